Context: an optimization exercise on an open-source flow, tuned for small area, a short achievable clock period and few clock cycles. The choices shown serve that exercise and are no tape-out recipe. The RTL was checked by simulation tests, not by an equivalence proof against the original design. Runs are listed by start time; runs that overlapped did not see each other's results, and the first one shown may already differ from the original design. Some runs may be left out. An edit can pass the tests and still lose a function that they never use. No activity file was given, so power comes from the tool's default toggle rates.

==> design/flow/design.v <==
module HAMMING_IP #(parameter IP_BIT = 8) (
    IN_code,
    OUT_code
);
input [IP_BIT+4-1:0]  IN_code;
output reg [IP_BIT-1:0] OUT_code;
wire [11-IP_BIT:0] padding;
wire [15:0]        full;
wire [3:0]         correct;
reg  [10:0]  decode;
assign padding = 0;
assign full = {IN_code, padding};
assign correct[0] = full[15] ^ full[13] ^ full[11] ^ full[9] ^ full[7] ^ full[5] ^ full[3] ^ full[1];
assign correct[1] = full[14] ^ full[13] ^ full[10] ^ full[9] ^ full[6] ^ full[5] ^ full[2] ^ full[1];
assign correct[2] = full[12] ^ full[11] ^ full[10] ^ full[9] ^ full[4] ^ full[3] ^ full[2] ^ full[1];
assign correct[3] = full[8]  ^ full[7]  ^ full[6]  ^ full[5] ^ full[4] ^ full[3] ^ full[2] ^ full[1];
always @(*) begin
    decode[0]  = full[1];
    decode[1]  = full[2];
    decode[2]  = full[3];
    decode[3]  = full[4];
    decode[4]  = full[5];
    decode[5]  = full[6];
    decode[6]  = full[7];
    decode[7]  = full[9];
    decode[8]  = full[10];
    decode[9]  = full[11];
    decode[10] = full[13];
    case (correct)
        4'd3: begin
            decode[10] = ~full[13];
        end
        4'd5: begin
            decode[9]  = ~full[11];
        end
        4'd6: begin
            decode[8]  = ~full[10];
        end
        4'd7: begin
            decode[7]  = ~full[9];
        end
        4'd9: begin
            decode[6]  = ~full[7];
        end
        4'd10: begin
            decode[5]  = ~full[6];
        end
        4'd11: begin
            decode[4]  = ~full[5];
        end
        4'd12: begin
            decode[3]  = ~full[4];
        end
        4'd13: begin
            decode[2]  = ~full[3];
        end
        4'd14: begin
            decode[1]  = ~full[2];
        end
        4'd15: begin
            decode[0]  = ~full[1];
        end
    endcase
end
assign OUT_code = (decode >> (11-IP_BIT));
endmodule
module MDC(
    clk,
	rst_n,
	in_valid,
    in_data, 
	in_mode,
    out_valid, 
	out_data
);
input clk, rst_n, in_valid;
input [8:0] in_mode;
input [14:0] in_data;
output reg out_valid;
output reg [206:0] out_data;
parameter IDLE = 2'b00;
parameter IPUT = 2'b01;
parameter CALC = 2'b11;
parameter OPUT = 2'b10;
parameter IN_OVER = 4'd15;
parameter IP_BIT_1 = 5;
parameter IP_BIT_2 = 11;
integer i, j, k;
reg [1:0] mode_cs, mode_ns;
reg [3:0] count_cs, count_ns;
reg [1:0] in_mode_cs, in_mode_ns;
reg signed [10:0] single_cs [0:1][0:3];
reg signed [10:0] single_ns [0:1][0:3];
reg signed [21:0] double_cs [0:2][0:3];
reg signed [21:0] double_ns [0:2][0:3];
reg signed [22:0] triple_cs [0:13];
reg signed [22:0] triple_ns [0:13];
reg signed [35:0] quadru_cs [0:5];
reg signed [35:0] quadru_ns [0:5];
reg signed [48:0] quintu_cs [0:1];
reg signed [48:0] quintu_ns [0:1];
reg signed [33:0] pre_qua_cs [0:5];
reg signed [33:0] pre_qua_ns [0:5];
wire signed [4:0]  ham_5b;
wire signed [10:0] ham_11b;
reg  signed [10:0] muls_a;
reg  signed [10:0] muls_b;
wire signed [21:0] muls_out;
reg  signed [11:0] mulm_a [0:2];
reg  signed [22:0] mulm_b [0:2];
wire signed [33:0] mulm_out [0:2];
reg  signed [11:0] mull_a;
reg  signed [35:0] mull_b;
wire signed [46:0] mull_out;
reg  signed [47:0] add_a [0:2];
reg  signed [47:0] add_b [0:2];
wire signed [48:0] add_out [0:2];
always @(posedge clk or negedge rst_n)begin
    if(!rst_n)begin
        mode_cs <= IDLE;
        for(i=0 ; i<2 ; i=i+1) for(j=0 ; j<4 ; j=j+1) single_cs[i][j] <= 11'd0;
        for(i=0 ; i<3 ; i=i+1) for(j=0 ; j<4 ; j=j+1) double_cs[i][j] <= 22'd0;
        for(i=0 ; i<14 ; i=i+1) triple_cs[i] <= 23'd0;
        for(i=0 ; i<6 ; i=i+1)  quadru_cs[i] <= 36'd0;
        for(i=0 ; i<2 ; i=i+1)  quintu_cs[i] <= 49'd0;
    end
    else begin
        mode_cs <= mode_ns;
        for(i=0 ; i<2 ; i=i+1) for(j=0 ; j<4 ; j=j+1) single_cs[i][j] <= single_ns[i][j];
        for(i=0 ; i<3 ; i=i+1) for(j=0 ; j<4 ; j=j+1) double_cs[i][j] <= double_ns[i][j];
        for(i=0 ; i<14 ; i=i+1) triple_cs[i] <= triple_ns[i];
        for(i=0 ; i<6 ; i=i+1)  quadru_cs[i] <= quadru_ns[i];
        for(i=0 ; i<2 ; i=i+1)  quintu_cs[i] <= quintu_ns[i];
    end
end
always @(posedge clk) begin
    count_cs <= count_ns;
    in_mode_cs <= in_mode_ns;
    for(i=0 ; i<6 ; i=i+1) pre_qua_cs[i] <= pre_qua_ns[i];
end
always @(*) begin
    case (mode_cs)
        IDLE: begin
            if(in_valid) mode_ns = IPUT;
            else         mode_ns = mode_cs;
        end
        IPUT: begin
            if(count_cs == IN_OVER)begin
                if(in_mode_cs == 3) mode_ns = CALC;
                else                mode_ns = OPUT;
            end
            else                    mode_ns = mode_cs;
        end
        CALC: begin
            mode_ns = OPUT;
        end
        OPUT: mode_ns = IDLE;
        default: mode_ns = mode_cs;
    endcase
end
HAMMING_IP #(IP_BIT_1) HI_5B ( .IN_code(in_mode), .OUT_code(ham_5b) );
HAMMING_IP #(IP_BIT_2) HI_11B ( .IN_code(in_data), .OUT_code(ham_11b) );
MULT_11B11B MU0( .a(muls_a),    .b(muls_b),    .out(muls_out) );
MULT_11B23B MU1( .a(mulm_a[0]), .b(mulm_b[0]), .out(mulm_out[0]) );
MULT_11B23B MU2( .a(mulm_a[1]), .b(mulm_b[1]), .out(mulm_out[1]) );
MULT_11B23B MU3( .a(mulm_a[2]), .b(mulm_b[2]), .out(mulm_out[2]) );
MULT_11B36B MU4( .a(mull_a),    .b(mull_b),    .out(mull_out) );
always @(*) begin
    case (mode_cs)
        IDLE: count_ns = 0;
        IPUT: begin
            if(count_cs == IN_OVER) count_ns = 0;
            else                    count_ns = count_cs + 1;
        end
        CALC: begin
            count_ns = count_cs + 1;
        end
        OPUT: count_ns = 0;
    endcase
end
always @(*) begin
    case (mode_cs)
        IDLE: begin
            if(in_valid) in_mode_ns = {ham_5b[4], ham_5b[1]};
            else         in_mode_ns = 0;
        end
        IPUT: in_mode_ns = in_mode_cs;
        CALC: in_mode_ns = in_mode_cs;
        OPUT: in_mode_ns = 0;
    endcase
end
always @(*) begin
    for(i=0 ; i<2 ; i=i+1) for(j=0 ; j<4 ; j=j+1) single_ns[i][j] = single_cs[i][j];
    case (mode_cs)
        IDLE: if(in_valid) single_ns[0][0] = ham_11b;
        IPUT: begin
            case (count_cs)
                0: single_ns[0][1] = ham_11b;
                1: single_ns[0][2] = ham_11b;
                2: single_ns[0][3] = ham_11b;
                3: single_ns[1][0] = ham_11b;
                4: single_ns[1][1] = ham_11b;
                5: single_ns[1][2] = ham_11b;
                6: single_ns[1][3] = ham_11b;
                7: begin
                    single_ns[0][0] = single_cs[1][0];
                    single_ns[0][1] = single_cs[1][1];
                    single_ns[0][2] = single_cs[1][2];
                    single_ns[0][3] = single_cs[1][3];
                    single_ns[1][0] = ham_11b;
                end
                8: single_ns[1][1] = ham_11b;
                9: single_ns[1][2] = ham_11b;
                10: single_ns[1][3] = ham_11b;
                11: begin
                    single_ns[0][0] = single_cs[1][0];
                    single_ns[0][1] = single_cs[1][1];
                    single_ns[0][2] = single_cs[1][2];
                    single_ns[0][3] = single_cs[1][3];
                    single_ns[1][0] = ham_11b;
                end
                12: single_ns[1][1] = ham_11b;
                13: single_ns[1][2] = ham_11b;
                14: single_ns[1][3] = ham_11b;
            endcase
        end
    endcase
end
always @(*) begin
    case (mode_cs)
        IDLE: for(i=0 ; i<6 ; i=i+1)  quadru_ns[i] = 0;
        IPUT: for(i=0 ; i<6 ; i=i+1)  quadru_ns[i] = quadru_cs[i] + pre_qua_cs[i];
        CALC: for(i=0 ; i<6 ; i=i+1)  quadru_ns[i] = quadru_cs[i] + pre_qua_cs[i];
        OPUT: for(i=0 ; i<6 ; i=i+1)  quadru_ns[i] = quadru_cs[i] + pre_qua_cs[i];
    endcase
end
always @(*) begin
    for(i=0 ; i<3 ; i=i+1) for(j=0 ; j<4 ; j=j+1) double_ns[i][j] = double_cs[i][j];
    for(i=0 ; i<14 ; i=i+1) triple_ns[i] = triple_cs[i];
    for(i=0 ; i<6 ; i=i+1)  pre_qua_ns[i] = 0;
    quintu_ns[0] = quintu_cs[0] + quintu_cs[1];
    quintu_ns[1] = 0;
    muls_a = 0; muls_b = 0;
    mulm_a[0] = 0; mulm_b[0] = 0; mulm_a[1] = 0; mulm_b[1] = 0; mulm_a[2] = 0; mulm_b[2] = 0;
    mull_a = 0; mull_b = 0;
    case (mode_cs)
        IDLE: begin
            for(i=0 ; i<3 ; i=i+1) for(j=0 ; j<4 ; j=j+1) double_ns[i][j] = 0;
            for(i=0 ; i<14 ; i=i+1) triple_ns[i] = 0;
            quintu_ns[0] = 0;
        end
        IPUT: begin
            case (count_cs)
                4: begin         
                    muls_a    = single_cs[1][0]; muls_b    = single_cs[0][1];                              double_ns[0][0] = muls_out;  
                    mulm_a[2] = $signed({single_cs[1][0][10], single_cs[1][0]}); mulm_b[2] = {{12{single_cs[0][2][10]}}, single_cs[0][2]}; double_ns[1][0] = mulm_out[2][21:0];  
                    mull_a    = $signed({single_cs[1][0][10], single_cs[1][0]}); mull_b    = {{25{single_cs[0][3][10]}}, single_cs[0][3]}; double_ns[2][0] = mull_out;  
                end
                5: begin         
                    muls_a    = single_cs[1][1]; muls_b    = single_cs[0][0];                              double_ns[0][1] = muls_out;  
                    mulm_a[2] = $signed({single_cs[1][1][10], single_cs[1][1]}); mulm_b[2] = {{12{single_cs[0][2][10]}}, single_cs[0][2]}; double_ns[1][1] = mulm_out[2][21:0];  
                    mull_a    = $signed({single_cs[1][1][10], single_cs[1][1]}); mull_b    = {{25{single_cs[0][3][10]}}, single_cs[0][3]}; double_ns[2][1] = mull_out;  
                end
                6: begin         
                    muls_a    = single_cs[1][2]; muls_b    = single_cs[0][0];                              double_ns[0][2] = muls_out;  
                    mulm_a[2] = $signed({single_cs[1][2][10], single_cs[1][2]}); mulm_b[2] = {{12{single_cs[0][1][10]}}, single_cs[0][1]}; double_ns[1][2] = mulm_out[2][21:0];  
                    mull_a    = $signed({single_cs[1][2][10], single_cs[1][2]}); mull_b    = {{25{single_cs[0][3][10]}}, single_cs[0][3]}; double_ns[2][2] = mull_out;  
                    triple_ns[0] = double_cs[0][1] - double_cs[0][0];  
                end
                7: begin         
                    muls_a    = single_cs[1][3]; muls_b    = single_cs[0][0];                              double_ns[0][3] = muls_out;  
                    mulm_a[2] = $signed({single_cs[1][3][10], single_cs[1][3]}); mulm_b[2] = {{12{single_cs[0][1][10]}}, single_cs[0][1]}; double_ns[1][3] = mulm_out[2][21:0];  
                    mull_a    =$signed( {single_cs[1][3][10], single_cs[1][3]}); mull_b    = {{25{single_cs[0][2][10]}}, single_cs[0][2]}; double_ns[2][3] = mull_out;  
                    triple_ns[1] = double_cs[0][2] - double_cs[1][0];  
                    triple_ns[2] = double_cs[1][2] - double_cs[1][1];  
                end
                8: begin         
                    muls_a    = $signed({single_cs[1][0][10], single_cs[1][0]}); muls_b    = single_cs[0][1];                              double_ns[0][0] = muls_out;  
                    mulm_a[2] = $signed({single_cs[1][0][10], single_cs[1][0]}); mulm_b[2] = {{12{single_cs[0][2][10]}}, single_cs[0][2]}; double_ns[1][0] = mulm_out[2][21:0];  
                    triple_ns[3] = double_cs[0][3] - double_cs[2][0];  
                    triple_ns[4] = double_cs[1][3] - double_cs[2][1];  
                    triple_ns[5] = double_cs[2][3] - double_cs[2][2];  
                    mulm_a[0] = $signed({single_cs[1][0][10], single_cs[1][0]}); mulm_b[0] = triple_cs[2]; pre_qua_ns[0] = mulm_out[0];  
                end
                9: begin         
                    muls_a    = single_cs[1][1]; muls_b    = single_cs[0][0];                              double_ns[0][1] = muls_out;  
                    mulm_a[2] = $signed({single_cs[1][1][10], single_cs[1][1]}); mulm_b[2] = {{12{single_cs[0][2][10]}}, single_cs[0][2]}; double_ns[1][1] = mulm_out[2][21:0];  
                    mull_a    = $signed({single_cs[1][1][10], single_cs[1][1]}); mull_b    = {{25{single_cs[0][3][10]}}, single_cs[0][3]}; double_ns[2][1] = mull_out;  
                    mulm_a[0] = $signed({single_cs[1][0][10], single_cs[1][0]}); mulm_b[0] = triple_cs[5]; pre_qua_ns[4] = mulm_out[0];  
                    mulm_a[1] = $signed({single_cs[1][1][10], single_cs[1][1]}); mulm_b[1] = triple_cs[5]; pre_qua_ns[1] = mulm_out[1];  
                end
                10: begin         
                    muls_a    = single_cs[1][2]; muls_b    = single_cs[0][0];                              double_ns[0][2] = muls_out;  
                    mulm_a[2] = $signed({single_cs[1][2][10], single_cs[1][2]}); mulm_b[2] = {{12{single_cs[0][1][10]}}, single_cs[0][1]}; double_ns[1][2] = mulm_out[2][21:0];  
                    mull_a    = $signed({single_cs[1][2][10], single_cs[1][2]}); mull_b    = {{25{single_cs[0][3][10]}}, single_cs[0][3]}; double_ns[2][2] = mull_out;  
                    triple_ns[6] = double_cs[0][1] - double_cs[0][0];
                    mulm_a[0] = -$signed({single_cs[1][2][10], single_cs[1][2]}); mulm_b[0] = triple_cs[4]; pre_qua_ns[1] = mulm_out[0];  
                    mulm_a[1] = $signed({single_cs[1][0][10], single_cs[1][0]});    mulm_b[1] = triple_cs[4]; pre_qua_ns[5] = mulm_out[1];  
                end
                11: begin         
                    muls_a    = single_cs[1][3]; muls_b    = single_cs[0][1];                              double_ns[1][3] = muls_out;  
                    mulm_a[2] = $signed({single_cs[1][3][10], single_cs[1][3]}); mulm_b[2] = {{12{single_cs[0][2][10]}}, single_cs[0][2]}; double_ns[2][3] = mulm_out[2][21:0];  
                    triple_ns[7] = double_cs[0][2] - double_cs[1][0];
                    triple_ns[8] = double_cs[1][2] - double_cs[1][1];
                    mulm_a[0] = $signed({single_cs[1][3][10], single_cs[1][3]});    mulm_b[0] = triple_cs[2]; pre_qua_ns[1] = mulm_out[0];  
                    mulm_a[1] = -$signed({single_cs[1][2][10], single_cs[1][2]}); mulm_b[1] = triple_cs[3]; pre_qua_ns[4] = mulm_out[1];  
                    mull_a    = -$signed({single_cs[1][1][10], single_cs[1][1]}); mull_b    = {{13{triple_cs[3][22]}}, triple_cs[3]}; pre_qua_ns[5] = mull_out;  
                end
                12: begin         
                    muls_a = single_cs[1][0]; muls_b = single_cs[0][1]; double_ns[0][0] = muls_out;  
                    triple_ns[9] = double_cs[1][3] - double_cs[2][1];
                    triple_ns[10] = double_cs[2][3] - double_cs[2][2];
                    mulm_a[0] = $signed({single_cs[0][3][10], single_cs[0][3]});    mulm_b[0] = triple_cs[0]; pre_qua_ns[5] = mulm_out[0];  
                    mulm_a[1] = -$signed({single_cs[0][1][10], single_cs[0][1]}); mulm_b[1] = triple_cs[1]; pre_qua_ns[0] = mulm_out[1];  
                    mulm_a[2] = $signed({single_cs[1][0][10], single_cs[1][0]});    mulm_b[2] = triple_cs[8]; pre_qua_ns[2] = mulm_out[2];  
                    mull_a    = $signed({single_cs[0][3][10], single_cs[0][3]});    mull_b    = {{13{triple_cs[1][22]}}, triple_cs[1]}; pre_qua_ns[4] = mull_out;  
                end
                13: begin         
                    muls_a    = single_cs[1][1]; muls_b    = single_cs[0][0];                              double_ns[0][1] = muls_out;  
                    mulm_a[2] = $signed({single_cs[1][1][10], single_cs[1][1]}); mulm_b[2] = {{12{single_cs[0][2][10]}}, single_cs[0][2]}; double_ns[1][1] = mulm_out[2][21:0];  
                    mulm_a[0] = $signed({single_cs[1][1][10], single_cs[1][1]});    mulm_b[0] = triple_cs[10]; pre_qua_ns[3] = mulm_out[0];  
                    mulm_a[1] = -$signed({single_cs[1][1][10], single_cs[1][1]}); mulm_b[1] = triple_cs[7];  pre_qua_ns[2] = mulm_out[1];  
                    mull_a = -$signed({single_cs[1][0][10], single_cs[1][0]}); mull_b = quadru_cs[1]; quintu_ns[1] = {{2{mull_out[46]}}, mull_out};  
                end
                14: begin         
                    muls_a    = single_cs[1][2]; muls_b    = single_cs[0][1];                              double_ns[1][2] = muls_out;  
                    mulm_a[2] = $signed({single_cs[1][2][10], single_cs[1][2]}); mulm_b[2] = {{12{single_cs[0][3][10]}}, single_cs[0][3]}; double_ns[2][2] = mulm_out[2][21:0];  
                    triple_ns[11] = double_cs[0][1] - double_cs[0][0];
                    mulm_a[0] = $signed({single_cs[0][2][10], single_cs[0][2]});    mulm_b[0] = triple_cs[0]; pre_qua_ns[0] = mulm_out[0];  
                    mulm_a[1] = -$signed({single_cs[1][2][10], single_cs[1][2]}); mulm_b[1] = triple_cs[9]; pre_qua_ns[3] = mulm_out[1];  
                    mull_a = $signed({single_cs[1][1][10], single_cs[1][1]}); mull_b = quadru_cs[4]; quintu_ns[1] = {{2{mull_out[46]}}, mull_out};  
                end
                15: begin         
                    muls_a = single_cs[1][3]; muls_b = single_cs[0][2]; double_ns[2][3] = muls_out;  
                    triple_ns[12] = double_cs[1][2] - double_cs[1][1];
                    mulm_a[0] = $signed({single_cs[1][3][10], single_cs[1][3]}); mulm_b[0] = triple_cs[8]; pre_qua_ns[3] = mulm_out[0];  
                    mulm_a[1] = $signed({single_cs[1][2][10], single_cs[1][2]}); mulm_b[1] = triple_cs[6]; pre_qua_ns[2] = mulm_out[1];  
                    mull_a = -$signed({single_cs[1][2][10], single_cs[1][2]}); mull_b = quadru_cs[5]; quintu_ns[1] = {{2{mull_out[46]}}, mull_out};  
                end
            endcase
        end
        CALC: begin
            mull_a = {single_cs[1][3][10], single_cs[1][3]}; mull_b = quadru_cs[0]; quintu_ns[1] = {{2{mull_out[46]}}, mull_out};  
        end
        OPUT: begin
            triple_ns[13] = double_cs[2][3] - double_cs[2][2];
        end
    endcase
end
always @(*) begin
    case (mode_cs)
        IDLE: begin
            out_valid = 0;
            out_data = 0;
        end
        IPUT: begin
            out_valid = 0;
            out_data = 0;
        end
        CALC: begin
            out_valid = 0;
            out_data = 0;
        end
        OPUT: begin
            out_valid = 1;
            case (in_mode_cs)
                2'b00: out_data = {triple_cs[0], triple_cs[2], triple_cs[5], triple_cs[6], triple_cs[8], triple_cs[10], triple_cs[11], triple_cs[12], triple_ns[13]};
                2'b01: out_data = {{3{1'b0}}, {15{quadru_cs[0][35]}}, quadru_cs[0], {15{quadru_cs[1][35]}}, quadru_cs[1], {15{quadru_ns[2][35]}}, quadru_ns[2], {15{quadru_ns[3][35]}}, quadru_ns[3]};
                2'b11: out_data = {{158{quintu_ns[0][48]}}, quintu_ns[0]};
                default: out_data = 0;
            endcase
        end
    endcase
end
endmodule
module MULT_11B11B(
    input signed [10:0] a,
    input signed [10:0] b,
    output reg signed [21:0] out
);
assign out = a * b;
endmodule
module MULT_11B23B(
    input signed [11:0] a,
    input signed [22:0] b,
    output reg signed [33:0] out
);
assign out = a * b;
endmodule
module MULT_11B36B(
    input signed [11:0] a,
    input signed [35:0] b,
    output reg signed [46:0] out
);
assign out = a * b;
endmodule
module SIGNED_ADD(
    input signed [47:0] a,
    input signed [47:0] b,
    output reg signed [48:0] out
);
assign out = a + b;
endmodule
==> design/flow/run.sh <==
#!/bin/bash
# synth_recipe.tcl (not shown) runs the flow's synth.tcl, then flattens the netlist and writes it again
# the make line also repeats each setting of config.mk as NAME=value (left out here)
make -C /OpenROAD-flow-scripts/flow DESIGN_CONFIG=/design/flow/config.mk WORK_HOME=/design/flow/orfs CLKGATE_MAP_FILE= SYNTH_SCRIPT=/design/flow/synth_recipe.tcl finish
==> design/flow/config.mk <==
export PLATFORM = sky130hd
export DESIGN_NAME = MDC
export DESIGN_NICKNAME = MDC
export VERILOG_FILES = /design/flow/design.v
export SDC_FILE = /design/flow/constraint.sdc
export NUM_CORES = 4
export LEC_CHECK = 0
export CAP_MARGIN = 20
export CORE_MARGIN = 2
export CORE_UTILIZATION = 30
export SLEW_MARGIN = 20
==> design/flow/constraint.sdc <==
create_clock -name core_clock -period 11.0 [get_ports {clk}]
set_input_delay 2.2000 -clock core_clock [delete_from_list [all_inputs] [get_ports {clk}]]
set_output_delay 2.2000 -clock core_clock [all_outputs]
set_load 0.01 [all_outputs]
==> results of run 1 <==
-- sequential cells by signal, summed over array words and instances (netlist names) --
register,cells
count_cs,4
double_cs,264
in_mode_cs,2
mode_cs,2
pre_qua_cs,204
quadru_cs,216
quintu_cs,96
single_cs,88
triple_cs,320
-- layer usage --
layer	part of all wire (%)	vias to the layer above	wire [µm]
met4	9.1	34	49100
met3	10	1563	54200
met1	38	52481	207000
met2	42	5842	229000
li1	-	44951	-
met5	0.051	-	276
-- layout by cell type (no fill, tap or decap), types with 226 or more instances in the layout --
cell type        instances
fa_1                  1237
ha_1                   754
nor2_1                1156
inv_1                 1680
a21o_1                 266
xor2_1                 226
dfrtp_1                985
o21ai_0                771
a21oi_1                753
nand2_1               2014
xnor2_1                338
buf_4                  364
clkdlybuf4s50_1        233
-- cell type report --
class | count | area [µm²] | share of cell area (%)
Antenna cell | 65 | 163 | 0.124
Clock buffer | 200 | 4160 | 3.17
Clock inverter | 73 | 1050 | 0.799
Inverter | 1687 | 6340 | 4.82
Multi-Input combinational cell | 9958 | 79000 | 60.1
Sequential cell | 1196 | 28900 | 22.0
Tap cell | 5175 | 6470 | 4.93
Timing Repair Buffer | 612 | 5330 | 4.06
-- worst paths after layout --
kind                              startpoint                end  slack, ns  depth (start not counted)
setup / recovery                 count_cs[3]   quintu_cs[1][45]       0.85                         31
hold / removal             triple_cs[11][14]  triple_cs[11][14]       0.48                          2
setup reg to reg                 count_cs[3]   quintu_cs[1][45]       0.85                         31
hold reg to reg            triple_cs[11][14]  triple_cs[11][14]       0.48                          2
min in group asynchronous              rst_n   double_cs[6][13]       1.41                          1
max in group asynchronous              rst_n    single_cs[5][2]       7.25                          3
-- logic make-up after synthesis --
group,count (synthesis),synth area share (%)
adder cells (fa/ha/maj),1991,29.4
XOR/XNOR,574,4.32
AND/OR/NAND/NOR,4135,15.1
AO/OA/AOI/OAI,3138,17.5
multiplexers,120,1.13
buffers and inverters,2405,7.78
flip-flops,1196,24.8
-- per-stage QoR --
step / util (%) / worst slack [ns] / hold WS [ns]
after detailed placement: 32.6 / 1.11 / 0.466
after CTS: 34.0 / 1.03 / 0.480
after floorplan: - / 2.57 / 0.445
final: 34.0 / 0.854 / 0.476
after global routing: 34.0 / 0.409 / 0.490
after global placement: 32.6 / 1.15 / 0.459
-- critical path: cells and delay by family (launching register included) --
| kind | cells | cell delay [ns] |
|---|---|---|
| and+or+nand+nor | 6 | 1.45 |
| buffers and inverters | 6 | 1.07 |
| adders and majority gates | 6 | 2.76 |
| xor gates and xnor gates | 2 | 0.41 |
| DFF | 1 | 0.86 |
| AOI/OAI and AO/OA | 11 | 3.38 |
-- power by group through the flow --
stage | clock network [µW] | registers [µW] | logic [µW]
6_report | 5330 | 6690 | 19000
3_3_place_gp | 0 | 6620 | 17900
2_1_floorplan | 0 | 5770 | 9600
4_1_cts | 5340 | 6550 | 18100
3_5_place_dp | 0 | 6630 | 18000
5_1_grt | 5510 | 6640 | 19600
==> run summary, run 1 <==
clock skew=0.0717 ns; Flop pwr share=21.5%; wire length per cell=28.5 µm; RSZ-0062 raised after global routing=false; Placed Cells=18,627; top post-synthesis cells by area=fa_1 21%, dfrtp_1 21%, ha_1 8.1%, nand2_1 6.5%, inv_1 5.4%; DP Area=126,000 µm²; Internal=13,200 µW; final setup violation count=0; number of library cell types mapped by synthesis=98; Crit-path slowest cell=dfxtp_1; #FFs+latches synth=1,196; top-area cell type share of the netlist area=21.3%; area of the mapped netlist=116,000 µm²; I/O pin count=235; CTS Sinks=1,196; CTS max path bufs=3; Synth Flop Type=dfrtp_1; Setup CP Type=reg2reg; met3 GRT Util=6.49%; clock latency (worst-skew pair)=0.88 ns; Sw Share=57.5%; hold buffer count at CTS=0; Worst VDD drop=0.000503 V; Worst Path Required=11.71 ns; layout cell share with drive strength beyond 1=6.55%; Data arrival, critical path=10.86 ns; endpoints failing hold=0; Slew @ Worst Pin=1.26 ns; setup TNS=0 ns; GRT Util Overall=26.9%; Post-synth ARST share=82.4%; Switch Pwr=17,900 µW; DRT antenna net count=0; Row Count=228; total power=31,000 µW; die area=393,000 µm²; met1 Use GR=33.8%; area leader, netlist=fa_1; Mean Syn Cell Area=8.59 µm²; pwr/cell area=236 nW/µm²; Remaining DRCs=0; LEAKAGE=0.0596 µW; max cap viols=0; top cells by count, synth=2,022 x nand2_1, 1,682 x inv_1, 1,237 x fa_1; initial DRC count=13,223; CTS resizes=0; CTS root buffer=clkbuf_16; H-tree depth=4; Worst setup EP type=flop; register area share after synthesis=24.8%; placer congestion estimate=1.04; initial core utilization=30.2%; syn nets=15,577; Comb power frac=61.3%; Fmax achieved=98.6 MHz; Port-buffer cells=234; Vias/cell=5.53; routed vias=104,871; Mapped Cells=13,559; First-pass DRT Iterations=10; status=complete, no violations; Die H=627 µm; crit path time final=10.15 ns; Top Usage Layer GRT=met2; Total Wirelength=540,000 µm; Final Max Slew Viols=0; clk slew on worst S/H paths=0.06 ns; first-pass GRT wire length=757,000 µm; initial antenna violation count=77; core area=386,000 µm²; crit path launch type=flop; vias in the first global route=101,355; worst min-delay path class=reg2reg; period utilization=92.2%; Worst Path Max Fanout=25; fin area=131,000 µm²; CP most frequent cell=fa_1; Inserted Clock Buffers=147; clock share of power=17.2%; largest net degree at the start of global routing=142; synth warn=36; Slew HR=15.1%; Filler Cell Count=40,388; EDFF count, synth=2; fin cells=18,966; net count reported at finish=15,620; top-count cell post-synth=nand2_1; slowest stage delay, CP=0.86 ns; DIE WIDTH=627 µm; met2 Use GR=40.0%; CTS tree=built; Area Growth Syn to Fin=12.8%; setup bufs post-CTS=0; GRT Residual Overflow=0; HPWL Detailed=427,000 µm
Testbench counts, summed over its fixed seeds: cycles 29,337.
## Run 2: large edit since run 1, in outline
design/flow/design.v: 403 -> 1534 lines; modules unchanged: 1
  MDC: edited, 309 -> 1468 lines, shown in part
  removed: MULT_11B11B, MULT_11B23B, MULT_11B36B, SIGNED_ADD
==> module MDC as of run 2, first 52 of 1468 lines <==
module MDC(clk, rst_n, in_valid, in_data, in_mode, out_valid, out_data);
input clk, rst_n, in_valid;
input [8:0] in_mode;
input [14:0] in_data;
output reg out_valid;
output [206:0] out_data;
wire [15:1] cw;
genvar gi;
generate for (gi = 1; gi <= 15; gi = gi + 1) begin : g_cw
  assign cw[gi] = in_data[15-gi];
end endgenerate
wire [3:0] syn;
assign syn[0] = cw[1]^cw[3]^cw[5]^cw[7]^cw[9]^cw[11]^cw[13]^cw[15];
assign syn[1] = cw[2]^cw[3]^cw[6]^cw[7]^cw[10]^cw[11]^cw[14]^cw[15];
assign syn[2] = cw[4]^cw[5]^cw[6]^cw[7]^cw[12]^cw[13]^cw[14]^cw[15];
assign syn[3] = cw[8]^cw[9]^cw[10]^cw[11]^cw[12]^cw[13]^cw[14]^cw[15];
wire [10:0] din;
assign din[10] = cw[3] ^ (syn == 4'd3);
assign din[9] = cw[5] ^ (syn == 4'd5);
assign din[8] = cw[6] ^ (syn == 4'd6);
assign din[7] = cw[7] ^ (syn == 4'd7);
assign din[6] = cw[9] ^ (syn == 4'd9);
assign din[5] = cw[10] ^ (syn == 4'd10);
assign din[4] = cw[11] ^ (syn == 4'd11);
assign din[3] = cw[12] ^ (syn == 4'd12);
assign din[2] = cw[13] ^ (syn == 4'd13);
assign din[1] = cw[14] ^ (syn == 4'd14);
assign din[0] = cw[15] ^ (syn == 4'd15);
wire [9:1] mw;
generate for (gi = 1; gi <= 9; gi = gi + 1) begin : g_mw
  assign mw[gi] = in_mode[9-gi];
end endgenerate
wire [3:0] msyn;
assign msyn[0] = mw[1]^mw[3]^mw[5]^mw[7]^mw[9];
assign msyn[1] = mw[2]^mw[3]^mw[6]^mw[7];
assign msyn[2] = mw[4]^mw[5]^mw[6]^mw[7];
assign msyn[3] = mw[8]^mw[9];
wire md4 = mw[3] ^ (msyn == 4'd3);
wire md1 = mw[7] ^ (msyn == 4'd7);
reg [3:0] icnt;       
reg plast;            
reg [1:0] mode;       
always @(posedge clk or negedge rst_n) begin
  if (!rst_n) begin
    icnt <= 4'd0; plast <= 1'b0; out_valid <= 1'b0;
  end else begin
    icnt <= in_valid ? icnt + 4'd1 : icnt;
    plast <= in_valid && (icnt == 4'd15);
    out_valid <= plast;
  end
end
always @(posedge clk) begin
--- a/design/flow/config.mk
+++ b/design/flow/config.mk
@@ -9,3 +9,4 @@
 export CORE_MARGIN = 2
-export CORE_UTILIZATION = 30
+export CORE_UTILIZATION = 45
+export SETUP_SLACK_MARGIN = 5
 export SLEW_MARGIN = 20
==> run summary, run 2 <==
initial core utilization=45.3%; CTS Sinks=477; DIE WIDTH=332 µm; Port-buffer cells=234; max cap viols=0; hold buffer count at CTS=0; Slew @ Worst Pin=1.31 ns; WP buf/inv=4; placer congestion estimate=1.02; CTS max path bufs=3; clock skew=0.0857 ns; most frequent cells in the layout=535 x a22oi_1, 526 x inv_1, 369 x fa_1; core area=107,000 µm²; Inserted Clock Buffers=57; top post-synthesis cells by area=edfxtp_1 23%, fa_1 16%, a22oi_1 9.5%, xnor2_1 6.7%, ha_1 5.6%; Slew HR=12.3%; Placed Cells=6,352; clock latency (worst-skew pair)=0.74 ns; top-count cell post-synth=a22oi_1; Total Wirelength=248,000 µm; area of the mapped netlist=48,400 µm²; GRT Residual Overflow=0; Synth Flop Type=edfxtp_1; Crit path max-delay family=adder cells; Worst Path Max Fanout=11; period utilization=63.1%; final setup violation count=0; GRT Util Overall=43.5%; CP Cell Sequence=buf_4 -> a222oi_1 -> nand2_4 -> buf_6 -> a22oi_2 -> xor2_2 -> fa_1 -> fa_1 -> inv_2 -> fa_1 -> fa_1 -> ha_4 -> nand4_1 -> nor3_2 -> a21oi_2 -> a21oi_4 -> o41ai_4 -> buf_6 -> o21ai_4 -> mux2_4 -> a211o_1; I/O pin count=235; crit path launch type=flop; net count reported at finish=5,988; slowest stage delay, CP=1.04 ns; Final Max Slew Viols=0; die area=110,000 µm²; #FFs+latches synth=477; synth warn=1; Crit-path slowest cell=a222oi_1; CTS tree=built; number of library cell types mapped by synthesis=74; RSZ-0062 raised after global routing=true; commonest non-fill, non-tap cell in the layout=a22oi_1; Vias/cell=6.88; layout cell share with drive strength beyond 1=23.1%; routed vias=46,972; Data arrival, critical path=7.38 ns; wire length per cell=36.3 µm; HPWL Detailed=177,000 µm; top-area cell type share of the netlist area=22.7%; DRT antenna net count=0; top cells by count, synth=612 x a22oi_1, 579 x inv_1, 379 x fa_1; EDFF count, synth=367; crit path time final=6.94 ns; Setup CP Type=reg2reg; initial DRC count=7,705; Row Count=120; Worst setup EP type=flop; vias in the first global route=45,083; initial antenna violation count=30; worst min-delay path class=reg2reg; H-tree depth=2; First-pass DRT Iterations=12; largest net degree at the start of global routing=193; clk slew on worst S/H paths=0.07 ns; fin cells=6,825; Area Growth Syn to Fin=26.9%; Die H=332 µm; status=complete, no violations; Mean Syn Cell Area=9.64 µm²; first-pass GRT wire length=344,000 µm; setup TNS=0 ns; Worst Path Required=11.44 ns; Mapped Cells=5,024; Post-synth ARST share=1.26%; Fmax achieved=144 MHz; register area share after synthesis=27.4%; CP most frequent cell=fa_1; area leader, netlist=edfxtp_1; Remaining DRCs=0; Final Util=57.5%; syn nets=5,648; endpoints failing hold=0; CTS root buffer=clkbuf_16
[run 2: cell count changes after synthesis, sizes merged, moves of 141 or more]
cell,delta
dfrtp,-980
a21oi,-629
a21o,-147
edfxtp,+365
ha,-536
fa,-858
a22oi,+454
inv,-1107
nand2,-1720
o21ai,-690
clkbuf,-274
and2,-141
nor2,-1056
[run 2: final timing paths]
kind,startpoint,to,slack [ns],depth (start not counted)
max in group asynchronous,rst_n,out_valid,8.96,1
hold reg to reg,plast,out_valid,0.36,0
setup / recovery,U1_cs_b2,b2[30],4.06,21
setup reg to reg,U1_cs_b2,b2[30],4.06,21
hold / removal,plast,out_valid,0.36,0
min in group asynchronous,rst_n,icnt[2],1.78,1
[run 2: layer usage]
metal / up-vias / GRT usage, % / wire (µm)
li1: 18653 / - / -
met1: 23263 / 54.9 / 89900
met2: 3981 / 61.9 / 101000
met3: 1035 / 18.0 / 36600
met4: 40 / 25.9 / 19500
met5: - / 2.04 / 779
[run 2: per-stage QoR]
| stage | area, µm² | setup WS (ns) | hold WS [ns] |
|---|---|---|---|
| after detailed placement | 52200 | 2.96 | 0.345 |
| after floorplan | 49000 | 4.99 | 0.331 |
| after global routing | 61400 | 4.07 | 0.380 |
| after CTS | 59400 | 4.25 | 0.361 |
| after global placement | 52200 | 2.98 | 0.335 |
| final | 61500 | 4.06 | 0.357 |
[run 2: cells by family (layout without fill, tap and decap cells)]
| kind of cell | count (synthesis) | after routing | share of synthesized area, % |
|---|---|---|---|
| xor+xnor | 644 | 644 | 11.7 |
| simple gates | 739 | 743 | 7.18 |
| compound gates | 1479 | 1479 | 22.8 |
| mux | 75 | 75 | 1.71 |
| other cells | 0 | 10 | 0 |
| buf+inv | 1013 | 1397 | 7.93 |
| flops | 477 | 477 | 27.4 |
| fa+ha+maj | 597 | 597 | 21.3 |
[run 2: what timing repair did]
item | CTS | global route
endpoints found under the hold margin | 0 | 0
endpoints found under the setup margin | 334 | 180
buffers inserted | 268 | 80
gates cloned | 6 | 0
resized for setup | 602 | 296
pin swaps | 280 | 256
[run 2: area by class of cell]
type / instances / area (µm²)
fillers: 9292 / 45400
multi-input cells: 3538 / 35600
flip-flops and latches: 477 / 13300
repair buffers: 710 / 6610
inverters: 580 / 2180
well taps: 1403 / 1760
clock buffers: 76 / 1630
clock inverters: 31 / 363
diodes: 10 / 25.0
Testbench counts for the RTL of run 2, summed over its fixed seeds: cycles 28,800.
Power of run 2 is left out: the tool's default activity adds up to more than one toggle a clock period on the data nets, which glitch-free logic cannot reach.
--- run 3: outline of the changes from run 2 ---
design/flow/design.v: 1534 -> 1994 lines; modules unchanged: 1
  MDC: edited, 1468 -> 1928 lines, shown in part
==> module MDC, changes in run 3, first 49 of 2990 lines <==
@@ -39,20 +39,26 @@
 wire md1 = mw[7] ^ (msyn == 4'd7);
-reg [3:0] icnt;       
-reg plast;            
+reg [4:0] cyc;
+reg oe2, oe3, oe4;    
 reg [1:0] mode;       
+wire m4 = mode[1];
+wire m3 = ~mode[1] & mode[0];
+wire m2 = ~mode[0];
 always @(posedge clk or negedge rst_n) begin
   if (!rst_n) begin
-    icnt <= 4'd0; plast <= 1'b0; out_valid <= 1'b0;
+    cyc <= 5'd0; out_valid <= 1'b0; oe2 <= 1'b0; oe3 <= 1'b0; oe4 <= 1'b0;
   end else begin
-    icnt <= in_valid ? icnt + 4'd1 : icnt;
-    plast <= in_valid && (icnt == 4'd15);
-    out_valid <= plast;
+    if (cyc == 5'd0) cyc <= in_valid ? 5'd1 : 5'd0;
+    else if ((cyc == 5'd18 && !m4) || cyc == 5'd19) cyc <= 5'd0;
+    else cyc <= cyc + 5'd1;
+    out_valid <= (cyc == 5'd17 && !m4) || (cyc == 5'd18 && m4);
+    oe2 <= cyc == 5'd17 && m2;
+    oe3 <= cyc == 5'd17 && m3;
+    oe4 <= cyc == 5'd18 && m4;
   end
 end
+reg signed [10:0] xd;    
 always @(posedge clk) begin
-  if (in_valid && icnt == 4'd0) mode <= {md4, md1};
+  if (in_valid && cyc == 5'd0) mode <= {md4, md1};
+  xd <= din;
 end
-wire m4 = mode[1];
-wire m3 = ~mode[1] & mode[0];
-wire m2 = ~mode[0];
 reg signed [10:0] e0 [0:3];
@@ -60,37 +66,5 @@
 always @(posedge clk) begin
-  if (in_valid && (icnt[3:2] == 2'd0 || (icnt[3:2] == 2'd2 && m2))) e0[icnt[1:0]] <= din;
-  if (in_valid && icnt[3:2] == 2'd1) e1[icnt[1:0]] <= din;
+  if (in_valid && (cyc[4:2] == 3'd0 || (cyc[4:2] == 3'd2 && m2))) e0[cyc[1:0]] <= din;
+  if (in_valid && (cyc[4:2] == 3'd1 || (cyc[4:2] == 3'd2 && m4))) e1[cyc[1:0]] <= din;
 end
-wire st_2_4 = in_valid & m2 & (icnt == 4'd4);
-wire st_2_5 = in_valid & m2 & (icnt == 4'd5);
-wire st_2_6 = in_valid & m2 & (icnt == 4'd6);
-wire st_2_7 = in_valid & m2 & (icnt == 4'd7);
-wire st_2_8 = in_valid & m2 & (icnt == 4'd8);
--- a/design/flow/config.mk
+++ b/design/flow/config.mk
@@ -10,3 +10,2 @@
 export CORE_UTILIZATION = 45
-export SETUP_SLACK_MARGIN = 5
 export SLEW_MARGIN = 20
==> run summary, run 3 <==
WHS Endpoint=U0_C[0]; Hold Crit Start=U0_C[0]; CTS Sinks=796; worst min-delay path class=reg2reg; Filler Cell Count=12,012; CTS root buffer=clkbuf_16; CTS max path bufs=3; GRT Residual Overflow=0; Fmax achieved=160 MHz; vias in the first global route=48,314; crit path time final=6.27 ns; core area=130,000 µm²; area leader, netlist=edfxtp_1; crit path launch type=flop; slowest stage delay, CP=0.84 ns; setup TNS=0 ns; DRT antenna net count=0; Row Count=132; Crit-path slowest cell=dfrtp_4; Total Wirelength=257,000 µm; top post-synthesis cells by area=edfxtp_1 19%, fa_1 17%, dfxtp_1 14%, a22oi_1 7.6%, xnor2_1 7.1%; Area Growth Syn to Fin=12.0%; CTS tree=built; most frequent cells in the layout=715 x inv_1, 599 x a22oi_1, 504 x nand2_1; Worst Path Required=8.80 ns; period utilization=57.0%; final setup violation count=0; First-pass DRT Iterations=13; Synth Flop Type=dfxtp_1; initial DRC count=7,773; RSZ-0062 raised after global routing=false; top sig layer=met5; Slew @ Worst Pin=1.36 ns; Fin Hold WS=0.475 ns; routed vias=49,843; Worst Path Max Fanout=58; top cells by count, synth=715 x inv_1, 599 x a22oi_1, 504 x nand2_1; Post-synth ARST share=1.13%; I/O pin count=235; DIE WIDTH=366 µm; hold buffer count at CTS=0; net count reported at finish=6,632; top-area cell type share of the netlist area=18.7%; RR Endpoint=b3[27]; CP most frequent cell=nand2_1; clock latency (worst-skew pair)=0.77 ns; register-to-register setup slack=6.62 ns; Port-buffer cells=234; Data arrival, critical path=4.07 ns; Die H=366 µm; met3 wire len=37,400 µm; H-tree depth=3; initial core utilization=45.4%; Inserted Clock Buffers=92; Worst R2R Path Depth=10; layout cell share with drive strength beyond 1=6.52%; placer congestion estimate=1.03; clk slew on worst S/H paths=0.06 ns; first-pass GRT wire length=364,000 µm; Hold Crit Depth=1; HPWL Detailed=193,000 µm; setup bufs post-CTS=0; area of the mapped netlist=58,900 µm²; top-count cell post-synth=inv_1; die area=134,000 µm²; number of library cell types mapped by synthesis=79; max cap viols=0; clock skew=0.0852 ns; initial antenna violation count=28; met2 wire length=104,000 µm; met1 wire length=101,000 µm; Remaining DRCs=0; reg2reg start=U1_S[9]; Vias/cell=6.45; Worst setup EP type=output port; Mean Syn Cell Area=10.0 µm²; Mapped Cells=5,894; register area share after synthesis=33.3%; GRT Util Overall=37.7%; largest net degree at the start of global routing=79; CP Cell Sequence=buf_4 -> nand2_1 -> nand2_1 -> clkdlybuf4s50_1; wire length per cell=33.3 µm; Setup crit start=oe3; endpoints failing hold=0; #FFs+latches synth=796; commonest non-fill, non-tap cell in the layout=inv_1; Final Max Slew Viols=0; Slew HR=8.55%; Setup CP Type=reg2out; status=complete, no violations; synth warn=1; EDFF count, synth=367; CTS resizes=0; syn nets=6,633
-- run 3: cell types whose count changed in the layout (fill, tap and decap cells not counted), sizes merged, moves of 46 or more --
cell,before,now
buf,474,120
dfxtp,104,420
nand2,302,504
inv,588,723
fa,379,496
and2,35,146
xnor2,370,480
xor2,272,170
a21o,120,52
clkbuf,78,124
-- run 3: critical path, delay by kind of cell, from the launching register on --
family	cells	cell delay [ns]
buffers and inverters	2	1.32
flip-flops	1	0.84
AND/OR/NAND/NOR	2	1.04
-- run 3: cell families after synthesis --
family / after synthesis / share of synthesized area, %
AND/OR/NAND/NOR: 1068 / 8.57
AO/OA/AOI/OAI: 1423 / 18.0
flip-flops: 796 / 33.3
adder cells (fa/ha/maj): 713 / 21.5
XOR/XNOR: 652 / 9.79
multiplexers: 72 / 1.32
buffers and inverters: 1170 / 7.47
-- run 3: per-stage QoR --
stage	instance area (µm²)	utilization (%)	instances	setup slack, ns
3_3_place_gp	62700	48.3	7541	5.11
5_1_grt	65900	50.8	7710	4.71
2_1_floorplan	58900	-	5894	6.46
3_5_place_dp	62700	48.3	7541	5.36
6_report	66000	50.8	7722	4.73
4_1_cts	65900	50.8	7710	4.63
-- run 3: worst max-delay path by stage --
stage / endpoint / slack [ns] / cells past startpoint
CTS: out_data[12] / 4.63 / 4
floorplan: U2_two[1] / 6.46 / 8
global route: out_data[14] / 4.71 / 4
detailed placement: U0_two[4] / 5.36 / 9
global placement: U2_two[2] / 5.11 / 10
finish: out_data[32] / 4.73 / 4
-- run 3: cell type report --
type	instances	area [µm²]	area share, %
Inverter	721	2710	4.10
Timing Repair Buffer	354	3240	4.92
Multi-Input combinational cell	3928	35000	53.0
Clock buffer	124	2540	3.86
Tap cell	1742	2180	3.30
Sequential cell	796	19700	29.8
Antenna cell	12	30.0	0.0455
Clock inverter	45	622	0.942
-- run 3: routing by layer --
layer / vias up / track usage, %
li1: 20467 / -
met1: 24698 / 51.3
met2: 3905 / 52.7
met3: 751 / 14.3
met4: 22 / 17.5
met5: - / 0
Testbench counts for the RTL of run 3, summed over its fixed seeds: cycles 30,937.
Power of run 3 is left out for the same reason.
==> run 4: changes to the inputs <==
==> design/flow/flow/run.sh (new file) <==
#!/bin/bash
# The standard layout (standard.sh: unchanged synthesis, floorplan, placement, CTS,
# routing), with timing repair aiming below the design's period: SETUP_SLACK_MARGIN asks
# repair_timing for that much positive slack at the design's clock period.
set -euo pipefail
bash standard.sh SETUP_SLACK_MARGIN=7 finish > standard.log 2>&1
==> design/flow/standard.sh (new file) <==
#!/bin/bash
# synth_recipe.tcl (not shown) runs the flow's synth.tcl, then flattens the netlist and writes it again
# the make line also repeats each setting of config.mk as NAME=value (left out here)
make -C /OpenROAD-flow-scripts/flow DESIGN_CONFIG=/design/flow/config.mk WORK_HOME=/design/flow/orfs CLKGATE_MAP_FILE= SYNTH_SCRIPT=/design/flow/synth_recipe.tcl "${@:-finish}"
removed: design/flow/run.sh
==> run summary, run 4 <==
status=complete, no violations; register-to-register setup slack=6.96 ns; CTS tree=built; initial antenna violation count=35; Worst Path Max Fanout=5; Slew HR=13.7%; Fmax achieved=208 MHz; layout cell share with drive strength beyond 1=15.4%; CTS root buffer=clkbuf_16; H-tree depth=3; Vias/cell=6.49; RR Endpoint=U0_B[6]; #FFs+latches synth=796; register area share after synthesis=33.3%; area leader, netlist=edfxtp_1; Area Growth Syn to Fin=18.7%; DRT antenna net count=0; Mean Syn Cell Area=10.0 µm²; final setup violation count=0; initial core utilization=45.4%; I/O pin count=235; EDFF count, synth=367; met3 GRT Util=17.6%; placer congestion estimate=1.01; clock latency (worst-skew pair)=0.75 ns; Total Wirelength=266,000 µm; Sequential Area=19,700 µm²; Worst R2R Path Depth=8; Die H=366 µm; setup TNS=0 ns; WHS Endpoint=U1_C[0]; First-pass DRT Iterations=12; endpoints failing hold=0; top-count cell post-synth=inv_1; area of the mapped netlist=58,900 µm²; Synth Flop Type=dfxtp_1; first-pass GRT wire length=371,000 µm; WP buf/inv=7; reg2reg start=U2_S[0]; CTS Sinks=796; number of library cell types mapped by synthesis=79; Filler Cell Count=11,435; CP Cell Sequence=buf_12 -> and2_4 -> buf_6 -> buf_12 -> buf_12 -> buf_16 -> buf_12 -> a221o_1 -> buf_2; slowest stage delay, CP=0.40 ns; Inserted Clock Buffers=90; CP most frequent cell=buf_12; worst min-delay path class=reg2reg; GRT Util Overall=38.4%; Worst setup EP type=output port; top-area cell type share of the netlist area=18.7%; HPWL Detailed=190,000 µm; Remaining DRCs=0; most frequent cells in the layout=715 x inv_1, 589 x a22oi_1, 496 x fa_1; RSZ-0062 raised after global routing=true; Multi-input gate area=36,100 µm²; Mapped Cells=5,894; Hold Crit Depth=1; syn nets=6,633; Worst Path Required=8.80 ns; DIE WIDTH=366 µm; CTS max path bufs=3; core area=130,000 µm²; Setup CP Type=reg2out; period utilization=43.6%; vias in the first global route=49,853; crit path launch type=flop; clk slew on worst S/H paths=0.06 ns; hold buffer count at CTS=0; synth warn=1; Post-synth ARST share=1.13%; Row Count=132; Data arrival, critical path=2.60 ns; clock skew=0.0681 ns; wire length per cell=33.6 µm; Hold Crit Start=U1_C[0]; Top Usage Layer GRT=met2; Port-buffer cells=234; largest net degree at the start of global routing=70; Crit path max-delay family=buffers and inverters; top post-synthesis cells by area=edfxtp_1 19%, fa_1 17%, dfxtp_1 14%, a22oi_1 7.6%, xnor2_1 7.1%; Crit-path slowest cell=dfrtp_1; Slew @ Worst Pin=1.28 ns; max cap viols=0; net count reported at finish=6,839; initial DRC count=8,505; die area=134,000 µm²; met1 Use GR=48.9%; GRT Residual Overflow=0; commonest non-fill, non-tap cell in the layout=inv_1; top cells by count, synth=715 x inv_1, 599 x a22oi_1, 504 x nand2_1; Final Max Slew Viols=0; routed vias=51,458; met2 Use GR=53.6%; crit path time final=4.80 ns
## run 4: changes by cell type in the layout (fill, tap and decap cells not counted), moves of 18 or more
cell             delta
buf_4              +47
buf_2             +132
nand2_1            -52
nand2_4            +38
xnor2_1            -18
clkdlybuf4s50_1   -220
buf_6             +126
buf_16             +31
buf_12             +39
buf_8              +18
## run 4: routing by layer
layer | part of all wire [%] | vias up
met3 | 16 | 1001
met4 | 7.3 | 48
met1 | 37 | 25364
met2 | 40 | 4175
met5 | 0.18 | -
li1 | - | 20870
## run 4: cells by family after synthesis
group                    share of synthesized area, %
XOR/XNOR                                         9.79
AO/OA/AOI/OAI                                    18.0
buffers and inverters                            7.47
multiplexers                                     1.32
adder cells (fa/ha/maj)                          21.5
AND/OR/NAND/NOR                                  8.57
flip-flops                                       33.3
## run 4: worst max path at each step
stage,cells past startpoint,to,slack (ns),startpoint
after floorplan,8,U2_two[1],6.52,in_data[10]
after global placement,9,U2_two[1],5.22,in_data[8]
after detailed placement,9,U0_two[2],5.16,in_data[8]
after CTS,7,out_data[144],6.13,oe4
after global routing,9,out_data[58],6.19,oe4
final,9,out_data[58],6.20,oe4
## run 4: timing repair
action | 4_1_cts | 5_1_grt
setup buffers | 135 | 47
gates cloned | 29 | 8
resized for setup | 874 | 376
setup endpoints to repair | 313 | 308
pin swaps | 79 | 75
## run 4: final cells by class
class	count	share of cell area [%]
multi-input combinational	3933	51.7
tap	1742	3.12
timing repair buffer	558	8.29
sequential	796	28.2
clock buffer	117	3.61
clock inverter	51	1.26
antenna	13	0.0465
inverter	721	3.87
## run 4: through the flow
step | std cells | instance area, µm² | utilization [%] | setup slack (ns) | hold slack, ns
2_1_floorplan | 5894 | 59100 | - | 6.52 | 0.439
3_3_place_gp | 7531 | 62800 | 48.4 | 5.22 | 0.450
3_5_place_dp | 7531 | 62800 | 48.4 | 5.16 | 0.454
4_1_cts | 7863 | 68200 | 52.6 | 6.13 | 0.472
5_1_grt | 7918 | 69900 | 53.8 | 6.19 | 0.486
6_report | 7931 | 69900 | 53.9 | 6.20 | 0.469
Power of run 4 is left out for the same reason.
==> run 5: changes to the inputs <==
--- a/design/flow/design.v
+++ b/design/flow/design.v
@@ -106,3 +106,3 @@
 reg [4:0] cyc;
-reg oe2, oe3, oe4;    
+reg [7:0] oe2, oe3, oe4;
 reg [1:0] mode;       
@@ -113,3 +113,3 @@
   if (!rst_n) begin
-    cyc <= 5'd0; out_valid <= 1'b0; oe2 <= 1'b0; oe3 <= 1'b0; oe4 <= 1'b0;
+    cyc <= 5'd0; out_valid <= 1'b0; oe2 <= 8'd0; oe3 <= 8'd0; oe4 <= 8'd0;
   end else begin
@@ -119,5 +119,26 @@
     out_valid <= (cyc == 5'd17 && !m4) || (cyc == 5'd18 && m4);
-    oe2 <= cyc == 5'd17 && m2;
-    oe3 <= cyc == 5'd17 && m3;
-    oe4 <= cyc == 5'd18 && m4;
+    oe2[0] <= (cyc == 5'd17) && m2;
+    oe3[0] <= (cyc == 5'd17) && m3;
+    oe4[0] <= (cyc == 5'd18) && m4;
+    oe2[1] <= ((cyc & 5'd1) == 5'd1) && ((cyc & 5'd30) == 5'd16) && m2;
+    oe3[1] <= ((cyc & 5'd1) == 5'd1) && ((cyc & 5'd30) == 5'd16) && m3;
+    oe4[1] <= ((cyc & 5'd1) == 5'd0) && ((cyc & 5'd30) == 5'd18) && m4;
+    oe2[2] <= ((cyc & 5'd2) == 5'd0) && ((cyc & 5'd29) == 5'd17) && m2;
+    oe3[2] <= ((cyc & 5'd2) == 5'd0) && ((cyc & 5'd29) == 5'd17) && m3;
+    oe4[2] <= ((cyc & 5'd2) == 5'd2) && ((cyc & 5'd29) == 5'd16) && m4;
+    oe2[3] <= ((cyc & 5'd3) == 5'd1) && ((cyc & 5'd28) == 5'd16) && m2;
+    oe3[3] <= ((cyc & 5'd3) == 5'd1) && ((cyc & 5'd28) == 5'd16) && m3;
+    oe4[3] <= ((cyc & 5'd3) == 5'd2) && ((cyc & 5'd28) == 5'd16) && m4;
+    oe2[4] <= ((cyc & 5'd4) == 5'd0) && ((cyc & 5'd27) == 5'd17) && m2;
+    oe3[4] <= ((cyc & 5'd4) == 5'd0) && ((cyc & 5'd27) == 5'd17) && m3;
+    oe4[4] <= ((cyc & 5'd4) == 5'd0) && ((cyc & 5'd27) == 5'd18) && m4;
+    oe2[5] <= ((cyc & 5'd5) == 5'd1) && ((cyc & 5'd26) == 5'd16) && m2;
+    oe3[5] <= ((cyc & 5'd5) == 5'd1) && ((cyc & 5'd26) == 5'd16) && m3;
+    oe4[5] <= ((cyc & 5'd5) == 5'd0) && ((cyc & 5'd26) == 5'd18) && m4;
+    oe2[6] <= ((cyc & 5'd6) == 5'd0) && ((cyc & 5'd25) == 5'd17) && m2;
+    oe3[6] <= ((cyc & 5'd6) == 5'd0) && ((cyc & 5'd25) == 5'd17) && m3;
+    oe4[6] <= ((cyc & 5'd6) == 5'd2) && ((cyc & 5'd25) == 5'd16) && m4;
+    oe2[7] <= ((cyc & 5'd7) == 5'd1) && ((cyc & 5'd24) == 5'd16) && m2;
+    oe3[7] <= ((cyc & 5'd7) == 5'd1) && ((cyc & 5'd24) == 5'd16) && m3;
+    oe4[7] <= ((cyc & 5'd7) == 5'd2) && ((cyc & 5'd24) == 5'd16) && m4;
   end
@@ -129,2 +150,3 @@
 end
+wire [4:0] pc = cyc - 5'd1;
 reg signed [10:0] e0 [0:3];
@@ -132,4 +154,4 @@
 always @(posedge clk) begin
-  if (in_valid && (cyc[4:2] == 3'd0 || (cyc[4:2] == 3'd2 && m2))) e0[cyc[1:0]] <= din;
-  if (in_valid && (cyc[4:2] == 3'd1 || (cyc[4:2] == 3'd2 && m4))) e1[cyc[1:0]] <= din;
+  if ((pc[4:2] == 3'd0 && cyc != 5'd0) || (pc[4:2] == 3'd2 && m2)) e0[pc[1:0]] <= xd;
+  if (pc[4:2] == 3'd1 || (pc[4:2] == 3'd2 && m4)) e1[pc[1:0]] <= xd;
 end
@@ -1222,3 +1244,4 @@
   ({22{U2_bs_m12}} & m12) |
-  ({22{U2_bs_m13}} & m13);
+  ({22{U2_bs_m13}} & m13) |
+  ({22{U2_bs_xd}} & {{11{xd[10]}}, xd});
 wire [32:0] U2_ca =
@@ -1690,2 +1713,3 @@
 reg U2_bs_m13;
+reg U2_bs_xd;
 reg U2_cf_U2;
@@ -1890,3 +1914,2 @@
       (cyc == 5'd13 && m2) ||
-      (cyc == 5'd3 && m4) ||
       (cyc == 5'd4 && m4) ||
@@ -1905,2 +1928,3 @@
   U2_bs_m13 <= (cyc == 5'd13 && m3);
+  U2_bs_xd <= (cyc == 5'd3 && m4);
   U2_cf_U2 <= (cyc == 5'd7 && m2) ||
@@ -1992,3 +2016,10 @@
 wire [206:0] o4 = {{161{det[45]}}, det};
-assign out_data = ({207{oe2}} & o2) | ({207{oe3}} & o3) | ({207{oe4}} & o4);
+assign out_data[24:0] = ({25{oe2[0]}} & o2[24:0]) | ({25{oe3[0]}} & o3[24:0]) | ({25{oe4[0]}} & o4[24:0]);
+assign out_data[50:25] = ({26{oe2[1]}} & o2[50:25]) | ({26{oe3[1]}} & o3[50:25]) | ({26{oe4[1]}} & o4[50:25]);
+assign out_data[76:51] = ({26{oe2[2]}} & o2[76:51]) | ({26{oe3[2]}} & o3[76:51]) | ({26{oe4[2]}} & o4[76:51]);
+assign out_data[102:77] = ({26{oe2[3]}} & o2[102:77]) | ({26{oe3[3]}} & o3[102:77]) | ({26{oe4[3]}} & o4[102:77]);
+assign out_data[128:103] = ({26{oe2[4]}} & o2[128:103]) | ({26{oe3[4]}} & o3[128:103]) | ({26{oe4[4]}} & o4[128:103]);
+assign out_data[154:129] = ({26{oe2[5]}} & o2[154:129]) | ({26{oe3[5]}} & o3[154:129]) | ({26{oe4[5]}} & o4[154:129]);
+assign out_data[180:155] = ({26{oe2[6]}} & o2[180:155]) | ({26{oe3[6]}} & o3[180:155]) | ({26{oe4[6]}} & o4[180:155]);
+assign out_data[206:181] = ({26{oe2[7]}} & o2[206:181]) | ({26{oe3[7]}} & o3[206:181]) | ({26{oe4[7]}} & o4[206:181]);
 endmodule
==> design/flow/flow/run.sh (replaced) <==
#!/bin/bash
set -euo pipefail
bash standard.sh SETUP_SLACK_MARGIN=7 TNS_END_PERCENT=25 \
  "BUFFER_PORTS_ARGS=-buffer_cell sky130_fd_sc_hd__buf_2" finish > standard.log 2>&1
==> run summary, run 5 <==
status=complete, no violations; CP Cell Sequence=a222oi_1 -> inv_1 -> buf_2; Post-synth ARST share=3.67%; most frequent cells in the layout=699 x inv_1, 624 x a22oi_1, 515 x nand2_1; Crit-path slowest cell=a222oi_1; First-pass DRT Iterations=14; Total Wirelength=267,000 µm; worst min-delay path class=reg2reg; CTS max path bufs=3; crit path launch type=flop; DRT antenna net count=0; Mapped Cells=5,973; top-area cell type share of the netlist area=18.5%; post-synthesis adder-cell area fraction=21.2%; HPWL Detailed=194,000 µm; core area=131,000 µm²; Synth Flop Type=dfxtp_1; Fmax achieved=220 MHz; layout cell share with drive strength beyond 1=12.1%; largest family of logic cells by synthesized area=adder cells; EDFF count, synth=367; routed vias=51,524; I/O pin count=235; top cells by count, synth=699 x inv_1, 632 x a22oi_1, 536 x nand2_1; largest net degree at the start of global routing=66; Synth Area in Simple Gates=8.71%; mux cell area share after synthesis=0.990%; CTS Sinks=818; top post-synthesis cells by area=edfxtp_1 18%, fa_1 17%, dfxtp_1 14%, a22oi_1 8.0%, xnor2_1 6.9%; Area Growth Syn to Fin=12.2%; final setup violation count=0; Die H=368 µm; endpoints failing hold=0; commonest non-fill, non-tap cell in the layout=inv_1; Worst Path Required=8.80 ns; initial DRC count=8,567; Mean Syn Cell Area=9.99 µm²; CTS tree=built; number of library cell types mapped by synthesis=85; #FFs+latches synth=818; Row Count=133; first-pass GRT wire length=372,000 µm; area leader, netlist=edfxtp_1; clk slew on worst S/H paths=0.06 ns; syn nets=6,713; Setup CP Type=reg2out; H-tree depth=3; Port-buffer cells=234; top-count cell post-synth=inv_1; wire length per cell=33.9 µm; register area share after synthesis=33.9%; WP buf/inv=2; CTS root buffer=clkbuf_16; initial core utilization=45.4%; XOR/XNOR Fraction of Synth Area=9.63%; slowest stage delay, CP=0.77 ns; Worst Path Max Fanout=8; Vias/cell=6.54; Worst setup EP type=output port; placer congestion estimate=1.04; Remaining DRCs=0; DIE WIDTH=368 µm; GRT Residual Overflow=0; clock latency (worst-skew pair)=0.76 ns; Slew @ Worst Pin=1.36 ns; period utilization=41.3%; Worst R2R Path Depth=12; synth warn=1; GRT Util Overall=38.4%; area of the mapped netlist=59,700 µm²; vias in the first global route=49,646; clock skew=0.0900 ns; crit path time final=4.55 ns; cell depth of the worst setup path=3; RSZ-0062 raised after global routing=true; initial antenna violation count=28; Hold Crit Depth=1; Slew HR=9.00%; max cap viols=0; net count reported at finish=6,771; Crit path max-delay family=compound AO/OA/AOI/OAI gates; Final Max Slew Viols=0; Compound-Gate Fraction of Synth Area=18.3%; setup TNS=0 ns; Inserted Clock Buffers=94; Data arrival, critical path=2.35 ns; die area=136,000 µm²
## run 5: cell count changes in the layout (fill, tap and decap cells not counted), sizes merged, moves of 12 or more
cell	previous run	this run
dfrtp	9	30
nor3	26	55
nand2	504	536
a221o	120	102
nand4	70	55
a211oi	19	31
buf	513	414
a22oi	599	632
inv	722	705
clkdlybuf4s50	14	0
## run 5: kinds of logic after synthesis
kind of cell | count (synthesis)
DFF | 818
muxes | 54
AOI/OAI and AO/OA | 1462
xor gates and xnor gates | 646
and+or+nand+nor | 1118
adders and majority gates | 714
buffers and inverters | 1161
## run 5: through the flow
stage | instances | hold slack (ns) | area (µm²) | utilization, % | setup slack, ns
after floorplan | 5973 | 0.439 | 59700 | - | 6.54
after global routing | 7869 | 0.480 | 66900 | 50.9 | 6.46
after global placement | 7624 | 0.450 | 62300 | 47.4 | 5.99
after CTS | 7828 | 0.471 | 66200 | 50.3 | 6.55
after detailed placement | 7626 | 0.459 | 62400 | 47.4 | 5.98
final | 7884 | 0.472 | 66900 | 50.9 | 6.45
## run 5: cell type report
type	instances	area [µm²]
multi-input cells	3994	35500
diodes	18	45.0
repair buffers	419	3000
clock buffers	133	2720
well taps	1755	2200
clock inverters	43	576
fillers	12034	64500
inverters	704	2640
flip-flops and latches	818	20300
## run 5: what timing repair did
item                       4_1_cts  5_1_grt
gates resized for setup         57       63
pin swaps                        7       15
hold buffers                     0        0
buffers inserted                25       31
gates cloned                     1        7
setup endpoints to repair      218      268
## run 5: final timing paths
kind / start / slack, ns / end
setup reg to reg: U2_S[0] / 6.72 / U0_B[12]
max in group asynchronous: rst_n / 8.66 / oe4[0]
setup / recovery: oe2[1] / 6.45 / out_data[25]
hold / removal: U1_C[0] / 0.47 / U1_C[0]
min in group asynchronous: rst_n / 1.60 / cyc[0]
hold reg to reg: U1_C[0] / 0.47 / U1_C[0]
## run 5: layer usage
| layer | up-vias | share of wire, % | GRT usage, % |
|---|---|---|---|
| li1 | 20878 | - | - |
| met1 | 25494 | 37 | 49.8 |
| met2 | 4210 | 40 | 54.0 |
| met3 | 904 | 16 | 18.1 |
| met4 | 38 | 5.8 | 17.3 |
| met5 | - | 0.25 | 1.28 |
Testbench counts for the RTL of run 5, summed over its fixed seeds: cycles 30,937.
Power of run 5 is left out for the same reason.
==> run 6: changes to the inputs <==
--- a/design/flow/design.v
+++ b/design/flow/design.v
@@ -106,3 +106,3 @@
 reg [4:0] cyc;
-reg [7:0] oe2, oe3, oe4;
+reg [15:0] oe2, oe3, oe4;
 reg [1:0] mode;       
@@ -113,3 +113,3 @@
   if (!rst_n) begin
-    cyc <= 5'd0; out_valid <= 1'b0; oe2 <= 8'd0; oe3 <= 8'd0; oe4 <= 8'd0;
+    cyc <= 5'd0; out_valid <= 1'b0; oe2 <= 16'd0; oe3 <= 16'd0; oe4 <= 16'd0;
   end else begin
@@ -143,2 +143,26 @@
     oe4[7] <= ((cyc & 5'd7) == 5'd2) && ((cyc & 5'd24) == 5'd16) && m4;
+    oe2[8] <= ((cyc & 5'd8) == 5'd0) && ((cyc & 5'd23) == 5'd17) && m2;
+    oe3[8] <= ((cyc & 5'd8) == 5'd0) && ((cyc & 5'd23) == 5'd17) && m3;
+    oe4[8] <= ((cyc & 5'd8) == 5'd0) && ((cyc & 5'd23) == 5'd18) && m4;
+    oe2[9] <= ((cyc & 5'd9) == 5'd1) && ((cyc & 5'd22) == 5'd16) && m2;
+    oe3[9] <= ((cyc & 5'd9) == 5'd1) && ((cyc & 5'd22) == 5'd16) && m3;
+    oe4[9] <= ((cyc & 5'd9) == 5'd0) && ((cyc & 5'd22) == 5'd18) && m4;
+    oe2[10] <= ((cyc & 5'd10) == 5'd0) && ((cyc & 5'd21) == 5'd17) && m2;
+    oe3[10] <= ((cyc & 5'd10) == 5'd0) && ((cyc & 5'd21) == 5'd17) && m3;
+    oe4[10] <= ((cyc & 5'd10) == 5'd2) && ((cyc & 5'd21) == 5'd16) && m4;
+    oe2[11] <= ((cyc & 5'd11) == 5'd1) && ((cyc & 5'd20) == 5'd16) && m2;
+    oe3[11] <= ((cyc & 5'd11) == 5'd1) && ((cyc & 5'd20) == 5'd16) && m3;
+    oe4[11] <= ((cyc & 5'd11) == 5'd2) && ((cyc & 5'd20) == 5'd16) && m4;
+    oe2[12] <= ((cyc & 5'd12) == 5'd0) && ((cyc & 5'd19) == 5'd17) && m2;
+    oe3[12] <= ((cyc & 5'd12) == 5'd0) && ((cyc & 5'd19) == 5'd17) && m3;
+    oe4[12] <= ((cyc & 5'd12) == 5'd0) && ((cyc & 5'd19) == 5'd18) && m4;
+    oe2[13] <= ((cyc & 5'd13) == 5'd1) && ((cyc & 5'd18) == 5'd16) && m2;
+    oe3[13] <= ((cyc & 5'd13) == 5'd1) && ((cyc & 5'd18) == 5'd16) && m3;
+    oe4[13] <= ((cyc & 5'd13) == 5'd0) && ((cyc & 5'd18) == 5'd18) && m4;
+    oe2[14] <= ((cyc & 5'd14) == 5'd0) && ((cyc & 5'd17) == 5'd17) && m2;
+    oe3[14] <= ((cyc & 5'd14) == 5'd0) && ((cyc & 5'd17) == 5'd17) && m3;
+    oe4[14] <= ((cyc & 5'd14) == 5'd2) && ((cyc & 5'd17) == 5'd16) && m4;
+    oe2[15] <= ((cyc & 5'd15) == 5'd1) && ((cyc & 5'd16) == 5'd16) && m2;
+    oe3[15] <= ((cyc & 5'd15) == 5'd1) && ((cyc & 5'd16) == 5'd16) && m3;
+    oe4[15] <= ((cyc & 5'd15) == 5'd2) && ((cyc & 5'd16) == 5'd16) && m4;
   end
@@ -2016,10 +2040,18 @@
 wire [206:0] o4 = {{161{det[45]}}, det};
-assign out_data[24:0] = ({25{oe2[0]}} & o2[24:0]) | ({25{oe3[0]}} & o3[24:0]) | ({25{oe4[0]}} & o4[24:0]);
-assign out_data[50:25] = ({26{oe2[1]}} & o2[50:25]) | ({26{oe3[1]}} & o3[50:25]) | ({26{oe4[1]}} & o4[50:25]);
-assign out_data[76:51] = ({26{oe2[2]}} & o2[76:51]) | ({26{oe3[2]}} & o3[76:51]) | ({26{oe4[2]}} & o4[76:51]);
-assign out_data[102:77] = ({26{oe2[3]}} & o2[102:77]) | ({26{oe3[3]}} & o3[102:77]) | ({26{oe4[3]}} & o4[102:77]);
-assign out_data[128:103] = ({26{oe2[4]}} & o2[128:103]) | ({26{oe3[4]}} & o3[128:103]) | ({26{oe4[4]}} & o4[128:103]);
-assign out_data[154:129] = ({26{oe2[5]}} & o2[154:129]) | ({26{oe3[5]}} & o3[154:129]) | ({26{oe4[5]}} & o4[154:129]);
-assign out_data[180:155] = ({26{oe2[6]}} & o2[180:155]) | ({26{oe3[6]}} & o3[180:155]) | ({26{oe4[6]}} & o4[180:155]);
-assign out_data[206:181] = ({26{oe2[7]}} & o2[206:181]) | ({26{oe3[7]}} & o3[206:181]) | ({26{oe4[7]}} & o4[206:181]);
+assign out_data[11:0] = ({12{oe2[0]}} & o2[11:0]) | ({12{oe3[0]}} & o3[11:0]) | ({12{oe4[0]}} & o4[11:0]);
+assign out_data[24:12] = ({13{oe2[1]}} & o2[24:12]) | ({13{oe3[1]}} & o3[24:12]) | ({13{oe4[1]}} & o4[24:12]);
+assign out_data[37:25] = ({13{oe2[2]}} & o2[37:25]) | ({13{oe3[2]}} & o3[37:25]) | ({13{oe4[2]}} & o4[37:25]);
+assign out_data[50:38] = ({13{oe2[3]}} & o2[50:38]) | ({13{oe3[3]}} & o3[50:38]) | ({13{oe4[3]}} & o4[50:38]);
+assign out_data[63:51] = ({13{oe2[4]}} & o2[63:51]) | ({13{oe3[4]}} & o3[63:51]) | ({13{oe4[4]}} & o4[63:51]);
+assign out_data[76:64] = ({13{oe2[5]}} & o2[76:64]) | ({13{oe3[5]}} & o3[76:64]) | ({13{oe4[5]}} & o4[76:64]);
+assign out_data[89:77] = ({13{oe2[6]}} & o2[89:77]) | ({13{oe3[6]}} & o3[89:77]) | ({13{oe4[6]}} & o4[89:77]);
+assign out_data[102:90] = ({13{oe2[7]}} & o2[102:90]) | ({13{oe3[7]}} & o3[102:90]) | ({13{oe4[7]}} & o4[102:90]);
+assign out_data[115:103] = ({13{oe2[8]}} & o2[115:103]) | ({13{oe3[8]}} & o3[115:103]) | ({13{oe4[8]}} & o4[115:103]);
+assign out_data[128:116] = ({13{oe2[9]}} & o2[128:116]) | ({13{oe3[9]}} & o3[128:116]) | ({13{oe4[9]}} & o4[128:116]);
+assign out_data[141:129] = ({13{oe2[10]}} & o2[141:129]) | ({13{oe3[10]}} & o3[141:129]) | ({13{oe4[10]}} & o4[141:129]);
+assign out_data[154:142] = ({13{oe2[11]}} & o2[154:142]) | ({13{oe3[11]}} & o3[154:142]) | ({13{oe4[11]}} & o4[154:142]);
+assign out_data[167:155] = ({13{oe2[12]}} & o2[167:155]) | ({13{oe3[12]}} & o3[167:155]) | ({13{oe4[12]}} & o4[167:155]);
+assign out_data[180:168] = ({13{oe2[13]}} & o2[180:168]) | ({13{oe3[13]}} & o3[180:168]) | ({13{oe4[13]}} & o4[180:168]);
+assign out_data[193:181] = ({13{oe2[14]}} & o2[193:181]) | ({13{oe3[14]}} & o3[193:181]) | ({13{oe4[14]}} & o4[193:181]);
+assign out_data[206:194] = ({13{oe2[15]}} & o2[206:194]) | ({13{oe3[15]}} & o3[206:194]) | ({13{oe4[15]}} & o4[206:194]);
 endmodule
==> run summary, run 6 <==
First-pass DRT Iterations=13; first-pass GRT wire length=379,000 µm; EDFF count, synth=367; RR Endpoint=b3[28]; Critical Path Sink=out_data[102]; syn nets=6,798; Mean Syn Cell Area=9.96 µm²; Setup CP Type=reg2out; post-synthesis adder-cell area fraction=21.0%; commonest non-fill, non-tap cell in the layout=inv_1; largest net degree at the start of global routing=66; top-count cell post-synth=inv_1; DIE WIDTH=370 µm; synth warn=1; layout cell share with drive strength beyond 1=12.1%; Vias/cell=6.43; initial antenna violation count=17; Fmax achieved=222 MHz; Inserted Clock Buffers=98; wire length per cell=34.0 µm; Row Count=134; Worst Path Max Fanout=2; most frequent cells in the layout=701 x inv_1, 649 x a22oi_1, 598 x nand2_1; #FFs+latches synth=839; register-to-register setup slack=6.61 ns; H-tree depth=3; Compound-Gate Fraction of Synth Area=17.6%; reg2reg start=U2_S[0]; clock latency (worst-skew pair)=0.75 ns; Slew HR=8.41%; DRT antenna net count=0; Die H=370 µm; I/O pin count=235; initial core utilization=45.3%; die area=137,000 µm²; top post-synthesis cells by area=edfxtp_1 18%, fa_1 16%, dfxtp_1 14%, a22oi_1 8.3%, xnor2_1 7.0%; status=complete, no violations; Synth Flop Type=dfxtp_1; met3 GRT Util=14.1%; number of library cell types mapped by synthesis=86; crit path launch type=flop; register area share after synthesis=34.4%; Remaining DRCs=0; RSZ-0062 raised after global routing=true; net count reported at finish=6,860; met2 Use GR=57.8%; XOR/XNOR Fraction of Synth Area=9.62%; Setup crit start=m13[10]; CP Cell Sequence=a222oi_1 -> inv_1 -> buf_6; Worst setup EP type=output port; placer congestion estimate=1.05; GRT Residual Overflow=0; met1 Use GR=48.8%; setup TNS=0 ns; Data arrival, critical path=2.30 ns; crit path time final=4.50 ns; largest family of logic cells by synthesized area=adder cells; CTS max path bufs=3; initial DRC count=7,622; slowest stage delay, CP=0.68 ns; Port-buffer cells=234; clk slew on worst S/H paths=0.06 ns; CTS Sinks=839; top cells by count, synth=701 x inv_1, 664 x a22oi_1, 605 x nand2_1; Mapped Cells=6,058; area of the mapped netlist=60,300 µm²; Top Usage Layer GRT=met2; worst min-delay path class=reg2reg; GRT Util Overall=39.0%; clock skew=0.0528 ns; Crit-path slowest cell=a222oi_1; area leader, netlist=edfxtp_1; max cap viols=0; top-area cell type share of the netlist area=18.3%; vias in the first global route=49,824; Slew @ Worst Pin=1.36 ns; CTS root buffer=clkbuf_16; Post-synth ARST share=6.08%; final setup violation count=0; period utilization=40.9%; endpoints failing hold=0; Synth Area in Simple Gates=9.20%; routed vias=51,371; Final Util=50.6%; CTS tree=built; Total Wirelength=271,000 µm; Filler Cell Count=12,352; HPWL Detailed=202,000 µm; mux cell area share after synthesis=1.05%; Final Max Slew Viols=0; Area Growth Syn to Fin=11.7%; Worst R2R Path Depth=13; Worst Path Required=8.80 ns; core area=133,000 µm²
## run 6: changes by cell type after synthesis, moves of 8 or more
cell and delta:
nand2b_1 -10, a221o_1 -27, nor3_1 +9, dfrtp_1 +21, a21o_1 -11, xnor2_1 +8, nand3_1 +8, clkbuf_1 -18
nor2_1 +15, and2_1 -10, a22oi_1 +32, nand2_1 +69
## run 6: worst min path at each step
| stage | startpoint | to | slack (ns) | cells past startpoint |
|---|---|---|---|---|
| 3_3_place_gp | U2_C[0] | U2_C[0] | 0.45 | 1 |
| 2_1_floorplan | U0_C[0] | U0_C[0] | 0.44 | 1 |
| 6_report | U1_C[0] | U1_C[0] | 0.47 | 1 |
| 3_5_place_dp | U1_C[0] | U1_C[0] | 0.46 | 1 |
| 4_1_cts | U1_C[0] | U1_C[0] | 0.47 | 1 |
| 5_1_grt | U1_C[0] | U1_C[0] | 0.49 | 1 |
## run 6: worst max-delay path, delay by kind of cell, from the launching register on
kind / cells / cell delay, ns
buffers and inverters: 2 / 0.30
flip-flops: 1 / 0.59
AO/OA/AOI/OAI: 1 / 0.68
## run 6: metrics by stage
step / instance area, µm² / hold WS, ns / instances / worst slack, ns
CTS: 66800 / 0.471 / 7949 / 6.56
floorplan: 60400 / 0.439 / 6058 / 6.59
global placement: 63100 / 0.451 / 7744 / 6.01
detailed placement: 63100 / 0.455 / 7744 / 5.98
global route: 67400 / 0.485 / 7976 / 6.53
finish: 67400 / 0.472 / 7986 / 6.50
## run 6: cell families (layout without fill, tap and decap cells)
family | after synthesis | after routing
compound gates | 1434 | 1435
mux | 58 | 58
other cells | 0 | 12
fa+ha+maj | 714 | 714
flops | 839 | 839
buf+inv | 1154 | 1298
simple gates | 1207 | 1210
xor+xnor | 652 | 652
## run 6: layer usage
| metal | part of all wire, % | wire, µm | vias up |
|---|---|---|---|
| li1 | - | - | 21113 |
| met5 | 0.10 | 284 | - |
| met4 | 7.5 | 20300 | 12 |
| met1 | 36 | 98900 | 25565 |
| met2 | 42 | 115000 | 3830 |
| met3 | 13 | 36600 | 851 |
## run 6: cell type report
cell class / count / area (µm²) / area share, %
multi-input combinational: 4069 / 35700 / 53.0
sequential: 839 / 20800 / 30.8
clock buffer: 124 / 2680 / 3.98
inverter: 709 / 2660 / 3.95
timing repair buffer: 403 / 2590 / 3.85
tap: 1768 / 2210 / 3.28
clock inverter: 62 / 694 / 1.03
antenna: 12 / 30.0 / 0.0446
## run 6: what timing repair did
item	4_1_cts	5_1_grt
cloned	2	4
gates resized for setup	36	78
pin swaps	5	28
endpoints found under the setup margin	224	276
buffers inserted	17	20
hold buffers	0	0
Testbench counts for the RTL of run 6, summed over its fixed seeds: cycles 30,937.
Power of run 6 is left out for the same reason.
==> run 7: changes to the inputs <==
--- a/design/flow/design.v
+++ b/design/flow/design.v
@@ -2035,23 +2035,223 @@
 end
-function [22:0] sx23(input [21:0] v); sx23 = {v[21], v}; endfunction
-function [50:0] sx51(input [32:0] v); sx51 = {{18{v[32]}}, v}; endfunction
-wire [206:0] o2 = {sx23(m01[21:0]), sx23(m12[21:0]), sx23(m23[21:0]), sx23(m02[21:0]), sx23(m13[21:0]), sx23(m03[21:0]), sx23(b0[21:0]), sx23(b1[21:0]), sx23(b2[21:0])};
-wire [206:0] o3 = {3'b000, sx51(b0), sx51(b3), sx51(b1), sx51(b2)};
-wire [206:0] o4 = {{161{det[45]}}, det};
-assign out_data[11:0] = ({12{oe2[0]}} & o2[11:0]) | ({12{oe3[0]}} & o3[11:0]) | ({12{oe4[0]}} & o4[11:0]);
-assign out_data[24:12] = ({13{oe2[1]}} & o2[24:12]) | ({13{oe3[1]}} & o3[24:12]) | ({13{oe4[1]}} & o4[24:12]);
-assign out_data[37:25] = ({13{oe2[2]}} & o2[37:25]) | ({13{oe3[2]}} & o3[37:25]) | ({13{oe4[2]}} & o4[37:25]);
-assign out_data[50:38] = ({13{oe2[3]}} & o2[50:38]) | ({13{oe3[3]}} & o3[50:38]) | ({13{oe4[3]}} & o4[50:38]);
-assign out_data[63:51] = ({13{oe2[4]}} & o2[63:51]) | ({13{oe3[4]}} & o3[63:51]) | ({13{oe4[4]}} & o4[63:51]);
-assign out_data[76:64] = ({13{oe2[5]}} & o2[76:64]) | ({13{oe3[5]}} & o3[76:64]) | ({13{oe4[5]}} & o4[76:64]);
-assign out_data[89:77] = ({13{oe2[6]}} & o2[89:77]) | ({13{oe3[6]}} & o3[89:77]) | ({13{oe4[6]}} & o4[89:77]);
-assign out_data[102:90] = ({13{oe2[7]}} & o2[102:90]) | ({13{oe3[7]}} & o3[102:90]) | ({13{oe4[7]}} & o4[102:90]);
-assign out_data[115:103] = ({13{oe2[8]}} & o2[115:103]) | ({13{oe3[8]}} & o3[115:103]) | ({13{oe4[8]}} & o4[115:103]);
-assign out_data[128:116] = ({13{oe2[9]}} & o2[128:116]) | ({13{oe3[9]}} & o3[128:116]) | ({13{oe4[9]}} & o4[128:116]);
-assign out_data[141:129] = ({13{oe2[10]}} & o2[141:129]) | ({13{oe3[10]}} & o3[141:129]) | ({13{oe4[10]}} & o4[141:129]);
-assign out_data[154:142] = ({13{oe2[11]}} & o2[154:142]) | ({13{oe3[11]}} & o3[154:142]) | ({13{oe4[11]}} & o4[154:142]);
-assign out_data[167:155] = ({13{oe2[12]}} & o2[167:155]) | ({13{oe3[12]}} & o3[167:155]) | ({13{oe4[12]}} & o4[167:155]);
-assign out_data[180:168] = ({13{oe2[13]}} & o2[180:168]) | ({13{oe3[13]}} & o3[180:168]) | ({13{oe4[13]}} & o4[180:168]);
-assign out_data[193:181] = ({13{oe2[14]}} & o2[193:181]) | ({13{oe3[14]}} & o3[193:181]) | ({13{oe4[14]}} & o4[193:181]);
-assign out_data[206:194] = ({13{oe2[15]}} & o2[206:194]) | ({13{oe3[15]}} & o3[206:194]) | ({13{oe4[15]}} & o4[206:194]);
+reg s4a, s4b;       
+reg [3:0] s3;       
+always @(posedge clk or negedge rst_n) begin
+  if (!rst_n) begin
+    s4a <= 1'b0; s4b <= 1'b0; s3 <= 4'd0;
+  end else begin
+    s4a <= (cyc == 5'd18) && m4 && U0_Y[45];
+    s4b <= (cyc == 5'd18) && m4 && U0_Y[44];
+    s3[3] <= (cyc == 5'd17) && m3 && b0[32];
+    s3[2] <= (cyc == 5'd17) && m3 && U0_Y[32];
+    s3[1] <= (cyc == 5'd17) && m3 && b1[32];
+    s3[0] <= (cyc == 5'd17) && m3 && U2_Y[32];
+  end
+end
+assign out_data[0] = (oe2[0] & b2[0]) | (oe3[0] & b2[0]) | (oe4[0] & det[0]);
+assign out_data[1] = (oe2[0] & b2[1]) | (oe3[0] & b2[1]) | (oe4[0] & det[1]);
+assign out_data[2] = (oe2[0] & b2[2]) | (oe3[0] & b2[2]) | (oe4[0] & det[2]);
+assign out_data[3] = (oe2[0] & b2[3]) | (oe3[0] & b2[3]) | (oe4[0] & det[3]);
+assign out_data[4] = (oe2[0] & b2[4]) | (oe3[0] & b2[4]) | (oe4[0] & det[4]);
+assign out_data[5] = (oe2[0] & b2[5]) | (oe3[0] & b2[5]) | (oe4[0] & det[5]);
+assign out_data[6] = (oe2[0] & b2[6]) | (oe3[0] & b2[6]) | (oe4[0] & det[6]);
+assign out_data[7] = (oe2[0] & b2[7]) | (oe3[0] & b2[7]) | (oe4[0] & det[7]);
+assign out_data[8] = (oe2[0] & b2[8]) | (oe3[0] & b2[8]) | (oe4[0] & det[8]);
+assign out_data[9] = (oe2[0] & b2[9]) | (oe3[0] & b2[9]) | (oe4[0] & det[9]);
+assign out_data[10] = (oe2[0] & b2[10]) | (oe3[0] & b2[10]) | (oe4[0] & det[10]);
+assign out_data[11] = (oe2[0] & b2[11]) | (oe3[0] & b2[11]) | (oe4[0] & det[11]);
+assign out_data[12] = (oe2[1] & b2[12]) | (oe3[1] & b2[12]) | (oe4[1] & det[12]);
+assign out_data[13] = (oe2[1] & b2[13]) | (oe3[1] & b2[13]) | (oe4[1] & det[13]);
+assign out_data[14] = (oe2[1] & b2[14]) | (oe3[1] & b2[14]) | (oe4[1] & det[14]);
+assign out_data[15] = (oe2[1] & b2[15]) | (oe3[1] & b2[15]) | (oe4[1] & det[15]);
+assign out_data[16] = (oe2[1] & b2[16]) | (oe3[1] & b2[16]) | (oe4[1] & det[16]);
+assign out_data[17] = (oe2[1] & b2[17]) | (oe3[1] & b2[17]) | (oe4[1] & det[17]);
+assign out_data[18] = (oe2[1] & b2[18]) | (oe3[1] & b2[18]) | (oe4[1] & det[18]);
+assign out_data[19] = (oe2[1] & b2[19]) | (oe3[1] & b2[19]) | (oe4[1] & det[19]);
+assign out_data[20] = (oe2[1] & b2[20]) | (oe3[1] & b2[20]) | (oe4[1] & det[20]);
+assign out_data[21] = (oe2[1] & b2[21]) | (oe3[1] & b2[21]) | (oe4[1] & det[21]);
+assign out_data[22] = (oe2[1] & b2[21]) | (oe3[1] & b2[22]) | (oe4[1] & det[22]);
+assign out_data[23] = (oe2[1] & b1[0]) | (oe3[1] & b2[23]) | (oe4[1] & det[23]);
+assign out_data[24] = (oe2[1] & b1[1]) | (oe3[1] & b2[24]) | (oe4[1] & det[24]);
+assign out_data[25] = (oe2[2] & b1[2]) | (oe3[2] & b2[25]) | (oe4[2] & det[25]);
+assign out_data[26] = (oe2[2] & b1[3]) | (oe3[2] & b2[26]) | (oe4[2] & det[26]);
+assign out_data[27] = (oe2[2] & b1[4]) | (oe3[2] & b2[27]) | (oe4[2] & det[27]);
+assign out_data[28] = (oe2[2] & b1[5]) | (oe3[2] & b2[28]) | (oe4[2] & det[28]);
+assign out_data[29] = (oe2[2] & b1[6]) | (oe3[2] & b2[29]) | (oe4[2] & det[29]);
+assign out_data[30] = (oe2[2] & b1[7]) | (oe3[2] & b2[30]) | (oe4[2] & det[30]);
+assign out_data[31] = (oe2[2] & b1[8]) | (oe3[2] & b2[31]) | (oe4[2] & det[31]);
+assign out_data[32] = (oe2[2] & b1[9]) | (oe3[2] & b2[32]) | (oe4[2] & det[32]);
+assign out_data[33] = (oe2[2] & b1[10]) | s3[0] | (oe4[2] & det[33]);
+assign out_data[34] = (oe2[2] & b1[11]) | s3[0] | (oe4[2] & det[34]);
+assign out_data[35] = (oe2[2] & b1[12]) | s3[0] | (oe4[2] & det[35]);
+assign out_data[36] = (oe2[2] & b1[13]) | s3[0] | (oe4[2] & det[36]);
+assign out_data[37] = (oe2[2] & b1[14]) | s3[0] | (oe4[2] & det[37]);
+assign out_data[38] = (oe2[3] & b1[15]) | s3[0] | (oe4[3] & det[38]);
+assign out_data[39] = (oe2[3] & b1[16]) | s3[0] | (oe4[3] & det[39]);
+assign out_data[40] = (oe2[3] & b1[17]) | s3[0] | (oe4[3] & det[40]);
+assign out_data[41] = (oe2[3] & b1[18]) | s3[0] | (oe4[3] & det[41]);
+assign out_data[42] = (oe2[3] & b1[19]) | s3[0] | (oe4[3] & det[42]);
+assign out_data[43] = (oe2[3] & b1[20]) | s3[0] | (oe4[3] & det[43]);
+assign out_data[44] = (oe2[3] & b1[21]) | s3[0] | (oe4[3] & det[44]);
+assign out_data[45] = (oe2[3] & b1[21]) | s3[0] | (oe4[3] & det[45]);
+assign out_data[46] = (oe2[3] & b0[0]) | s3[0] | s4b;
+assign out_data[47] = (oe2[3] & b0[1]) | s3[0] | s4a;
+assign out_data[48] = (oe2[3] & b0[2]) | s3[0] | s4b;
+assign out_data[49] = (oe2[3] & b0[3]) | s3[0] | s4a;
+assign out_data[50] = (oe2[3] & b0[4]) | s3[0] | s4b;
+assign out_data[51] = (oe2[4] & b0[5]) | (oe3[4] & b1[0]) | s4a;
+assign out_data[52] = (oe2[4] & b0[6]) | (oe3[4] & b1[1]) | s4b;
+assign out_data[53] = (oe2[4] & b0[7]) | (oe3[4] & b1[2]) | s4a;
+assign out_data[54] = (oe2[4] & b0[8]) | (oe3[4] & b1[3]) | s4b;
+assign out_data[55] = (oe2[4] & b0[9]) | (oe3[4] & b1[4]) | s4a;
+assign out_data[56] = (oe2[4] & b0[10]) | (oe3[4] & b1[5]) | s4b;
+assign out_data[57] = (oe2[4] & b0[11]) | (oe3[4] & b1[6]) | s4a;
+assign out_data[58] = (oe2[4] & b0[12]) | (oe3[4] & b1[7]) | s4b;
+assign out_data[59] = (oe2[4] & b0[13]) | (oe3[4] & b1[8]) | s4a;
+assign out_data[60] = (oe2[4] & b0[14]) | (oe3[4] & b1[9]) | s4b;
+assign out_data[61] = (oe2[4] & b0[15]) | (oe3[4] & b1[10]) | s4a;
+assign out_data[62] = (oe2[4] & b0[16]) | (oe3[4] & b1[11]) | s4b;
+assign out_data[63] = (oe2[4] & b0[17]) | (oe3[4] & b1[12]) | s4a;
+assign out_data[64] = (oe2[5] & b0[18]) | (oe3[5] & b1[13]) | s4b;
+assign out_data[65] = (oe2[5] & b0[19]) | (oe3[5] & b1[14]) | s4a;
+assign out_data[66] = (oe2[5] & b0[20]) | (oe3[5] & b1[15]) | s4b;
+assign out_data[67] = (oe2[5] & b0[21]) | (oe3[5] & b1[16]) | s4a;
+assign out_data[68] = (oe2[5] & b0[21]) | (oe3[5] & b1[17]) | s4b;
+assign out_data[69] = (oe2[5] & m03[0]) | (oe3[5] & b1[18]) | s4a;
+assign out_data[70] = (oe2[5] & m03[1]) | (oe3[5] & b1[19]) | s4b;
+assign out_data[71] = (oe2[5] & m03[2]) | (oe3[5] & b1[20]) | s4a;
+assign out_data[72] = (oe2[5] & m03[3]) | (oe3[5] & b1[21]) | s4b;
+assign out_data[73] = (oe2[5] & m03[4]) | (oe3[5] & b1[22]) | s4a;
+assign out_data[74] = (oe2[5] & m03[5]) | (oe3[5] & b1[23]) | s4b;
+assign out_data[75] = (oe2[5] & m03[6]) | (oe3[5] & b1[24]) | s4a;
+assign out_data[76] = (oe2[5] & m03[7]) | (oe3[5] & b1[25]) | s4b;
+assign out_data[77] = (oe2[6] & m03[8]) | (oe3[6] & b1[26]) | s4a;
+assign out_data[78] = (oe2[6] & m03[9]) | (oe3[6] & b1[27]) | s4b;
+assign out_data[79] = (oe2[6] & m03[10]) | (oe3[6] & b1[28]) | s4a;
+assign out_data[80] = (oe2[6] & m03[11]) | (oe3[6] & b1[29]) | s4b;
+assign out_data[81] = (oe2[6] & m03[12]) | (oe3[6] & b1[30]) | s4a;
+assign out_data[82] = (oe2[6] & m03[13]) | (oe3[6] & b1[31]) | s4b;
+assign out_data[83] = (oe2[6] & m03[14]) | (oe3[6] & b1[32]) | s4a;
+assign out_data[84] = (oe2[6] & m03[15]) | s3[1] | s4b;
+assign out_data[85] = (oe2[6] & m03[16]) | s3[1] | s4a;
+assign out_data[86] = (oe2[6] & m03[17]) | s3[1] | s4b;
+assign out_data[87] = (oe2[6] & m03[18]) | s3[1] | s4a;
+assign out_data[88] = (oe2[6] & m03[19]) | s3[1] | s4b;
+assign out_data[89] = (oe2[6] & m03[20]) | s3[1] | s4a;
+assign out_data[90] = (oe2[7] & m03[21]) | s3[1] | s4b;
+assign out_data[91] = (oe2[7] & m03[21]) | s3[1] | s4a;
+assign out_data[92] = (oe2[7] & m13[0]) | s3[1] | s4b;
+assign out_data[93] = (oe2[7] & m13[1]) | s3[1] | s4a;
+assign out_data[94] = (oe2[7] & m13[2]) | s3[1] | s4b;
+assign out_data[95] = (oe2[7] & m13[3]) | s3[1] | s4a;
+assign out_data[96] = (oe2[7] & m13[4]) | s3[1] | s4b;
+assign out_data[97] = (oe2[7] & m13[5]) | s3[1] | s4a;
+assign out_data[98] = (oe2[7] & m13[6]) | s3[1] | s4b;
+assign out_data[99] = (oe2[7] & m13[7]) | s3[1] | s4a;
+assign out_data[100] = (oe2[7] & m13[8]) | s3[1] | s4b;
+assign out_data[101] = (oe2[7] & m13[9]) | s3[1] | s4a;
+assign out_data[102] = (oe2[7] & m13[10]) | (oe3[7] & b3[0]) | s4b;
+assign out_data[103] = (oe2[8] & m13[11]) | (oe3[8] & b3[1]) | s4a;
+assign out_data[104] = (oe2[8] & m13[12]) | (oe3[8] & b3[2]) | s4b;
+assign out_data[105] = (oe2[8] & m13[13]) | (oe3[8] & b3[3]) | s4a;
+assign out_data[106] = (oe2[8] & m13[14]) | (oe3[8] & b3[4]) | s4b;
+assign out_data[107] = (oe2[8] & m13[15]) | (oe3[8] & b3[5]) | s4a;
+assign out_data[108] = (oe2[8] & m13[16]) | (oe3[8] & b3[6]) | s4b;
+assign out_data[109] = (oe2[8] & m13[17]) | (oe3[8] & b3[7]) | s4a;
+assign out_data[110] = (oe2[8] & m13[18]) | (oe3[8] & b3[8]) | s4b;
+assign out_data[111] = (oe2[8] & m13[19]) | (oe3[8] & b3[9]) | s4a;
+assign out_data[112] = (oe2[8] & m13[20]) | (oe3[8] & b3[10]) | s4b;
+assign out_data[113] = (oe2[8] & m13[21]) | (oe3[8] & b3[11]) | s4a;
+assign out_data[114] = (oe2[8] & m13[21]) | (oe3[8] & b3[12]) | s4b;
+assign out_data[115] = (oe2[8] & m02[0]) | (oe3[8] & b3[13]) | s4a;
+assign out_data[116] = (oe2[9] & m02[1]) | (oe3[9] & b3[14]) | s4b;
+assign out_data[117] = (oe2[9] & m02[2]) | (oe3[9] & b3[15]) | s4a;
+assign out_data[118] = (oe2[9] & m02[3]) | (oe3[9] & b3[16]) | s4b;
+assign out_data[119] = (oe2[9] & m02[4]) | (oe3[9] & b3[17]) | s4a;
+assign out_data[120] = (oe2[9] & m02[5]) | (oe3[9] & b3[18]) | s4b;
+assign out_data[121] = (oe2[9] & m02[6]) | (oe3[9] & b3[19]) | s4a;
+assign out_data[122] = (oe2[9] & m02[7]) | (oe3[9] & b3[20]) | s4b;
+assign out_data[123] = (oe2[9] & m02[8]) | (oe3[9] & b3[21]) | s4a;
+assign out_data[124] = (oe2[9] & m02[9]) | (oe3[9] & b3[22]) | s4b;
+assign out_data[125] = (oe2[9] & m02[10]) | (oe3[9] & b3[23]) | s4a;
+assign out_data[126] = (oe2[9] & m02[11]) | (oe3[9] & b3[24]) | s4b;
+assign out_data[127] = (oe2[9] & m02[12]) | (oe3[9] & b3[25]) | s4a;
+assign out_data[128] = (oe2[9] & m02[13]) | (oe3[9] & b3[26]) | s4b;
+assign out_data[129] = (oe2[10] & m02[14]) | (oe3[10] & b3[27]) | s4a;
+assign out_data[130] = (oe2[10] & m02[15]) | (oe3[10] & b3[28]) | s4b;
+assign out_data[131] = (oe2[10] & m02[16]) | (oe3[10] & b3[29]) | s4a;
+assign out_data[132] = (oe2[10] & m02[17]) | (oe3[10] & b3[30]) | s4b;
+assign out_data[133] = (oe2[10] & m02[18]) | (oe3[10] & b3[31]) | s4a;
+assign out_data[134] = (oe2[10] & m02[19]) | (oe3[10] & b3[32]) | s4b;
+assign out_data[135] = (oe2[10] & m02[20]) | s3[2] | s4a;
+assign out_data[136] = (oe2[10] & m02[21]) | s3[2] | s4b;
+assign out_data[137] = (oe2[10] & m02[21]) | s3[2] | s4a;
+assign out_data[138] = (oe2[10] & m23[0]) | s3[2] | s4b;
+assign out_data[139] = (oe2[10] & m23[1]) | s3[2] | s4a;
+assign out_data[140] = (oe2[10] & m23[2]) | s3[2] | s4b;
+assign out_data[141] = (oe2[10] & m23[3]) | s3[2] | s4a;
+assign out_data[142] = (oe2[11] & m23[4]) | s3[2] | s4b;
+assign out_data[143] = (oe2[11] & m23[5]) | s3[2] | s4a;
+assign out_data[144] = (oe2[11] & m23[6]) | s3[2] | s4b;
+assign out_data[145] = (oe2[11] & m23[7]) | s3[2] | s4a;
+assign out_data[146] = (oe2[11] & m23[8]) | s3[2] | s4b;
+assign out_data[147] = (oe2[11] & m23[9]) | s3[2] | s4a;
+assign out_data[148] = (oe2[11] & m23[10]) | s3[2] | s4b;
+assign out_data[149] = (oe2[11] & m23[11]) | s3[2] | s4a;
+assign out_data[150] = (oe2[11] & m23[12]) | s3[2] | s4b;
+assign out_data[151] = (oe2[11] & m23[13]) | s3[2] | s4a;
+assign out_data[152] = (oe2[11] & m23[14]) | s3[2] | s4b;
+assign out_data[153] = (oe2[11] & m23[15]) | (oe3[11] & b0[0]) | s4a;
+assign out_data[154] = (oe2[11] & m23[16]) | (oe3[11] & b0[1]) | s4b;
+assign out_data[155] = (oe2[12] & m23[17]) | (oe3[12] & b0[2]) | s4a;
+assign out_data[156] = (oe2[12] & m23[18]) | (oe3[12] & b0[3]) | s4b;
+assign out_data[157] = (oe2[12] & m23[19]) | (oe3[12] & b0[4]) | s4a;
+assign out_data[158] = (oe2[12] & m23[20]) | (oe3[12] & b0[5]) | s4b;
+assign out_data[159] = (oe2[12] & m23[21]) | (oe3[12] & b0[6]) | s4a;
+assign out_data[160] = (oe2[12] & m23[21]) | (oe3[12] & b0[7]) | s4b;
+assign out_data[161] = (oe2[12] & m12[0]) | (oe3[12] & b0[8]) | s4a;
+assign out_data[162] = (oe2[12] & m12[1]) | (oe3[12] & b0[9]) | s4b;
+assign out_data[163] = (oe2[12] & m12[2]) | (oe3[12] & b0[10]) | s4a;
+assign out_data[164] = (oe2[12] & m12[3]) | (oe3[12] & b0[11]) | s4b;
+assign out_data[165] = (oe2[12] & m12[4]) | (oe3[12] & b0[12]) | s4a;
+assign out_data[166] = (oe2[12] & m12[5]) | (oe3[12] & b0[13]) | s4b;
+assign out_data[167] = (oe2[12] & m12[6]) | (oe3[12] & b0[14]) | s4a;
+assign out_data[168] = (oe2[13] & m12[7]) | (oe3[13] & b0[15]) | s4b;
+assign out_data[169] = (oe2[13] & m12[8]) | (oe3[13] & b0[16]) | s4a;
+assign out_data[170] = (oe2[13] & m12[9]) | (oe3[13] & b0[17]) | s4b;
+assign out_data[171] = (oe2[13] & m12[10]) | (oe3[13] & b0[18]) | s4a;
+assign out_data[172] = (oe2[13] & m12[11]) | (oe3[13] & b0[19]) | s4b;
+assign out_data[173] = (oe2[13] & m12[12]) | (oe3[13] & b0[20]) | s4a;
+assign out_data[174] = (oe2[13] & m12[13]) | (oe3[13] & b0[21]) | s4b;
+assign out_data[175] = (oe2[13] & m12[14]) | (oe3[13] & b0[22]) | s4a;
+assign out_data[176] = (oe2[13] & m12[15]) | (oe3[13] & b0[23]) | s4b;
+assign out_data[177] = (oe2[13] & m12[16]) | (oe3[13] & b0[24]) | s4a;
+assign out_data[178] = (oe2[13] & m12[17]) | (oe3[13] & b0[25]) | s4b;
+assign out_data[179] = (oe2[13] & m12[18]) | (oe3[13] & b0[26]) | s4a;
+assign out_data[180] = (oe2[13] & m12[19]) | (oe3[13] & b0[27]) | s4b;
+assign out_data[181] = (oe2[14] & m12[20]) | (oe3[14] & b0[28]) | s4a;
+assign out_data[182] = (oe2[14] & m12[21]) | (oe3[14] & b0[29]) | s4b;
+assign out_data[183] = (oe2[14] & m12[21]) | (oe3[14] & b0[30]) | s4a;
+assign out_data[184] = (oe2[14] & m01[0]) | (oe3[14] & b0[31]) | s4b;
+assign out_data[185] = (oe2[14] & m01[1]) | (oe3[14] & b0[32]) | s4a;
+assign out_data[186] = (oe2[14] & m01[2]) | s3[3] | s4b;
+assign out_data[187] = (oe2[14] & m01[3]) | s3[3] | s4a;
+assign out_data[188] = (oe2[14] & m01[4]) | s3[3] | s4b;
+assign out_data[189] = (oe2[14] & m01[5]) | s3[3] | s4a;
+assign out_data[190] = (oe2[14] & m01[6]) | s3[3] | s4b;
+assign out_data[191] = (oe2[14] & m01[7]) | s3[3] | s4a;
+assign out_data[192] = (oe2[14] & m01[8]) | s3[3] | s4b;
+assign out_data[193] = (oe2[14] & m01[9]) | s3[3] | s4a;
+assign out_data[194] = (oe2[15] & m01[10]) | s3[3] | s4b;
+assign out_data[195] = (oe2[15] & m01[11]) | s3[3] | s4a;
+assign out_data[196] = (oe2[15] & m01[12]) | s3[3] | s4b;
+assign out_data[197] = (oe2[15] & m01[13]) | s3[3] | s4a;
+assign out_data[198] = (oe2[15] & m01[14]) | s3[3] | s4b;
+assign out_data[199] = (oe2[15] & m01[15]) | s3[3] | s4a;
+assign out_data[200] = (oe2[15] & m01[16]) | s3[3] | s4b;
+assign out_data[201] = (oe2[15] & m01[17]) | s3[3] | s4a;
+assign out_data[202] = (oe2[15] & m01[18]) | s3[3] | s4b;
+assign out_data[203] = (oe2[15] & m01[19]) | s3[3] | s4a;
+assign out_data[204] = (oe2[15] & m01[20]) | s4b;
+assign out_data[205] = (oe2[15] & m01[21]) | s4a;
+assign out_data[206] = (oe2[15] & m01[21]) | s4b;
 endmodule
==> run summary, run 7 <==
status=complete, no violations; placer congestion estimate=1.05; Die H=369 µm; number of library cell types mapped by synthesis=84; crit path time final=4.83 ns; initial antenna violation count=25; final setup violation count=0; CTS Sinks=833; core area=132,000 µm²; reg2reg start=U1_S[1]; met2 Use GR=53.3%; CTS max path bufs=3; Mapped Cells=5,944; Row Count=133; top cells by count, synth=719 x inv_1, 590 x a22oi_1, 510 x nand2_1; most frequent cells in the layout=719 x inv_1, 590 x a22oi_1, 496 x fa_1; setup TNS=0 ns; HPWL Detailed=194,000 µm; Hold Crit Depth=1; Worst R2R Path Depth=12; initial DRC count=9,140; GRT Residual Overflow=0; worst min-delay path class=reg2reg; largest net degree at the start of global routing=66; area of the mapped netlist=59,800 µm²; register area share after synthesis=34.4%; Data arrival, critical path=2.63 ns; CTS tree=built; #FFs+latches synth=833; First-pass DRT Iterations=13; Hold Crit Start=U1_C[0]; crit path launch type=flop; syn nets=6,684; synth warn=1; GRT Util Overall=38.1%; top post-synthesis cells by area=edfxtp_1 18%, fa_1 17%, dfxtp_1 14%, a22oi_1 7.4%, xnor2_1 7.2%; Vias/cell=6.54; RSZ-0062 raised after global routing=true; clk slew on worst S/H paths=0.06 ns; register-to-register setup slack=6.67 ns; Fmax achieved=207 MHz; Synth Flop Type=dfxtp_1; Worst setup EP type=output port; Final Max Slew Viols=0; RR Endpoint=U2_B[19]; DIE WIDTH=369 µm; Top Usage Layer GRT=met2; Area Growth Syn to Fin=12.2%; Multi-input gate area=35,200 µm²; period utilization=43.9%; top-count cell post-synth=inv_1; top-area cell type share of the netlist area=18.4%; Worst Path Required=8.80 ns; clock latency (worst-skew pair)=0.74 ns; Sequential Area=20,600 µm²; DRT antenna net count=0; Filler Cell Count=12,108; Worst Path Max Fanout=2; met3 GRT Util=18.2%; met1 Use GR=48.4%; vias in the first global route=49,600; layout cell share with drive strength beyond 1=12.2%; Inserted Clock Buffers=96; H-tree depth=3; net count reported at finish=6,772; commonest non-fill, non-tap cell in the layout=inv_1; EDFF count, synth=367; initial core utilization=45.4%; clock skew=0.0561 ns; hold buffer count at CTS=0; max cap viols=0; Total Wirelength=264,000 µm; Mean Syn Cell Area=10.1 µm²; area leader, netlist=edfxtp_1; Remaining DRCs=0; Post-synth ARST share=5.40%; Port-buffer cells=234; WHS Endpoint=U1_C[0]; die area=136,000 µm²; Setup CP Type=reg2out; CTS root buffer=clkbuf_16; Slew @ Worst Pin=1.26 ns; Slew HR=15.1%; endpoints failing hold=0; routed vias=51,517; first-pass GRT wire length=371,000 µm; wire length per cell=33.5 µm; I/O pin count=235; Fin Hold WS=0.468 ns
==> run 7: how the worst max path moves through the flow <==
stage                    to         from  slack (ns)  cells after the start
2_1_floorplan     U2_two[2]  in_data[14]        6.75                     10
3_3_place_gp   out_data[90]          s4b        6.13                      4
3_5_place_dp      U2_two[2]  in_data[12]        6.12                     11
4_1_cts        out_data[26]        b1[3]        6.40                      4
5_1_grt        out_data[26]        b1[3]        6.30                      4
6_report       out_data[26]        b1[3]        6.17                      4
==> run 7: cells by family (layout without fill, tap and decap cells) <==
kind of cell               Yosys count  count (layout)  share of synthesized area, %
muxes                               49              49                         0.893
adders and majority gates          714             714                          21.1
other                                0              12                             0
buffers and inverters             1160            1331                          7.29
xor gates and xnor gates           664             664                          9.76
DFF                                833             833                          34.4
and+or+nand+nor                   1077            1078                          8.35
AOI/OAI and AO/OA                 1447            1447                          18.2
==> run 7: final cells by class <==
type                    instances  share of cell area (%)
clock buffers                 135                    4.14
inverters                     725                    4.05
repair buffers                424                    4.58
diodes                         12                  0.0447
clock inverters                47                   0.675
flip-flops and latches        833                    30.7
well taps                    1755                    3.27
multi-input cells            3952                    52.5
==> run 7: per-layer routing <==
| metal | up-vias | part of all wire (%) |
|---|---|---|
| li1 | 20767 | - |
| met1 | 25492 | 36 |
| met2 | 4331 | 40 |
| met3 | 905 | 16 |
| met4 | 22 | 6.8 |
| met5 | - | 0.25 |
==> run 7: timing repair <==
item / 4_1_cts / 5_1_grt
setup endpoints to repair: 214 / 286
pin swaps: 19 / 22
setup buffers: 27 / 29
resized for setup: 87 / 52
gates cloned: 4 / 7
==> run 7: critical path, stage by stage, from the launching register on <==
cell and delay, ns:
edfxtp_1 0.39, buf_6 0.17, a222oi_1 1.00, inv_1 0.14, buf_2 0.19
==> run 7: through the flow <==
step | cell area (µm²) | util (%) | worst slack, ns | instances
floorplan | 59900 | - | 6.75 | 5944
global placement | 62600 | 47.5 | 6.13 | 7622
detailed placement | 62600 | 47.5 | 6.12 | 7622
CTS | 66500 | 50.5 | 6.40 | 7835
global route | 67100 | 50.9 | 6.30 | 7872
finish | 67100 | 50.9 | 6.17 | 7883
Testbench counts for the RTL of run 7, summed over its fixed seeds: cycles 30,937.
Power of run 7 is left out for the same reason.
==> run 8: changes to the inputs <==
--- a/design/flow/design.v
+++ b/design/flow/design.v
@@ -199,4 +199,23 @@
 wire [32:0] U2_Y = U2_S + U2_C;
+wire [12:0] encd_e = {din[10], din, 1'b0};
+wire [5:0] encd_one, encd_two, encd_sgn;
+assign encd_one[0] = encd_e[1] ^ encd_e[0];
+assign encd_two[0] = (encd_e[2] & ~encd_e[1] & ~encd_e[0]) | (~encd_e[2] & encd_e[1] & encd_e[0]);
+assign encd_sgn[0] = encd_e[2];
+assign encd_one[1] = encd_e[3] ^ encd_e[2];
+assign encd_two[1] = (encd_e[4] & ~encd_e[3] & ~encd_e[2]) | (~encd_e[4] & encd_e[3] & encd_e[2]);
+assign encd_sgn[1] = encd_e[4];
+assign encd_one[2] = encd_e[5] ^ encd_e[4];
+assign encd_two[2] = (encd_e[6] & ~encd_e[5] & ~encd_e[4]) | (~encd_e[6] & encd_e[5] & encd_e[4]);
+assign encd_sgn[2] = encd_e[6];
+assign encd_one[3] = encd_e[7] ^ encd_e[6];
+assign encd_two[3] = (encd_e[8] & ~encd_e[7] & ~encd_e[6]) | (~encd_e[8] & encd_e[7] & encd_e[6]);
+assign encd_sgn[3] = encd_e[8];
+assign encd_one[4] = encd_e[9] ^ encd_e[8];
+assign encd_two[4] = (encd_e[10] & ~encd_e[9] & ~encd_e[8]) | (~encd_e[10] & encd_e[9] & encd_e[8]);
+assign encd_sgn[4] = encd_e[10];
+assign encd_one[5] = encd_e[11] ^ encd_e[10];
+assign encd_two[5] = (encd_e[12] & ~encd_e[11] & ~encd_e[10]) | (~encd_e[12] & encd_e[11] & encd_e[10]);
+assign encd_sgn[5] = encd_e[12];
 wire [10:0] U0_A =
-  ({11{U0_as_din}} & din) |
   ({11{U0_as_e00}} & e0[0]) |
@@ -208,23 +227,22 @@
 always @(posedge clk) begin
-  U0_one[0] <= U0_Ae[1] ^ U0_Ae[0];
-  U0_two[0] <= (U0_Ae[2] & ~U0_Ae[1] & ~U0_Ae[0]) | (~U0_Ae[2] & U0_Ae[1] & U0_Ae[0]);
-  U0_neg[0] <= U0_Ae[2] ^ U0_sg;
-  U0_one[1] <= U0_Ae[3] ^ U0_Ae[2];
-  U0_two[1] <= (U0_Ae[4] & ~U0_Ae[3] & ~U0_Ae[2]) | (~U0_Ae[4] & U0_Ae[3] & U0_Ae[2]);
-  U0_neg[1] <= U0_Ae[4] ^ U0_sg;
-  U0_one[2] <= U0_Ae[5] ^ U0_Ae[4];
-  U0_two[2] <= (U0_Ae[6] & ~U0_Ae[5] & ~U0_Ae[4]) | (~U0_Ae[6] & U0_Ae[5] & U0_Ae[4]);
-  U0_neg[2] <= U0_Ae[6] ^ U0_sg;
-  U0_one[3] <= U0_Ae[7] ^ U0_Ae[6];
-  U0_two[3] <= (U0_Ae[8] & ~U0_Ae[7] & ~U0_Ae[6]) | (~U0_Ae[8] & U0_Ae[7] & U0_Ae[6]);
-  U0_neg[3] <= U0_Ae[8] ^ U0_sg;
-  U0_one[4] <= U0_Ae[9] ^ U0_Ae[8];
-  U0_two[4] <= (U0_Ae[10] & ~U0_Ae[9] & ~U0_Ae[8]) | (~U0_Ae[10] & U0_Ae[9] & U0_Ae[8]);
-  U0_neg[4] <= U0_Ae[10] ^ U0_sg;
-  U0_one[5] <= U0_Ae[11] ^ U0_Ae[10];
-  U0_two[5] <= (U0_Ae[12] & ~U0_Ae[11] & ~U0_Ae[10]) | (~U0_Ae[12] & U0_Ae[11] & U0_Ae[10]);
-  U0_neg[5] <= U0_Ae[12] ^ U0_sg;
+  U0_one[0] <= (U0_as_din ? encd_one[0] : (U0_Ae[1] ^ U0_Ae[0]));
+  U0_two[0] <= (U0_as_din ? encd_two[0] : ((U0_Ae[2] & ~U0_Ae[1] & ~U0_Ae[0]) | (~U0_Ae[2] & U0_Ae[1] & U0_Ae[0])));
+  U0_neg[0] <= (U0_as_din ? encd_sgn[0] : U0_Ae[2]) ^ U0_sg;
+  U0_one[1] <= (U0_as_din ? encd_one[1] : (U0_Ae[3] ^ U0_Ae[2]));
+  U0_two[1] <= (U0_as_din ? encd_two[1] : ((U0_Ae[4] & ~U0_Ae[3] & ~U0_Ae[2]) | (~U0_Ae[4] & U0_Ae[3] & U0_Ae[2])));
+  U0_neg[1] <= (U0_as_din ? encd_sgn[1] : U0_Ae[4]) ^ U0_sg;
+  U0_one[2] <= (U0_as_din ? encd_one[2] : (U0_Ae[5] ^ U0_Ae[4]));
+  U0_two[2] <= (U0_as_din ? encd_two[2] : ((U0_Ae[6] & ~U0_Ae[5] & ~U0_Ae[4]) | (~U0_Ae[6] & U0_Ae[5] & U0_Ae[4])));
+  U0_neg[2] <= (U0_as_din ? encd_sgn[2] : U0_Ae[6]) ^ U0_sg;
+  U0_one[3] <= (U0_as_din ? encd_one[3] : (U0_Ae[7] ^ U0_Ae[6]));
+  U0_two[3] <= (U0_as_din ? encd_two[3] : ((U0_Ae[8] & ~U0_Ae[7] & ~U0_Ae[6]) | (~U0_Ae[8] & U0_Ae[7] & U0_Ae[6])));
+  U0_neg[3] <= (U0_as_din ? encd_sgn[3] : U0_Ae[8]) ^ U0_sg;
+  U0_one[4] <= (U0_as_din ? encd_one[4] : (U0_Ae[9] ^ U0_Ae[8]));
+  U0_two[4] <= (U0_as_din ? encd_two[4] : ((U0_Ae[10] & ~U0_Ae[9] & ~U0_Ae[8]) | (~U0_Ae[10] & U0_Ae[9] & U0_Ae[8])));
+  U0_neg[4] <= (U0_as_din ? encd_sgn[4] : U0_Ae[10]) ^ U0_sg;
+  U0_one[5] <= (U0_as_din ? encd_one[5] : (U0_Ae[11] ^ U0_Ae[10]));
+  U0_two[5] <= (U0_as_din ? encd_two[5] : ((U0_Ae[12] & ~U0_Ae[11] & ~U0_Ae[10]) | (~U0_Ae[12] & U0_Ae[11] & U0_Ae[10])));
+  U0_neg[5] <= (U0_as_din ? encd_sgn[5] : U0_Ae[12]) ^ U0_sg;
 end
-reg [32:0] U0_B;
-always @(posedge clk) U0_B <=
+wire [32:0] U0_Bq =
   ({33{U0_bs_e00}} & {{22{e0[0][10]}}, e0[0]}) |
@@ -233,7 +251,2 @@
   ({33{U0_bs_e11}} & {{22{e1[1][10]}}, e1[1]}) |
-  ({33{U0_bs_fU0b0}} & U0_Y[32:0]) |
-  ({33{U0_bs_fU0m01}} & {{11{U0_Y[21:0][21]}}, U0_Y[21:0]}) |
-  ({33{U0_bs_fU1b3}} & U1_Y[32:0]) |
-  ({33{U0_bs_fU1m12}} & {{11{U1_Y[21:0][21]}}, U1_Y[21:0]}) |
-  ({33{U0_bs_fU2m23}} & {{11{U2_Y[21:0][21]}}, U2_Y[21:0]}) |
   ({33{U0_bs_b1}} & b1) |
@@ -244,2 +257,10 @@
   ({33{U0_bs_m23}} & {{11{m23[21]}}, m23});
+reg [32:0] U0_B;
+wire [32:0] U0_Bf =
+  ({33{U0_bs_fU0b0}} & U0_Y[32:0]) |
+  ({33{U0_bs_fU0m01}} & {{11{U0_Y[21:0][21]}}, U0_Y[21:0]}) |
+  ({33{U0_bs_fU1b3}} & U1_Y[32:0]) |
+  ({33{U0_bs_fU1m12}} & {{11{U1_Y[21:0][21]}}, U1_Y[21:0]}) |
+  ({33{U0_bs_fU2m23}} & {{11{U2_Y[21:0][21]}}, U2_Y[21:0]});
+always @(posedge clk) U0_B <= U0_bfwd ? U0_Bf : U0_Bq;
 wire [45:0] U0_ca =
@@ -800,3 +821,2 @@
 wire [10:0] U1_A =
-  ({11{U1_as_din}} & din) |
   ({11{U1_as_e10}} & e1[0]) |
@@ -808,23 +828,22 @@
 always @(posedge clk) begin
-  U1_one[0] <= U1_Ae[1] ^ U1_Ae[0];
-  U1_two[0] <= (U1_Ae[2] & ~U1_Ae[1] & ~U1_Ae[0]) | (~U1_Ae[2] & U1_Ae[1] & U1_Ae[0]);
-  U1_neg[0] <= U1_Ae[2] ^ U1_sg;
-  U1_one[1] <= U1_Ae[3] ^ U1_Ae[2];
-  U1_two[1] <= (U1_Ae[4] & ~U1_Ae[3] & ~U1_Ae[2]) | (~U1_Ae[4] & U1_Ae[3] & U1_Ae[2]);
-  U1_neg[1] <= U1_Ae[4] ^ U1_sg;
-  U1_one[2] <= U1_Ae[5] ^ U1_Ae[4];
-  U1_two[2] <= (U1_Ae[6] & ~U1_Ae[5] & ~U1_Ae[4]) | (~U1_Ae[6] & U1_Ae[5] & U1_Ae[4]);
-  U1_neg[2] <= U1_Ae[6] ^ U1_sg;
-  U1_one[3] <= U1_Ae[7] ^ U1_Ae[6];
-  U1_two[3] <= (U1_Ae[8] & ~U1_Ae[7] & ~U1_Ae[6]) | (~U1_Ae[8] & U1_Ae[7] & U1_Ae[6]);
-  U1_neg[3] <= U1_Ae[8] ^ U1_sg;
-  U1_one[4] <= U1_Ae[9] ^ U1_Ae[8];
-  U1_two[4] <= (U1_Ae[10] & ~U1_Ae[9] & ~U1_Ae[8]) | (~U1_Ae[10] & U1_Ae[9] & U1_Ae[8]);
-  U1_neg[4] <= U1_Ae[10] ^ U1_sg;
-  U1_one[5] <= U1_Ae[11] ^ U1_Ae[10];
-  U1_two[5] <= (U1_Ae[12] & ~U1_Ae[11] & ~U1_Ae[10]) | (~U1_Ae[12] & U1_Ae[11] & U1_Ae[10]);
-  U1_neg[5] <= U1_Ae[12] ^ U1_sg;
+  U1_one[0] <= (U1_as_din ? encd_one[0] : (U1_Ae[1] ^ U1_Ae[0]));
+  U1_two[0] <= (U1_as_din ? encd_two[0] : ((U1_Ae[2] & ~U1_Ae[1] & ~U1_Ae[0]) | (~U1_Ae[2] & U1_Ae[1] & U1_Ae[0])));
+  U1_neg[0] <= (U1_as_din ? encd_sgn[0] : U1_Ae[2]) ^ U1_sg;
+  U1_one[1] <= (U1_as_din ? encd_one[1] : (U1_Ae[3] ^ U1_Ae[2]));
+  U1_two[1] <= (U1_as_din ? encd_two[1] : ((U1_Ae[4] & ~U1_Ae[3] & ~U1_Ae[2]) | (~U1_Ae[4] & U1_Ae[3] & U1_Ae[2])));
+  U1_neg[1] <= (U1_as_din ? encd_sgn[1] : U1_Ae[4]) ^ U1_sg;
+  U1_one[2] <= (U1_as_din ? encd_one[2] : (U1_Ae[5] ^ U1_Ae[4]));
+  U1_two[2] <= (U1_as_din ? encd_two[2] : ((U1_Ae[6] & ~U1_Ae[5] & ~U1_Ae[4]) | (~U1_Ae[6] & U1_Ae[5] & U1_Ae[4])));
+  U1_neg[2] <= (U1_as_din ? encd_sgn[2] : U1_Ae[6]) ^ U1_sg;
+  U1_one[3] <= (U1_as_din ? encd_one[3] : (U1_Ae[7] ^ U1_Ae[6]));
+  U1_two[3] <= (U1_as_din ? encd_two[3] : ((U1_Ae[8] & ~U1_Ae[7] & ~U1_Ae[6]) | (~U1_Ae[8] & U1_Ae[7] & U1_Ae[6])));
+  U1_neg[3] <= (U1_as_din ? encd_sgn[3] : U1_Ae[8]) ^ U1_sg;
+  U1_one[4] <= (U1_as_din ? encd_one[4] : (U1_Ae[9] ^ U1_Ae[8]));
+  U1_two[4] <= (U1_as_din ? encd_two[4] : ((U1_Ae[10] & ~U1_Ae[9] & ~U1_Ae[8]) | (~U1_Ae[10] & U1_Ae[9] & U1_Ae[8])));
+  U1_neg[4] <= (U1_as_din ? encd_sgn[4] : U1_Ae[10]) ^ U1_sg;
+  U1_one[5] <= (U1_as_din ? encd_one[5] : (U1_Ae[11] ^ U1_Ae[10]));
+  U1_two[5] <= (U1_as_din ? encd_two[5] : ((U1_Ae[12] & ~U1_Ae[11] & ~U1_Ae[10]) | (~U1_Ae[12] & U1_Ae[11] & U1_Ae[10])));
+  U1_neg[5] <= (U1_as_din ? encd_sgn[5] : U1_Ae[12]) ^ U1_sg;
 end
-reg [21:0] U1_B;
-always @(posedge clk) U1_B <=
+wire [21:0] U1_Bq =
   ({22{U1_bs_e01}} & {{11{e0[1][10]}}, e0[1]}) |
@@ -833,4 +852,2 @@
   ({22{U1_bs_e12}} & {{11{e1[2][10]}}, e1[2]}) |
-  ({22{U1_bs_fU1m12}} & U1_Y[21:0]) |
-  ({22{U1_bs_fU2m23}} & U2_Y[21:0]) |
   ({22{U1_bs_m01}} & m01) |
@@ -839,2 +856,7 @@
   ({22{U1_bs_m12}} & m12);
+reg [21:0] U1_B;
+wire [21:0] U1_Bf =
+  ({22{U1_bs_fU1m12}} & U1_Y[21:0]) |
+  ({22{U1_bs_fU2m23}} & U2_Y[21:0]);
+always @(posedge clk) U1_B <= U1_bfwd ? U1_Bf : U1_Bq;
 wire [32:0] U1_ca =
@@ -1231,3 +1253,2 @@
 wire [10:0] U2_A =
-  ({11{U2_as_din}} & din) |
   ({11{U2_as_e03}} & e0[3]) |
@@ -1237,23 +1258,22 @@
 always @(posedge clk) begin
-  U2_one[0] <= U2_Ae[1] ^ U2_Ae[0];
-  U2_two[0] <= (U2_Ae[2] & ~U2_Ae[1] & ~U2_Ae[0]) | (~U2_Ae[2] & U2_Ae[1] & U2_Ae[0]);
-  U2_neg[0] <= U2_Ae[2] ^ U2_sg;
-  U2_one[1] <= U2_Ae[3] ^ U2_Ae[2];
-  U2_two[1] <= (U2_Ae[4] & ~U2_Ae[3] & ~U2_Ae[2]) | (~U2_Ae[4] & U2_Ae[3] & U2_Ae[2]);
-  U2_neg[1] <= U2_Ae[4] ^ U2_sg;
-  U2_one[2] <= U2_Ae[5] ^ U2_Ae[4];
-  U2_two[2] <= (U2_Ae[6] & ~U2_Ae[5] & ~U2_Ae[4]) | (~U2_Ae[6] & U2_Ae[5] & U2_Ae[4]);
-  U2_neg[2] <= U2_Ae[6] ^ U2_sg;
-  U2_one[3] <= U2_Ae[7] ^ U2_Ae[6];
-  U2_two[3] <= (U2_Ae[8] & ~U2_Ae[7] & ~U2_Ae[6]) | (~U2_Ae[8] & U2_Ae[7] & U2_Ae[6]);
-  U2_neg[3] <= U2_Ae[8] ^ U2_sg;
-  U2_one[4] <= U2_Ae[9] ^ U2_Ae[8];
-  U2_two[4] <= (U2_Ae[10] & ~U2_Ae[9] & ~U2_Ae[8]) | (~U2_Ae[10] & U2_Ae[9] & U2_Ae[8]);
-  U2_neg[4] <= U2_Ae[10] ^ U2_sg;
-  U2_one[5] <= U2_Ae[11] ^ U2_Ae[10];
-  U2_two[5] <= (U2_Ae[12] & ~U2_Ae[11] & ~U2_Ae[10]) | (~U2_Ae[12] & U2_Ae[11] & U2_Ae[10]);
-  U2_neg[5] <= U2_Ae[12] ^ U2_sg;
+  U2_one[0] <= (U2_as_din ? encd_one[0] : (U2_Ae[1] ^ U2_Ae[0]));
+  U2_two[0] <= (U2_as_din ? encd_two[0] : ((U2_Ae[2] & ~U2_Ae[1] & ~U2_Ae[0]) | (~U2_Ae[2] & U2_Ae[1] & U2_Ae[0])));
+  U2_neg[0] <= (U2_as_din ? encd_sgn[0] : U2_Ae[2]) ^ U2_sg;
+  U2_one[1] <= (U2_as_din ? encd_one[1] : (U2_Ae[3] ^ U2_Ae[2]));
+  U2_two[1] <= (U2_as_din ? encd_two[1] : ((U2_Ae[4] & ~U2_Ae[3] & ~U2_Ae[2]) | (~U2_Ae[4] & U2_Ae[3] & U2_Ae[2])));
+  U2_neg[1] <= (U2_as_din ? encd_sgn[1] : U2_Ae[4]) ^ U2_sg;
+  U2_one[2] <= (U2_as_din ? encd_one[2] : (U2_Ae[5] ^ U2_Ae[4]));
+  U2_two[2] <= (U2_as_din ? encd_two[2] : ((U2_Ae[6] & ~U2_Ae[5] & ~U2_Ae[4]) | (~U2_Ae[6] & U2_Ae[5] & U2_Ae[4])));
+  U2_neg[2] <= (U2_as_din ? encd_sgn[2] : U2_Ae[6]) ^ U2_sg;
+  U2_one[3] <= (U2_as_din ? encd_one[3] : (U2_Ae[7] ^ U2_Ae[6]));
+  U2_two[3] <= (U2_as_din ? encd_two[3] : ((U2_Ae[8] & ~U2_Ae[7] & ~U2_Ae[6]) | (~U2_Ae[8] & U2_Ae[7] & U2_Ae[6])));
+  U2_neg[3] <= (U2_as_din ? encd_sgn[3] : U2_Ae[8]) ^ U2_sg;
+  U2_one[4] <= (U2_as_din ? encd_one[4] : (U2_Ae[9] ^ U2_Ae[8]));
+  U2_two[4] <= (U2_as_din ? encd_two[4] : ((U2_Ae[10] & ~U2_Ae[9] & ~U2_Ae[8]) | (~U2_Ae[10] & U2_Ae[9] & U2_Ae[8])));
+  U2_neg[4] <= (U2_as_din ? encd_sgn[4] : U2_Ae[10]) ^ U2_sg;
+  U2_one[5] <= (U2_as_din ? encd_one[5] : (U2_Ae[11] ^ U2_Ae[10]));
+  U2_two[5] <= (U2_as_din ? encd_two[5] : ((U2_Ae[12] & ~U2_Ae[11] & ~U2_Ae[10]) | (~U2_Ae[12] & U2_Ae[11] & U2_Ae[10])));
+  U2_neg[5] <= (U2_as_din ? encd_sgn[5] : U2_Ae[12]) ^ U2_sg;
 end
-reg [21:0] U2_B;
-always @(posedge clk) U2_B <=
+wire [21:0] U2_Bq =
   ({22{U2_bs_e02}} & {{11{e0[2][10]}}, e0[2]}) |
@@ -1262,5 +1282,2 @@
   ({22{U2_bs_e13}} & {{11{e1[3][10]}}, e1[3]}) |
-  ({22{U2_bs_fU1m12}} & U1_Y[21:0]) |
-  ({22{U2_bs_fU1m13}} & U1_Y[21:0]) |
-  ({22{U2_bs_fU2m23}} & U2_Y[21:0]) |
   ({22{U2_bs_m01}} & m01) |
@@ -1270,2 +1287,8 @@
   ({22{U2_bs_xd}} & {{11{xd[10]}}, xd});
+reg [21:0] U2_B;
+wire [21:0] U2_Bf =
+  ({22{U2_bs_fU1m12}} & U1_Y[21:0]) |
+  ({22{U2_bs_fU1m13}} & U1_Y[21:0]) |
+  ({22{U2_bs_fU2m23}} & U2_Y[21:0]);
+always @(posedge clk) U2_B <= U2_bfwd ? U2_Bf : U2_Bq;
 wire [32:0] U2_ca =
@@ -1700,2 +1723,3 @@
 reg U0_bs_m23;
+reg U0_bfwd;
 reg U0_cf_U0;
@@ -1720,2 +1744,3 @@
 reg U1_bs_m12;
+reg U1_bfwd;
 reg U1_cf_U1;
@@ -1738,2 +1763,3 @@
 reg U2_bs_xd;
+reg U2_bfwd;
 reg U2_cf_U2;
@@ -1817,2 +1843,7 @@
   U0_bs_m23 <= (cyc == 5'd13 && m3);
+  U0_bfwd <= (cyc == 5'd10 && m3) ||
+      (cyc == 5'd11 && m3) ||
+      (cyc == 5'd8 && m4) ||
+      (cyc == 5'd12 && m4) ||
+      (cyc == 5'd15 && m4);
   U0_cf_U0 <= (cyc == 5'd5 && m2) ||
@@ -1890,2 +1921,4 @@
   U1_bs_m12 <= (cyc == 5'd11 && m4);
+  U1_bfwd <= (cyc == 5'd11 && m3) ||
+      (cyc == 5'd8 && m4);
   U1_cf_U1 <= (cyc == 5'd6 && m2) ||
@@ -1953,2 +1986,5 @@
   U2_bs_xd <= (cyc == 5'd3 && m4);
+  U2_bfwd <= (cyc == 5'd11 && m3) ||
+      (cyc == 5'd12 && m3) ||
+      (cyc == 5'd8 && m4);
   U2_cf_U2 <= (cyc == 5'd7 && m2) ||
==> run summary, run 8 <==
crit path launch type=flop; GRT Residual Overflow=0; Mean Syn Cell Area=9.91 µm²; First-pass DRT Iterations=9; status=complete, no violations; commonest non-fill, non-tap cell in the layout=inv_1; net count reported at finish=6,936; CTS root buffer=clkbuf_16; Crit-path slowest cell=a222oi_1; RR Endpoint=U1_B[19]; die area=138,000 µm²; clock skew=0.0764 ns; initial DRC count=7,916; clk slew on worst S/H paths=0.06 ns; area of the mapped netlist=60,700 µm²; EDFF count, synth=367; #FFs+latches synth=836; clock latency (worst-skew pair)=0.77 ns; CTS max path bufs=3; RSZ-0062 raised after global routing=true; register-to-register setup slack=6.81 ns; most frequent cells in the layout=701 x inv_1, 592 x a22oi_1, 532 x nand2_1; synth warn=1; routed vias=52,032; top-count cell post-synth=inv_1; DRT antenna net count=0; Port-buffer cells=234; max cap viols=0; placer congestion estimate=1.03; Slew @ Worst Pin=1.26 ns; HPWL Detailed=197,000 µm; Hold Crit Start=U1_C[0]; endpoints failing hold=0; Die H=371 µm; Final Util=51.1%; largest net degree at the start of global routing=91; top-area cell type share of the netlist area=18.2%; I/O pin count=235; CP Cell Sequence=a222oi_1 -> inv_1 -> buf_2; CTS Sinks=836; H-tree depth=3; layout cell share with drive strength beyond 1=12.2%; Crit path max-delay family=compound AO/OA/AOI/OAI gates; crit path time final=4.43 ns; Data arrival, critical path=2.23 ns; register area share after synthesis=34.0%; Total Wirelength=268,000 µm; Worst Path Max Fanout=2; Hold Crit Depth=1; WP buf/inv=2; final setup violation count=0; setup TNS=0 ns; CTS tree=built; Setup CP Type=reg2out; WHS Endpoint=U1_C[0]; core area=134,000 µm²; Inserted Clock Buffers=98; vias in the first global route=50,610; Worst R2R Path Depth=11; Row Count=134; Vias/cell=6.46; Slew HR=14.4%; Post-synth ARST share=5.38%; hold buffer count at CTS=0; Worst setup EP type=output port; period utilization=40.3%; Fmax achieved=226 MHz; worst min-delay path class=reg2reg; syn nets=6,861; Synth Flop Type=dfxtp_1; initial core utilization=45.4%; Remaining DRCs=0; number of library cell types mapped by synthesis=79; DIE WIDTH=371 µm; wire length per cell=33.3 µm; area leader, netlist=edfxtp_1; GRT Util Overall=38.2%; reg2reg start=U2_S[1]; Area Growth Syn to Fin=12.6%; Worst Path Required=8.80 ns; slowest stage delay, CP=0.65 ns; Final Max Slew Viols=0; top post-synthesis cells by area=edfxtp_1 18%, fa_1 16%, dfxtp_1 14%, a22oi_1 7.3%, xnor2_1 7.0%; Mapped Cells=6,120; initial antenna violation count=21; top cells by count, synth=701 x inv_1, 593 x a22oi_1, 554 x nand2_1; first-pass GRT wire length=376,000 µm
==> run 8: final cells by class <==
type	instances	area [µm²]
multi-input cells	4126	36100
flip-flops and latches	836	20700
diodes	4	10.0
well taps	1768	2210
repair buffers	426	3190
clock inverters	41	408
clock buffers	145	3060
inverters	707	2650
fillers	12085	65300
==> run 8: cells by family after synthesis <==
family          Yosys count  share of synthesized area, %
compound gates         1531                          18.6
xor+xnor                658                          9.51
fa+ha+maj               715                          20.9
buf+inv                1160                          7.20
flops                   836                          34.0
mux                      68                          1.20
simple gates           1152                          8.57
==> run 8: worst reg2reg max path, delay by kind of cell (launching register included) <==
family                     cells  cell delay [ns]
adders and majority gates      1             0.32
DFF                            1             0.35
AOI/OAI and AO/OA              8             2.31
xor gates and xnor gates       1             0.89
and+or+nand+nor                1             0.21
==> run 8: through the flow <==
step | cells | instance area (µm²) | worst slack [ns] | hold slack (ns)
after floorplan | 6120 | 60700 | 6.98 | 0.439
after global placement | 7807 | 63500 | 6.21 | 0.451
after detailed placement | 7807 | 63500 | 6.23 | 0.455
after CTS | 8029 | 67900 | 6.60 | 0.473
after global routing | 8049 | 68300 | 6.57 | 0.479
final | 8053 | 68300 | 6.57 | 0.469
==> run 8: repair_timing <==
item	4_1_cts	5_1_grt
pin swaps	18	17
setup endpoints to repair	211	248
gates cloned	5	7
gates resized for setup	111	43
buffers inserted	31	13
==> run 8: layer usage <==
layer  share of wire [%]  GRT usage, %  vias up
met1                  38          50.7    25998
met5                0.12         0.350        -
met2                  42          55.6     3892
li1                    -             -    21335
met3                  13          12.6      781
met4                 6.5          19.7       26
==> run 8: worst max-delay path by stage <==
stage | cells past startpoint | from | end | slack, ns
2_1_floorplan | 10 | in_data[9] | U2_two[4] | 6.98
3_3_place_gp | 11 | in_data[1] | U0_two[1] | 6.21
3_5_place_dp | 12 | in_data[9] | U0_one[4] | 6.23
4_1_cts | 3 | b1[1] | out_data[24] | 6.60
5_1_grt | 5 | s4b | out_data[104] | 6.57
6_report | 3 | b1[9] | out_data[32] | 6.57
Testbench counts for the RTL of run 8, summed over its fixed seeds: cycles 30,937.
Power of run 8 is left out for the same reason.
==> run 9: changes to the inputs <==
--- a/design/flow/config.mk
+++ b/design/flow/config.mk
@@ -10,2 +10,2 @@
 export CORE_UTILIZATION = 45
-export SLEW_MARGIN = 20
+export SLEW_MARGIN = 60
==> run summary, run 9 <==
syn nets=6,861; Setup crit start=s4a; Final Max Slew Viols=0; Fmax achieved=229 MHz; top post-synthesis cells by area=edfxtp_1 18%, fa_1 16%, dfxtp_1 14%, a22oi_1 7.3%, xnor2_1 7.0%; hold buffer count at CTS=0; register area share after synthesis=34.0%; top-area cell type share of the netlist area=18.2%; synth warn=1; DIE WIDTH=371 µm; most frequent cells in the layout=700 x inv_1, 590 x a22oi_1, 539 x nand2_1; top-count cell post-synth=inv_1; first-pass GRT wire length=376,000 µm; wire length per cell=33.2 µm; RR Endpoint=b3[30]; Worst setup EP type=output port; register-to-register setup slack=7.03 ns; area of the mapped netlist=60,700 µm²; Synth Flop Type=dfxtp_1; clk slew on worst S/H paths=0.07 ns; Port-buffer cells=234; EDFF count, synth=367; GRT Residual Overflow=0; Synth Area in Simple Gates=8.57%; Mean Syn Cell Area=9.91 µm²; die area=138,000 µm²; Worst Path Max Fanout=14; status=complete, no violations; clock latency (worst-skew pair)=0.78 ns; First-pass DRT Iterations=10; Remaining DRCs=0; Compound-Gate Fraction of Synth Area=18.6%; reg2reg start=U1_S[0]; DRT antenna net count=0; commonest non-fill, non-tap cell in the layout=inv_1; core area=134,000 µm²; largest net degree at the start of global routing=91; vias in the first global route=50,596; endpoints failing hold=0; mux cell area share after synthesis=1.20%; fin area=69,100 µm²; Filler Cell Count=12,107; Worst R2R Path Depth=12; final setup violation count=0; Area Growth Syn to Fin=13.9%; placer congestion estimate=1.03; Setup CP Type=reg2out; worst min-delay path class=reg2reg; Critical Path Sink=out_data[123]; Slew HR=54.3%; top cells by count, synth=701 x inv_1, 593 x a22oi_1, 554 x nand2_1; post-synthesis adder-cell area fraction=20.9%; XOR/XNOR Fraction of Synth Area=9.51%; net count reported at finish=6,970; largest family of logic cells by synthesized area=adder cells; Post-synth ARST share=5.38%; area leader, netlist=edfxtp_1; I/O pin count=235; CTS max path bufs=3; CTS root buffer=clkbuf_16; Vias/cell=6.44; DP Area=64,400 µm²; routed vias=52,131; Worst Path Required=8.80 ns; #FFs+latches synth=836; crit path time final=4.37 ns; number of library cell types mapped by synthesis=79; CTS tree=built; Die H=371 µm; max cap viols=0; Inserted Clock Buffers=96; initial core utilization=45.4%; CTS Sinks=836; RSZ-0062 raised after global routing=true; layout cell share with drive strength beyond 1=14.3%; Slew @ Worst Pin=0.683 ns; initial DRC count=8,150; H-tree depth=3; setup TNS=0 ns; initial antenna violation count=26; crit path launch type=flop; Total Wirelength=269,000 µm; period utilization=39.7%; clock skew=0.0828 ns; GRT Util Overall=38.2%; HPWL Detailed=199,000 µm; Mapped Cells=6,120; Data arrival, critical path=2.17 ns; Row Count=134
run 9: how the worst min path moves through the flow:
| stage | startpoint | slack, ns | endpoint | cells past startpoint |
|---|---|---|---|---|
| floorplan | U0_C[0] | 0.44 | U0_C[0] | 1 |
| global placement | U1_C[0] | 0.45 | U1_C[0] | 1 |
| detailed placement | U1_C[0] | 0.45 | U1_C[0] | 1 |
| CTS | U1_C[0] | 0.47 | U1_C[0] | 1 |
| global route | U1_C[0] | 0.48 | U1_C[0] | 1 |
| finish | U1_C[0] | 0.47 | U1_C[0] | 1 |
run 9: worst max-delay path, cell delays in order, from the launching register on:
cell and delay (ns):
dfrtp_2 0.46, buf_4 0.17, clkbuf_16 0.20, a221o_1 0.39, buf_2 0.18
run 9: cell families (layout without fill, tap and decap cells):
family	after synthesis	count (layout)
xor gates and xnor gates	658	658
other	0	13
muxes	68	68
and+or+nand+nor	1152	1154
DFF	836	836
AOI/OAI and AO/OA	1531	1531
buffers and inverters	1160	1349
adders and majority gates	715	715
run 9: per-layer routing:
| layer | part of all wire [%] | GRT usage [%] |
|---|---|---|
| met3 | 14 | 12.9 |
| met2 | 42 | 55.5 |
| met4 | 6.6 | 19.9 |
| met1 | 38 | 50.3 |
| met5 | 0.14 | 0.210 |
run 9: final cells by class:
cell class                      instances  area (µm²)  share of cell area, %
Inverter                              707        2660                   3.85
Antenna cell                           13        32.5                 0.0471
Sequential cell                       836       20800                   30.1
Tap cell                             1768        2210                   3.20
Clock inverter                         51         648                  0.938
Timing Repair Buffer                  462        3580                   5.18
Multi-Input combinational cell       4126       36500                   52.8
Clock buffer                          129        2720                   3.93
run 9: timing repair:
action | CTS | global route
buffers inserted | 22 | 19
resized for setup | 51 | 44
gates cloned | 3 | 10
setup endpoints to repair | 207 | 225
pin swaps | 18 | 15
run 9: through the flow:
stage | util (%) | hold WS (ns) | instances | setup WS (ns)
after global placement | 47.5 | 0.451 | 7807 | 6.21
after floorplan | - | 0.439 | 6120 | 6.98
after CTS | 51.1 | 0.471 | 8041 | 6.60
final | 51.7 | 0.470 | 8092 | 6.63
after global routing | 51.7 | 0.478 | 8080 | 6.62
after detailed placement | 48.2 | 0.454 | 7836 | 6.29
Power of run 9 is left out for the same reason.
==> run 10: changes to the inputs <==
==> design/flow/flow/run.sh (replaced) <==
#!/bin/bash
set -euo pipefail
bash standard.sh SETUP_SLACK_MARGIN=7 TNS_END_PERCENT=5 \
  "BUFFER_PORTS_ARGS=-buffer_cell sky130_fd_sc_hd__buf_2" finish > standard.log 2>&1
--- a/design/flow/config.mk
+++ b/design/flow/config.mk
@@ -10,2 +10,2 @@
 export CORE_UTILIZATION = 45
-export SLEW_MARGIN = 60
+export SLEW_MARGIN = 20
==> run summary, run 10 <==
status=complete, no violations; net count reported at finish=6,919; register-to-register setup slack=6.77 ns; H-tree depth=3; RR Endpoint=b3[30]; DIE WIDTH=371 µm; setup TNS=0 ns; EDFF count, synth=367; area of the mapped netlist=60,700 µm²; initial core utilization=45.4%; #FFs+latches synth=836; Critical Path Sink=out_data[71]; CTS root buffer=clkbuf_16; clock skew=0.0758 ns; layout cell share with drive strength beyond 1=11.5%; max cap viols=0; final setup violation count=0; crit path launch type=flop; clock latency (worst-skew pair)=0.78 ns; Port-buffer cells=234; Filler Cell Count=12,136; Die H=371 µm; Setup crit start=oe3[5]; Compound-Gate Fraction of Synth Area=18.6%; syn nets=6,861; slowest stage delay, CP=0.78 ns; placer congestion estimate=1.03; Worst setup EP type=output port; First-pass DRT Iterations=12; largest family of logic cells by synthesized area=adder cells; Setup CP Type=reg2out; hold buffer count at CTS=0; Total Wirelength=266,000 µm; Synth Area in Simple Gates=8.57%; most frequent cells in the layout=701 x inv_1, 592 x a22oi_1, 545 x nand2_1; Worst R2R Path Depth=12; Post-synth ARST share=5.38%; I/O pin count=235; Fmax achieved=225 MHz; Mean Syn Cell Area=9.91 µm²; synth warn=1; GRT Util Overall=38.0%; HPWL Detailed=197,000 µm; area leader, netlist=edfxtp_1; worst min-delay path class=reg2reg; CTS max path bufs=3; period utilization=40.4%; Vias/cell=6.44; routed vias=51,830; Slew @ Worst Pin=1.23 ns; top post-synthesis cells by area=edfxtp_1 18%, fa_1 16%, dfxtp_1 14%, a22oi_1 7.3%, xnor2_1 7.0%; reg2reg start=U1_S[0]; XOR/XNOR Fraction of Synth Area=9.51%; number of library cell types mapped by synthesis=79; Worst Path Required=8.80 ns; Crit-path slowest cell=dfrtp_1; Row Count=134; post-synthesis adder-cell area fraction=20.9%; Inserted Clock Buffers=98; Mapped Cells=6,120; Worst Path Max Fanout=13; initial antenna violation count=20; CP Cell Sequence=a221o_1 -> buf_2; GRT Residual Overflow=0; register area share after synthesis=34.0%; die area=138,000 µm²; wire length per cell=33.1 µm; Final Max Slew Viols=0; mux cell area share after synthesis=1.20%; Synth Flop Type=dfxtp_1; top-area cell type share of the netlist area=18.2%; largest net degree at the start of global routing=91; CTS Sinks=836; endpoints failing hold=0; Area Growth Syn to Fin=11.7%; Data arrival, critical path=2.25 ns; top cells by count, synth=701 x inv_1, 593 x a22oi_1, 554 x nand2_1; top-count cell post-synth=inv_1; DRT antenna net count=0; Remaining DRCs=0; Slew HR=17.6%; CTS tree=built; first-pass GRT wire length=374,000 µm; vias in the first global route=50,315; commonest non-fill, non-tap cell in the layout=inv_1; initial DRC count=7,590; crit path time final=4.45 ns; clk slew on worst S/H paths=0.06 ns; core area=134,000 µm²; RSZ-0062 raised after global routing=true
run 10: changes by cell type in the layout (fill, tap and decap cells not counted), moves of 13 or more:
| cell | delta |
|---|---|
| dfxtp_1 | +51 |
| dfxtp_2 | -39 |
| xnor2_1 | +15 |
| buf_6 | -31 |
| dfrtp_1 | +13 |
| dfrtp_2 | -14 |
run 10: how the worst min path moves through the flow:
stage                 start      end  slack (ns)  cells past startpoint
detailed placement  U2_C[0]  U2_C[0]        0.46                      1
global placement    U1_C[0]  U1_C[0]        0.45                      1
CTS                 U1_C[0]  U1_C[0]        0.47                      1
finish              U1_C[0]  U1_C[0]        0.47                      1
floorplan           U0_C[0]  U0_C[0]        0.44                      1
global route        U2_C[0]  U2_C[0]        0.48                      1
run 10: metal layers:
layer  global-route usage, %  part of all wire, %  vias to the layer above  wire length [µm]
met5                   0.594                 0.11                        -               298
met4                    19.4                  6.4                       30             17200
met3                    12.8                   13                      790             35500
met2                    55.4                   42                     3835            112000
met1                    50.2                   38                    25868            102000
li1                        -                    -                    21307                 -
run 10: cell type report:
class                           instances  area, µm²  share of cell area [%]
Multi-Input combinational cell       4124      35900                    52.9
Sequential cell                       836      20700                    30.5
Clock buffer                          145       3060                    4.52
Timing Repair Buffer                  411       2830                    4.17
Inverter                              707       2650                    3.92
Tap cell                             1768       2210                    3.26
Clock inverter                         41        408                   0.602
Antenna cell                           13       32.5                  0.0480
run 10: worst max-delay path, delay by kind of cell (launching register included):
kind / cells / cell delay [ns]
AO/OA/AOI/OAI: 1 / 0.48
buffers and inverters: 1 / 0.21
flip-flops: 1 / 0.78
run 10: timing repair:
item	in CTS	in global routing
endpoints found under the hold margin	0	0
resized for setup	23	38
pin swaps	12	8
cloned	1	4
buffers inserted	15	18
endpoints found under the setup margin	211	248
run 10: kinds of logic (layout without fill, tap and decap cells):
| kind of cell | count (synthesis) | after routing |
|---|---|---|
| AOI/OAI and AO/OA | 1531 | 1531 |
| xor gates and xnor gates | 658 | 658 |
| adders and majority gates | 715 | 715 |
| buffers and inverters | 1160 | 1304 |
| DFF | 836 | 836 |
| muxes | 68 | 68 |
| other | 0 | 13 |
| and+or+nand+nor | 1152 | 1152 |
run 10: per-stage QoR:
step	instances	area [µm²]	worst slack (ns)	util [%]	hold WS (ns)
finish	8045	67800	6.55	50.7	0.469
global route	8034	67700	6.60	50.7	0.479
CTS	8009	67200	6.60	50.3	0.473
detailed placement	7807	63500	6.23	47.5	0.455
global placement	7807	63500	6.21	47.5	0.451
floorplan	6120	60700	6.98	-	0.439
Power of run 10 is left out for the same reason.
==> run 11: changes to the inputs <==
--- a/design/flow/config.mk
+++ b/design/flow/config.mk
@@ -10,2 +10,2 @@
 export CORE_UTILIZATION = 45
-export SLEW_MARGIN = 20
+export SLEW_MARGIN = 60
==> run summary, run 11 <==
Data arrival, critical path=2.26 ns; placer congestion estimate=1.03; clock latency (worst-skew pair)=0.78 ns; net count reported at finish=6,956; Worst Path Required=8.80 ns; Top Usage Layer GRT=met2; DRT antenna net count=0; CTS root buffer=clkbuf_16; area leader, netlist=edfxtp_1; die area=138,000 µm²; HPWL Detailed=199,000 µm; crit path time final=4.46 ns; CP Cell Sequence=a221o_1 -> buf_2; Hold Crit Depth=1; DP Area=64,400 µm²; top-count cell post-synth=inv_1; Post-synth ARST share=5.38%; Slew @ Worst Pin=0.686 ns; CTS Sinks=836; commonest non-fill, non-tap cell in the layout=inv_1; Area Growth Syn to Fin=13.5%; Critical Path Sink=out_data[71]; most frequent cells in the layout=701 x inv_1, 590 x a22oi_1, 544 x nand2_1; Vias/cell=6.43; Hold Crit Start=U1_C[0]; Row Count=134; Synth Area in Simple Gates=8.57%; Slew HR=54.2%; Filler Cell Count=12,122; endpoints failing hold=0; crit path launch type=flop; Total Wirelength=268,000 µm; Compound-Gate Fraction of Synth Area=18.6%; Worst R2R Path Depth=12; initial core utilization=45.4%; Setup crit start=oe2[5]; Die H=371 µm; Worst setup EP type=output port; Setup CP Type=reg2out; syn nets=6,861; Inserted Clock Buffers=96; met2 Use GR=55.2%; cell depth of the worst setup path=2; core area=134,000 µm²; Final Util=51.5%; post-synthesis adder-cell area fraction=20.9%; RSZ-0062 raised after global routing=true; Mapped Cells=6,120; met3 GRT Util=13.1%; mux cell area share after synthesis=1.20%; final worst setup slack=6.54 ns; status=complete, no violations; max cap viols=0; GRT Util Overall=38.1%; largest net degree at the start of global routing=91; setup TNS=0 ns; number of library cell types mapped by synthesis=79; reg2reg start=U1_S[0]; Crit-path slowest cell=dfrtp_1; GRT Residual Overflow=0; WP buf/inv=1; CTS tree=built; Mean Syn Cell Area=9.91 µm²; #FFs+latches synth=836; H-tree depth=3; Port-buffer cells=234; fin area=68,900 µm²; slowest stage delay, CP=0.78 ns; worst min-delay path class=reg2reg; Remaining DRCs=0; clock skew=0.0830 ns; register-to-register setup slack=7.02 ns; wire length per cell=33.2 µm; top-area cell type share of the netlist area=18.2%; hold buffer count at CTS=0; CTS max path bufs=3; Worst Path Max Fanout=13; top cells by count, synth=701 x inv_1, 593 x a22oi_1, 554 x nand2_1; DIE WIDTH=371 µm; first-pass GRT wire length=375,000 µm; pre-CTS setup slack=6.29 ns; EDFF count, synth=367; routed vias=51,920; RR Endpoint=b3[30]; vias in the first global route=50,630; initial antenna violation count=21; XOR/XNOR Fraction of Synth Area=9.51%; Synth Flop Type=dfxtp_1; I/O pin count=235; layout cell share with drive strength beyond 1=13.7%; First-pass DRT Iterations=9; synth warn=1; area of the mapped netlist=60,700 µm²; period utilization=40.5%; Final Max Slew Viols=0; met1 Use GR=50.1%; final setup violation count=0; clk slew on worst S/H paths=0.06 ns; Fmax achieved=224 MHz; initial DRC count=7,944; register area share after synthesis=34.0%; Crit path max-delay family=flip-flops; top post-synthesis cells by area=edfxtp_1 18%, fa_1 16%, dfxtp_1 14%, a22oi_1 7.3%, xnor2_1 7.0%; largest family of logic cells by synthesized area=adder cells
[run 11: cell counts after synthesis]
No cell type changed its count.
[run 11: metal layers]
| layer | part of all wire (%) | up-vias |
|---|---|---|
| li1 | - | 21390 |
| met1 | 38 | 25959 |
| met2 | 42 | 3795 |
| met3 | 14 | 760 |
| met4 | 6.7 | 16 |
| met5 | 0.056 | - |
[run 11: area by class of cell]
class | instances | area [µm²] | share of cell area [%]
Tap cell | 1768 | 2210 | 3.21
Clock buffer | 129 | 2720 | 3.95
Timing Repair Buffer | 449 | 3430 | 4.98
Multi-Input combinational cell | 4125 | 36400 | 52.8
Clock inverter | 51 | 648 | 0.941
Antenna cell | 10 | 25.0 | 0.0363
Inverter | 707 | 2660 | 3.86
Sequential cell | 836 | 20800 | 30.2
[run 11: repair_timing]
item	CTS	global route
resized for setup	33	25
pin swaps	14	4
setup buffers	15	15
cloned	3	7
endpoints found under the setup margin	207	225
[run 11: through the flow]
step           cells  hold WS [ns]
3_3_place_gp    7807         0.451
6_report        8075         0.472
4_1_cts         8034         0.471
2_1_floorplan   6120         0.439
3_5_place_dp    7836         0.454
5_1_grt         8065         0.478
[run 11: worst min-delay path by stage]
stage	endpoint	slack [ns]
after CTS	U1_C[0]	0.47
after global placement	U1_C[0]	0.45
after detailed placement	U1_C[0]	0.45
after global routing	U1_C[0]	0.48
final	U1_C[0]	0.47
after floorplan	U0_C[0]	0.44
[run 11: cells by family (layout without fill, tap and decap cells)]
kind of cell	after synthesis	in the layout
flops	836	836
fa+ha+maj	715	715
other cells	0	10
compound gates	1531	1531
xor+xnor	658	658
mux	68	68
buf+inv	1160	1336
simple gates	1152	1153
Power of run 11 is left out for the same reason.
==> run 12: changes to the inputs <==
--- a/design/flow/design.v
+++ b/design/flow/design.v
@@ -106,3 +106,3 @@
 reg [4:0] cyc;
-reg [15:0] oe2, oe3, oe4;
+reg fin2, fin3, fin4;    
 reg [1:0] mode;       
@@ -113,3 +113,3 @@
   if (!rst_n) begin
-    cyc <= 5'd0; out_valid <= 1'b0; oe2 <= 16'd0; oe3 <= 16'd0; oe4 <= 16'd0;
+    cyc <= 5'd0; out_valid <= 1'b0; fin2 <= 1'b0; fin3 <= 1'b0; fin4 <= 1'b0;
   end else begin
@@ -119,50 +119,5 @@
     out_valid <= (cyc == 5'd17 && !m4) || (cyc == 5'd18 && m4);
-    oe2[0] <= (cyc == 5'd17) && m2;
-    oe3[0] <= (cyc == 5'd17) && m3;
-    oe4[0] <= (cyc == 5'd18) && m4;
-    oe2[1] <= ((cyc & 5'd1) == 5'd1) && ((cyc & 5'd30) == 5'd16) && m2;
-    oe3[1] <= ((cyc & 5'd1) == 5'd1) && ((cyc & 5'd30) == 5'd16) && m3;
-    oe4[1] <= ((cyc & 5'd1) == 5'd0) && ((cyc & 5'd30) == 5'd18) && m4;
-    oe2[2] <= ((cyc & 5'd2) == 5'd0) && ((cyc & 5'd29) == 5'd17) && m2;
-    oe3[2] <= ((cyc & 5'd2) == 5'd0) && ((cyc & 5'd29) == 5'd17) && m3;
-    oe4[2] <= ((cyc & 5'd2) == 5'd2) && ((cyc & 5'd29) == 5'd16) && m4;
-    oe2[3] <= ((cyc & 5'd3) == 5'd1) && ((cyc & 5'd28) == 5'd16) && m2;
-    oe3[3] <= ((cyc & 5'd3) == 5'd1) && ((cyc & 5'd28) == 5'd16) && m3;
-    oe4[3] <= ((cyc & 5'd3) == 5'd2) && ((cyc & 5'd28) == 5'd16) && m4;
-    oe2[4] <= ((cyc & 5'd4) == 5'd0) && ((cyc & 5'd27) == 5'd17) && m2;
-    oe3[4] <= ((cyc & 5'd4) == 5'd0) && ((cyc & 5'd27) == 5'd17) && m3;
-    oe4[4] <= ((cyc & 5'd4) == 5'd0) && ((cyc & 5'd27) == 5'd18) && m4;
-    oe2[5] <= ((cyc & 5'd5) == 5'd1) && ((cyc & 5'd26) == 5'd16) && m2;
-    oe3[5] <= ((cyc & 5'd5) == 5'd1) && ((cyc & 5'd26) == 5'd16) && m3;
-    oe4[5] <= ((cyc & 5'd5) == 5'd0) && ((cyc & 5'd26) == 5'd18) && m4;
-    oe2[6] <= ((cyc & 5'd6) == 5'd0) && ((cyc & 5'd25) == 5'd17) && m2;
-    oe3[6] <= ((cyc & 5'd6) == 5'd0) && ((cyc & 5'd25) == 5'd17) && m3;
-    oe4[6] <= ((cyc & 5'd6) == 5'd2) && ((cyc & 5'd25) == 5'd16) && m4;
-    oe2[7] <= ((cyc & 5'd7) == 5'd1) && ((cyc & 5'd24) == 5'd16) && m2;
-    oe3[7] <= ((cyc & 5'd7) == 5'd1) && ((cyc & 5'd24) == 5'd16) && m3;
-    oe4[7] <= ((cyc & 5'd7) == 5'd2) && ((cyc & 5'd24) == 5'd16) && m4;
-    oe2[8] <= ((cyc & 5'd8) == 5'd0) && ((cyc & 5'd23) == 5'd17) && m2;
-    oe3[8] <= ((cyc & 5'd8) == 5'd0) && ((cyc & 5'd23) == 5'd17) && m3;
-    oe4[8] <= ((cyc & 5'd8) == 5'd0) && ((cyc & 5'd23) == 5'd18) && m4;
-    oe2[9] <= ((cyc & 5'd9) == 5'd1) && ((cyc & 5'd22) == 5'd16) && m2;
-    oe3[9] <= ((cyc & 5'd9) == 5'd1) && ((cyc & 5'd22) == 5'd16) && m3;
-    oe4[9] <= ((cyc & 5'd9) == 5'd0) && ((cyc & 5'd22) == 5'd18) && m4;
-    oe2[10] <= ((cyc & 5'd10) == 5'd0) && ((cyc & 5'd21) == 5'd17) && m2;
-    oe3[10] <= ((cyc & 5'd10) == 5'd0) && ((cyc & 5'd21) == 5'd17) && m3;
-    oe4[10] <= ((cyc & 5'd10) == 5'd2) && ((cyc & 5'd21) == 5'd16) && m4;
-    oe2[11] <= ((cyc & 5'd11) == 5'd1) && ((cyc & 5'd20) == 5'd16) && m2;
-    oe3[11] <= ((cyc & 5'd11) == 5'd1) && ((cyc & 5'd20) == 5'd16) && m3;
-    oe4[11] <= ((cyc & 5'd11) == 5'd2) && ((cyc & 5'd20) == 5'd16) && m4;
-    oe2[12] <= ((cyc & 5'd12) == 5'd0) && ((cyc & 5'd19) == 5'd17) && m2;
-    oe3[12] <= ((cyc & 5'd12) == 5'd0) && ((cyc & 5'd19) == 5'd17) && m3;
-    oe4[12] <= ((cyc & 5'd12) == 5'd0) && ((cyc & 5'd19) == 5'd18) && m4;
-    oe2[13] <= ((cyc & 5'd13) == 5'd1) && ((cyc & 5'd18) == 5'd16) && m2;
-    oe3[13] <= ((cyc & 5'd13) == 5'd1) && ((cyc & 5'd18) == 5'd16) && m3;
-    oe4[13] <= ((cyc & 5'd13) == 5'd0) && ((cyc & 5'd18) == 5'd18) && m4;
-    oe2[14] <= ((cyc & 5'd14) == 5'd0) && ((cyc & 5'd17) == 5'd17) && m2;
-    oe3[14] <= ((cyc & 5'd14) == 5'd0) && ((cyc & 5'd17) == 5'd17) && m3;
-    oe4[14] <= ((cyc & 5'd14) == 5'd2) && ((cyc & 5'd17) == 5'd16) && m4;
-    oe2[15] <= ((cyc & 5'd15) == 5'd1) && ((cyc & 5'd16) == 5'd16) && m2;
-    oe3[15] <= ((cyc & 5'd15) == 5'd1) && ((cyc & 5'd16) == 5'd16) && m3;
-    oe4[15] <= ((cyc & 5'd15) == 5'd2) && ((cyc & 5'd16) == 5'd16) && m4;
+    fin2 <= cyc == 5'd16 && m2;
+    fin3 <= cyc == 5'd16 && m3;
+    fin4 <= cyc == 5'd17 && m4;
   end
@@ -2085,209 +2040,422 @@
 end
-assign out_data[0] = (oe2[0] & b2[0]) | (oe3[0] & b2[0]) | (oe4[0] & det[0]);
-assign out_data[1] = (oe2[0] & b2[1]) | (oe3[0] & b2[1]) | (oe4[0] & det[1]);
-assign out_data[2] = (oe2[0] & b2[2]) | (oe3[0] & b2[2]) | (oe4[0] & det[2]);
-assign out_data[3] = (oe2[0] & b2[3]) | (oe3[0] & b2[3]) | (oe4[0] & det[3]);
-assign out_data[4] = (oe2[0] & b2[4]) | (oe3[0] & b2[4]) | (oe4[0] & det[4]);
-assign out_data[5] = (oe2[0] & b2[5]) | (oe3[0] & b2[5]) | (oe4[0] & det[5]);
-assign out_data[6] = (oe2[0] & b2[6]) | (oe3[0] & b2[6]) | (oe4[0] & det[6]);
-assign out_data[7] = (oe2[0] & b2[7]) | (oe3[0] & b2[7]) | (oe4[0] & det[7]);
-assign out_data[8] = (oe2[0] & b2[8]) | (oe3[0] & b2[8]) | (oe4[0] & det[8]);
-assign out_data[9] = (oe2[0] & b2[9]) | (oe3[0] & b2[9]) | (oe4[0] & det[9]);
-assign out_data[10] = (oe2[0] & b2[10]) | (oe3[0] & b2[10]) | (oe4[0] & det[10]);
-assign out_data[11] = (oe2[0] & b2[11]) | (oe3[0] & b2[11]) | (oe4[0] & det[11]);
-assign out_data[12] = (oe2[1] & b2[12]) | (oe3[1] & b2[12]) | (oe4[1] & det[12]);
-assign out_data[13] = (oe2[1] & b2[13]) | (oe3[1] & b2[13]) | (oe4[1] & det[13]);
-assign out_data[14] = (oe2[1] & b2[14]) | (oe3[1] & b2[14]) | (oe4[1] & det[14]);
-assign out_data[15] = (oe2[1] & b2[15]) | (oe3[1] & b2[15]) | (oe4[1] & det[15]);
-assign out_data[16] = (oe2[1] & b2[16]) | (oe3[1] & b2[16]) | (oe4[1] & det[16]);
-assign out_data[17] = (oe2[1] & b2[17]) | (oe3[1] & b2[17]) | (oe4[1] & det[17]);
-assign out_data[18] = (oe2[1] & b2[18]) | (oe3[1] & b2[18]) | (oe4[1] & det[18]);
-assign out_data[19] = (oe2[1] & b2[19]) | (oe3[1] & b2[19]) | (oe4[1] & det[19]);
-assign out_data[20] = (oe2[1] & b2[20]) | (oe3[1] & b2[20]) | (oe4[1] & det[20]);
-assign out_data[21] = (oe2[1] & b2[21]) | (oe3[1] & b2[21]) | (oe4[1] & det[21]);
-assign out_data[22] = (oe2[1] & b2[21]) | (oe3[1] & b2[22]) | (oe4[1] & det[22]);
-assign out_data[23] = (oe2[1] & b1[0]) | (oe3[1] & b2[23]) | (oe4[1] & det[23]);
-assign out_data[24] = (oe2[1] & b1[1]) | (oe3[1] & b2[24]) | (oe4[1] & det[24]);
-assign out_data[25] = (oe2[2] & b1[2]) | (oe3[2] & b2[25]) | (oe4[2] & det[25]);
-assign out_data[26] = (oe2[2] & b1[3]) | (oe3[2] & b2[26]) | (oe4[2] & det[26]);
-assign out_data[27] = (oe2[2] & b1[4]) | (oe3[2] & b2[27]) | (oe4[2] & det[27]);
-assign out_data[28] = (oe2[2] & b1[5]) | (oe3[2] & b2[28]) | (oe4[2] & det[28]);
-assign out_data[29] = (oe2[2] & b1[6]) | (oe3[2] & b2[29]) | (oe4[2] & det[29]);
-assign out_data[30] = (oe2[2] & b1[7]) | (oe3[2] & b2[30]) | (oe4[2] & det[30]);
-assign out_data[31] = (oe2[2] & b1[8]) | (oe3[2] & b2[31]) | (oe4[2] & det[31]);
-assign out_data[32] = (oe2[2] & b1[9]) | (oe3[2] & b2[32]) | (oe4[2] & det[32]);
-assign out_data[33] = (oe2[2] & b1[10]) | s3[0] | (oe4[2] & det[33]);
-assign out_data[34] = (oe2[2] & b1[11]) | s3[0] | (oe4[2] & det[34]);
-assign out_data[35] = (oe2[2] & b1[12]) | s3[0] | (oe4[2] & det[35]);
-assign out_data[36] = (oe2[2] & b1[13]) | s3[0] | (oe4[2] & det[36]);
-assign out_data[37] = (oe2[2] & b1[14]) | s3[0] | (oe4[2] & det[37]);
-assign out_data[38] = (oe2[3] & b1[15]) | s3[0] | (oe4[3] & det[38]);
-assign out_data[39] = (oe2[3] & b1[16]) | s3[0] | (oe4[3] & det[39]);
-assign out_data[40] = (oe2[3] & b1[17]) | s3[0] | (oe4[3] & det[40]);
-assign out_data[41] = (oe2[3] & b1[18]) | s3[0] | (oe4[3] & det[41]);
-assign out_data[42] = (oe2[3] & b1[19]) | s3[0] | (oe4[3] & det[42]);
-assign out_data[43] = (oe2[3] & b1[20]) | s3[0] | (oe4[3] & det[43]);
-assign out_data[44] = (oe2[3] & b1[21]) | s3[0] | (oe4[3] & det[44]);
-assign out_data[45] = (oe2[3] & b1[21]) | s3[0] | (oe4[3] & det[45]);
-assign out_data[46] = (oe2[3] & b0[0]) | s3[0] | s4b;
-assign out_data[47] = (oe2[3] & b0[1]) | s3[0] | s4a;
-assign out_data[48] = (oe2[3] & b0[2]) | s3[0] | s4b;
-assign out_data[49] = (oe2[3] & b0[3]) | s3[0] | s4a;
-assign out_data[50] = (oe2[3] & b0[4]) | s3[0] | s4b;
-assign out_data[51] = (oe2[4] & b0[5]) | (oe3[4] & b1[0]) | s4a;
-assign out_data[52] = (oe2[4] & b0[6]) | (oe3[4] & b1[1]) | s4b;
-assign out_data[53] = (oe2[4] & b0[7]) | (oe3[4] & b1[2]) | s4a;
-assign out_data[54] = (oe2[4] & b0[8]) | (oe3[4] & b1[3]) | s4b;
-assign out_data[55] = (oe2[4] & b0[9]) | (oe3[4] & b1[4]) | s4a;
-assign out_data[56] = (oe2[4] & b0[10]) | (oe3[4] & b1[5]) | s4b;
-assign out_data[57] = (oe2[4] & b0[11]) | (oe3[4] & b1[6]) | s4a;
-assign out_data[58] = (oe2[4] & b0[12]) | (oe3[4] & b1[7]) | s4b;
-assign out_data[59] = (oe2[4] & b0[13]) | (oe3[4] & b1[8]) | s4a;
-assign out_data[60] = (oe2[4] & b0[14]) | (oe3[4] & b1[9]) | s4b;
-assign out_data[61] = (oe2[4] & b0[15]) | (oe3[4] & b1[10]) | s4a;
-assign out_data[62] = (oe2[4] & b0[16]) | (oe3[4] & b1[11]) | s4b;
-assign out_data[63] = (oe2[4] & b0[17]) | (oe3[4] & b1[12]) | s4a;
-assign out_data[64] = (oe2[5] & b0[18]) | (oe3[5] & b1[13]) | s4b;
-assign out_data[65] = (oe2[5] & b0[19]) | (oe3[5] & b1[14]) | s4a;
-assign out_data[66] = (oe2[5] & b0[20]) | (oe3[5] & b1[15]) | s4b;
-assign out_data[67] = (oe2[5] & b0[21]) | (oe3[5] & b1[16]) | s4a;
-assign out_data[68] = (oe2[5] & b0[21]) | (oe3[5] & b1[17]) | s4b;
-assign out_data[69] = (oe2[5] & m03[0]) | (oe3[5] & b1[18]) | s4a;
-assign out_data[70] = (oe2[5] & m03[1]) | (oe3[5] & b1[19]) | s4b;
-assign out_data[71] = (oe2[5] & m03[2]) | (oe3[5] & b1[20]) | s4a;
-assign out_data[72] = (oe2[5] & m03[3]) | (oe3[5] & b1[21]) | s4b;
-assign out_data[73] = (oe2[5] & m03[4]) | (oe3[5] & b1[22]) | s4a;
-assign out_data[74] = (oe2[5] & m03[5]) | (oe3[5] & b1[23]) | s4b;
-assign out_data[75] = (oe2[5] & m03[6]) | (oe3[5] & b1[24]) | s4a;
-assign out_data[76] = (oe2[5] & m03[7]) | (oe3[5] & b1[25]) | s4b;
-assign out_data[77] = (oe2[6] & m03[8]) | (oe3[6] & b1[26]) | s4a;
-assign out_data[78] = (oe2[6] & m03[9]) | (oe3[6] & b1[27]) | s4b;
-assign out_data[79] = (oe2[6] & m03[10]) | (oe3[6] & b1[28]) | s4a;
-assign out_data[80] = (oe2[6] & m03[11]) | (oe3[6] & b1[29]) | s4b;
-assign out_data[81] = (oe2[6] & m03[12]) | (oe3[6] & b1[30]) | s4a;
-assign out_data[82] = (oe2[6] & m03[13]) | (oe3[6] & b1[31]) | s4b;
-assign out_data[83] = (oe2[6] & m03[14]) | (oe3[6] & b1[32]) | s4a;
-assign out_data[84] = (oe2[6] & m03[15]) | s3[1] | s4b;
-assign out_data[85] = (oe2[6] & m03[16]) | s3[1] | s4a;
-assign out_data[86] = (oe2[6] & m03[17]) | s3[1] | s4b;
-assign out_data[87] = (oe2[6] & m03[18]) | s3[1] | s4a;
-assign out_data[88] = (oe2[6] & m03[19]) | s3[1] | s4b;
-assign out_data[89] = (oe2[6] & m03[20]) | s3[1] | s4a;
-assign out_data[90] = (oe2[7] & m03[21]) | s3[1] | s4b;
-assign out_data[91] = (oe2[7] & m03[21]) | s3[1] | s4a;
-assign out_data[92] = (oe2[7] & m13[0]) | s3[1] | s4b;
-assign out_data[93] = (oe2[7] & m13[1]) | s3[1] | s4a;
-assign out_data[94] = (oe2[7] & m13[2]) | s3[1] | s4b;
-assign out_data[95] = (oe2[7] & m13[3]) | s3[1] | s4a;
-assign out_data[96] = (oe2[7] & m13[4]) | s3[1] | s4b;
-assign out_data[97] = (oe2[7] & m13[5]) | s3[1] | s4a;
-assign out_data[98] = (oe2[7] & m13[6]) | s3[1] | s4b;
-assign out_data[99] = (oe2[7] & m13[7]) | s3[1] | s4a;
-assign out_data[100] = (oe2[7] & m13[8]) | s3[1] | s4b;
-assign out_data[101] = (oe2[7] & m13[9]) | s3[1] | s4a;
-assign out_data[102] = (oe2[7] & m13[10]) | (oe3[7] & b3[0]) | s4b;
-assign out_data[103] = (oe2[8] & m13[11]) | (oe3[8] & b3[1]) | s4a;
-assign out_data[104] = (oe2[8] & m13[12]) | (oe3[8] & b3[2]) | s4b;
-assign out_data[105] = (oe2[8] & m13[13]) | (oe3[8] & b3[3]) | s4a;
-assign out_data[106] = (oe2[8] & m13[14]) | (oe3[8] & b3[4]) | s4b;
-assign out_data[107] = (oe2[8] & m13[15]) | (oe3[8] & b3[5]) | s4a;
-assign out_data[108] = (oe2[8] & m13[16]) | (oe3[8] & b3[6]) | s4b;
-assign out_data[109] = (oe2[8] & m13[17]) | (oe3[8] & b3[7]) | s4a;
-assign out_data[110] = (oe2[8] & m13[18]) | (oe3[8] & b3[8]) | s4b;
-assign out_data[111] = (oe2[8] & m13[19]) | (oe3[8] & b3[9]) | s4a;
-assign out_data[112] = (oe2[8] & m13[20]) | (oe3[8] & b3[10]) | s4b;
-assign out_data[113] = (oe2[8] & m13[21]) | (oe3[8] & b3[11]) | s4a;
-assign out_data[114] = (oe2[8] & m13[21]) | (oe3[8] & b3[12]) | s4b;
-assign out_data[115] = (oe2[8] & m02[0]) | (oe3[8] & b3[13]) | s4a;
-assign out_data[116] = (oe2[9] & m02[1]) | (oe3[9] & b3[14]) | s4b;
-assign out_data[117] = (oe2[9] & m02[2]) | (oe3[9] & b3[15]) | s4a;
-assign out_data[118] = (oe2[9] & m02[3]) | (oe3[9] & b3[16]) | s4b;
-assign out_data[119] = (oe2[9] & m02[4]) | (oe3[9] & b3[17]) | s4a;
-assign out_data[120] = (oe2[9] & m02[5]) | (oe3[9] & b3[18]) | s4b;
-assign out_data[121] = (oe2[9] & m02[6]) | (oe3[9] & b3[19]) | s4a;
-assign out_data[122] = (oe2[9] & m02[7]) | (oe3[9] & b3[20]) | s4b;
-assign out_data[123] = (oe2[9] & m02[8]) | (oe3[9] & b3[21]) | s4a;
-assign out_data[124] = (oe2[9] & m02[9]) | (oe3[9] & b3[22]) | s4b;
-assign out_data[125] = (oe2[9] & m02[10]) | (oe3[9] & b3[23]) | s4a;
-assign out_data[126] = (oe2[9] & m02[11]) | (oe3[9] & b3[24]) | s4b;
-assign out_data[127] = (oe2[9] & m02[12]) | (oe3[9] & b3[25]) | s4a;
-assign out_data[128] = (oe2[9] & m02[13]) | (oe3[9] & b3[26]) | s4b;
-assign out_data[129] = (oe2[10] & m02[14]) | (oe3[10] & b3[27]) | s4a;
-assign out_data[130] = (oe2[10] & m02[15]) | (oe3[10] & b3[28]) | s4b;
-assign out_data[131] = (oe2[10] & m02[16]) | (oe3[10] & b3[29]) | s4a;
-assign out_data[132] = (oe2[10] & m02[17]) | (oe3[10] & b3[30]) | s4b;
-assign out_data[133] = (oe2[10] & m02[18]) | (oe3[10] & b3[31]) | s4a;
-assign out_data[134] = (oe2[10] & m02[19]) | (oe3[10] & b3[32]) | s4b;
-assign out_data[135] = (oe2[10] & m02[20]) | s3[2] | s4a;
-assign out_data[136] = (oe2[10] & m02[21]) | s3[2] | s4b;
-assign out_data[137] = (oe2[10] & m02[21]) | s3[2] | s4a;
-assign out_data[138] = (oe2[10] & m23[0]) | s3[2] | s4b;
-assign out_data[139] = (oe2[10] & m23[1]) | s3[2] | s4a;
-assign out_data[140] = (oe2[10] & m23[2]) | s3[2] | s4b;
-assign out_data[141] = (oe2[10] & m23[3]) | s3[2] | s4a;
-assign out_data[142] = (oe2[11] & m23[4]) | s3[2] | s4b;
-assign out_data[143] = (oe2[11] & m23[5]) | s3[2] | s4a;
-assign out_data[144] = (oe2[11] & m23[6]) | s3[2] | s4b;
-assign out_data[145] = (oe2[11] & m23[7]) | s3[2] | s4a;
-assign out_data[146] = (oe2[11] & m23[8]) | s3[2] | s4b;
-assign out_data[147] = (oe2[11] & m23[9]) | s3[2] | s4a;
-assign out_data[148] = (oe2[11] & m23[10]) | s3[2] | s4b;
-assign out_data[149] = (oe2[11] & m23[11]) | s3[2] | s4a;
-assign out_data[150] = (oe2[11] & m23[12]) | s3[2] | s4b;
-assign out_data[151] = (oe2[11] & m23[13]) | s3[2] | s4a;
-assign out_data[152] = (oe2[11] & m23[14]) | s3[2] | s4b;
-assign out_data[153] = (oe2[11] & m23[15]) | (oe3[11] & b0[0]) | s4a;
-assign out_data[154] = (oe2[11] & m23[16]) | (oe3[11] & b0[1]) | s4b;
-assign out_data[155] = (oe2[12] & m23[17]) | (oe3[12] & b0[2]) | s4a;
-assign out_data[156] = (oe2[12] & m23[18]) | (oe3[12] & b0[3]) | s4b;
-assign out_data[157] = (oe2[12] & m23[19]) | (oe3[12] & b0[4]) | s4a;
-assign out_data[158] = (oe2[12] & m23[20]) | (oe3[12] & b0[5]) | s4b;
-assign out_data[159] = (oe2[12] & m23[21]) | (oe3[12] & b0[6]) | s4a;
-assign out_data[160] = (oe2[12] & m23[21]) | (oe3[12] & b0[7]) | s4b;
-assign out_data[161] = (oe2[12] & m12[0]) | (oe3[12] & b0[8]) | s4a;
-assign out_data[162] = (oe2[12] & m12[1]) | (oe3[12] & b0[9]) | s4b;
-assign out_data[163] = (oe2[12] & m12[2]) | (oe3[12] & b0[10]) | s4a;
-assign out_data[164] = (oe2[12] & m12[3]) | (oe3[12] & b0[11]) | s4b;
-assign out_data[165] = (oe2[12] & m12[4]) | (oe3[12] & b0[12]) | s4a;
-assign out_data[166] = (oe2[12] & m12[5]) | (oe3[12] & b0[13]) | s4b;
-assign out_data[167] = (oe2[12] & m12[6]) | (oe3[12] & b0[14]) | s4a;
-assign out_data[168] = (oe2[13] & m12[7]) | (oe3[13] & b0[15]) | s4b;
-assign out_data[169] = (oe2[13] & m12[8]) | (oe3[13] & b0[16]) | s4a;
-assign out_data[170] = (oe2[13] & m12[9]) | (oe3[13] & b0[17]) | s4b;
-assign out_data[171] = (oe2[13] & m12[10]) | (oe3[13] & b0[18]) | s4a;
-assign out_data[172] = (oe2[13] & m12[11]) | (oe3[13] & b0[19]) | s4b;
-assign out_data[173] = (oe2[13] & m12[12]) | (oe3[13] & b0[20]) | s4a;
-assign out_data[174] = (oe2[13] & m12[13]) | (oe3[13] & b0[21]) | s4b;
-assign out_data[175] = (oe2[13] & m12[14]) | (oe3[13] & b0[22]) | s4a;
-assign out_data[176] = (oe2[13] & m12[15]) | (oe3[13] & b0[23]) | s4b;
-assign out_data[177] = (oe2[13] & m12[16]) | (oe3[13] & b0[24]) | s4a;
-assign out_data[178] = (oe2[13] & m12[17]) | (oe3[13] & b0[25]) | s4b;
-assign out_data[179] = (oe2[13] & m12[18]) | (oe3[13] & b0[26]) | s4a;
-assign out_data[180] = (oe2[13] & m12[19]) | (oe3[13] & b0[27]) | s4b;
-assign out_data[181] = (oe2[14] & m12[20]) | (oe3[14] & b0[28]) | s4a;
-assign out_data[182] = (oe2[14] & m12[21]) | (oe3[14] & b0[29]) | s4b;
-assign out_data[183] = (oe2[14] & m12[21]) | (oe3[14] & b0[30]) | s4a;
-assign out_data[184] = (oe2[14] & m01[0]) | (oe3[14] & b0[31]) | s4b;
-assign out_data[185] = (oe2[14] & m01[1]) | (oe3[14] & b0[32]) | s4a;
-assign out_data[186] = (oe2[14] & m01[2]) | s3[3] | s4b;
-assign out_data[187] = (oe2[14] & m01[3]) | s3[3] | s4a;
-assign out_data[188] = (oe2[14] & m01[4]) | s3[3] | s4b;
-assign out_data[189] = (oe2[14] & m01[5]) | s3[3] | s4a;
-assign out_data[190] = (oe2[14] & m01[6]) | s3[3] | s4b;
-assign out_data[191] = (oe2[14] & m01[7]) | s3[3] | s4a;
-assign out_data[192] = (oe2[14] & m01[8]) | s3[3] | s4b;
-assign out_data[193] = (oe2[14] & m01[9]) | s3[3] | s4a;
-assign out_data[194] = (oe2[15] & m01[10]) | s3[3] | s4b;
-assign out_data[195] = (oe2[15] & m01[11]) | s3[3] | s4a;
-assign out_data[196] = (oe2[15] & m01[12]) | s3[3] | s4b;
-assign out_data[197] = (oe2[15] & m01[13]) | s3[3] | s4a;
-assign out_data[198] = (oe2[15] & m01[14]) | s3[3] | s4b;
-assign out_data[199] = (oe2[15] & m01[15]) | s3[3] | s4a;
-assign out_data[200] = (oe2[15] & m01[16]) | s3[3] | s4b;
-assign out_data[201] = (oe2[15] & m01[17]) | s3[3] | s4a;
-assign out_data[202] = (oe2[15] & m01[18]) | s3[3] | s4b;
-assign out_data[203] = (oe2[15] & m01[19]) | s3[3] | s4a;
-assign out_data[204] = (oe2[15] & m01[20]) | s4b;
-assign out_data[205] = (oe2[15] & m01[21]) | s4a;
-assign out_data[206] = (oe2[15] & m01[21]) | s4b;
+reg [206:0] R;
+wire [206:0] Rn;
+assign Rn[0] = (fin2 & U2_Y[0]) | (fin3 & U2_Y[0]) | (fin4 & U0_Y[0]);
+assign Rn[1] = (fin2 & U2_Y[1]) | (fin3 & U2_Y[1]) | (fin4 & U0_Y[1]);
+assign Rn[2] = (fin2 & U2_Y[2]) | (fin3 & U2_Y[2]) | (fin4 & U0_Y[2]);
+assign Rn[3] = (fin2 & U2_Y[3]) | (fin3 & U2_Y[3]) | (fin4 & U0_Y[3]);
+assign Rn[4] = (fin2 & U2_Y[4]) | (fin3 & U2_Y[4]) | (fin4 & U0_Y[4]);
+assign Rn[5] = (fin2 & U2_Y[5]) | (fin3 & U2_Y[5]) | (fin4 & U0_Y[5]);
+assign Rn[6] = (fin2 & U2_Y[6]) | (fin3 & U2_Y[6]) | (fin4 & U0_Y[6]);
+assign Rn[7] = (fin2 & U2_Y[7]) | (fin3 & U2_Y[7]) | (fin4 & U0_Y[7]);
+assign Rn[8] = (fin2 & U2_Y[8]) | (fin3 & U2_Y[8]) | (fin4 & U0_Y[8]);
+assign Rn[9] = (fin2 & U2_Y[9]) | (fin3 & U2_Y[9]) | (fin4 & U0_Y[9]);
+assign Rn[10] = (fin2 & U2_Y[10]) | (fin3 & U2_Y[10]) | (fin4 & U0_Y[10]);
+assign Rn[11] = (fin2 & U2_Y[11]) | (fin3 & U2_Y[11]) | (fin4 & U0_Y[11]);
+assign Rn[12] = (fin2 & U2_Y[12]) | (fin3 & U2_Y[12]) | (fin4 & U0_Y[12]);
+assign Rn[13] = (fin2 & U2_Y[13]) | (fin3 & U2_Y[13]) | (fin4 & U0_Y[13]);
+assign Rn[14] = (fin2 & U2_Y[14]) | (fin3 & U2_Y[14]) | (fin4 & U0_Y[14]);
+assign Rn[15] = (fin2 & U2_Y[15]) | (fin3 & U2_Y[15]) | (fin4 & U0_Y[15]);
+assign Rn[16] = (fin2 & U2_Y[16]) | (fin3 & U2_Y[16]) | (fin4 & U0_Y[16]);
+assign Rn[17] = (fin2 & U2_Y[17]) | (fin3 & U2_Y[17]) | (fin4 & U0_Y[17]);
+assign Rn[18] = (fin2 & U2_Y[18]) | (fin3 & U2_Y[18]) | (fin4 & U0_Y[18]);
+assign Rn[19] = (fin2 & U2_Y[19]) | (fin3 & U2_Y[19]) | (fin4 & U0_Y[19]);
+assign Rn[20] = (fin2 & U2_Y[20]) | (fin3 & U2_Y[20]) | (fin4 & U0_Y[20]);
+assign Rn[21] = (fin2 & U2_Y[21]) | (fin3 & U2_Y[21]) | (fin4 & U0_Y[21]);
+assign Rn[22] = (fin2 & U2_Y[21]) | (fin3 & U2_Y[22]) | (fin4 & U0_Y[22]);
+assign Rn[23] = (fin2 & b1[0]) | (fin3 & U2_Y[23]) | (fin4 & U0_Y[23]);
+assign Rn[24] = (fin2 & b1[1]) | (fin3 & U2_Y[24]) | (fin4 & U0_Y[24]);
+assign Rn[25] = (fin2 & b1[2]) | (fin3 & U2_Y[25]) | (fin4 & U0_Y[25]);
+assign Rn[26] = (fin2 & b1[3]) | (fin3 & U2_Y[26]) | (fin4 & U0_Y[26]);
+assign Rn[27] = (fin2 & b1[4]) | (fin3 & U2_Y[27]) | (fin4 & U0_Y[27]);
+assign Rn[28] = (fin2 & b1[5]) | (fin3 & U2_Y[28]) | (fin4 & U0_Y[28]);
+assign Rn[29] = (fin2 & b1[6]) | (fin3 & U2_Y[29]) | (fin4 & U0_Y[29]);
+assign Rn[30] = (fin2 & b1[7]) | (fin3 & U2_Y[30]) | (fin4 & U0_Y[30]);
+assign Rn[31] = (fin2 & b1[8]) | (fin3 & U2_Y[31]) | (fin4 & U0_Y[31]);
+assign Rn[32] = (fin2 & b1[9]) | (fin3 & U2_Y[32]) | (fin4 & U0_Y[32]);
+assign Rn[33] = (fin2 & b1[10]) | (fin4 & U0_Y[33]);
+assign Rn[34] = (fin2 & b1[11]) | (fin4 & U0_Y[34]);
+assign Rn[35] = (fin2 & b1[12]) | (fin4 & U0_Y[35]);
+assign Rn[36] = (fin2 & b1[13]) | (fin4 & U0_Y[36]);
+assign Rn[37] = (fin2 & b1[14]) | (fin4 & U0_Y[37]);
+assign Rn[38] = (fin2 & b1[15]) | (fin4 & U0_Y[38]);
+assign Rn[39] = (fin2 & b1[16]) | (fin4 & U0_Y[39]);
+assign Rn[40] = (fin2 & b1[17]) | (fin4 & U0_Y[40]);
+assign Rn[41] = (fin2 & b1[18]) | (fin4 & U0_Y[41]);
+assign Rn[42] = (fin2 & b1[19]) | (fin4 & U0_Y[42]);
+assign Rn[43] = (fin2 & b1[20]) | (fin4 & U0_Y[43]);
+assign Rn[44] = (fin2 & b1[21]) | (fin4 & U0_Y[44]);
+assign Rn[45] = (fin2 & b1[21]) | (fin4 & U0_Y[45]);
+assign Rn[46] = (fin2 & b0[0]);
+assign Rn[47] = (fin2 & b0[1]);
+assign Rn[48] = (fin2 & b0[2]);
+assign Rn[49] = (fin2 & b0[3]);
+assign Rn[50] = (fin2 & b0[4]);
+assign Rn[51] = (fin2 & b0[5]) | (fin3 & b1[0]);
+assign Rn[52] = (fin2 & b0[6]) | (fin3 & b1[1]);
+assign Rn[53] = (fin2 & b0[7]) | (fin3 & b1[2]);
+assign Rn[54] = (fin2 & b0[8]) | (fin3 & b1[3]);
+assign Rn[55] = (fin2 & b0[9]) | (fin3 & b1[4]);
+assign Rn[56] = (fin2 & b0[10]) | (fin3 & b1[5]);
+assign Rn[57] = (fin2 & b0[11]) | (fin3 & b1[6]);
+assign Rn[58] = (fin2 & b0[12]) | (fin3 & b1[7]);
+assign Rn[59] = (fin2 & b0[13]) | (fin3 & b1[8]);
+assign Rn[60] = (fin2 & b0[14]) | (fin3 & b1[9]);
+assign Rn[61] = (fin2 & b0[15]) | (fin3 & b1[10]);
+assign Rn[62] = (fin2 & b0[16]) | (fin3 & b1[11]);
+assign Rn[63] = (fin2 & b0[17]) | (fin3 & b1[12]);
+assign Rn[64] = (fin2 & b0[18]) | (fin3 & b1[13]);
+assign Rn[65] = (fin2 & b0[19]) | (fin3 & b1[14]);
+assign Rn[66] = (fin2 & b0[20]) | (fin3 & b1[15]);
+assign Rn[67] = (fin2 & b0[21]) | (fin3 & b1[16]);
+assign Rn[68] = (fin2 & b0[21]) | (fin3 & b1[17]);
+assign Rn[69] = (fin2 & m03[0]) | (fin3 & b1[18]);
+assign Rn[70] = (fin2 & m03[1]) | (fin3 & b1[19]);
+assign Rn[71] = (fin2 & m03[2]) | (fin3 & b1[20]);
+assign Rn[72] = (fin2 & m03[3]) | (fin3 & b1[21]);
+assign Rn[73] = (fin2 & m03[4]) | (fin3 & b1[22]);
+assign Rn[74] = (fin2 & m03[5]) | (fin3 & b1[23]);
+assign Rn[75] = (fin2 & m03[6]) | (fin3 & b1[24]);
+assign Rn[76] = (fin2 & m03[7]) | (fin3 & b1[25]);
+assign Rn[77] = (fin2 & m03[8]) | (fin3 & b1[26]);
+assign Rn[78] = (fin2 & m03[9]) | (fin3 & b1[27]);
+assign Rn[79] = (fin2 & m03[10]) | (fin3 & b1[28]);
+assign Rn[80] = (fin2 & m03[11]) | (fin3 & b1[29]);
+assign Rn[81] = (fin2 & m03[12]) | (fin3 & b1[30]);
+assign Rn[82] = (fin2 & m03[13]) | (fin3 & b1[31]);
+assign Rn[83] = (fin2 & m03[14]) | (fin3 & b1[32]);
+assign Rn[84] = (fin2 & m03[15]);
+assign Rn[85] = (fin2 & m03[16]);
+assign Rn[86] = (fin2 & m03[17]);
+assign Rn[87] = (fin2 & m03[18]);
+assign Rn[88] = (fin2 & m03[19]);
+assign Rn[89] = (fin2 & m03[20]);
+assign Rn[90] = (fin2 & m03[21]);
+assign Rn[91] = (fin2 & m03[21]);
+assign Rn[92] = (fin2 & m13[0]);
+assign Rn[93] = (fin2 & m13[1]);
+assign Rn[94] = (fin2 & m13[2]);
+assign Rn[95] = (fin2 & m13[3]);
+assign Rn[96] = (fin2 & m13[4]);
+assign Rn[97] = (fin2 & m13[5]);
+assign Rn[98] = (fin2 & m13[6]);
+assign Rn[99] = (fin2 & m13[7]);
+assign Rn[100] = (fin2 & m13[8]);
+assign Rn[101] = (fin2 & m13[9]);
+assign Rn[102] = (fin2 & m13[10]) | (fin3 & U0_Y[0]);
+assign Rn[103] = (fin2 & m13[11]) | (fin3 & U0_Y[1]);
+assign Rn[104] = (fin2 & m13[12]) | (fin3 & U0_Y[2]);
+assign Rn[105] = (fin2 & m13[13]) | (fin3 & U0_Y[3]);
+assign Rn[106] = (fin2 & m13[14]) | (fin3 & U0_Y[4]);
+assign Rn[107] = (fin2 & m13[15]) | (fin3 & U0_Y[5]);
+assign Rn[108] = (fin2 & m13[16]) | (fin3 & U0_Y[6]);
+assign Rn[109] = (fin2 & m13[17]) | (fin3 & U0_Y[7]);
+assign Rn[110] = (fin2 & m13[18]) | (fin3 & U0_Y[8]);
+assign Rn[111] = (fin2 & m13[19]) | (fin3 & U0_Y[9]);
+assign Rn[112] = (fin2 & m13[20]) | (fin3 & U0_Y[10]);
+assign Rn[113] = (fin2 & m13[21]) | (fin3 & U0_Y[11]);
+assign Rn[114] = (fin2 & m13[21]) | (fin3 & U0_Y[12]);
+assign Rn[115] = (fin2 & m02[0]) | (fin3 & U0_Y[13]);
+assign Rn[116] = (fin2 & m02[1]) | (fin3 & U0_Y[14]);
+assign Rn[117] = (fin2 & m02[2]) | (fin3 & U0_Y[15]);
+assign Rn[118] = (fin2 & m02[3]) | (fin3 & U0_Y[16]);
+assign Rn[119] = (fin2 & m02[4]) | (fin3 & U0_Y[17]);
+assign Rn[120] = (fin2 & m02[5]) | (fin3 & U0_Y[18]);
+assign Rn[121] = (fin2 & m02[6]) | (fin3 & U0_Y[19]);
+assign Rn[122] = (fin2 & m02[7]) | (fin3 & U0_Y[20]);
+assign Rn[123] = (fin2 & m02[8]) | (fin3 & U0_Y[21]);
+assign Rn[124] = (fin2 & m02[9]) | (fin3 & U0_Y[22]);
+assign Rn[125] = (fin2 & m02[10]) | (fin3 & U0_Y[23]);
+assign Rn[126] = (fin2 & m02[11]) | (fin3 & U0_Y[24]);
+assign Rn[127] = (fin2 & m02[12]) | (fin3 & U0_Y[25]);
+assign Rn[128] = (fin2 & m02[13]) | (fin3 & U0_Y[26]);
+assign Rn[129] = (fin2 & m02[14]) | (fin3 & U0_Y[27]);
+assign Rn[130] = (fin2 & m02[15]) | (fin3 & U0_Y[28]);
+assign Rn[131] = (fin2 & m02[16]) | (fin3 & U0_Y[29]);
+assign Rn[132] = (fin2 & m02[17]) | (fin3 & U0_Y[30]);
+assign Rn[133] = (fin2 & m02[18]) | (fin3 & U0_Y[31]);
+assign Rn[134] = (fin2 & m02[19]) | (fin3 & U0_Y[32]);
+assign Rn[135] = (fin2 & m02[20]);
+assign Rn[136] = (fin2 & m02[21]);
+assign Rn[137] = (fin2 & m02[21]);
+assign Rn[138] = (fin2 & m23[0]);
+assign Rn[139] = (fin2 & m23[1]);
+assign Rn[140] = (fin2 & m23[2]);
+assign Rn[141] = (fin2 & m23[3]);
+assign Rn[142] = (fin2 & m23[4]);
+assign Rn[143] = (fin2 & m23[5]);
+assign Rn[144] = (fin2 & m23[6]);
+assign Rn[145] = (fin2 & m23[7]);
+assign Rn[146] = (fin2 & m23[8]);
+assign Rn[147] = (fin2 & m23[9]);
+assign Rn[148] = (fin2 & m23[10]);
+assign Rn[149] = (fin2 & m23[11]);
+assign Rn[150] = (fin2 & m23[12]);
+assign Rn[151] = (fin2 & m23[13]);
+assign Rn[152] = (fin2 & m23[14]);
+assign Rn[153] = (fin2 & m23[15]) | (fin3 & b0[0]);
+assign Rn[154] = (fin2 & m23[16]) | (fin3 & b0[1]);
+assign Rn[155] = (fin2 & m23[17]) | (fin3 & b0[2]);
+assign Rn[156] = (fin2 & m23[18]) | (fin3 & b0[3]);
+assign Rn[157] = (fin2 & m23[19]) | (fin3 & b0[4]);
+assign Rn[158] = (fin2 & m23[20]) | (fin3 & b0[5]);
+assign Rn[159] = (fin2 & m23[21]) | (fin3 & b0[6]);
+assign Rn[160] = (fin2 & m23[21]) | (fin3 & b0[7]);
+assign Rn[161] = (fin2 & m12[0]) | (fin3 & b0[8]);
+assign Rn[162] = (fin2 & m12[1]) | (fin3 & b0[9]);
+assign Rn[163] = (fin2 & m12[2]) | (fin3 & b0[10]);
+assign Rn[164] = (fin2 & m12[3]) | (fin3 & b0[11]);
+assign Rn[165] = (fin2 & m12[4]) | (fin3 & b0[12]);
+assign Rn[166] = (fin2 & m12[5]) | (fin3 & b0[13]);
+assign Rn[167] = (fin2 & m12[6]) | (fin3 & b0[14]);
+assign Rn[168] = (fin2 & m12[7]) | (fin3 & b0[15]);
+assign Rn[169] = (fin2 & m12[8]) | (fin3 & b0[16]);
+assign Rn[170] = (fin2 & m12[9]) | (fin3 & b0[17]);
+assign Rn[171] = (fin2 & m12[10]) | (fin3 & b0[18]);
+assign Rn[172] = (fin2 & m12[11]) | (fin3 & b0[19]);
+assign Rn[173] = (fin2 & m12[12]) | (fin3 & b0[20]);
+assign Rn[174] = (fin2 & m12[13]) | (fin3 & b0[21]);
+assign Rn[175] = (fin2 & m12[14]) | (fin3 & b0[22]);
+assign Rn[176] = (fin2 & m12[15]) | (fin3 & b0[23]);
+assign Rn[177] = (fin2 & m12[16]) | (fin3 & b0[24]);
+assign Rn[178] = (fin2 & m12[17]) | (fin3 & b0[25]);
+assign Rn[179] = (fin2 & m12[18]) | (fin3 & b0[26]);
+assign Rn[180] = (fin2 & m12[19]) | (fin3 & b0[27]);
+assign Rn[181] = (fin2 & m12[20]) | (fin3 & b0[28]);
+assign Rn[182] = (fin2 & m12[21]) | (fin3 & b0[29]);
+assign Rn[183] = (fin2 & m12[21]) | (fin3 & b0[30]);
+assign Rn[184] = (fin2 & m01[0]) | (fin3 & b0[31]);
+assign Rn[185] = (fin2 & m01[1]) | (fin3 & b0[32]);
+assign Rn[186] = (fin2 & m01[2]);
+assign Rn[187] = (fin2 & m01[3]);
+assign Rn[188] = (fin2 & m01[4]);
+assign Rn[189] = (fin2 & m01[5]);
+assign Rn[190] = (fin2 & m01[6]);
+assign Rn[191] = (fin2 & m01[7]);
+assign Rn[192] = (fin2 & m01[8]);
+assign Rn[193] = (fin2 & m01[9]);
+assign Rn[194] = (fin2 & m01[10]);
+assign Rn[195] = (fin2 & m01[11]);
+assign Rn[196] = (fin2 & m01[12]);
+assign Rn[197] = (fin2 & m01[13]);
+assign Rn[198] = (fin2 & m01[14]);
+assign Rn[199] = (fin2 & m01[15]);
+assign Rn[200] = (fin2 & m01[16]);
+assign Rn[201] = (fin2 & m01[17]);
+assign Rn[202] = (fin2 & m01[18]);
+assign Rn[203] = (fin2 & m01[19]);
+assign Rn[204] = (fin2 & m01[20]);
+assign Rn[205] = (fin2 & m01[21]);
+assign Rn[206] = (fin2 & m01[21]);
+always @(posedge clk or negedge rst_n) begin
+  if (!rst_n) R <= 207'd0;
+  else R <= Rn;
+end
+assign out_data[0] = R[0];
+assign out_data[1] = R[1];
+assign out_data[2] = R[2];
+assign out_data[3] = R[3];
+assign out_data[4] = R[4];
+assign out_data[5] = R[5];
+assign out_data[6] = R[6];
+assign out_data[7] = R[7];
+assign out_data[8] = R[8];
+assign out_data[9] = R[9];
+assign out_data[10] = R[10];
+assign out_data[11] = R[11];
+assign out_data[12] = R[12];
+assign out_data[13] = R[13];
+assign out_data[14] = R[14];
+assign out_data[15] = R[15];
+assign out_data[16] = R[16];
+assign out_data[17] = R[17];
+assign out_data[18] = R[18];
+assign out_data[19] = R[19];
+assign out_data[20] = R[20];
+assign out_data[21] = R[21];
+assign out_data[22] = R[22];
+assign out_data[23] = R[23];
+assign out_data[24] = R[24];
+assign out_data[25] = R[25];
+assign out_data[26] = R[26];
+assign out_data[27] = R[27];
+assign out_data[28] = R[28];
+assign out_data[29] = R[29];
+assign out_data[30] = R[30];
+assign out_data[31] = R[31];
+assign out_data[32] = R[32];
+assign out_data[33] = R[33] | s3[0];
+assign out_data[34] = R[34] | s3[0];
+assign out_data[35] = R[35] | s3[0];
+assign out_data[36] = R[36] | s3[0];
+assign out_data[37] = R[37] | s3[0];
+assign out_data[38] = R[38] | s3[0];
+assign out_data[39] = R[39] | s3[0];
+assign out_data[40] = R[40] | s3[0];
+assign out_data[41] = R[41] | s3[0];
+assign out_data[42] = R[42] | s3[0];
+assign out_data[43] = R[43] | s3[0];
+assign out_data[44] = R[44] | s3[0];
+assign out_data[45] = R[45] | s3[0];
+assign out_data[46] = R[46] | s3[0] | s4b;
+assign out_data[47] = R[47] | s3[0] | s4a;
+assign out_data[48] = R[48] | s3[0] | s4b;
+assign out_data[49] = R[49] | s3[0] | s4a;
+assign out_data[50] = R[50] | s3[0] | s4b;
+assign out_data[51] = R[51] | s4a;
+assign out_data[52] = R[52] | s4b;
+assign out_data[53] = R[53] | s4a;
+assign out_data[54] = R[54] | s4b;
+assign out_data[55] = R[55] | s4a;
+assign out_data[56] = R[56] | s4b;
+assign out_data[57] = R[57] | s4a;
+assign out_data[58] = R[58] | s4b;
+assign out_data[59] = R[59] | s4a;
+assign out_data[60] = R[60] | s4b;
+assign out_data[61] = R[61] | s4a;
+assign out_data[62] = R[62] | s4b;
+assign out_data[63] = R[63] | s4a;
+assign out_data[64] = R[64] | s4b;
+assign out_data[65] = R[65] | s4a;
+assign out_data[66] = R[66] | s4b;
+assign out_data[67] = R[67] | s4a;
+assign out_data[68] = R[68] | s4b;
+assign out_data[69] = R[69] | s4a;
+assign out_data[70] = R[70] | s4b;
+assign out_data[71] = R[71] | s4a;
+assign out_data[72] = R[72] | s4b;
+assign out_data[73] = R[73] | s4a;
+assign out_data[74] = R[74] | s4b;
+assign out_data[75] = R[75] | s4a;
+assign out_data[76] = R[76] | s4b;
+assign out_data[77] = R[77] | s4a;
+assign out_data[78] = R[78] | s4b;
+assign out_data[79] = R[79] | s4a;
+assign out_data[80] = R[80] | s4b;
+assign out_data[81] = R[81] | s4a;
+assign out_data[82] = R[82] | s4b;
+assign out_data[83] = R[83] | s4a;
+assign out_data[84] = R[84] | s3[1] | s4b;
+assign out_data[85] = R[85] | s3[1] | s4a;
+assign out_data[86] = R[86] | s3[1] | s4b;
+assign out_data[87] = R[87] | s3[1] | s4a;
+assign out_data[88] = R[88] | s3[1] | s4b;
+assign out_data[89] = R[89] | s3[1] | s4a;
+assign out_data[90] = R[90] | s3[1] | s4b;
+assign out_data[91] = R[91] | s3[1] | s4a;
+assign out_data[92] = R[92] | s3[1] | s4b;
+assign out_data[93] = R[93] | s3[1] | s4a;
+assign out_data[94] = R[94] | s3[1] | s4b;
+assign out_data[95] = R[95] | s3[1] | s4a;
+assign out_data[96] = R[96] | s3[1] | s4b;
+assign out_data[97] = R[97] | s3[1] | s4a;
+assign out_data[98] = R[98] | s3[1] | s4b;
+assign out_data[99] = R[99] | s3[1] | s4a;
+assign out_data[100] = R[100] | s3[1] | s4b;
+assign out_data[101] = R[101] | s3[1] | s4a;
+assign out_data[102] = R[102] | s4b;
+assign out_data[103] = R[103] | s4a;
+assign out_data[104] = R[104] | s4b;
+assign out_data[105] = R[105] | s4a;
+assign out_data[106] = R[106] | s4b;
+assign out_data[107] = R[107] | s4a;
+assign out_data[108] = R[108] | s4b;
+assign out_data[109] = R[109] | s4a;
+assign out_data[110] = R[110] | s4b;
+assign out_data[111] = R[111] | s4a;
+assign out_data[112] = R[112] | s4b;
+assign out_data[113] = R[113] | s4a;
+assign out_data[114] = R[114] | s4b;
+assign out_data[115] = R[115] | s4a;
+assign out_data[116] = R[116] | s4b;
+assign out_data[117] = R[117] | s4a;
+assign out_data[118] = R[118] | s4b;
+assign out_data[119] = R[119] | s4a;
+assign out_data[120] = R[120] | s4b;
+assign out_data[121] = R[121] | s4a;
+assign out_data[122] = R[122] | s4b;
+assign out_data[123] = R[123] | s4a;
+assign out_data[124] = R[124] | s4b;
+assign out_data[125] = R[125] | s4a;
+assign out_data[126] = R[126] | s4b;
+assign out_data[127] = R[127] | s4a;
+assign out_data[128] = R[128] | s4b;
+assign out_data[129] = R[129] | s4a;
+assign out_data[130] = R[130] | s4b;
+assign out_data[131] = R[131] | s4a;
+assign out_data[132] = R[132] | s4b;
+assign out_data[133] = R[133] | s4a;
+assign out_data[134] = R[134] | s4b;
+assign out_data[135] = R[135] | s3[2] | s4a;
+assign out_data[136] = R[136] | s3[2] | s4b;
+assign out_data[137] = R[137] | s3[2] | s4a;
+assign out_data[138] = R[138] | s3[2] | s4b;
+assign out_data[139] = R[139] | s3[2] | s4a;
+assign out_data[140] = R[140] | s3[2] | s4b;
+assign out_data[141] = R[141] | s3[2] | s4a;
+assign out_data[142] = R[142] | s3[2] | s4b;
+assign out_data[143] = R[143] | s3[2] | s4a;
+assign out_data[144] = R[144] | s3[2] | s4b;
+assign out_data[145] = R[145] | s3[2] | s4a;
+assign out_data[146] = R[146] | s3[2] | s4b;
+assign out_data[147] = R[147] | s3[2] | s4a;
+assign out_data[148] = R[148] | s3[2] | s4b;
+assign out_data[149] = R[149] | s3[2] | s4a;
+assign out_data[150] = R[150] | s3[2] | s4b;
+assign out_data[151] = R[151] | s3[2] | s4a;
+assign out_data[152] = R[152] | s3[2] | s4b;
+assign out_data[153] = R[153] | s4a;
+assign out_data[154] = R[154] | s4b;
+assign out_data[155] = R[155] | s4a;
+assign out_data[156] = R[156] | s4b;
+assign out_data[157] = R[157] | s4a;
+assign out_data[158] = R[158] | s4b;
+assign out_data[159] = R[159] | s4a;
+assign out_data[160] = R[160] | s4b;
+assign out_data[161] = R[161] | s4a;
+assign out_data[162] = R[162] | s4b;
+assign out_data[163] = R[163] | s4a;
+assign out_data[164] = R[164] | s4b;
+assign out_data[165] = R[165] | s4a;
+assign out_data[166] = R[166] | s4b;
+assign out_data[167] = R[167] | s4a;
+assign out_data[168] = R[168] | s4b;
+assign out_data[169] = R[169] | s4a;
+assign out_data[170] = R[170] | s4b;
+assign out_data[171] = R[171] | s4a;
+assign out_data[172] = R[172] | s4b;
+assign out_data[173] = R[173] | s4a;
+assign out_data[174] = R[174] | s4b;
+assign out_data[175] = R[175] | s4a;
+assign out_data[176] = R[176] | s4b;
+assign out_data[177] = R[177] | s4a;
+assign out_data[178] = R[178] | s4b;
+assign out_data[179] = R[179] | s4a;
+assign out_data[180] = R[180] | s4b;
+assign out_data[181] = R[181] | s4a;
+assign out_data[182] = R[182] | s4b;
+assign out_data[183] = R[183] | s4a;
+assign out_data[184] = R[184] | s4b;
+assign out_data[185] = R[185] | s4a;
+assign out_data[186] = R[186] | s3[3] | s4b;
+assign out_data[187] = R[187] | s3[3] | s4a;
+assign out_data[188] = R[188] | s3[3] | s4b;
+assign out_data[189] = R[189] | s3[3] | s4a;
+assign out_data[190] = R[190] | s3[3] | s4b;
+assign out_data[191] = R[191] | s3[3] | s4a;
+assign out_data[192] = R[192] | s3[3] | s4b;
+assign out_data[193] = R[193] | s3[3] | s4a;
+assign out_data[194] = R[194] | s3[3] | s4b;
+assign out_data[195] = R[195] | s3[3] | s4a;
+assign out_data[196] = R[196] | s3[3] | s4b;
+assign out_data[197] = R[197] | s3[3] | s4a;
+assign out_data[198] = R[198] | s3[3] | s4b;
+assign out_data[199] = R[199] | s3[3] | s4a;
+assign out_data[200] = R[200] | s3[3] | s4b;
+assign out_data[201] = R[201] | s3[3] | s4a;
+assign out_data[202] = R[202] | s3[3] | s4b;
+assign out_data[203] = R[203] | s3[3] | s4a;
+assign out_data[204] = R[204] | s4b;
+assign out_data[205] = R[205] | s4a;
+assign out_data[206] = R[206] | s4b;
 endmodule
==> design/flow/flow/run.sh (replaced) <==
#!/bin/bash
set -euo pipefail
bash standard.sh SETUP_SLACK_MARGIN=7 TNS_END_PERCENT=25 \
  "BUFFER_PORTS_ARGS=-buffer_cell sky130_fd_sc_hd__buf_2" finish > standard.log 2>&1
--- a/design/flow/config.mk
+++ b/design/flow/config.mk
@@ -10,2 +10,2 @@
 export CORE_UTILIZATION = 45
-export SLEW_MARGIN = 60
+export SLEW_MARGIN = 20
==> run summary, run 12 <==
status=complete, no violations; fin area=73,300 µm²; post-synthesis adder-cell area fraction=19.2%; Worst R2R Path Depth=9; GRT Residual Overflow=0; largest net degree at the start of global routing=144; initial antenna violation count=20; CTS Sinks=997; Sequential Area=24,600 µm²; commonest non-fill, non-tap cell in the layout=inv_1; max reg flops=204; Worst Path Max Fanout=81; Biggest register=R; placer congestion estimate=1.01; met3 wire len=33,400 µm; clk slew on worst S/H paths=0.06 ns; largest family of logic cells by synthesized area=adder cells; area of the mapped netlist=66,100 µm²; synth warn=1; routed vias=52,948; DRT antenna net count=0; EDFF count, synth=354; #FFs+latches synth=997; CP Cell Sequence=buf_12 -> or3_1 -> buf_2; wire length per cell=31.3 µm; Fmax achieved=238 MHz; Vias/cell=6.24; HPWL Detailed=194,000 µm; Total Wirelength=266,000 µm; CTS max path bufs=3; First-pass DRT Iterations=9; Remaining DRCs=0; Mean Syn Cell Area=10.2 µm²; net count reported at finish=7,212; top-area cell type share of the netlist area=16.1%; max cap viols=0; XOR/XNOR Fraction of Synth Area=8.84%; I/O pin count=235; final setup violation count=0; DIE WIDTH=387 µm; setup TNS=0 ns; Worst setup EP type=output port; WP buf/inv=2; top-count cell post-synth=inv_1; met1 wire length=102,000 µm; pre-CTS setup slack=5.88 ns; initial DRC count=7,509; top cells by count, synth=703 x inv_1, 602 x a22oi_1, 496 x fa_1; vias in the first global route=51,835; Compound-Gate Fraction of Synth Area=17.1%; die area=150,000 µm²; Port-buffer cells=234; core area=146,000 µm²; Mapped Cells=6,472; GRT Util Overall=34.8%; DP Area=69,000 µm²; Final Max Slew Viols=0; area leader, netlist=edfxtp_1; crit path launch type=flop; slowest stage delay, CP=0.42 ns; Synth Area in Simple Gates=9.40%; Crit-path slowest cell=or3_1; Setup CP Type=reg2out; H-tree depth=3; cell depth of the worst setup path=3; Worst Path Required=8.80 ns; most frequent cells in the layout=703 x inv_1, 601 x a22oi_1, 496 x fa_1; Data arrival, critical path=2.00 ns; number of library cell types mapped by synthesis=95; Slew @ Worst Pin=1.31 ns; top post-synthesis cells by area=edfxtp_1 16%, fa_1 15%, dfxtp_1 13%, dfrtp_1 8.3%, a22oi_1 6.8%; Inserted Clock Buffers=109; met2 wire length=112,000 µm; top sig layer=met5; Final Util=50.3%; Multi-input gate area=37,300 µm²; Filler Cell Count=13,343; first-pass GRT wire length=380,000 µm; Area Growth Syn to Fin=10.8%; Synth Flop Type=dfxtp_1; layout cell share with drive strength beyond 1=12.9%; final worst setup slack=6.80 ns; Die H=387 µm; Crit path max-delay family=simple AND/OR/NAND/NOR gates; clock latency (worst-skew pair)=0.80 ns; Hold Crit Depth=1; RSZ-0062 raised after global routing=true; CTS root buffer=clkbuf_16; Post-synth ARST share=22.0%; Slew HR=12.3%; endpoints failing hold=0; clock skew=0.0854 ns; hold buffer count at CTS=0; mux cell area share after synthesis=1.24%; crit path time final=4.20 ns; worst min-delay path class=reg2reg; initial core utilization=45.4%; register area share after synthesis=37.2%; Row Count=140; period utilization=38.2%; syn nets=7,213; CTS tree=built
## run 12: changes by cell type after synthesis, moves of 21 or more
cell      previous run  this run
dfrtp_1             45       219
a221o_1            117         8
or2_2               18       125
nand2_1            554       449
a22o_1             106       198
or3_1               10        72
and2_1             141       200
buf_4                0        33
clkbuf_1           378       411
nor2_1             209       181
nor3_1              58        30
nand3_1             48        69
## run 12: layout make-up
class,count,area share (%)
multi-input combinational,4261,50.9
sequential,997,33.6
clock buffer,156,4.30
inverter,708,3.63
timing repair buffer,394,3.47
tap,1917,3.27
clock inverter,50,0.721
antenna,8,0.0273
## run 12: stage by stage
step / cells / hold slack (ns)
floorplan: 6472 / 0.439
global placement: 8255 / 0.451
detailed placement: 8255 / 0.451
CTS: 8464 / 0.471
global route: 8483 / 0.471
finish: 8491 / 0.468
## run 12: what timing repair did
item	in CTS	in global routing
setup endpoints to repair	198	263
gates resized for setup	11	43
buffers inserted	1	16
gates cloned	2	1
hold endpoints to repair	0	0
pin swaps	0	15
## run 12: logic make-up after synthesis
family                     count (synthesis)
AOI/OAI and AO/OA                       1563
and+or+nand+nor                         1253
buffers and inverters                   1214
DFF                                      997
adders and majority gates                715
xor gates and xnor gates                 654
muxes                                     76
## run 12: worst paths after layout
kind,startpoint,endpoint,slack (ns)
min reg2reg,b0[27],R[180],0.47
max,s4b,out_data[140],6.80
max reg2reg,U0_S[1],R[13],6.94
min in group asynchronous,rst_n,out_valid,1.40
max in group asynchronous,rst_n,R[105],8.15
min,b0[27],R[180],0.47
## run 12: routing by layer
metal	vias up	GRT usage, %
li1	22183	-
met1	26425	45.7
met2	3494	51.2
met3	826	11.2
met4	20	18.7
met5	-	0.351
Testbench counts for the RTL of run 12, summed over its fixed seeds: cycles 30,937.
Power of run 12 is left out for the same reason.
--- run 13: outline of the changes from run 12 ---
design/flow/design.v: 2461 -> 1895 lines; modules unchanged: 1
  MDC: edited, 2395 -> 1829 lines, shown in part
==> module MDC, changes in run 13, first 33 of 1881 lines <==
@@ -40,3 +40,3 @@
 reg [4:0] cyc;
-reg fin2, fin3, fin4;    
+reg [15:0] oe2, oe3, oe4;
 reg [1:0] mode;       
@@ -47,11 +47,56 @@
   if (!rst_n) begin
-    cyc <= 5'd0; out_valid <= 1'b0; fin2 <= 1'b0; fin3 <= 1'b0; fin4 <= 1'b0;
+    cyc <= 5'd0; out_valid <= 1'b0; oe2 <= 16'd0; oe3 <= 16'd0; oe4 <= 16'd0;
   end else begin
     if (cyc == 5'd0) cyc <= in_valid ? 5'd1 : 5'd0;
-    else if ((cyc == 5'd18 && !m4) || cyc == 5'd19) cyc <= 5'd0;
+    else if ((cyc == 5'd18 && m2) || (cyc == 5'd21 && m3) || (cyc == 5'd21 && m4) || cyc == 5'd31) cyc <= 5'd0;
     else cyc <= cyc + 5'd1;
-    out_valid <= (cyc == 5'd17 && !m4) || (cyc == 5'd18 && m4);
-    fin2 <= cyc == 5'd16 && m2;
-    fin3 <= cyc == 5'd16 && m3;
-    fin4 <= cyc == 5'd17 && m4;
+    out_valid <= (cyc == 5'd17 && m2) || (cyc == 5'd20 && m3) || (cyc == 5'd20 && m4);
+    oe2[0] <= (cyc == 5'd17) && m2;
+    oe3[0] <= (cyc == 5'd20) && m3;
+    oe4[0] <= (cyc == 5'd20) && m4;
+    oe2[1] <= ((cyc & 5'd1) == 5'd1) && ((cyc & 5'd30) == 5'd16) && m2;
+    oe3[1] <= ((cyc & 5'd1) == 5'd0) && ((cyc & 5'd30) == 5'd20) && m3;
+    oe4[1] <= ((cyc & 5'd1) == 5'd0) && ((cyc & 5'd30) == 5'd20) && m4;
+    oe2[2] <= ((cyc & 5'd2) == 5'd0) && ((cyc & 5'd29) == 5'd17) && m2;
+    oe3[2] <= ((cyc & 5'd2) == 5'd0) && ((cyc & 5'd29) == 5'd20) && m3;
+    oe4[2] <= ((cyc & 5'd2) == 5'd0) && ((cyc & 5'd29) == 5'd20) && m4;
+    oe2[3] <= ((cyc & 5'd3) == 5'd1) && ((cyc & 5'd28) == 5'd16) && m2;
+    oe3[3] <= ((cyc & 5'd3) == 5'd0) && ((cyc & 5'd28) == 5'd20) && m3;
+    oe4[3] <= ((cyc & 5'd3) == 5'd0) && ((cyc & 5'd28) == 5'd20) && m4;
+    oe2[4] <= ((cyc & 5'd4) == 5'd0) && ((cyc & 5'd27) == 5'd17) && m2;
+    oe3[4] <= ((cyc & 5'd4) == 5'd4) && ((cyc & 5'd27) == 5'd16) && m3;
==> run summary, run 13 <==
status=complete, no violations; I/O pin count=235; area of the mapped netlist=52,300 µm²; Die H=345 µm; Fin Hold WS=0.511 ns; die area=119,000 µm²; Port-buffer cells=234; GRT Residual Overflow=0; WP buf/inv=2; register area share after synthesis=36.1%; syn nets=5,861; clock latency (worst-skew pair)=0.74 ns; DP Area=54,800 µm²; CTS Sinks=749; Fmax achieved=214 MHz; H-tree depth=3; HPWL Detailed=186,000 µm; layout cell share with drive strength beyond 1=12.8%; Final Util=51.0%; top-count cell post-synth=nand2_1; reg2reg start=U0_neg[1]; cell depth of the worst setup path=3; endpoints failing hold=0; register-to-register setup slack=6.93 ns; clk slew on worst S/H paths=0.06 ns; top sig layer=met5; Sequential Area=18,900 µm²; met2 wire length=107,000 µm; RR Endpoint=U0_S[11]; Multi-input gate area=30,200 µm²; Worst R2R Path Depth=9; top-area cell type share of the netlist area=21.1%; Data arrival, critical path=2.48 ns; met3 wire len=34,800 µm; Synth Flop Type=edfxtp_1; crit path time final=4.68 ns; initial core utilization=45.2%; Remaining DRCs=0; Critical Path Sink=out_data[29]; first-pass GRT wire length=350,000 µm; GRT Util Overall=41.9%; Row Count=125; Mean Syn Cell Area=9.83 µm²; max cap viols=0; CP Cell Sequence=a222oi_1 -> inv_1 -> buf_2; commonest non-fill, non-tap cell in the layout=inv_1; worst min-delay path class=reg2reg; largest net degree at the start of global routing=67; Worst Path Required=8.80 ns; met1 wire length=86,600 µm; Slew @ Worst Pin=1.25 ns; setup TNS=0 ns; First-pass DRT Iterations=15; CTS root buffer=clkbuf_16; clock skew=0.0337 ns; Worst setup EP type=output port; net count reported at finish=5,905; slowest stage delay, CP=0.88 ns; initial antenna violation count=16; Slew HR=16.4%; Inserted Clock Buffers=85; initial DRC count=8,773; final setup violation count=0; core area=116,000 µm²; Final Max Slew Viols=0; DRT antenna net count=0; crit path launch type=flop; Worst Path Max Fanout=2; RSZ-0062 raised after global routing=true; Mapped Cells=5,323; Crit-path slowest cell=a222oi_1; EDFF count, synth=367; Area Growth Syn to Fin=12.8%; CTS tree=built; Filler Cell Count=10,703; top post-synthesis cells by area=edfxtp_1 21%, fa_1 14%, dfxtp_1 13%, a22oi_1 6.8%, xnor2_1 5.0%; Setup CP Type=reg2out; fin area=59,000 µm²; Post-synth ARST share=6.01%; period utilization=42.6%; CTS max path bufs=3; Vias/cell=6.84; placer congestion estimate=1.07; synth warn=1; Crit path max-delay family=compound AO/OA/AOI/OAI gates; Total Wirelength=254,000 µm; Setup crit start=b0[29]; DIE WIDTH=345 µm; area leader, netlist=edfxtp_1; routed vias=47,714; wire length per cell=36.5 µm; #FFs+latches synth=749; most frequent cells in the layout=522 x inv_1, 509 x nand2_1, 471 x a22oi_1; number of library cell types mapped by synthesis=80; top cells by count, synth=527 x nand2_1, 522 x inv_1, 471 x a22oi_1; vias in the first global route=45,058
[run 13: changes by cell type in the layout (fill, tap and decap cells not counted), moves of 61 or more]
cell / before / now
a22o_1: 198 / 109
dfxtp_1: 408 / 323
nand2_1: 448 / 509
a221o_1: 8 / 118
a222oi_1: 23 / 110
or2_2: 124 / 22
o21ai_0: 150 / 249
and2_1: 200 / 42
xnor2_1: 451 / 284
dfrtp_1: 212 / 28
a22oi_1: 601 / 471
fa_1: 496 / 353
inv_1: 703 / 522
or3_1: 72 / 6
[run 13: cell type report]
class                           count  share of cell area (%)
Multi-Input combinational cell   3601                    51.2
Sequential cell                   749                    32.1
Timing Repair Buffer              403                    5.11
Clock buffer                      107                    3.97
Inverter                          527                    3.35
Tap cell                         1524                    3.23
Clock inverter                     53                   0.935
Antenna cell                       12                  0.0509
[run 13: worst min-delay path by stage]
stage                     startpoint       to  slack (ns)  cells after the start
after CTS                    U1_C[0]  U0_C[0]        0.51                      1
after detailed placement     U1_C[0]  U0_C[0]        0.51                      1
after global placement       U1_C[0]  U0_C[0]        0.49                      1
after floorplan               b3[32]    s3[2]        0.46                      1
after global routing         U1_C[0]  U0_C[0]        0.55                      1
final                        U1_C[0]  U0_C[0]        0.51                      1
[run 13: metal layers]
metal  global-route usage [%]  vias up
li1                         -    19131
met1                     49.8    23395
met2                     61.7     4042
met3                     15.0     1136
met4                     32.4       10
met5                     1.28        -
[run 13: per-stage QoR]
stage | instances | setup slack, ns
6_report | 6976 | 6.32
3_3_place_gp | 6742 | 6.32
3_5_place_dp | 6743 | 6.36
2_1_floorplan | 5323 | 6.90
4_1_cts | 6940 | 6.47
5_1_grt | 6967 | 6.38
[run 13: cell families (layout without fill, tap and decap cells)]
logic type / Yosys count / count (layout) / synth area share [%]
and+or+nand+nor: 1009 / 1012 / 8.61
other: 0 / 12 / 0
buffers and inverters: 976 / 1090 / 7.01
xor gates and xnor gates: 475 / 475 / 7.99
DFF: 749 / 749 / 36.1
muxes: 68 / 68 / 1.35
adders and majority gates: 512 / 512 / 17.3
AOI/OAI and AO/OA: 1534 / 1534 / 21.6
[run 13: worst register-to-register path, delay by kind of cell (launching register included)]
family	cells	cell delay, ns
xor+xnor	1	0.32
buf+inv	4	0.75
flops	1	0.80
fa+ha+maj	4	2.04
[run 13: timing repair]
item | 4_1_cts | 5_1_grt
buffers inserted | 31 | 15
gates resized for setup | 64 | 67
cloned | 6 | 7
setup endpoints to repair | 210 | 256
pin swaps | 14 | 17
hold buffers | 0 | 0
Testbench counts for the RTL of run 13, summed over its fixed seeds: cycles 33,619.
Power of run 13 is left out for the same reason.
==> run 14: changes to the inputs <==
--- a/design/flow/config.mk
+++ b/design/flow/config.mk
@@ -10,2 +10,2 @@
 export CORE_UTILIZATION = 45
-export SLEW_MARGIN = 20
+export SLEW_MARGIN = 60
==> run summary, run 14 <==
status=complete, no violations; vias in the first global route=45,241; I/O pin count=235; DIE WIDTH=345 µm; register area share after synthesis=36.1%; H-tree depth=3; Post-synth ARST share=6.01%; Crit-path slowest cell=dfrtp_4; Data arrival, critical path=2.11 ns; Port-buffer cells=234; clock skew=0.0311 ns; Total Wirelength=252,000 µm; Vias/cell=6.81; crit path launch type=flop; Die H=345 µm; Worst setup EP type=output port; Final Max Slew Viols=0; initial DRC count=9,030; top-count cell post-synth=nand2_1; commonest non-fill, non-tap cell in the layout=inv_1; Setup CP Type=reg2out; layout cell share with drive strength beyond 1=15.0%; Worst Path Required=8.80 ns; DRT antenna net count=0; Remaining DRCs=0; pre-CTS setup slack=6.42 ns; CP Cell Sequence=clkbuf_16 -> a221o_1 -> buf_2; wire length per cell=36.1 µm; Fmax achieved=232 MHz; period utilization=39.2%; hold buffer count at CTS=0; synth warn=1; initial antenna violation count=13; number of library cell types mapped by synthesis=80; placer congestion estimate=1.07; Row Count=125; syn nets=5,861; RSZ-0062 raised after global routing=true; Placed Cells=6,778; Synth Flop Type=edfxtp_1; Top Usage Layer GRT=met2; Mapped Cells=5,323; WP buf/inv=2; max cap viols=0; Mean Syn Cell Area=9.83 µm²; Slew @ Worst Pin=0.681 ns; area leader, netlist=edfxtp_1; CTS max path bufs=3; met3 GRT Util=14.9%; Area Growth Syn to Fin=13.7%; fin cells=6,997; final worst setup slack=6.69 ns; clock latency (worst-skew pair)=0.72 ns; final setup violation count=0; CTS Sinks=749; met1 Use GR=49.4%; slowest stage delay, CP=0.61 ns; CTS root buffer=clkbuf_16; met2 Use GR=61.2%; Final Util=51.4%; EDFF count, synth=367; largest net degree at the start of global routing=67; worst min-delay path class=reg2reg; crit path time final=4.31 ns; #FFs+latches synth=749; Slew HR=54.6%; clk slew on worst S/H paths=0.06 ns; top-area cell type share of the netlist area=21.1%; most frequent cells in the layout=519 x inv_1, 517 x nand2_1, 471 x a22oi_1; Worst Path Max Fanout=22; net count reported at finish=5,930; GRT Residual Overflow=0; top cells by count, synth=527 x nand2_1, 522 x inv_1, 471 x a22oi_1; setup TNS=0 ns; core area=116,000 µm²; first-pass GRT wire length=348,000 µm; Crit path max-delay family=flip-flops; First-pass DRT Iterations=13; CTS tree=built; HPWL Detailed=188,000 µm; die area=119,000 µm²; Inserted Clock Buffers=83; top post-synthesis cells by area=edfxtp_1 21%, fa_1 14%, dfxtp_1 13%, a22oi_1 6.8%, xnor2_1 5.0%; GRT Util Overall=41.5%; routed vias=47,673; initial core utilization=45.2%; endpoints failing hold=0; area of the mapped netlist=52,300 µm²
[run 14: kinds of logic (layout without fill, tap and decap cells)]
family                   Yosys count  in the layout  synth area share (%)
flip-flops                       749            749                  36.1
buffers and inverters            976           1114                  7.01
adder cells (fa/ha/maj)          512            512                  17.3
XOR/XNOR                         475            475                  7.99
AO/OA/AOI/OAI                   1534           1534                  21.6
other                              0             10                     0
multiplexers                      68             68                  1.35
AND/OR/NAND/NOR                 1009           1011                  8.61
[run 14: final timing paths]
path	start	to	slack [ns]	depth (start not counted)
worst min register to register	U1_C[0]	U0_C[0]	0.52	1
worst max register to register	U1_C[10]	U0_B[29]	6.99	10
min in group asynchronous	rst_n	oe4[3]	1.46	2
worst min-delay path	U1_C[0]	U0_C[0]	0.52	1
worst max-delay path	s4b	out_data[74]	6.69	3
max in group asynchronous	rst_n	s3[0]	8.98	3
[run 14: metrics by stage]
stage          hold WS [ns]  instance area [µm²]
2_1_floorplan         0.457                52400
6_report              0.521                59500
3_5_place_dp          0.502                55600
5_1_grt               0.556                59500
3_3_place_gp          0.486                54700
4_1_cts               0.514                58800
[run 14: layer usage]
layer	wire, µm	vias to the layer above
li1	-	19163
met1	85600	23504
met2	107000	3909
met3	34700	1083
met4	24500	14
met5	287	-
[run 14: layout make-up]
type | count | area (µm²)
fill | 10722 | 56200
multi-input combinational | 3600 | 30500
sequential | 749 | 19000
timing repair buffer | 431 | 3110
clock buffer | 113 | 2350
inverter | 527 | 1980
tap | 1524 | 1910
clock inverter | 43 | 518
antenna | 10 | 25.0
[run 14: timing repair]
| item | CTS | global route |
|---|---|---|
| endpoints found under the setup margin | 205 | 215 |
| gates cloned | 1 | 3 |
| gates resized for setup | 22 | 46 |
| setup buffers | 13 | 21 |
| pin swaps | 9 | 15 |
Power of run 14 is left out for the same reason.
==> run 15: changes to the inputs <==
==> design/flow/flow/run.sh (replaced) <==
#!/bin/bash
set -euo pipefail
bash standard.sh SETUP_SLACK_MARGIN=6.75 TNS_END_PERCENT=25 \
  "BUFFER_PORTS_ARGS=-buffer_cell sky130_fd_sc_hd__buf_2" finish > standard.log 2>&1
==> run summary, run 15 <==
Inserted Clock Buffers=89; EDFF count, synth=367; Synth Area in Simple Gates=8.61%; initial DRC count=8,167; die area=119,000 µm²; Vias/cell=6.80; Setup CP Type=reg2out; top post-synthesis cells by area=edfxtp_1 21%, fa_1 14%, dfxtp_1 13%, a22oi_1 6.8%, xnor2_1 5.0%; Placed Cells=6,775; wire length per cell=36.6 µm; area leader, netlist=edfxtp_1; Worst Path Required=8.80 ns; top-area cell type share of the netlist area=21.1%; mux cell area share after synthesis=1.35%; Area Growth Syn to Fin=13.7%; area of the mapped netlist=52,300 µm²; CTS tree=built; Total Wirelength=256,000 µm; GRT Util Overall=42.3%; routed vias=47,568; Final Max Slew Viols=0; hold buffer count at CTS=0; largest net degree at the start of global routing=67; initial antenna violation count=23; period utilization=39.9%; final setup violation count=0; Data arrival, critical path=2.19 ns; largest family of logic cells by synthesized area=compound AO/OA/AOI/OAI gates; crit path time final=4.39 ns; Crit-path slowest cell=dfrtp_4; Port-buffer cells=234; Mapped Cells=5,323; GRT Residual Overflow=0; clk slew on worst S/H paths=0.07 ns; setup TNS=0 ns; Slew HR=53.1%; post-synthesis adder-cell area fraction=17.3%; First-pass DRT Iterations=14; Remaining DRCs=0; Compound-Gate Fraction of Synth Area=21.6%; top-count cell post-synth=nand2_1; Die H=345 µm; top cells by count, synth=527 x nand2_1, 522 x inv_1, 471 x a22oi_1; max cap viols=0; fin cells=6,998; crit path launch type=flop; HPWL Detailed=191,000 µm; Worst setup EP type=output port; CP Cell Sequence=buf_12 -> a221o_1 -> buf_2; initial core utilization=45.2%; commonest non-fill, non-tap cell in the layout=nand2_1; Row Count=125; slowest stage delay, CP=0.63 ns; Synth Flop Type=edfxtp_1; RSZ-0062 raised after global routing=true; Post-synth ARST share=6.01%; number of library cell types mapped by synthesis=80; placer congestion estimate=1.06; layout cell share with drive strength beyond 1=14.4%; syn nets=5,861; clock latency (worst-skew pair)=0.71 ns; most frequent cells in the layout=525 x nand2_1, 522 x inv_1, 471 x a22oi_1; Worst Path Max Fanout=33; Fmax achieved=228 MHz; vias in the first global route=45,881; CTS Sinks=749; Filler Cell Count=10,662; #FFs+latches synth=749; first-pass GRT wire length=353,000 µm; DRT antenna net count=0; register area share after synthesis=36.1%; Mean Syn Cell Area=9.83 µm²; XOR/XNOR Fraction of Synth Area=7.99%; clock skew=0.0312 ns; H-tree depth=3; DIE WIDTH=345 µm; Slew @ Worst Pin=0.704 ns; CTS max path bufs=3; synth warn=1; status=complete, no violations; CTS root buffer=clkbuf_16; core area=116,000 µm²; worst min-delay path class=reg2reg; net count reported at finish=5,921; I/O pin count=235; endpoints failing hold=0
==> run 15: final timing paths <==
| check | startpoint | endpoint | slack (ns) | cells past startpoint |
|---|---|---|---|---|
| worst max-delay path | s4a | out_data[131] | 6.61 | 3 |
| min in group asynchronous | rst_n | oe2[8] | 1.42 | 2 |
| max in group asynchronous | rst_n | s4a | 9.00 | 3 |
| worst max register to register | U1_C[1] | U0_B[31] | 6.82 | 10 |
| worst min-delay path | U1_C[0] | U0_C[0] | 0.52 | 1 |
| worst min register to register | U1_C[0] | U0_C[0] | 0.52 | 1 |
==> run 15: through the flow <==
step	hold WS (ns)	setup WS [ns]	utilization, %	area (µm²)
global route	0.550	6.62	51.3	59400
global placement	0.496	6.09	47.3	54700
floorplan	0.457	6.77	-	52300
finish	0.525	6.61	51.4	59500
detailed placement	0.504	6.40	48.0	55600
CTS	0.523	6.63	51.0	59000
==> run 15: kinds of logic (layout without fill, tap and decap cells) <==
logic type | count (synthesis) | after routing
fa+ha+maj | 512 | 512
flops | 749 | 749
other cells | 0 | 15
compound gates | 1534 | 1534
simple gates | 1009 | 1009
mux | 68 | 68
buf+inv | 976 | 1112
xor+xnor | 475 | 475
==> run 15: final cells by class <==
type | count | area [µm²] | share of cell area, %
antenna | 15 | 37.5 | 0.0631
clock inverter | 46 | 666 | 1.12
clock buffer | 121 | 2500 | 4.20
sequential | 749 | 19000 | 32.0
timing repair buffer | 418 | 2950 | 4.96
multi-input combinational | 3598 | 30400 | 51.1
tap | 1524 | 1910 | 3.21
inverter | 527 | 1980 | 3.34
==> run 15: what timing repair did <==
item | in CTS | in global routing
resized for setup | 10 | 9
buffers inserted | 10 | 14
pin swaps | 1 | 3
hold endpoints to repair | 0 | 0
gates cloned | 3 | 0
setup endpoints to repair | 136 | 126
==> run 15: critical path: cells and delay by family (launching register included) <==
family                 cells  cell delay, ns
buffers and inverters      2            0.44
AO/OA/AOI/OAI              1            0.40
flip-flops                 1            0.63
==> run 15: per-layer routing <==
metal | routed length, µm | GRT usage, % | vias up
li1 | - | - | 19151
met1 | 87000 | 49.1 | 23396
met2 | 109000 | 61.9 | 3874
met3 | 33700 | 16.0 | 1133
met4 | 26300 | 34.9 | 14
met5 | 99 | 0 | -
Power of run 15 is left out for the same reason.

separate check: timing with driven ports:
The flow's constraints put no driver on any port. The routed layouts listed below were extracted and timed again, unchanged, in two steps. Step 1 assumes that a clkbuf_16 drives the clock port and a buf_2 every other input. Step 2 times the ports against the registers' clock, not the clock port: input delays grow and output delays shrink by t, the midpoint of the rising clock arrivals with the driver on. a / b / c = ideal ports / drivers / drivers and shift; a / b = the first two.
run | t (ns) | slack for setup (ns) | worst setup path after step 2
run 1 | 0.926 | 0.854 / 0.854 / 0.854 | register to register
run 2 | 0.781 | 4.064 / 4.064 / 4.064 | register to register
run 3 | 0.813 | 4.732 / 4.649 / 5.409 | input to register
run 4 | 0.800 | 6.200 / 6.122 / 6.127 | input to register
run 5 | 0.795 | 6.454 / 6.368 / 6.272 | input to register
run 6 | 0.811 | 6.496 / 6.413 / 6.172 | input to register
run 7 | 0.801 | 6.172 / 6.087 / 6.220 | input to register
run 8 | 0.820 | 6.569 / 6.485 / 6.270 | input to register
run 9 | 0.825 | 6.632 / 6.546 / 6.315 | input to register
run 10 | 0.820 | 6.554 / 6.472 / 6.269 | input to register
run 11 | 0.824 | 6.543 / 6.458 / 6.300 | input to register
run 12 | 0.829 | 6.802 / 6.726 / 6.275 | input to register
run 13 | 0.803 | 6.319 / 6.237 / 6.359 | input to register
run 14 | 0.786 | 6.692 / 6.611 / 6.324 | input to register
run 15 | 0.775 | 6.612 / 6.537 / 6.370 | input to register
After both steps setup and hold are still met in every run listed. For run 12, which loses most, drivers alone change the setup slack by -0.076 ns; drivers and shift together by -0.527 ns.
